Source: an optimization exercise on an open RTL-to-GDS flow (aim: a short achievable clock period). Production flows keep margins and buffers that such runs may drop.
RTL that was checked went through simulation tests only; none was proved equivalent to the original.
Order is by start time. A run may have started before the one above it ended, and the first run may already hold edits.
Some runs may be left out. An edit can pass the tests and still lose a function that they never use.
No functional check of the RTL was part of runs 2 and 3.
In runs 5 to 11 the design's own scripts or RTL, not TritonCTS, make the clock network.
The flow treats the clock pin as an ideal source. Dropping or thinning the clock tree relies on that and would not hold on a real chip.

[run.sh]
#!/bin/bash
# synth_recipe.tcl (not shown) runs the flow's synth.tcl, then flattens the netlist and writes it again
# the make line also repeats each setting of config.mk as NAME=value (left out here)
make -C /OpenROAD-flow-scripts/flow DESIGN_CONFIG=/design/flow/config.mk WORK_HOME=/design/flow/orfs CLKGATE_MAP_FILE= SYNTH_SCRIPT=/design/flow/synth_recipe.tcl finish
[config.mk]
export PLATFORM = sky130hd
export DESIGN_NAME = Sine_wave
export DESIGN_NICKNAME = Sine_wave
export VERILOG_FILES = /design/flow/design.v
export SDC_FILE = /design/flow/constraint.sdc
export NUM_CORES = 4
export LEC_CHECK = 0
export CAP_MARGIN = 20
export CORE_MARGIN = 2
export CORE_UTILIZATION = 40
export SLEW_MARGIN = 20
[constraint.sdc]
create_clock -name core_clock -period 3.8 [get_ports {clk}]
set_input_delay 0.7600 -clock core_clock [delete_from_list [all_inputs] [get_ports {clk}]]
set_output_delay 0.7600 -clock core_clock [all_outputs]
set_load 0.01 [all_outputs]
[design.v]
`timescale 1ns / 1ps
module rotator
    #( 
    parameter DATA_WIDTH    = 12,
    parameter ANGLE_WIDTH   = 16,
    parameter ROTATOR_NUMBER = 1
    )(  
    input                                   clk,
    input                                   rst,
    input  wire signed [DATA_WIDTH:0]       x_i,
    input  wire signed [DATA_WIDTH:0]       y_i,
    input  wire signed [ANGLE_WIDTH:0]      z_i,
    input              [1:0]                quarter_in,
    input  wire        [ANGLE_WIDTH:0]      atan,
    output reg signed  [DATA_WIDTH:0]       x_o,
    output reg signed  [DATA_WIDTH:0]       y_o,
    output reg signed  [ANGLE_WIDTH:0]      z_o,
    output reg         [1:0]                quarter_out
);
wire signed [DATA_WIDTH:0] shifted_x;
wire signed [DATA_WIDTH:0] shifted_y;
assign shifted_x = x_i >>> ROTATOR_NUMBER;
assign shifted_y = y_i >>> ROTATOR_NUMBER;
always@(posedge clk)begin
    if (rst) begin
        x_o <= 0;
        y_o <= 0;
        z_o <= 0;
        quarter_out <=0;
    end else begin
        quarter_out <= quarter_in;
        if (z_i > 0) begin
            x_o <= x_i - shifted_y;
            y_o <= y_i + shifted_x;
            z_o <= z_i - atan;
        end else begin
            x_o <= x_i + shifted_y;
            y_o <= y_i - shifted_x;
            z_o <= z_i + atan;
        end
    end
end
endmodule
`timescale 1ns / 1ps
module cordic#(
    parameter DATA_WIDTH    = 12,
    parameter ANGLE_WIDTH   = 16
    )(
    input                           clk,
    input                           rst,
    input  signed [DATA_WIDTH:0]    x_i,
    input         [1:0]             quarter_in,
    input         [ANGLE_WIDTH-1:0]   theta_i,  
    output signed [DATA_WIDTH:0]    x_o,
    output signed [DATA_WIDTH:0]    y_o,
    output        [1:0]             quarter_out
    );
parameter ROTATORS_COUNT = 16;
genvar i;
wire signed   [DATA_WIDTH:0]  x_wire     [ROTATORS_COUNT:0]; 
wire signed   [DATA_WIDTH:0]  y_wire     [ROTATORS_COUNT:0]; 
wire signed   [ANGLE_WIDTH:0] z_wire     [ROTATORS_COUNT:0]; 
wire          [1:0]           quarter    [ROTATORS_COUNT:0]; 
assign x_wire[0][DATA_WIDTH:0] = x_i[DATA_WIDTH:0];
assign y_wire[0][DATA_WIDTH:0] = 0;
assign z_wire[0][ANGLE_WIDTH:0] = theta_i[ANGLE_WIDTH-1:0];
assign quarter[0][1:0] = quarter_in[1:0];
assign x_o[DATA_WIDTH:0] = x_wire[ROTATORS_COUNT][DATA_WIDTH:0];
assign y_o[DATA_WIDTH:0] = y_wire[ROTATORS_COUNT][DATA_WIDTH:0];
assign quarter_out[1:0] = quarter[ROTATORS_COUNT][1:0];
generate
    for(i=0; i < ROTATORS_COUNT; i = i + 1) begin
        rotator
        #( 
        .DATA_WIDTH    (DATA_WIDTH),
        .ANGLE_WIDTH   (ANGLE_WIDTH),
        .ROTATOR_NUMBER(i)
        ) rotator (  
        .clk        ( clk ),
        .rst        ( rst ),
        .x_i        ( x_wire[i][DATA_WIDTH:0]   ),
        .y_i        ( y_wire[i][DATA_WIDTH:0]   ),
        .z_i        ( z_wire[i][ANGLE_WIDTH:0]  ),
        .quarter_in (quarter[i]                 ),
        .atan       ( tanangle(i)               ),
        .x_o        ( x_wire[i+1][DATA_WIDTH:0] ),
        .y_o        ( y_wire[i+1][DATA_WIDTH:0] ),
        .z_o        ( z_wire[i+1][ANGLE_WIDTH:0]),
        .quarter_out( quarter[i+1]              )
        );
    end
endgenerate
function [ANGLE_WIDTH:0] tanangle;
    input [3:0] i;
begin
    case (i)
    4'b0000: tanangle = 25723;  
    4'b0001: tanangle = 15204;  
    4'b0010: tanangle = 8028;  
    4'b0011: tanangle = 4076;  
    4'b0100: tanangle = 2045;  
    4'b0101: tanangle = 1022;  
    4'b0110: tanangle = 511;  
    4'b0111: tanangle = 256;  
    4'b1000: tanangle = 128;  
    4'b1001: tanangle = 65;  
    4'b1010: tanangle = 32;  
    4'b1011: tanangle = 16;  
    4'b1100: tanangle = 8;  
    4'b1101: tanangle = 4;  
    4'b1110: tanangle = 2;  
    4'b1111: tanangle = 1;  
    endcase
    end
endfunction
endmodule
`timescale 1ns / 1ps
module Sine_wave
    #(
        parameter DATA_WIDTH    = 12,
        parameter ANGLE_WIDTH   = 16
    )(
    input                       clk,
    input                       reset,
    input                       ce,
    input  [DATA_WIDTH:0]       ampl,  
    input  [ANGLE_WIDTH-1:0]    step,  
    output [DATA_WIDTH:0]    sin_wave,
    output [DATA_WIDTH:0]    cos_wave   
);
localparam  MID_LVL = 2 << (DATA_WIDTH-1);
localparam angle_90 = 51315; 
wire signed [DATA_WIDTH:0] Xo_cordic, Yo_cordic;
reg [ANGLE_WIDTH-1:0] angle ;
wire [1:0] quarter;
localparam QUARTER_1 = 0;
localparam QUARTER_2 = 1;
localparam QUARTER_3 = 2;
localparam QUARTER_4 = 3;
reg [2:0] state;
cordic # (
    .DATA_WIDTH    (DATA_WIDTH),
    .ANGLE_WIDTH   (ANGLE_WIDTH)
    ) cordic ( 
    .clk        ( clk), 
    .rst        ( reset      ),
    .x_i        ( ampl       ), 
    .quarter_in ( state      ),
    .theta_i    ( angle      ),
    .x_o        ( Xo_cordic  ), 
    .y_o        ( Yo_cordic  ),
    .quarter_out( quarter    )
);
assign sin_wave = (quarter == QUARTER_1) | (quarter == QUARTER_2) ? MID_LVL + Yo_cordic : MID_LVL -Yo_cordic;
assign cos_wave = (quarter == QUARTER_1) | (quarter == QUARTER_4) ? MID_LVL + Xo_cordic : MID_LVL -Xo_cordic;
always@(posedge clk)begin
    if (!ce) begin
    end else if (reset) begin
        state <= QUARTER_1;
        angle <= 0;
    end else begin
        case (state)
            QUARTER_1: begin
                if (angle < angle_90 - step)
                    angle <= angle + step;
                else begin
                    state <= QUARTER_2;
                end
            end
            QUARTER_2: begin
                if (angle > step)
                    angle <= angle - step;
                else begin
                    state <= QUARTER_3;
                end
            end
            QUARTER_3: begin
                if (angle < angle_90 - step)
                    angle <= angle + step;
                else begin
                    state <= QUARTER_4;
                end
            end
            QUARTER_4: begin
                if (angle > step)
                    angle <= angle - step;
                else begin
                    state <= QUARTER_1;
                end
            end
        endcase
    end
end
endmodule
==> run summary, run 1 <==
CTS tree -> yes
Vias in the first global route -> 38200
Crit-path max FO -> 13
Cts bufs inserted -> 83
WL final -> 108000 um
Hold Path Class -> reg2reg
Setup Buffers After CTS -> 0
Chip Height -> 354 um
Gp weighted congestion -> 0.879
Initial antenna violation count -> 0
Worst-margin pin slew -> 869 ps
Fin cells -> 7615
Synth Flop Type -> dfxtp_1
Number of flops mapped to enable cells by yosys -> 18
First-pass GRT wire length -> 183000 um
Syn_area_per_cell -> 8.52 um^2
Gr usage total -> 0.171
Achievable frequency -> 279 MHz
Placed cells -> 7466
# hold bufs at CTS -> 0
Clock root buffer -> clkbuf_16
Initial core utilization -> 0.402
FF-to-FF path depth -> 15
Final Skew -> 41.4 ps
Detailed Route Iter0 Violations -> 2208
Critical Path Source -> cordic.genblk1[5].rotator.z_o[0]
Hold wc startpoint -> cordic.genblk1[7].rotator.quarter_out[1]
Worst reg2reg path startpoint -> cordic.genblk1[5].rotator.z_o[0]
HPWL after DPL -> 84200 um
Min Tclk post-route -> 3590 ps
Async SR Flop Fraction -> 0
Setup crit end kind -> flip-flop
Die X -> 354 um
Final setup vio count -> 0
Drt drc -> 0
Row count -> 128
IO Pins -> 58
H-tree level count -> 3
Largest net degree at the start of global routing -> 110
Fin nets -> 6639
CTS sink cnt -> 720
Detail Route Antenna Nets -> 0
Fin crit share -> 0.944
Synthesized cell area -> 48900 um^2
I/O Buffers -> 57
Relative slew slack -> 0.421
Unrepaired setup endpoints after global routing -> true
Die Area -> 125000 um^2
Pins Over Slew Limit -> 0
Clk pin slew, worst setup/hold paths -> 60 ps
Run status -> finished clean
DR vias/cell -> 5.18
Core area -> 122000 um^2
Global route total overflow -> 0
Filler cells -> 11800
Final Hold Viols -> 0
Crit start category -> flip-flop
# diodes -> 0
Largest cells by area after synthesis -> dfxtp_1, ha_1, xnor2_1
Top-area cell type share of the netlist area -> 0.287
Vias -> 39400
CP Data Required Time -> 4350 ps
Syn-to-layout area delta -> 13.8%
Max-cap violations -> 0
Pre-antenna DRT Iters -> 5
Clock Path Buffers -> 3
WL/cell -> 14.2 um
Critical Path AT -> 4140 ps
Number of synthesis warnings -> 19
Ratio of cells with drive above 1 in the final layout -> 0.0716
Commonest cells in the netlist -> nor2_1, dfxtp_1, ha_1, xnor2_1, a21oi_1
Post-synth top area cell -> dfxtp_1
Register area share after synthesis -> 0.298
Most frequent cell after synthesis -> nor2_1
Synth Register Bits -> 720
Post-synth cell types -> 87
Clock latency (worst-skew pair) -> 660 ps
Cells after Synth -> 5742
Hold Path Cell Cnt -> 1
WS Path Type -> reg2reg
==> sequential cells by signal, indices dropped and copies added (netlist names) <==
name                                flops
cordic.genblk1.rotator.x_o            208
state                                   2
angle                                  16
cordic.genblk1.rotator.z_o            255
cordic.genblk1.rotator.y_o            207
cordic.genblk1.rotator.quarter_out     32
==> per-layer routing <==
metal,vias up,wire [um],track usage
met3,141,3130,0.0221
met4,0,2530,0.0446
met2,475,49900,0.291
met1,18000,52900,0.226
met5,-,0,0
li1,20800,-,-
==> what timing repair did <==
| action | 4_1_cts | 5_1_grt |
|---|---|---|
| setup endpoints to repair | 1 | 22 |
| cloned | 0 | 0 |
| gates resized for setup | 1 | 21 |
| pin swaps | 0 | 1 |
==> per-stage QoR <==
step | setup slack [ps] | TNS [ps] | hold slack, ps | util | instance area [um^2]
final | 213 | 0 | 419 | 0.458 | 55700
after global routing | -24.9 | -24.9 | 426 | 0.458 | 55700
after CTS | 102 | 0 | 419 | 0.457 | 55600
after detailed placement | -391 | -6740 | 422 | 0.432 | 52500
after global placement | -389 | -6660 | 416 | 0.432 | 52500
after floorplan | 17.8 | 0 | 414 | - | 48900
==> critical path, stage by stage, from the launching register on <==
cell and delay (ps):
dfxtp_1 360, nor4_1 340, buf_4 180, a41oi_2 190, buf_4 260, nand2_1 70, o21ai_0 140, ha_1 310
a21oi_1 210, o21ai_0 150, a2111oi_0 560, buf_4 210, nor4_1 50, nor3_1 210, xor2_1 170, nor2_1 60
==> path summary, 6_finish.rpt <==
kind,end,slack [ps]
setup / recovery,cordic.genblk1[6].rotator.x_o[11],210
hold reg to reg,cordic.genblk1[8].rotator.quarter_out[1],420
hold / removal,cordic.genblk1[8].rotator.quarter_out[1],420
setup reg to reg,cordic.genblk1[6].rotator.x_o[11],210
==> layout by cell type, fill, tap and decap left out, drive strengths merged, types with 149 or more instances in the layout <==
cell type  count
a21o         189
nor2         846
buf          178
xnor2        379
nor2b        221
xor2         204
o21ai        254
ha           635
inv          271
nor3         149
nand2        252
dfxtp        702
a21oi        373
==> layout make-up <==
cell class	instances	area, um^2	area share
multi-input cells	4618	32900	0.591
flip-flops and latches	720	14600	0.262
clock buffers	111	2470	0.0444
repair buffers	234	2040	0.0367
well taps	1625	2030	0.0365
inverters	269	1020	0.0184
clock inverters	38	613	0.0110
==> kinds of logic (layout without fill, tap and decap cells) <==
group,Yosys count,after routing,synth area share
compound gates,1365,1365,0.182
xor+xnor,586,586,0.106
fa+ha+maj,681,681,0.181
buf+inv,404,652,0.0317
flops,720,720,0.298
mux,48,48,0.0111
simple gates,1938,1938,0.190
Power of run 1 is not shown: the default activity estimate is doubtful for this run.
==> run 2, diff against run 1 <==
==> design.v (replaced) <==
module rotator
    #(
    parameter DATA_WIDTH     = 12,
    parameter ZW             = 16,    
    parameter ZWO            = 16,    
    parameter ROTATOR_NUMBER = 2,
    parameter [16:0] ATAN    = 1
    )(
    input                                   clk,
    input  wire signed [DATA_WIDTH:0]       x_i,
    input  wire signed [DATA_WIDTH:0]       y_i,
    input  wire                             d_i,    
    input  wire signed [ZW-1:0]             z_i,
    input              [1:0]                quarter_in,
    input                                   kill_in,
    output reg signed  [DATA_WIDTH:0]       x_o,
    output reg signed  [DATA_WIDTH:0]       y_o,
    output reg                              d_o,    
    output reg signed  [ZWO-1:0]            z_o,
    output reg         [1:0]                quarter_out,
    output reg                              kill_out
);
wire signed [DATA_WIDTH:0] shifted_x = x_i >>> ROTATOR_NUMBER;
wire signed [DATA_WIDTH:0] shifted_y = y_i >>> ROTATOR_NUMBER;
wire signed [17:0] a   = $signed({1'b0, ATAN});
wire signed [17:0] z_e = z_i;
always @(posedge clk) begin
    quarter_out <= quarter_in;
    kill_out    <= kill_in;
    if (d_i) begin
        x_o <= x_i - shifted_y;
        y_o <= y_i + shifted_x;
        z_o <= z_e - a;
        d_o <= z_e > a;
    end else begin
        x_o <= x_i + shifted_y;
        y_o <= y_i - shifted_x;
        z_o <= z_e + a;
        d_o <= z_e > -a;
    end
end
endmodule
module cordic#(
    parameter DATA_WIDTH    = 12,
    parameter ANGLE_WIDTH   = 16
    )(
    input                           clk,
    input                           rst,       
    input  signed [DATA_WIDTH:0]    a_i,       
    input  signed [DATA_WIDTH:0]    na_i,      
    input                           kill_i,    
    input         [1:0]             quarter_in,
    input         [ANGLE_WIDTH-1:0] theta_i,   
    output reg    [DATA_WIDTH:0]    sin_o,
    output reg    [DATA_WIDTH:0]    cos_o
    );
localparam N = 16;
localparam W = DATA_WIDTH + 1;
function [16:0] tanangle;
    input integer i;
begin
    case (i)
    0: tanangle = 25723;
    1: tanangle = 15204;
    2: tanangle = 8028;
    3: tanangle = 4076;
    4: tanangle = 2045;
    5: tanangle = 1022;
    6: tanangle = 511;
    7: tanangle = 256;
    8: tanangle = 128;
    9: tanangle = 65;
    10: tanangle = 32;
    11: tanangle = 16;
    12: tanangle = 8;
    13: tanangle = 4;
    14: tanangle = 2;
    default: tanangle = 1;
    endcase
end
endfunction
function integer zwidth;
    input integer k;
begin
    if (k <= 1)      zwidth = 17;
    else if (k <= 3) zwidth = 16;
    else             zwidth = 15;
end
endfunction
wire [ANGLE_WIDTH-1:0] A = theta_i;
wire d0 = |A;
wire d1 = ~d0 | (A > 16'd25723);
wire signed [W-1:0] a  = a_i;
wire signed [W-1:0] na = na_i;
wire signed [W-1:0] P  = a  >>> 1;
wire signed [W-1:0] M  = na >>> 1;
wire signed [W-1:0] x2_11 = a - P;
wire signed [W-1:0] y2_11 = a + P;
wire signed [W-1:0] x2_10 = a + P;
wire signed [W-1:0] y2_10 = a - P;
wire signed [W-1:0] x2_01 = a - M;
wire signed [W-1:0] y2_01 = na + P;
wire signed [W-1:0] x2_00 = a + M;
wire signed [W-1:0] y2_00 = na - P;
wire signed [17:0] Ae = {2'b00, A};
wire signed [17:0] z2_11 = Ae - 18'sd40927;
wire signed [17:0] z2_10 = Ae - 18'sd10519;
wire signed [17:0] z2_0x = 18'sd10519;           
wire d2_11 = A > 16'd40927;
wire d2_10 = A > 16'd10519;
reg signed [W-1:0] x2, y2;
reg signed [15:0]  z2;
reg                d2;
reg        [1:0]   q2;
reg                k2;
always @(posedge clk) begin
    q2 <= quarter_in;
    k2 <= kill_i | rst;
    case ({d0, d1})
        2'b11: begin x2 <= x2_11; y2 <= y2_11; z2 <= z2_11; d2 <= d2_11; end
        2'b10: begin x2 <= x2_10; y2 <= y2_10; z2 <= z2_10; d2 <= d2_10; end
        2'b01: begin x2 <= x2_01; y2 <= y2_01; z2 <= z2_0x; d2 <= 1'b1;  end
        default: begin x2 <= x2_00; y2 <= y2_00; z2 <= z2_0x; d2 <= 1'b1;  end
    endcase
end
wire signed [W-1:0] xs [N:2];
wire signed [W-1:0] ys [N:2];
wire signed [17:0]  zs [N:2];
wire                ds [N:2];
wire        [1:0]   qs [N:2];
wire                ks [N:2];
assign xs[2] = x2;
assign ys[2] = y2;
assign zs[2] = z2;
assign ds[2] = d2;
assign qs[2] = q2;
assign ks[2] = k2;
genvar i;
generate
    for (i = 2; i < N-1; i = i + 1) begin : stage
        wire signed [zwidth(i+1)-1:0] z_o;
        rotator #(
            .DATA_WIDTH    (DATA_WIDTH),
            .ZW            (zwidth(i)),
            .ZWO           (zwidth(i+1)),
            .ROTATOR_NUMBER(i),
            .ATAN          (tanangle(i))
        ) rotator (
            .clk        (clk),
            .x_i        (xs[i]),
            .y_i        (ys[i]),
            .d_i        (ds[i]),
            .z_i        (zs[i][zwidth(i)-1:0]),
            .quarter_in (qs[i]),
            .kill_in    (ks[i] | rst),
            .x_o        (xs[i+1]),
            .y_o        (ys[i+1]),
            .d_o        (ds[i+1]),
            .z_o        (z_o),
            .quarter_out(qs[i+1]),
            .kill_out   (ks[i+1])
        );
        assign zs[i+1] = z_o;
    end
endgenerate
wire signed [W-1:0] x15 = xs[N-1];
wire signed [W-1:0] y15 = ys[N-1];
wire                d15 = ds[N-1];
wire        [1:0]   q15 = qs[N-1];
wire ux = y15[W-1];    
wire uy = x15[W-1];
wire signed [2:0] dx = ux ? (d15 ? 3'sd1 : -3'sd1) : 3'sd0;
wire signed [2:0] dy = uy ? (d15 ? -3'sd1 : 3'sd1) : 3'sd0;
wire neg_s = q15[1];
wire neg_c = q15[1] ^ q15[0];
wire signed [2:0] ey = neg_s ? 3'sd1 - dy : dy;
wire signed [2:0] ex = neg_c ? 3'sd1 - dx : dx;
wire [W-1:0] s_val = (y15 ^ {W{neg_s}}) + {{(W-3){ey[2]}}, ey};
wire [W-1:0] c_val = (x15 ^ {W{neg_c}}) + {{(W-3){ex[2]}}, ex};
always @(posedge clk) begin
    if (rst | ks[N-1]) begin
        sin_o <= 13'h1000;
        cos_o <= 13'h1000;
    end else begin
        sin_o <= s_val ^ 13'h1000;
        cos_o <= c_val ^ 13'h1000;
    end
end
endmodule
module Sine_wave
    #(
        parameter DATA_WIDTH    = 12,
        parameter ANGLE_WIDTH   = 16
    )(
    input                       clk,
    input                       reset,
    input                       ce,
    input  [DATA_WIDTH:0]       ampl,
    input  [ANGLE_WIDTH-1:0]    step,
    output [DATA_WIDTH:0]       sin_wave,
    output [DATA_WIDTH:0]       cos_wave
);
localparam angle_90 = 51315;
reg [ANGLE_WIDTH-1:0] step_r;
reg [ANGLE_WIDTH:0]   lim_r;      
reg                   ce_r, rst_r;
reg [DATA_WIDTH:0]    a_r, na_r;  
reg                   k0;         
always @(posedge clk) begin
    step_r <= step;
    lim_r  <= (step > angle_90) ? 17'h10000 : angle_90 - step;
    ce_r   <= ce;
    rst_r  <= reset;
    a_r    <= ampl;
    na_r   <= -ampl;
    k0     <= reset;
end
reg [ANGLE_WIDTH-1:0] angle;
reg [1:0]             state;
wire [ANGLE_WIDTH-1:0] a_sum  = angle + step_r;
wire [ANGLE_WIDTH-1:0] a_diff = angle - step_r;
wire go_up   = {1'b0, angle} < lim_r;
wire go_down = angle > step_r;
always @(posedge clk) begin
    if (ce_r) begin
        if (rst_r) begin
            state <= 2'd0;
            angle <= 0;
        end else if (!state[0]) begin
            if (go_up) angle <= a_sum;
            else       state <= state + 2'd1;
        end else begin
            if (go_down) angle <= a_diff;
            else         state <= state + 2'd1;
        end
    end
end
cordic #(
    .DATA_WIDTH    (DATA_WIDTH),
    .ANGLE_WIDTH   (ANGLE_WIDTH)
    ) cordic (
    .clk        (clk),
    .rst        (reset),
    .a_i        (a_r),
    .na_i       (na_r),
    .kill_i     (k0),
    .quarter_in (state),
    .theta_i    (angle),
    .sin_o      (sin_wave),
    .cos_o      (cos_wave)
);
endmodule
--- a/config.mk
+++ b/config.mk
@@ -6,6 +6,8 @@
 export NUM_CORES = 4
 export LEC_CHECK = 0
+export ABC_CLOCK_PERIOD_IN_PS = 1500
 export CAP_MARGIN = 20
 export CORE_MARGIN = 2
 export CORE_UTILIZATION = 40
+export SETUP_SLACK_MARGIN = 2.3
 export SLEW_MARGIN = 20
==> run 2 against run 1 <==
Against the previous run: wire length up 8.8%; area after synthesis down 11%; count of clock-buffer cells in the layout up 3; die area down 11%; sequential share of layout area down 2.6 points; final cell count down 7.7%.
==> run summary, run 2 <==
Final setup vio count -> 0
Post-synth cell types -> 87
Clock latency (worst-skew pair) -> 670 ps
Synth Register Bits -> 721
Register area share after synthesis -> 0.337
Core area -> 107000 um^2
Max reg flops -> 181
First-pass GRT wire length -> 182000 um
Worst-margin pin slew -> 817 ps
Simple-Gate Fraction of Synth Area -> 0.154
Top layer in use -> met4
Fin crit share -> 0.863
Gr usage total -> 0.195
Gp weighted congestion -> 0.884
Biggest regs -> cordic.stage.rotator.z_o: 181 flops, cordic.stage.rotator.x_o: 169 flops, cordic.stage.rotator.y_o: 169 flops
Cts bufs inserted -> 85
Worst reg2reg path startpoint -> angle[4]
Met3 wire length -> 4010 um
Synthesized cell area -> 43400 um^2
Syn-to-layout area delta -> 46.5%
Compound-cell area share of the yosys netlist -> 0.160
Syn_area_per_cell -> 9.03 um^2
Adder-cell area share of the yosys netlist -> 0.165
Most common cell after layout, fill and taps aside -> dfxtp_1
Hold wc startpoint -> step[2]
Drt drc -> 0
PnR worst setup slack -> 521 ps
Met1 wire length -> 51000 um
HPWL after DPL -> 74600 um
Largest cells by area after synthesis -> dfxtp_1, ha_1, xnor2_1
CP Data Required Time -> 4360 ps
FF-to-FF path depth -> 13
Max-cap violations -> 0
Vias -> 37400
Unrepaired setup endpoints after global routing -> true
Cells after Synth -> 4804
Most frequent cell after synthesis -> dfxtp_1
Min Tclk post-route -> 3280 ps
Synth Flop Type -> dfxtp_1
Fin nets -> 6136
Pre-antenna DRT Iters -> 5
Met2 WL -> 60200 um
Hold Path Cell Cnt -> 1
Fin cells -> 7025
Number of synthesis warnings -> 15
Top-area cell type share of the netlist area -> 0.324
Post-synth top area cell -> dfxtp_1
Hold endpoint -> step_r[2]
Run status -> finished clean
# diodes -> 0
Post-route setup TNS -> 0 ps
Chip Height -> 333 um
Setup crit end kind -> flip-flop
WL/cell -> 16.8 um
Initial core utilization -> 0.404
Relative slew slack -> 0.453
Global route total overflow -> 0
Place WS -> 426 ps
Number of flops mapped to enable cells by yosys -> 18
Commonest cells in the netlist -> dfxtp_1, ha_1, xnor2_1, nor2_1, a21oi_1
Reg2reg end -> cordic.y2[12]
Most frequent cells in the layout -> dfxtp_1, buf_4, xnor2_1
Detailed Route Iter0 Violations -> 1712
Clock Path Buffers -> 3
Clock root buffer -> clkbuf_16
Final Hold Viols -> 0
Placed cells -> 6188
Clk pin slew, worst setup/hold paths -> 70 ps
Largest family of logic cells by synthesized area -> adder cells
Async SR Flop Fraction -> 0
Largest net degree at the start of global routing -> 28
Die X -> 333 um
Crit-path max FO -> 5
DR vias/cell -> 5.33
Pins Over Slew Limit -> 0
Row count -> 120
H-tree level count -> 3
Achievable frequency -> 305 MHz
Crit start category -> flip-flop
Detail Route Antenna Nets -> 0
Final Skew -> 31.0 ps
I/O Buffers -> 57
WL final -> 118000 um
CTS tree -> yes
Ratio of cells with drive above 1 in the final layout -> 0.427
CTS sink cnt -> 721
Critical Path AT -> 3830 ps
Die Area -> 111000 um^2
XOR/XNOR share of the synthesized area -> 0.131
IO Pins -> 58
# hold bufs at CTS -> 0
Hold Path Class -> in2reg
Mux contribution to synthesized area -> 0.0162
WS Path Type -> reg2reg
Vias in the first global route -> 36400
Biggest register -> cordic.stage.rotator.z_o
Initial antenna violation count -> 0
R2R setup slack -> 520 ps
run 2: cell count changes in the layout (fill, tap and decap cells not counted), moves of 184 or more:
cell,previous run,this run
a21oi_1,369,139
a21oi_2,4,215
buf_4,166,485
ha_1,635,354
nor2_1,845,293
nor2b_1,221,37
o21ai_0,248,45
run 2: stage by stage:
| step | hold WS [ps] | util | area, um^2 |
|---|---|---|---|
| finish | 234 | 0.592 | 63600 |
| floorplan | 310 | - | 46300 |
| CTS | 193 | 0.543 | 58300 |
| detailed placement | 312 | 0.446 | 47900 |
| global route | 199 | 0.592 | 63600 |
| global placement | 310 | 0.446 | 47900 |
run 2: layer usage:
metal	vias up	global-route usage
met4	0	0.0574
met5	-	0
met3	199	0.0262
met2	599	0.347
li1	18500	-
met1	18100	0.245
run 2: cell type report:
type / count / area (um^2)
flip-flops and latches: 721 / 15000
clock buffers: 114 / 2420
repair buffers: 769 / 7250
multi-input cells: 3680 / 35400
well taps: 1403 / 1760
clock inverters: 43 / 490
repair inverters: 1 / 8.76
fillers: 8564 / 43800
inverters: 294 / 1210
run 2: logic make-up (layout without fill, tap and decap cells):
kind of cell,count (synthesis),after routing
mux,67,67
compound gates,1081,1082
simple gates,1327,1330
flops,721,721
buf+inv,407,1221
xor+xnor,649,649
fa+ha+maj,552,552
run 2: worst max-delay path by stage:
stage	startpoint	endpoint	slack, ps	cells after the start
global placement	angle[0]	cordic.x2[12]	450	16
finish	angle[4]	cordic.y2[12]	520	13
CTS	angle[0]	cordic.y2[12]	610	15
detailed placement	angle[0]	cordic.x2[12]	430	15
global route	a_r[2]	cordic.y2[12]	440	13
floorplan	angle[3]	cordic.x2[12]	650	14
run 2: repair_timing:
action / in CTS / in global routing
gates resized for setup: 1030 / 741
pin swaps: 558 / 585
setup endpoints to repair: 542 / 536
setup buffers: 436 / 228
gates cloned: 14 / 2
run 2: worst max-delay path, stage by stage (launching register included):
cell and delay (ps):
edfxtp_1 420, nor4_2 380, and4_4 340, buf_12 140, nor2_2 40, xnor2_1 120
ha_1 320, nor2b_4 130, o21a_1 200, o21ai_2 170, a21boi_2 110, a211o_1 310
xor2_1 150, a221o_1 330
Power of run 2 is left out: the tool's default activity adds up to more than one toggle a clock period on the data nets, which glitch-free logic cannot reach.
==> run 3, diff against run 2 <==
--- a/config.mk
+++ b/config.mk
@@ -9,5 +9,6 @@
 export CAP_MARGIN = 20
 export CORE_MARGIN = 2
-export CORE_UTILIZATION = 40
+export CORE_UTILIZATION = 60
+export PLACE_DENSITY = 0.7
 export SETUP_SLACK_MARGIN = 2.3
 export SLEW_MARGIN = 20
==> run 3 against run 2 <==
Against the previous run: still clean; highest routed layer is now met5; non-clock buffer count shrank 43; area after synthesis is the same; via count grew 4.5%; global-route usage grew 9.6 points; flip-flop and latch count is the same; wire length grew 11%; hold slack gained 13 ps; sequential share of layout area grew 0.72 points.
==> run summary, run 3 <==
Run status -> finished clean
Die X -> 273 um
Cts bufs inserted -> 79
Drt drc -> 0
Chip Height -> 273 um
Clock latency (worst-skew pair) -> 640 ps
Detailed Route Iter0 Violations -> 2802
H-tree level count -> 3
Crit start category -> flip-flop
DR vias/cell -> 6.00
Post-synth cell types -> 87
Crit-path max FO -> 11
Final Skew -> 32.3 ps
First-pass GRT wire length -> 181000 um
Critical path's slowest cell -> edfxtp_1
# diodes -> 0
Final Hold Viols -> 0
Pre-antenna DRT Iters -> 5
IO Pins -> 58
Syn-to-layout area delta -> 42.1%
Worst-path cell chain -> nor4_4, nand4_1, buf_12, nor2_4, a21oi_4, fa_2, a211oi_2, o21ai_1, a221o_1, a31oi_1, xnor2_1, o22ai_1, a21o_1
Post-route setup TNS -> 0 ps
Cell family with most CP delay -> compound AO/OA/AOI/OAI gates
Synthesized cell area -> 43400 um^2
WP buf/inv -> 1
WL final -> 132000 um
WS Path Type -> reg2reg
Hold Path Class -> in2reg
Top-area cell type share of the netlist area -> 0.324
Cells after Synth -> 4804
Achievable frequency -> 307 MHz
Gr usage total -> 0.291
Core area -> 71600 um^2
Filler cells -> 3591
Gp weighted congestion -> 0.888
Post-synth top area cell -> dfxtp_1
Critical Path AT -> 3780 ps
Register area share after synthesis -> 0.337
Max-cap violations -> 0
Max reg flops -> 181
Clock root buffer -> clkbuf_16
Most frequent cell after synthesis -> dfxtp_1
Async SR Flop Fraction -> 0
Final setup vio count -> 0
Relative slew slack -> 0.473
Pins Over Slew Limit -> 0
Synth Flop Type -> dfxtp_1
Fin crit share -> 0.856
Unrepaired setup endpoints after global routing -> true
Clk pin slew, worst setup/hold paths -> 60 ps
Setup crit end kind -> flip-flop
Number of synthesis warnings -> 15
CTS tree -> yes
CTS sink cnt -> 721
Vias -> 39100
Number of flops mapped to enable cells by yosys -> 18
Detail Route Antenna Nets -> 0
Row count -> 98
Worst path max stage delay -> 440 ps
Die Area -> 74500 um^2
Largest cells by area after synthesis -> dfxtp_1, ha_1, xnor2_1
Initial antenna violation count -> 1
Ratio of cells with drive above 1 in the final layout -> 0.414
WL/cell -> 20.2 um
I/O Buffers -> 57
Biggest regs -> cordic.stage.rotator.z_o: 181 flops, cordic.stage.rotator.x_o: 169 flops, cordic.stage.rotator.y_o: 169 flops
Largest net degree at the start of global routing -> 30
Fin nets -> 6086
Biggest register -> cordic.stage.rotator.z_o
Most common cell after layout, fill and taps aside -> dfxtp_1
Initial core utilization -> 0.606
Synth Register Bits -> 721
HPWL after DPL -> 71600 um
Syn_area_per_cell -> 9.03 um^2
Worst-margin pin slew -> 789 ps
Min Tclk post-route -> 3250 ps
Commonest cells in the netlist -> dfxtp_1, ha_1, xnor2_1, nor2_1, a21oi_1
Final Util -> 0.862
CP Data Required Time -> 4330 ps
Most frequent cells in the layout -> dfxtp_1, buf_4, xnor2_1
FF+latch area -> 15000 um^2
Vias in the first global route -> 36800
Global route total overflow -> 0
Clock Path Buffers -> 3
Area taken by multi-input logic gates -> 34900 um^2
-- run 3: worst paths after layout --
check	startpoint	endpoint	slack (ps)	cells after the start
worst max-delay path	angle[3]	cordic.x2[12]	550	13
worst min-delay path	step[2]	step_r[2]	250	1
worst max register to register	angle[3]	cordic.x2[12]	550	13
worst min register to register	cordic.stage[6].rotator.quarter_out[0]	cordic.stage[7].rotator.quarter_out[0]	310	0
-- run 3: cell families after synthesis --
group | after synthesis | share of synthesized area
multiplexers | 67 | 0.0162
AND/OR/NAND/NOR | 1327 | 0.154
adder cells (fa/ha/maj) | 552 | 0.165
XOR/XNOR | 649 | 0.131
flip-flops | 721 | 0.337
AO/OA/AOI/OAI | 1081 | 0.160
buffers and inverters | 407 | 0.0361
-- run 3: per-stage QoR --
step,setup slack (ps),cell area [um^2],hold WS [ps],instances
global route,407,61700,232,6516
floorplan,649,46300,310,4804
detailed placement,460,47300,312,5730
CTS,571,57000,224,6298
global placement,459,47300,311,5730
finish,548,61700,247,6516
-- run 3: layout make-up --
type                    instances  share of cell area
multi-input cells            3680               0.566
flip-flops and latches        721               0.244
repair buffers                726               0.107
clock buffers                 108              0.0364
inverters                     294              0.0196
well taps                     950              0.0193
clock inverters                37             0.00763
-- run 3: timing repair --
action / 4_1_cts / 5_1_grt
setup endpoints to repair: 546 / 527
pin swaps: 551 / 526
hold buffers: 0 / 0
cloned: 11 / 1
setup buffers: 412 / 217
gates resized for setup: 997 / 644
-- run 3: layer usage --
metal	wire length (um)	global-route usage
met4	5770	0.0850
met3	6240	0.0355
met5	13	0
met2	67200	0.524
met1	52300	0.363
Power of run 3 is left out for the same reason.
==> run 4, diff against run 3 <==
--- a/design.v
+++ b/design.v
@@ -21,24 +21,151 @@
     output reg                              kill_out
 );
-wire signed [DATA_WIDTH:0] shifted_x = x_i >>> ROTATOR_NUMBER;
-wire signed [DATA_WIDTH:0] shifted_y = y_i >>> ROTATOR_NUMBER;
-wire signed [17:0] a   = $signed({1'b0, ATAN});
-wire signed [17:0] z_e = z_i;
+localparam W = DATA_WIDTH + 1;
+wire signed [W-1:0] shifted_x = x_i >>> ROTATOR_NUMBER;
+wire signed [W-1:0] shifted_y = y_i >>> ROTATOR_NUMBER;
+wire [W-1:0] x_m, x_p, y_p, y_m;
+ks_add #(.W(W), .CIN(1)) u_xm (.a(x_i), .b(~shifted_y), .s(x_m));
+ks_add #(.W(W), .CIN(0)) u_xp (.a(x_i), .b( shifted_y), .s(x_p));
+ks_add #(.W(W), .CIN(0)) u_yp (.a(y_i), .b( shifted_x), .s(y_p));
+ks_add #(.W(W), .CIN(1)) u_ym (.a(y_i), .b(~shifted_x), .s(y_m));
+wire signed [ZW:0] z_e = z_i;
+wire signed [ZW:0] a_s = ATAN;
 always @(posedge clk) begin
     quarter_out <= quarter_in;
     kill_out    <= kill_in;
     if (d_i) begin
-        x_o <= x_i - shifted_y;
-        y_o <= y_i + shifted_x;
-        z_o <= z_e - a;
-        d_o <= z_e > a;
+        x_o <= x_m;
+        y_o <= y_p;
+        z_o <= z_e - a_s;
+        d_o <= z_e > a_s;
     end else begin
-        x_o <= x_i + shifted_y;
-        y_o <= y_i - shifted_x;
-        z_o <= z_e + a;
-        d_o <= z_e > -a;
+        x_o <= x_p;
+        y_o <= y_m;
+        z_o <= z_e + a_s;
+        d_o <= z_e > -a_s;
     end
 end
 endmodule
+module ks_add #(parameter W = 13, parameter CIN = 0) (
+    input  [W-1:0] a,
+    input  [W-1:0] b,
+    output [W-1:0] s
+);
+wire [W-2:0] c;      
+ks_prefix #(.W(W), .CIN(CIN), .MODE(0)) u_p (.a(a), .b(b), .c(c));
+assign s = a ^ b ^ {c, CIN[0]};
+endmodule
+module ks_cmp #(parameter W = 16, parameter CIN = 0) (
+    input  [W-1:0] a,
+    input  [W-1:0] b,
+    output         co
+);
+ks_prefix #(.W(W), .CIN(CIN), .MODE(2)) u_p (.a(a), .b(b), .c(co));
+endmodule
+module ks_prefix #(parameter W = 13, parameter CIN = 0, parameter MODE = 0) (
+    input  [W-1:0] a,
+    input  [W-1:0] b,
+    output [(MODE == 2 ? 1 : MODE == 1 ? W : W-1)-1:0] c
+);
+function integer nlev;
+    input integer w;
+    integer k;
+begin
+    nlev = 0;
+    for (k = 1; k < w; k = k * 2) nlev = nlev + 1;
+end
+endfunction
+localparam L = nlev(W);
+function [255:0] need;
+    input integer which;
+    reg [255:0] ng, nt;
+    integer l, i, k;
+begin
+    ng = 0;
+    nt = 0;
+    for (i = 0; i < W; i = i + 1)
+        ng[L*32+i] = (MODE == 0) ? (i <= W-2) : (MODE == 1) ? 1'b1 : (i == W-1);
+    for (l = L; l >= 1; l = l - 1) begin
+        k = 1 << (l-1);
+        for (i = 0; i < W; i = i + 1) begin
+            if (i >= k) begin
+                if (ng[l*32+i]) begin
+                    ng[(l-1)*32+i]   = 1'b1;
+                    nt[(l-1)*32+i]   = 1'b1;
+                    ng[(l-1)*32+i-k] = 1'b1;
+                end
+                if (nt[l*32+i]) begin
+                    nt[(l-1)*32+i]   = 1'b1;
+                    nt[(l-1)*32+i-k] = 1'b1;
+                end
+            end else if (ng[l*32+i]) begin
+                ng[(l-1)*32+i] = 1'b1;
+            end
+        end
+    end
+    need = which ? nt : ng;
+end
+endfunction
+localparam [255:0] NG = need(0);
+localparam [255:0] NT = need(1);
+wire [W-1:0] g [0:L];
+wire [W-1:0] t [0:L];
+genvar i, l;
+generate
+    for (i = 0; i < W; i = i + 1) begin : pg
+        if (i == 0) begin : b0
+            if (NG[i]) begin : g0
+                if (CIN) ks_nor2  u_g (.a(a[0]), .b(b[0]), .y(g[0][0]));
+                else     ks_nand2 u_g (.a(a[0]), .b(b[0]), .y(g[0][0]));
+            end
+        end else begin : bi
+            if (NG[i]) begin : gi
+                ks_nand2 u_g (.a(a[i]), .b(b[i]), .y(g[0][i]));
+            end
+            if (NT[i]) begin : ti
+                ks_nor2 u_t (.a(a[i]), .b(b[i]), .y(t[0][i]));
+            end
+        end
+    end
+    for (l = 1; l <= L; l = l + 1) begin : lev
+        for (i = 0; i < W; i = i + 1) begin : bt
+            if (i >= (1 << (l-1))) begin : comb
+                if (NG[l*32+i]) begin : gn
+                    if (l % 2) ks_oai21 u_g (.a1(t[l-1][i]), .a2(g[l-1][i-(1<<(l-1))]), .b1(g[l-1][i]), .y(g[l][i]));
+                    else       ks_aoi21 u_g (.a1(t[l-1][i]), .a2(g[l-1][i-(1<<(l-1))]), .b1(g[l-1][i]), .y(g[l][i]));
+                end
+                if (NT[l*32+i]) begin : tn
+                    if (l % 2) ks_nor2  u_t (.a(t[l-1][i]), .b(t[l-1][i-(1<<(l-1))]), .y(t[l][i]));
+                    else       ks_nand2 u_t (.a(t[l-1][i]), .b(t[l-1][i-(1<<(l-1))]), .y(t[l][i]));
+                end
+            end else if (NG[l*32+i]) begin : pass
+                ks_inv u_g (.a(g[l-1][i]), .y(g[l][i]));
+            end
+        end
+    end
+    if (MODE == 2) begin : o2
+        if (L % 2) assign c = g[L][W-1];
+        else       assign c = ~g[L][W-1];
+    end else begin : o01
+        if (L % 2) assign c = g[L][(MODE == 1 ? W : W-1)-1:0];
+        else       assign c = ~g[L][(MODE == 1 ? W : W-1)-1:0];
+    end
+endgenerate
+endmodule
+module ks_nand2 (input a, input b, output y);
+assign y = ~(a & b);
+endmodule
+module ks_nor2 (input a, input b, output y);
+assign y = ~(a | b);
+endmodule
+module ks_oai21 (input a1, input a2, input b1, output y);
+assign y = ~((a1 | a2) & b1);
+endmodule
+module ks_aoi21 (input a1, input a2, input b1, output y);
+assign y = ~((a1 & a2) | b1);
+endmodule
+module ks_inv (input a, output y);
+assign y = ~a;
+endmodule
 module cordic#(
     parameter DATA_WIDTH    = 12,
@@ -90,23 +217,28 @@
 wire [ANGLE_WIDTH-1:0] A = theta_i;
 wire d0 = |A;
-wire d1 = ~d0 | (A > 16'd25723);
+wire gt_a0, gt_a01, gt_a0m1;
+ks_cmp #(.W(16), .CIN(0)) u_c0 (.a(A), .b(~16'd25723), .co(gt_a0));
+ks_cmp #(.W(16), .CIN(0)) u_c1 (.a(A), .b(~16'd40927), .co(gt_a01));
+ks_cmp #(.W(16), .CIN(0)) u_c2 (.a(A), .b(~16'd10519), .co(gt_a0m1));
+wire d1 = ~d0 | gt_a0;
 wire signed [W-1:0] a  = a_i;
 wire signed [W-1:0] na = na_i;
 wire signed [W-1:0] P  = a  >>> 1;
 wire signed [W-1:0] M  = na >>> 1;
-wire signed [W-1:0] x2_11 = a - P;
-wire signed [W-1:0] y2_11 = a + P;
-wire signed [W-1:0] x2_10 = a + P;
-wire signed [W-1:0] y2_10 = a - P;
-wire signed [W-1:0] x2_01 = a - M;
-wire signed [W-1:0] y2_01 = na + P;
-wire signed [W-1:0] x2_00 = a + M;
-wire signed [W-1:0] y2_00 = na - P;
-wire signed [17:0] Ae = {2'b00, A};
-wire signed [17:0] z2_11 = Ae - 18'sd40927;
-wire signed [17:0] z2_10 = Ae - 18'sd10519;
-wire signed [17:0] z2_0x = 18'sd10519;           
-wire d2_11 = A > 16'd40927;
-wire d2_10 = A > 16'd10519;
+wire [W-1:0] x2_11, y2_11, x2_10, y2_10, x2_01, y2_01;
+ks_add #(.W(W), .CIN(1)) u_x11 (.a(a),  .b(~P), .s(x2_11));   
+ks_add #(.W(W), .CIN(0)) u_y11 (.a(a),  .b( P), .s(y2_11));   
+assign x2_10 = y2_11;                                              
+assign y2_10 = x2_11;                                              
+ks_add #(.W(W), .CIN(1)) u_x01 (.a(a),  .b(~M), .s(x2_01));   
+ks_add #(.W(W), .CIN(0)) u_y01 (.a(na), .b( P), .s(y2_01));   
+wire [16:0] Ae = {1'b0, A};
+wire [16:0] z2_11, z2_10;
+ks_add #(.W(17), .CIN(1)) u_z11 (.a(Ae), .b(~17'd40927), .s(z2_11));
+ks_add #(.W(17), .CIN(1)) u_z10 (.a(Ae), .b(~17'd10519), .s(z2_10));
+wire [16:0] z2_0x = 17'd10519;                     
+wire s11 = d0 & d1;
+wire s10 = d0 & ~d1;
+wire s0x = ~d0;
 reg signed [W-1:0] x2, y2;
 reg signed [15:0]  z2;
@@ -117,10 +249,8 @@
     q2 <= quarter_in;
     k2 <= kill_i | rst;
-    case ({d0, d1})
-        2'b11: begin x2 <= x2_11; y2 <= y2_11; z2 <= z2_11; d2 <= d2_11; end
-        2'b10: begin x2 <= x2_10; y2 <= y2_10; z2 <= z2_10; d2 <= d2_10; end
-        2'b01: begin x2 <= x2_01; y2 <= y2_01; z2 <= z2_0x; d2 <= 1'b1;  end
-        default: begin x2 <= x2_00; y2 <= y2_00; z2 <= z2_0x; d2 <= 1'b1;  end
-    endcase
+    x2 <= ({W{s11}} & x2_11) | ({W{s10}} & x2_10) | ({W{s0x}} & x2_01);
+    y2 <= ({W{s11}} & y2_11) | ({W{s10}} & y2_10) | ({W{s0x}} & y2_01);
+    z2 <= ({16{s11}} & z2_11[15:0]) | ({16{s10}} & z2_10[15:0]) | ({16{s0x}} & z2_0x[15:0]);
+    d2 <= (s11 & gt_a01) | (s10 & gt_a0m1) | s0x;
 end
 wire signed [W-1:0] xs [N:2];
@@ -176,6 +306,7 @@
 wire signed [2:0] ey = neg_s ? 3'sd1 - dy : dy;
 wire signed [2:0] ex = neg_c ? 3'sd1 - dx : dx;
-wire [W-1:0] s_val = (y15 ^ {W{neg_s}}) + {{(W-3){ey[2]}}, ey};
-wire [W-1:0] c_val = (x15 ^ {W{neg_c}}) + {{(W-3){ex[2]}}, ex};
+wire [W-1:0] s_val, c_val;
+ks_add #(.W(W), .CIN(0)) u_s (.a(y15 ^ {W{neg_s}}), .b({{(W-3){ey[2]}}, ey}), .s(s_val));
+ks_add #(.W(W), .CIN(0)) u_c (.a(x15 ^ {W{neg_c}}), .b({{(W-3){ex[2]}}, ex}), .s(c_val));
 always @(posedge clk) begin
     if (rst | ks[N-1]) begin
@@ -202,37 +333,40 @@
 );
 localparam angle_90 = 51315;
-reg [ANGLE_WIDTH-1:0] step_r;
-reg [ANGLE_WIDTH:0]   lim_r;      
-reg                   ce_r, rst_r;
+reg [ANGLE_WIDTH-1:0] step_r;     
+reg [ANGLE_WIDTH-1:0] nstep_r;    
+reg [ANGLE_WIDTH:0]   nlim_r;     
+reg                   go_r;       
+reg                   clr_r;      
 reg [DATA_WIDTH:0]    a_r, na_r;  
 reg                   k0;         
+wire [DATA_WIDTH:0] neg_ampl = -ampl;
 always @(posedge clk) begin
-    step_r <= step;
-    lim_r  <= (step > angle_90) ? 17'h10000 : angle_90 - step;
-    ce_r   <= ce;
-    rst_r  <= reset;
-    a_r    <= ampl;
-    na_r   <= -ampl;
-    k0     <= reset;
+    step_r  <= step;
+    nstep_r <= ~step;
+    nlim_r  <= (step > angle_90) ? ~17'h10000 : ~(angle_90 - step);
+    go_r    <= ce & ~reset;
+    clr_r   <= ce & reset;
+    a_r     <= ampl;
+    na_r    <= neg_ampl;
+    k0      <= reset;
 end
 reg [ANGLE_WIDTH-1:0] angle;
 reg [1:0]             state;
-wire [ANGLE_WIDTH-1:0] a_sum  = angle + step_r;
-wire [ANGLE_WIDTH-1:0] a_diff = angle - step_r;
-wire go_up   = {1'b0, angle} < lim_r;
-wire go_down = angle > step_r;
+wire [ANGLE_WIDTH-1:0] a_sum, a_diff;
+wire up_n, down;
+ks_add #(.W(ANGLE_WIDTH), .CIN(0)) u_sum  (.a(angle), .b(step_r),  .s(a_sum));
+ks_add #(.W(ANGLE_WIDTH), .CIN(1)) u_diff (.a(angle), .b(nstep_r), .s(a_diff));
+ks_cmp #(.W(ANGLE_WIDTH+1), .CIN(1)) u_up (.a({1'b0, angle}), .b(nlim_r), .co(up_n));
+ks_cmp #(.W(ANGLE_WIDTH),   .CIN(0)) u_dn (.a(angle), .b(nstep_r), .co(down));
+wire even     = ~state[0];
+wire sel_sum  = go_r &  even & ~up_n;
+wire sel_diff = go_r & ~even &  down;
+wire turn     = go_r & (even ? up_n : ~down);
+wire sel_hold = ~go_r & ~clr_r | turn;
 always @(posedge clk) begin
-    if (ce_r) begin
-        if (rst_r) begin
-            state <= 2'd0;
-            angle <= 0;
-        end else if (!state[0]) begin
-            if (go_up) angle <= a_sum;
-            else       state <= state + 2'd1;
-        end else begin
-            if (go_down) angle <= a_diff;
-            else         state <= state + 2'd1;
-        end
-    end
+    angle <= ({ANGLE_WIDTH{sel_sum}}  & a_sum)
+           | ({ANGLE_WIDTH{sel_diff}} & a_diff)
+           | ({ANGLE_WIDTH{sel_hold}} & angle);
+    state <= clr_r ? 2'd0 : state + {1'b0, turn};
 end
 cordic #(
--- a/config.mk
+++ b/config.mk
@@ -9,6 +9,7 @@
 export CAP_MARGIN = 20
 export CORE_MARGIN = 2
-export CORE_UTILIZATION = 60
-export PLACE_DENSITY = 0.7
+export CORE_UTILIZATION = 40
 export SETUP_SLACK_MARGIN = 2.3
 export SLEW_MARGIN = 20
+export SYNTH_HIERARCHICAL = 1
+export SYNTH_MINIMUM_KEEP_SIZE = 0
==> run 4 against run 3 <==
Against the previous run: utilization down 29 points; wire length up 87%; synthesized cell count increased by 110%; die area rose to 2.7 times the previous value; design area rose by 82%; register-to-register slack improved by 1100 ps.
==> run summary, run 4 <==
Drt drc -> 0
Ratio of cells with drive above 1 in the final layout -> 0.499
Cts bufs inserted -> 94
IO Pins -> 58
CTS tree -> yes
Pins Over Slew Limit -> 0
Detail Route Antenna Nets -> 0
Number of synthesis warnings -> 28
Syn-to-layout area delta -> 43.1%
Clock root buffer -> clkbuf_16
Final Hold Viols -> 0
WL/cell -> 17.3 um
Max reg flops -> 181
Final Skew -> 48.2 ps
Relative slew slack -> 0.586
Clock latency (worst-skew pair) -> 750 ps
H-tree level count -> 3
Vias -> 72400
Biggest regs -> cordic.stage.rotator.z_o: 181 flops, cordic.stage.rotator.x_o: 169 flops, cordic.stage.rotator.y_o: 169 flops
Initial core utilization -> 0.402
WS Path Type -> reg2reg
DR vias/cell -> 5.11
Clock Path Buffers -> 3
Area taken by multi-input logic gates -> 69400 um^2
CTS sink cnt -> 738
Achievable frequency -> 456 MHz
I/O Buffers -> 57
Max-cap violations -> 0
Cells after Synth -> 10200
Initial antenna violation count -> 1
Crit-path max FO -> 6
Core area -> 195000 um^2
Setup crit end kind -> flip-flop
Post-route setup TNS -> 0 ps
Unrepaired setup endpoints after global routing -> true
WL final -> 246000 um
Clk pin slew, worst setup/hold paths -> 60 ps
Die X -> 447 um
Chip Height -> 447 um
Fin nets -> 11600
Critical Path AT -> 2800 ps
Detailed Route Iter0 Violations -> 3820
CP Data Required Time -> 4410 ps
Biggest register -> cordic.stage.rotator.z_o
Most frequent cells in the layout -> inv_1, nand2_1, a21oi_2
Worst-margin pin slew -> 620 ps
Gr usage total -> 0.234
HPWL after DPL -> 157000 um
Row count -> 162
Synthesized cell area -> 78400 um^2
FF+latch area -> 15900 um^2
Filler cells -> 16700
Fin crit share -> 0.577
Most common cell after layout, fill and taps aside -> inv_1
Syn_area_per_cell -> 7.72 um^2
Run status -> finished clean
Largest net degree at the start of global routing -> 36
Final setup vio count -> 0
Crit start category -> flip-flop
Die Area -> 200000 um^2
First-pass GRT wire length -> 378000 um
Global route total overflow -> 0
Vias in the first global route -> 71700
Pre-antenna DRT Iters -> 7
# diodes -> 0
Hold Path Class -> in2reg
Min Tclk post-route -> 2190 ps
Gp weighted congestion -> 0.895
[run 4: final timing paths]
check / startpoint / end / slack (ps) / cells past startpoint
worst max-delay path: a_r[4] / cordic.y2[11] / 1610 / 10
worst min-delay path: step[2] / step_r[2] / 240 / 1
worst max register to register: a_r[4] / cordic.y2[11] / 1610 / 10
worst min register to register: cordic.stage[6].rotator.quarter_out[1] / cordic.stage[7].rotator.quarter_out[1] / 320 / 0
[run 4: area by class of cell]
type / count / area share
repair inverters: 25 / 0.00193
repair buffers: 1101 / 0.111
inverters: 1950 / 0.0691
clock buffers: 126 / 0.0245
multi-input cells: 7568 / 0.618
clock inverters: 51 / 0.00473
well taps: 2624 / 0.0292
flip-flops and latches: 738 / 0.142
[run 4: metal layers]
layer,up-vias,track usage,share of wire
li1,35700,-,-
met1,34600,0.288,0.42
met4,0,0.0889,0.040
met2,1609,0.420,0.50
met5,-,0,0
met3,540,0.0213,0.038
[run 4: worst max-delay path: stages (launching register included)]
cell,delay [ps]
dfxtp_4,390
buf_12,150
nor2_4,180
o21ai_4,90
a21oi_2,140
o21ai_1,90
a21oi_2,130
inv_1,60
xor3_2,270
mux2_4,290
mux2_4,250
[run 4: what timing repair did]
| item | CTS | global route |
|---|---|---|
| endpoints found under the setup margin | 554 | 531 |
| gates resized for setup | 2434 | 1237 |
| pin swaps | 635 | 515 |
| endpoints found under the hold margin | 0 | 0 |
| hold buffers | 0 | 0 |
| gates cloned | 81 | 5 |
| buffers inserted | 795 | 157 |
[run 4: metrics by stage]
step	utilization	cell area, um^2	worst slack, ps	instances	hold slack (ps)
global route	0.576	112000	1510	14200	214
floorplan	-	83700	1490	10300	310
CTS	0.546	107000	1610	14000	325
detailed placement	0.447	87200	998	13000	312
finish	0.576	112000	1610	14200	236
global placement	0.447	87200	1060	13000	312
Power of run 4 is left out for the same reason.
==> run 5, diff against run 4 <==
--- a/design.v
+++ b/design.v
@@ -5,5 +5,6 @@
     parameter ZWO            = 16,    
     parameter ROTATOR_NUMBER = 2,
-    parameter [16:0] ATAN    = 1
+    parameter [16:0] ATAN    = 1,
+    parameter        LAST    = 0      
     )(
     input                                   clk,
@@ -22,11 +23,8 @@
 );
 localparam W = DATA_WIDTH + 1;
-wire signed [W-1:0] shifted_x = x_i >>> ROTATOR_NUMBER;
-wire signed [W-1:0] shifted_y = y_i >>> ROTATOR_NUMBER;
-wire [W-1:0] x_m, x_p, y_p, y_m;
-ks_add #(.W(W), .CIN(1)) u_xm (.a(x_i), .b(~shifted_y), .s(x_m));
-ks_add #(.W(W), .CIN(0)) u_xp (.a(x_i), .b( shifted_y), .s(x_p));
-ks_add #(.W(W), .CIN(0)) u_yp (.a(y_i), .b( shifted_x), .s(y_p));
-ks_add #(.W(W), .CIN(1)) u_ym (.a(y_i), .b(~shifted_x), .s(y_m));
+localparam KE = ROTATOR_NUMBER < W - 1 ? ROTATOR_NUMBER : W - 1;
+wire [W-1:0] x_o_next, y_o_next;
+rot_half #(.W(W), .K(KE)) u_x (.a(x_i), .b(y_i), .sub(d_i),  .s(x_o_next));
+rot_half #(.W(W), .K(KE)) u_y (.a(y_i), .b(x_i), .sub(~d_i), .s(y_o_next));
 wire signed [ZW:0] z_e = z_i;
 wire signed [ZW:0] a_s = ATAN;
@@ -34,12 +32,10 @@
     quarter_out <= quarter_in;
     kill_out    <= kill_in;
+    x_o <= x_o_next ^ {W{LAST[0] & (quarter_in[1] ^ quarter_in[0])}};
+    y_o <= y_o_next ^ {W{LAST[0] & quarter_in[1]}};
     if (d_i) begin
-        x_o <= x_m;
-        y_o <= y_p;
         z_o <= z_e - a_s;
         d_o <= z_e > a_s;
     end else begin
-        x_o <= x_p;
-        y_o <= y_m;
         z_o <= z_e + a_s;
         d_o <= z_e > -a_s;
@@ -47,4 +43,115 @@
 end
 endmodule
+module rot_half #(parameter W = 13, parameter K = 2) (
+    input  [W-1:0] a,
+    input  [W-1:0] b,
+    input          sub,
+    output [W-1:0] s
+);
+localparam N = W - K;               
+wire         sgn = b[W-1];
+wire [N-1:0] a_lo = a[N-1:0];
+wire [N-1:0] b_lo = b[W-1:K] ^ {N{sub}};
+wire [K-1:0] a_hi = a[W-1:N];
+wire [N-1:0] lo;
+wire         c;
+ks_addv #(.W(N)) u_lo (.a(a_lo), .b(b_lo), .cin(sub), .s(lo), .co(c));
+wire [K-1:0] hi_p1, hi_m1;
+generate
+    if (K == 1) begin : k1
+        assign hi_p1 = ~a_hi;
+        assign hi_m1 = ~a_hi;
+    end else begin : kn
+        wire [K-2:0] all1, all0;
+        pf_and #(.W(K-1), .INV(0)) u_p1 (.a(a_hi[K-2:0]), .p(all1));
+        pf_and #(.W(K-1), .INV(1)) u_m1 (.a(a_hi[K-2:0]), .p(all0));
+        assign hi_p1 = a_hi ^ {all1, 1'b1};
+        assign hi_m1 = a_hi ^ {all0, 1'b1};
+    end
+endgenerate
+wire         e = ~(sub ^ sgn);
+wire [K-1:0] hi_c1 = e ? hi_p1 : a_hi;
+wire [K-1:0] hi_c0 = e ? a_hi  : hi_m1;
+wire [K-1:0] hi;
+genvar i;
+generate
+    for (i = 0; i < K; i = i + 1) begin : hm
+        cell_mux2 u_m (.s(c), .a1(hi_c1[i]), .a0(hi_c0[i]), .y(hi[i]));
+    end
+endgenerate
+assign s = {hi, lo};
+endmodule
+module cell_mux2 (input s, input a1, input a0, output y);
+assign y = s ? a1 : a0;
+endmodule
+module ks_addv #(parameter W = 11) (
+    input  [W-1:0] a,
+    input  [W-1:0] b,
+    input          cin,
+    output [W-1:0] s,
+    output         co
+);
+wire [W-1:0] c;      
+generate
+    if (W == 1) begin : w1
+        assign c = (a & b) | ((a | b) & cin);
+    end else begin : wn
+        ks_prefixv #(.W(W), .CIN(2), .MODE(1)) u_p (.a(a), .b(b), .cin(cin), .c(c));
+    end
+endgenerate
+assign s  = a ^ b ^ {c[W-2:0], cin};
+assign co = c[W-1];
+endmodule
+module pf_and #(parameter W = 4, parameter INV = 0) (
+    input  [W-1:0] a,
+    output [W-1:0] p
+);
+function integer nlev;
+    input integer w;
+    integer k;
+begin
+    nlev = 0;
+    for (k = 1; k < w; k = k * 2) nlev = nlev + 1;
+end
+endfunction
+localparam L = nlev(W);
+wire [W-1:0] v [0:L];
+assign v[0] = a;
+genvar i, l;
+generate
+    for (l = 1; l <= L; l = l + 1) begin : lev
+        for (i = 0; i < W; i = i + 1) begin : bt
+            if (i >= (1 << (l-1))) begin : comb
+                if ((INV + l) % 2) ks_nand2 u_c (.a(v[l-1][i]), .b(v[l-1][i-(1<<(l-1))]), .y(v[l][i]));
+                else               ks_nor2  u_c (.a(v[l-1][i]), .b(v[l-1][i-(1<<(l-1))]), .y(v[l][i]));
+            end else begin : pass
+                ks_inv u_c (.a(v[l-1][i]), .y(v[l][i]));
+            end
+        end
+    end
+    if ((INV + L) % 2) begin : o_inv
+        assign p = ~v[L];
+    end else begin : o_pos
+        assign p = v[L];
+    end
+endgenerate
+endmodule
+module ks_addc #(parameter W = 13, parameter CIN = 0) (
+    input  [W-1:0] a,
+    input  [W-1:0] b,
+    output [W-1:0] s,
+    output         co
+);
+wire [W-1:0] c;      
+generate
+    if (W == 1) begin : w1
+        assign c = CIN ? (a | b) : (a & b);
+    end else begin : wn
+        ks_prefix #(.W(W), .CIN(CIN), .MODE(1)) u_p (.a(a), .b(b), .c(c));
+    end
+endgenerate
+assign s  = a ^ b ^ {c[W-2:0], CIN[0]};
+assign co = c[W-1];
+endmodule
 module ks_add #(parameter W = 13, parameter CIN = 0) (
     input  [W-1:0] a,
@@ -116,6 +223,98 @@
         if (i == 0) begin : b0
             if (NG[i]) begin : g0
-                if (CIN) ks_nor2  u_g (.a(a[0]), .b(b[0]), .y(g[0][0]));
-                else     ks_nand2 u_g (.a(a[0]), .b(b[0]), .y(g[0][0]));
+                if (CIN == 1)      ks_nor2  u_g (.a(a[0]), .b(b[0]), .y(g[0][0]));
+                else               ks_nand2 u_g (.a(a[0]), .b(b[0]), .y(g[0][0]));
+            end
+        end else begin : bi
+            if (NG[i]) begin : gi
+                ks_nand2 u_g (.a(a[i]), .b(b[i]), .y(g[0][i]));
+            end
+            if (NT[i]) begin : ti
+                ks_nor2 u_t (.a(a[i]), .b(b[i]), .y(t[0][i]));
+            end
+        end
+    end
+    for (l = 1; l <= L; l = l + 1) begin : lev
+        for (i = 0; i < W; i = i + 1) begin : bt
+            if (i >= (1 << (l-1))) begin : comb
+                if (NG[l*32+i]) begin : gn
+                    if (l % 2) ks_oai21 u_g (.a1(t[l-1][i]), .a2(g[l-1][i-(1<<(l-1))]), .b1(g[l-1][i]), .y(g[l][i]));
+                    else       ks_aoi21 u_g (.a1(t[l-1][i]), .a2(g[l-1][i-(1<<(l-1))]), .b1(g[l-1][i]), .y(g[l][i]));
+                end
+                if (NT[l*32+i]) begin : tn
+                    if (l % 2) ks_nor2  u_t (.a(t[l-1][i]), .b(t[l-1][i-(1<<(l-1))]), .y(t[l][i]));
+                    else       ks_nand2 u_t (.a(t[l-1][i]), .b(t[l-1][i-(1<<(l-1))]), .y(t[l][i]));
+                end
+            end else if (NG[l*32+i]) begin : pass
+                ks_inv u_g (.a(g[l-1][i]), .y(g[l][i]));
+            end
+        end
+    end
+    if (MODE == 2) begin : o2
+        if (L % 2) assign c = g[L][W-1];
+        else       assign c = ~g[L][W-1];
+    end else begin : o01
+        if (L % 2) assign c = g[L][(MODE == 1 ? W : W-1)-1:0];
+        else       assign c = ~g[L][(MODE == 1 ? W : W-1)-1:0];
+    end
+endgenerate
+endmodule
+module ks_prefixv #(parameter W = 13, parameter CIN = 0, parameter MODE = 0) (
+    input  [W-1:0] a,
+    input  [W-1:0] b,
+    input          cin,      
+    output [(MODE == 2 ? 1 : MODE == 1 ? W : W-1)-1:0] c
+);
+function integer nlev;
+    input integer w;
+    integer k;
+begin
+    nlev = 0;
+    for (k = 1; k < w; k = k * 2) nlev = nlev + 1;
+end
+endfunction
+localparam L = nlev(W);
+function [255:0] need;
+    input integer which;
+    reg [255:0] ng, nt;
+    integer l, i, k;
+begin
+    ng = 0;
+    nt = 0;
+    for (i = 0; i < W; i = i + 1)
+        ng[L*32+i] = (MODE == 0) ? (i <= W-2) : (MODE == 1) ? 1'b1 : (i == W-1);
+    for (l = L; l >= 1; l = l - 1) begin
+        k = 1 << (l-1);
+        for (i = 0; i < W; i = i + 1) begin
+            if (i >= k) begin
+                if (ng[l*32+i]) begin
+                    ng[(l-1)*32+i]   = 1'b1;
+                    nt[(l-1)*32+i]   = 1'b1;
+                    ng[(l-1)*32+i-k] = 1'b1;
+                end
+                if (nt[l*32+i]) begin
+                    nt[(l-1)*32+i]   = 1'b1;
+                    nt[(l-1)*32+i-k] = 1'b1;
+                end
+            end else if (ng[l*32+i]) begin
+                ng[(l-1)*32+i] = 1'b1;
+            end
+        end
+    end
+    need = which ? nt : ng;
+end
+endfunction
+localparam [255:0] NG = need(0);
+localparam [255:0] NT = need(1);
+wire [W-1:0] g [0:L];
+wire [W-1:0] t [0:L];
+genvar i, l;
+generate
+    for (i = 0; i < W; i = i + 1) begin : pg
+        if (i == 0) begin : b0
+            if (NG[i]) begin : g0
+                if (CIN == 2)      ks_maj_n u_g (.a(a[0]), .b(b[0]), .c(cin), .y(g[0][0]));
+                else if (CIN == 1) ks_nor2  u_g (.a(a[0]), .b(b[0]), .y(g[0][0]));
+                else               ks_nand2 u_g (.a(a[0]), .b(b[0]), .y(g[0][0]));
             end
         end else begin : bi
@@ -165,4 +364,7 @@
 assign y = ~((a1 & a2) | b1);
 endmodule
+module ks_maj_n (input a, input b, input c, output y);
+assign y = ~((a & b) | ((a | b) & c));
+endmodule
 module ks_inv (input a, output y);
 assign y = ~a;
@@ -221,5 +423,4 @@
 ks_cmp #(.W(16), .CIN(0)) u_c1 (.a(A), .b(~16'd40927), .co(gt_a01));
 ks_cmp #(.W(16), .CIN(0)) u_c2 (.a(A), .b(~16'd10519), .co(gt_a0m1));
-wire d1 = ~d0 | gt_a0;
 wire signed [W-1:0] a  = a_i;
 wire signed [W-1:0] na = na_i;
@@ -238,7 +439,26 @@
 ks_add #(.W(17), .CIN(1)) u_z10 (.a(Ae), .b(~17'd10519), .s(z2_10));
 wire [16:0] z2_0x = 17'd10519;                     
-wire s11 = d0 & d1;
-wire s10 = d0 & ~d1;
-wire s0x = ~d0;
+wire [W-1:0] x2_g1 = d0 ? x2_11 : x2_01;
+wire [W-1:0] x2_g0 = d0 ? x2_10 : x2_01;
+wire [W-1:0] y2_g1 = d0 ? y2_11 : y2_01;
+wire [W-1:0] y2_g0 = d0 ? y2_10 : y2_01;
+wire [15:0]  z2_g1 = d0 ? z2_11[15:0] : z2_0x[15:0];
+wire [15:0]  z2_g0 = d0 ? z2_10[15:0] : z2_0x[15:0];
+wire         d2_g1 = ~d0 | gt_a01;
+wire         d2_g0 = ~d0 | gt_a0m1;
+wire [W-1:0] x2_n, y2_n;
+wire [15:0]  z2_n;
+wire         d2_n;
+genvar j;
+generate
+    for (j = 0; j < W; j = j + 1) begin : m1
+        cell_mux2 u_x (.s(gt_a0), .a1(x2_g1[j]), .a0(x2_g0[j]), .y(x2_n[j]));
+        cell_mux2 u_y (.s(gt_a0), .a1(y2_g1[j]), .a0(y2_g0[j]), .y(y2_n[j]));
+    end
+    for (j = 0; j < 16; j = j + 1) begin : m2
+        cell_mux2 u_z (.s(gt_a0), .a1(z2_g1[j]), .a0(z2_g0[j]), .y(z2_n[j]));
+    end
+endgenerate
+cell_mux2 u_d (.s(gt_a0), .a1(d2_g1), .a0(d2_g0), .y(d2_n));
 reg signed [W-1:0] x2, y2;
 reg signed [15:0]  z2;
@@ -249,8 +469,8 @@
     q2 <= quarter_in;
     k2 <= kill_i | rst;
-    x2 <= ({W{s11}} & x2_11) | ({W{s10}} & x2_10) | ({W{s0x}} & x2_01);
-    y2 <= ({W{s11}} & y2_11) | ({W{s10}} & y2_10) | ({W{s0x}} & y2_01);
-    z2 <= ({16{s11}} & z2_11[15:0]) | ({16{s10}} & z2_10[15:0]) | ({16{s0x}} & z2_0x[15:0]);
-    d2 <= (s11 & gt_a01) | (s10 & gt_a0m1) | s0x;
+    x2 <= x2_n;
+    y2 <= y2_n;
+    z2 <= z2_n;
+    d2 <= d2_n;
 end
 wire signed [W-1:0] xs [N:2];
@@ -275,5 +495,6 @@
             .ZWO           (zwidth(i+1)),
             .ROTATOR_NUMBER(i),
-            .ATAN          (tanangle(i))
+            .ATAN          (tanangle(i)),
+            .LAST          (i == N-2)
         ) rotator (
             .clk        (clk),
@@ -294,19 +515,19 @@
     end
 endgenerate
-wire signed [W-1:0] x15 = xs[N-1];
-wire signed [W-1:0] y15 = ys[N-1];
-wire                d15 = ds[N-1];
 wire        [1:0]   q15 = qs[N-1];
-wire ux = y15[W-1];    
-wire uy = x15[W-1];
-wire signed [2:0] dx = ux ? (d15 ? 3'sd1 : -3'sd1) : 3'sd0;
-wire signed [2:0] dy = uy ? (d15 ? -3'sd1 : 3'sd1) : 3'sd0;
 wire neg_s = q15[1];
 wire neg_c = q15[1] ^ q15[0];
+wire [W-1:0] x15c = xs[N-1];
+wire [W-1:0] y15c = ys[N-1];
+wire                d15 = ds[N-1];
+wire ux = y15c[W-1] ^ neg_s;    
+wire uy = x15c[W-1] ^ neg_c;    
+wire signed [2:0] dx = ux ? (d15 ? 3'sd1 : -3'sd1) : 3'sd0;
+wire signed [2:0] dy = uy ? (d15 ? -3'sd1 : 3'sd1) : 3'sd0;
 wire signed [2:0] ey = neg_s ? 3'sd1 - dy : dy;
 wire signed [2:0] ex = neg_c ? 3'sd1 - dx : dx;
 wire [W-1:0] s_val, c_val;
-ks_add #(.W(W), .CIN(0)) u_s (.a(y15 ^ {W{neg_s}}), .b({{(W-3){ey[2]}}, ey}), .s(s_val));
-ks_add #(.W(W), .CIN(0)) u_c (.a(x15 ^ {W{neg_c}}), .b({{(W-3){ex[2]}}, ex}), .s(c_val));
+ks_add #(.W(W), .CIN(0)) u_s (.a(y15c), .b({{(W-3){ey[2]}}, ey}), .s(s_val));
+ks_add #(.W(W), .CIN(0)) u_c (.a(x15c), .b({{(W-3){ex[2]}}, ex}), .s(c_val));
 always @(posedge clk) begin
     if (rst | ks[N-1]) begin
@@ -354,18 +575,28 @@
 reg [1:0]             state;
 wire [ANGLE_WIDTH-1:0] a_sum, a_diff;
-wire up_n, down;
 ks_add #(.W(ANGLE_WIDTH), .CIN(0)) u_sum  (.a(angle), .b(step_r),  .s(a_sum));
 ks_add #(.W(ANGLE_WIDTH), .CIN(1)) u_diff (.a(angle), .b(nstep_r), .s(a_diff));
-ks_cmp #(.W(ANGLE_WIDTH+1), .CIN(1)) u_up (.a({1'b0, angle}), .b(nlim_r), .co(up_n));
-ks_cmp #(.W(ANGLE_WIDTH),   .CIN(0)) u_dn (.a(angle), .b(nstep_r), .co(down));
-wire even     = ~state[0];
-wire sel_sum  = go_r &  even & ~up_n;
-wire sel_diff = go_r & ~even &  down;
-wire turn     = go_r & (even ? up_n : ~down);
-wire sel_hold = ~go_r & ~clr_r | turn;
+wire [1:0] up_n, down;
+genvar h, i;
+generate
+    for (h = 0; h < 2; h = h + 1) begin : cp
+        ks_cmp #(.W(ANGLE_WIDTH+1), .CIN(1)) u_up (.a({1'b0, angle}), .b(nlim_r), .co(up_n[h]));
+        ks_cmp #(.W(ANGLE_WIDTH),   .CIN(0)) u_dn (.a(angle), .b(nstep_r), .co(down[h]));
+    end
+endgenerate
+wire       even = ~state[0];
+wire [1:0] move = {go_r & (even ? ~up_n[1] : down[1]),
+                   go_r & (even ? ~up_n[0] : down[0])};
+wire       turn = go_r & (even ? up_n[0] : ~down[0]);
+wire [ANGLE_WIDTH-1:0] moved = even ? a_sum : a_diff;
+wire [ANGLE_WIDTH-1:0] held  = clr_r ? {ANGLE_WIDTH{1'b0}} : angle;
+wire [ANGLE_WIDTH-1:0] angle_next;
+generate
+    for (i = 0; i < ANGLE_WIDTH; i = i + 1) begin : nx
+        cell_mux2 u_m (.s(move[i / (ANGLE_WIDTH / 2)]), .a1(moved[i]), .a0(held[i]), .y(angle_next[i]));
+    end
+endgenerate
 always @(posedge clk) begin
-    angle <= ({ANGLE_WIDTH{sel_sum}}  & a_sum)
-           | ({ANGLE_WIDTH{sel_diff}} & a_diff)
-           | ({ANGLE_WIDTH{sel_hold}} & angle);
+    angle <= angle_next;
     state <= clr_r ? 2'd0 : state + {1'b0, turn};
 end
==> flow/run.sh (new file) <==
#!/bin/bash
# Layout flow: the standard ORFS flow, except that the clock tree is
# built by flow/cts_custom.tcl (two buffer levels: the clock port drives
# four root buffers, each root drives a column of leaf buffers, each leaf
# drives a balanced cluster of flip-flops).  Each tool's output goes to a
# log file of its own in this folder.
set -euo pipefail
export TREE_COLS=4
export TREE_ROWS=10

# synthesis, floorplan and placement: standard
bash standard.sh place > 1_standard_to_place.log 2>&1

# clock tree: the make command of standard.sh, running our script
MAKECMD=$(grep '^make ' standard.sh | sed 's/"\${@:-finish}"//')
eval "$MAKECMD run RUN_SCRIPT=$PWD/flow/cts_custom.tcl RUN_LOG_NAME_STEM=4_1_cts" > 2_custom_cts.log 2>&1

# routing and finishing: standard (CTS results are up to date)
bash standard.sh finish > 3_standard_finish.log 2>&1
==> flow/cts_custom.tcl (new file) <==
# Clock tree built by hand: the clock port drives a few root buffers, each
# root drives a column of leaf buffers, each leaf drives one balanced
# cluster of flip-flops.  Then the usual post-CTS steps of ORFS's cts.tcl.
utl::set_metrics_stage "cts__{}"
source $::env(SCRIPTS_DIR)/load.tcl
erase_non_stage_variables cts
load_design 3_place.odb 3_place.sdc
set_dont_use $::env(DONT_USE_CELLS)

set NCOL   [expr {[info exists ::env(TREE_COLS)] ? $::env(TREE_COLS) : 4}]
set NROW   [expr {[info exists ::env(TREE_ROWS)] ? $::env(TREE_ROWS) : 5}]
set LEAF   [expr {[info exists ::env(TREE_LEAF)] ? $::env(TREE_LEAF) : "sky130_fd_sc_hd__clkbuf_16"}]
set ROOT   [expr {[info exists ::env(TREE_ROOT)] ? $::env(TREE_ROOT) : "sky130_fd_sc_hd__clkbuf_16"}]

set db    [ord::get_db]
set block [ord::get_db_block]
set clk   [$block findNet clk]
set leafm [$db findMaster $LEAF]
set rootm [$db findMaster $ROOT]

# sinks: every instance pin on the clock net
set sinks {}
foreach it [$clk getITerms] {
  set inst [$it getInst]
  set b [$inst getBBox]
  lappend sinks [list $it [expr {([$b xMin] + [$b xMax]) / 2}] [expr {([$b yMin] + [$b yMax]) / 2}]]
}
set n [llength $sinks]
puts "tree: $n sinks, $NCOL columns x $NROW rows"

# balanced grid: columns by x, then rows by y inside each column
set byx [lsort -integer -index 1 $sinks]
set cols {}
for {set c 0} {$c < $NCOL} {incr c} {
  set lo [expr {$c * $n / $NCOL}]
  set hi [expr {($c + 1) * $n / $NCOL - 1}]
  lappend cols [lrange $byx $lo $hi]
}

proc centroid {pts} {
  set sx 0; set sy 0
  foreach p $pts { set sx [expr {$sx + [lindex $p 1]}]; set sy [expr {$sy + [lindex $p 2]}] }
  set k [llength $pts]
  return [list [expr {$sx / $k}] [expr {$sy / $k}]]
}

set c 0
foreach col $cols {
  set m [llength $col]
  set byy [lsort -integer -index 2 $col]
  # root of this column
  set rnet [odb::dbNet_create $block "clknet_root_$c"]
  $rnet setSigType CLOCK
  set rinst [odb::dbInst_create $block $rootm "clkbuf_root_$c"]
  set leafpos {}
  for {set r 0} {$r < $NROW} {incr r} {
    set lo [expr {$r * $m / $NROW}]
    set hi [expr {($r + 1) * $m / $NROW - 1}]
    set grp [lrange $byy $lo $hi]
    lassign [centroid $grp] lx ly
    lappend leafpos [list x $lx $ly]
    set lnet [odb::dbNet_create $block "clknet_leaf_${c}_$r"]
    $lnet setSigType CLOCK
    set linst [odb::dbInst_create $block $leafm "clkbuf_leaf_${c}_$r"]
    $linst setLocation [expr {$lx - [$leafm getWidth] / 2}] $ly
    $linst setPlacementStatus PLACED
    [$linst findITerm A] connect $rnet
    [$linst findITerm X] connect $lnet
    foreach p $grp {
      set it [lindex $p 0]
      $it disconnect
      $it connect $lnet
    }
  }
  lassign [centroid $leafpos] rx ry
  $rinst setLocation [expr {$rx - [$rootm getWidth] / 2}] $ry
  $rinst setPlacementStatus PLACED
  [$rinst findITerm A] connect $clk
  [$rinst findITerm X] connect $rnet
  incr c
}

set_propagated_clock [all_clocks]
estimate_parasitics -placement
report_clock_latency

set_placement_padding -global \
  -left $::env(CELL_PAD_IN_SITES_DETAIL_PLACEMENT) \
  -right $::env(CELL_PAD_IN_SITES_DETAIL_PLACEMENT)
detailed_placement
estimate_parasitics -placement
report_clock_latency

if { !$::env(SKIP_CTS_REPAIR_TIMING) } {
  repair_timing_helper
  detailed_placement
  check_placement -verbose
}

report_clock_latency
report_metrics 4 "cts final"
orfs_write_db $::env(RESULTS_DIR)/4_1_cts.odb
orfs_write_sdc $::env(RESULTS_DIR)/4_cts.sdc
==> standard.sh (new file) <==
#!/bin/bash
# synth_recipe.tcl (not shown) runs the flow's synth.tcl, then flattens the netlist and writes it again
# the make line also repeats each setting of config.mk as NAME=value (left out here)
make -C /OpenROAD-flow-scripts/flow DESIGN_CONFIG=/design/flow/config.mk WORK_HOME=/design/flow/orfs CLKGATE_MAP_FILE= SYNTH_SCRIPT=/design/flow/synth_recipe.tcl "${@:-finish}"
removed: run.sh
==> run 5 against run 4 <==
Against the previous run: largest cell class unchanged; maximum frequency up 0.39%; die area is 26% lower; wire length shrank 37%.
==> run summary, run 5 <==
Setup crit end kind -> flip-flop
Most common cell after layout, fill and taps aside -> nand2_1
Synthesized cell area -> 58000 um^2
Fin nets -> 8242
CP Data Required Time -> 4110 ps
Syn-to-layout area delta -> 33.4%
Initial antenna violation count -> 0
Ratio of cells with drive above 1 in the final layout -> 0.386
Worst-margin pin slew -> 897 ps
Max-cap violations -> 0
Number of synthesis warnings -> 61
Clk pin slew, worst setup/hold paths -> 80 ps
Unrepaired setup endpoints after global routing -> true
Final Skew -> 30.5 ps
Vias -> 48100
Relative slew slack -> 0.401
HPWL after DPL -> 103000 um
Die X -> 385 um
Pins Over Slew Limit -> 0
Biggest regs -> cordic.stage.rotator.z_o: 181 flops, cordic.stage.rotator.x_o: 169 flops, cordic.stage.rotator.y_o: 169 flops
Achievable frequency -> 458 MHz
Crit-path max FO -> 8
Drt drc -> 0
Chip Height -> 385 um
Row count -> 139
Largest net degree at the start of global routing -> 87
Biggest register -> cordic.stage.rotator.z_o
IO Pins -> 58
Vias in the first global route -> 46400
WS Path Type -> reg2reg
Cells after Synth -> 7319
WL/cell -> 15.3 um
Core area -> 144000 um^2
Clock latency (worst-skew pair) -> 420 ps
Gr usage total -> 0.196
Crit start category -> flip-flop
Most frequent cells in the layout -> nand2_1, inv_1, nor2_1
# diodes -> 0
First-pass GRT wire length -> 239000 um
Final setup vio count -> 0
Final Hold Viols -> 0
Gp weighted congestion -> 0.870
Syn_area_per_cell -> 7.92 um^2
Die Area -> 148000 um^2
Detailed Route Iter0 Violations -> 2230
Detail Route Antenna Nets -> 0
WL final -> 154000 um
Post-route setup TNS -> 0 ps
DR vias/cell -> 4.78
Fin crit share -> 0.574
Global route total overflow -> 0
Hold Path Class -> reg2reg
Initial core utilization -> 0.403
Run status -> finished clean
Pre-antenna DRT Iters -> 16
Critical Path AT -> 2490 ps
I/O Buffers -> 57
WHS -> 320 ps
Min Tclk post-route -> 2180 ps
Max reg flops -> 181
## run 5: critical path, cell delays in order (launching register included)
cell and delay [ps]:
dfxtp_4 380, buf_12 130, buf_16 140, nand2_8 60, o21ai_2 70, a21oi_2 190
o21ai_2 120, a21oi_2 170, inv_1 60, xor3_1 220, mux2_4 270, mux2_4 250
## run 5: final timing paths
check,depth (start not counted),startpoint,slack (ps),end
hold / removal,0,cordic.stage[6].rotator.quarter_out[1],320,cordic.stage[7].rotator.quarter_out[1]
setup reg to reg,11,angle[3],1620,angle[14]
hold reg to reg,0,cordic.stage[6].rotator.quarter_out[1],320,cordic.stage[7].rotator.quarter_out[1]
setup / recovery,11,angle[3],1620,angle[14]
## run 5: layout make-up
| class | count | area (um^2) |
|---|---|---|
| timing repair buffer | 694 | 7520 |
| sequential | 738 | 15200 |
| multi-input combinational | 5363 | 45700 |
| tap | 1903 | 2380 |
| timing repair inverter | 9 | 131 |
| inverter | 1304 | 5290 |
| fill | 12800 | 66400 |
| buffer | 44 | 1100 |
## run 5: what timing repair did
action                                  in CTS  in global routing
endpoints found under the setup margin     548                550
pin swaps                                  293                297
buffers inserted                           460                144
cloned                                      23                  8
hold buffers                                 0                  0
gates resized for setup                   1018                685
## run 5: per-layer routing
metal,global-route usage,wire length [um],share of wire
met3,0.00703,4030,0.026
met1,0.240,64800,0.42
met4,0.0475,4740,0.031
met5,0,0,0
met2,0.376,80100,0.52
## run 5: stage by stage
step	area (um^2)	utilization	instances	setup slack (ps)
detailed placement	64300	0.447	9376	1060
floorplan	62200	-	7503	1270
global route	77300	0.538	10100	1520
global placement	64300	0.447	9376	1090
finish	77300	0.538	10100	1620
Power of run 5 is not shown: the default activity estimate is doubtful for this run.
==> run 6, diff against run 5 <==
--- a/design.v
+++ b/design.v
@@ -12,4 +12,7 @@
     input  wire signed [DATA_WIDTH:0]       y_i,
     input  wire                             d_i,    
+    input  wire                             dn_i,   
+    input  wire                             d2_i,   
+    input  wire                             dn2_i,  
     input  wire signed [ZW-1:0]             z_i,
     input              [1:0]                quarter_in,
@@ -18,4 +21,7 @@
     output reg signed  [DATA_WIDTH:0]       y_o,
     output reg                              d_o,    
+    output reg                              dn_o,   
+    output wire                             d2_o,   
+    output wire                             dn2_o,  
     output reg signed  [ZWO-1:0]            z_o,
     output reg         [1:0]                quarter_out,
@@ -25,6 +31,9 @@
 localparam KE = ROTATOR_NUMBER < W - 1 ? ROTATOR_NUMBER : W - 1;
 wire [W-1:0] x_o_next, y_o_next;
-rot_half #(.W(W), .K(KE)) u_x (.a(x_i), .b(y_i), .sub(d_i),  .s(x_o_next));
-rot_half #(.W(W), .K(KE)) u_y (.a(y_i), .b(x_i), .sub(~d_i), .s(y_o_next));
+rot_half #(.W(W), .K(KE)) u_x (.a(x_i), .b(y_i), .sub(d_i),  .sub2(d2_i),  .s(x_o_next));
+rot_half #(.W(W), .K(KE)) u_y (.a(y_i), .b(x_i), .sub(dn_i), .sub2(dn2_i), .s(y_o_next));
+wire d_next = d_i ? (z_e > a_s) : (z_e > -a_s);
+dreg u_d2  (.clk(clk), .d( d_next), .q(d2_o));
+dreg u_dn2 (.clk(clk), .d(~d_next), .q(dn2_o));
 wire signed [ZW:0] z_e = z_i;
 wire signed [ZW:0] a_s = ATAN;
@@ -37,7 +46,9 @@
         z_o <= z_e - a_s;
         d_o <= z_e > a_s;
+        dn_o <= ~(z_e > a_s);
     end else begin
         z_o <= z_e + a_s;
         d_o <= z_e > -a_s;
+        dn_o <= ~(z_e > -a_s);
     end
 end
@@ -47,4 +58,5 @@
     input  [W-1:0] b,
     input          sub,
+    input          sub2,    
     output [W-1:0] s
 );
@@ -52,9 +64,10 @@
 wire         sgn = b[W-1];
 wire [N-1:0] a_lo = a[N-1:0];
-wire [N-1:0] b_lo = b[W-1:K] ^ {N{sub}};
+localparam NH = N / 2;
+wire [N-1:0] b_lo = b[W-1:K] ^ {{(N-NH){sub2}}, {NH{sub}}};
 wire [K-1:0] a_hi = a[W-1:N];
 wire [N-1:0] lo;
 wire         c;
-ks_addv #(.W(N)) u_lo (.a(a_lo), .b(b_lo), .cin(sub), .s(lo), .co(c));
+ks_addv #(.W(N)) u_lo (.a(a_lo), .b(b_lo), .cin(sub2), .s(lo), .co(c));
 wire [K-1:0] hi_p1, hi_m1;
 generate
@@ -70,5 +83,5 @@
     end
 endgenerate
-wire         e = ~(sub ^ sgn);
+wire         e = ~(sub2 ^ sgn);
 wire [K-1:0] hi_c1 = e ? hi_p1 : a_hi;
 wire [K-1:0] hi_c0 = e ? a_hi  : hi_m1;
@@ -82,4 +95,41 @@
 assign s = {hi, lo};
 endmodule
+module add_small #(parameter W = 13) (
+    input  [W-1:0] a,
+    input  [2:0]   e,
+    input          kill,
+    output [W-1:0] s
+);
+localparam K = W - 2;
+wire [K-1:0] a_hi = a[W-1:2];
+wire [1:0]   lo = a[1:0] + e[1:0];
+wire         gn0, gn1, tn1;
+wire [1:0]   c;
+ks_nand2 u_g0 (.a(a[0]), .b(e[0]), .y(gn0));
+ks_nand2 u_g1 (.a(a[1]), .b(e[1]), .y(gn1));
+ks_nor2  u_t1 (.a(a[1]), .b(e[1]), .y(tn1));
+ks_oai21 u_c0 (.a1(tn1), .a2(gn0), .b1(gn1), .y(c[0]));
+ks_oai21 u_c1 (.a1(tn1), .a2(gn0), .b1(gn1), .y(c[1]));
+wire [K-2:0] all1, all0;
+pf_and #(.W(K-1), .INV(0)) u_p1 (.a(a_hi[K-2:0]), .p(all1));
+pf_and #(.W(K-1), .INV(1)) u_m1 (.a(a_hi[K-2:0]), .p(all0));
+wire [K-1:0] hi_p1 = a_hi ^ {all1, 1'b1};
+wire [K-1:0] hi_m1 = a_hi ^ {all0, 1'b1};
+wire [K-1:0] mid   = {1'b1, {(K-1){1'b0}}};
+wire [K-1:0] flip  = {1'b1, {(K-1){1'b0}}};
+wire [K-1:0] hi_c1 = kill ? mid : (e[2] ? a_hi  : hi_p1) ^ flip;
+wire [K-1:0] hi_c0 = kill ? mid : (e[2] ? hi_m1 : a_hi) ^ flip;
+wire [K-1:0] hi;
+genvar i;
+generate
+    for (i = 0; i < K; i = i + 1) begin : hm
+        cell_mux2 u_m (.s(c[i * 2 / K]), .a1(hi_c1[i]), .a0(hi_c0[i]), .y(hi[i]));
+    end
+endgenerate
+assign s = {hi, kill ? 2'b00 : lo};
+endmodule
+module dreg (input clk, input d, output reg q);
+always @(posedge clk) q <= d;
+endmodule
 module cell_mux2 (input s, input a1, input a0, output y);
 assign y = s ? a1 : a0;
@@ -100,7 +150,21 @@
     end
 endgenerate
-assign s  = a ^ b ^ {c[W-2:0], cin};
+generate
+    if (W == 1) begin : s1
+        assign s = a ^ b ^ cin;
+    end else begin : sn
+        ks_sumv #(.W(W)) u_s (.a(a), .b(b), .c(c[W-2:0]), .cin(cin), .s(s));
+    end
+endgenerate
 assign co = c[W-1];
 endmodule
+module ks_cmpv #(parameter W = 16) (
+    input  [W-1:0] a,
+    input  [W-1:0] b,
+    input          cin,
+    output         co
+);
+ks_prefixv #(.W(W), .CIN(2), .MODE(2)) u_p (.a(a), .b(b), .cin(cin), .c(co));
+endmodule
 module pf_and #(parameter W = 4, parameter INV = 0) (
     input  [W-1:0] a,
@@ -151,5 +215,5 @@
     end
 endgenerate
-assign s  = a ^ b ^ {c[W-2:0], CIN[0]};
+ks_sum #(.W(W), .CIN(CIN)) u_s (.a(a), .b(b), .c(c[W-2:0]), .s(s));
 assign co = c[W-1];
 endmodule
@@ -161,5 +225,5 @@
 wire [W-2:0] c;      
 ks_prefix #(.W(W), .CIN(CIN), .MODE(0)) u_p (.a(a), .b(b), .c(c));
-assign s = a ^ b ^ {c, CIN[0]};
+ks_sum #(.W(W), .CIN(CIN)) u_s (.a(a), .b(b), .c(c), .s(s));
 endmodule
 module ks_cmp #(parameter W = 16, parameter CIN = 0) (
@@ -352,4 +416,44 @@
 endgenerate
 endmodule
+module ks_sum #(parameter W = 13, parameter CIN = 0) (
+    input  [W-1:0] a,
+    input  [W-1:0] b,
+    input  [W-2:0] c,       
+    output [W-1:0] s
+);
+wire [W-1:0] p;
+genvar i;
+generate
+    for (i = 0; i < W; i = i + 1) begin : bt
+        ks_xor2 u_p (.a(a[i]), .b(b[i]), .y(p[i]));
+        if (i > 0) begin : hi
+            ks_xor2 u_s (.a(p[i]), .b(c[i-1]), .y(s[i]));
+        end
+    end
+endgenerate
+assign s[0] = CIN ? ~p[0] : p[0];
+endmodule
+module ks_sumv #(parameter W = 13) (
+    input  [W-1:0] a,
+    input  [W-1:0] b,
+    input  [W-2:0] c,       
+    input          cin,
+    output [W-1:0] s
+);
+wire [W-1:0] p;
+genvar i;
+generate
+    for (i = 0; i < W; i = i + 1) begin : bt
+        ks_xor2 u_p (.a(a[i]), .b(b[i]), .y(p[i]));
+        if (i > 0) begin : hi
+            ks_xor2 u_s (.a(p[i]), .b(c[i-1]), .y(s[i]));
+        end
+    end
+endgenerate
+assign s[0] = p[0] ^ cin;
+endmodule
+module ks_xor2 (input a, input b, output y);
+assign y = a ^ b;
+endmodule
 module ks_nand2 (input a, input b, output y);
 assign y = ~(a & b);
@@ -376,9 +480,11 @@
     input                           clk,
     input                           rst,       
-    input  signed [DATA_WIDTH:0]    a_i,       
-    input  signed [DATA_WIDTH:0]    na_i,      
+    input         [DATA_WIDTH:0]    am_i,      
+    input         [DATA_WIDTH:0]    ap_i,      
+    input         [DATA_WIDTH:0]    x01_i,     
+    input         [DATA_WIDTH:0]    y01_i,     
     input                           kill_i,    
     input         [1:0]             quarter_in,
-    input         [ANGLE_WIDTH-1:0] theta_i,   
+    input         [ANGLE_WIDTH-1:0] theta_next,  
     output reg    [DATA_WIDTH:0]    sin_o,
     output reg    [DATA_WIDTH:0]    cos_o
@@ -417,21 +523,20 @@
 end
 endfunction
-wire [ANGLE_WIDTH-1:0] A = theta_i;
+reg [ANGLE_WIDTH-1:0] A;
+always @(posedge clk) A <= theta_next;
 wire d0 = |A;
-wire gt_a0, gt_a01, gt_a0m1;
-ks_cmp #(.W(16), .CIN(0)) u_c0 (.a(A), .b(~16'd25723), .co(gt_a0));
+wire [2:0] gt_a0;
+wire gt_a01, gt_a0m1;
+genvar j;
+generate
+    for (j = 0; j < 3; j = j + 1) begin : c0
+        ks_cmp #(.W(16), .CIN(0)) u_c0 (.a(A), .b(~16'd25723), .co(gt_a0[j]));
+    end
+endgenerate
 ks_cmp #(.W(16), .CIN(0)) u_c1 (.a(A), .b(~16'd40927), .co(gt_a01));
 ks_cmp #(.W(16), .CIN(0)) u_c2 (.a(A), .b(~16'd10519), .co(gt_a0m1));
-wire signed [W-1:0] a  = a_i;
-wire signed [W-1:0] na = na_i;
-wire signed [W-1:0] P  = a  >>> 1;
-wire signed [W-1:0] M  = na >>> 1;
-wire [W-1:0] x2_11, y2_11, x2_10, y2_10, x2_01, y2_01;
-ks_add #(.W(W), .CIN(1)) u_x11 (.a(a),  .b(~P), .s(x2_11));   
-ks_add #(.W(W), .CIN(0)) u_y11 (.a(a),  .b( P), .s(y2_11));   
-assign x2_10 = y2_11;                                              
-assign y2_10 = x2_11;                                              
-ks_add #(.W(W), .CIN(1)) u_x01 (.a(a),  .b(~M), .s(x2_01));   
-ks_add #(.W(W), .CIN(0)) u_y01 (.a(na), .b( P), .s(y2_01));   
+wire [W-1:0] x2_11 = am_i,  y2_11 = ap_i;
+wire [W-1:0] x2_10 = ap_i,  y2_10 = am_i;
+wire [W-1:0] x2_01 = x01_i, y2_01 = y01_i;
 wire [16:0] Ae = {1'b0, A};
 wire [16:0] z2_11, z2_10;
@@ -450,18 +555,17 @@
 wire [15:0]  z2_n;
 wire         d2_n;
-genvar j;
 generate
     for (j = 0; j < W; j = j + 1) begin : m1
-        cell_mux2 u_x (.s(gt_a0), .a1(x2_g1[j]), .a0(x2_g0[j]), .y(x2_n[j]));
-        cell_mux2 u_y (.s(gt_a0), .a1(y2_g1[j]), .a0(y2_g0[j]), .y(y2_n[j]));
+        cell_mux2 u_x (.s(gt_a0[0]), .a1(x2_g1[j]), .a0(x2_g0[j]), .y(x2_n[j]));
+        cell_mux2 u_y (.s(gt_a0[1]), .a1(y2_g1[j]), .a0(y2_g0[j]), .y(y2_n[j]));
     end
     for (j = 0; j < 16; j = j + 1) begin : m2
-        cell_mux2 u_z (.s(gt_a0), .a1(z2_g1[j]), .a0(z2_g0[j]), .y(z2_n[j]));
+        cell_mux2 u_z (.s(gt_a0[2]), .a1(z2_g1[j]), .a0(z2_g0[j]), .y(z2_n[j]));
     end
 endgenerate
-cell_mux2 u_d (.s(gt_a0), .a1(d2_g1), .a0(d2_g0), .y(d2_n));
+cell_mux2 u_d (.s(gt_a0[2]), .a1(d2_g1), .a0(d2_g0), .y(d2_n));
 reg signed [W-1:0] x2, y2;
 reg signed [15:0]  z2;
-reg                d2;
+reg                d2, d2n;
 reg        [1:0]   q2;
 reg                k2;
@@ -473,9 +577,16 @@
     z2 <= z2_n;
     d2 <= d2_n;
+    d2n <= ~d2_n;
 end
+wire d2b, d2nb;
+dreg u_d2b  (.clk(clk), .d( d2_n), .q(d2b));
+dreg u_d2nb (.clk(clk), .d(~d2_n), .q(d2nb));
 wire signed [W-1:0] xs [N:2];
 wire signed [W-1:0] ys [N:2];
 wire signed [17:0]  zs [N:2];
 wire                ds [N:2];
+wire                dns[N:2];
+wire                d2s[N:2];
+wire                dn2s[N:2];
 wire        [1:0]   qs [N:2];
 wire                ks [N:2];
@@ -484,4 +595,7 @@
 assign zs[2] = z2;
 assign ds[2] = d2;
+assign dns[2] = d2n;
+assign d2s[2] = d2b;
+assign dn2s[2] = d2nb;
 assign qs[2] = q2;
 assign ks[2] = k2;
@@ -502,4 +616,7 @@
             .y_i        (ys[i]),
             .d_i        (ds[i]),
+            .dn_i       (dns[i]),
+            .d2_i       (d2s[i]),
+            .dn2_i      (dn2s[i]),
             .z_i        (zs[i][zwidth(i)-1:0]),
             .quarter_in (qs[i]),
@@ -508,4 +625,7 @@
             .y_o        (ys[i+1]),
             .d_o        (ds[i+1]),
+            .dn_o       (dns[i+1]),
+            .d2_o       (d2s[i+1]),
+            .dn2_o      (dn2s[i+1]),
             .z_o        (z_o),
             .quarter_out(qs[i+1]),
@@ -527,15 +647,11 @@
 wire signed [2:0] ey = neg_s ? 3'sd1 - dy : dy;
 wire signed [2:0] ex = neg_c ? 3'sd1 - dx : dx;
+wire kill = rst | ks[N-1];
 wire [W-1:0] s_val, c_val;
-ks_add #(.W(W), .CIN(0)) u_s (.a(y15c), .b({{(W-3){ey[2]}}, ey}), .s(s_val));
-ks_add #(.W(W), .CIN(0)) u_c (.a(x15c), .b({{(W-3){ex[2]}}, ex}), .s(c_val));
+add_small #(.W(W)) u_s (.a(y15c), .e(ey), .kill(kill), .s(s_val));
+add_small #(.W(W)) u_c (.a(x15c), .e(ex), .kill(kill), .s(c_val));
 always @(posedge clk) begin
-    if (rst | ks[N-1]) begin
-        sin_o <= 13'h1000;
-        cos_o <= 13'h1000;
-    end else begin
-        sin_o <= s_val ^ 13'h1000;
-        cos_o <= c_val ^ 13'h1000;
-    end
+    sin_o <= s_val;
+    cos_o <= c_val;
 end
 endmodule
@@ -557,17 +673,39 @@
 reg [ANGLE_WIDTH-1:0] nstep_r;    
 reg [ANGLE_WIDTH:0]   nlim_r;     
-reg                   go_r;       
+reg                   fdn_r;      
 reg                   clr_r;      
-reg [DATA_WIDTH:0]    a_r, na_r;  
+reg [DATA_WIDTH:0]    am_r, ap_r, x01_r, y01_r;
 reg                   k0;         
-wire [DATA_WIDTH:0] neg_ampl = -ampl;
+localparam W = DATA_WIDTH + 1;
+wire [W-1:0] P = {ampl[W-1], ampl[W-1:1]};
+wire [W-1:0] am, ap, apo, pma;
+ks_add  #(.W(W), .CIN(1)) u_am  (.a(ampl), .b(~P),   .s(am));           
+ks_add  #(.W(W), .CIN(0)) u_ap  (.a(ampl), .b(P),    .s(ap));           
+ks_addv #(.W(W))          u_apo (.a(ampl), .b(P), .cin(ampl[0]), .s(apo), .co());  
+ks_add  #(.W(W), .CIN(1)) u_pma (.a(P),    .b(~ampl), .s(pma));         
+wire [W-1:0] x01 = (ampl == {1'b1, {(W-1){1'b0}}}) ? {2'b11, {(W-2){1'b0}}} : apo;
+wire [ANGLE_WIDTH:0] nlim = (step > angle_90) ? ~17'h10000 : ~(angle_90 - step);
 always @(posedge clk) begin
-    step_r  <= step;
-    nstep_r <= ~step;
-    nlim_r  <= (step > angle_90) ? ~17'h10000 : ~(angle_90 - step);
-    go_r    <= ce & ~reset;
+    if (!ce) begin
+        step_r  <= {ANGLE_WIDTH{1'b0}};
+        nstep_r <= {ANGLE_WIDTH{1'b1}};
+        nlim_r  <= ~17'h10000;
+        fdn_r   <= 1'b1;
+    end else if (reset) begin
+        step_r  <= {ANGLE_WIDTH{1'b0}};
+        nstep_r <= {ANGLE_WIDTH{1'b0}};
+        nlim_r  <= 17'h1ffff;
+        fdn_r   <= 1'b0;
+    end else begin
+        step_r  <= step;
+        nstep_r <= ~step;
+        nlim_r  <= nlim;
+        fdn_r   <= 1'b0;
+    end
     clr_r   <= ce & reset;
-    a_r     <= ampl;
-    na_r    <= neg_ampl;
+    am_r    <= am;
+    ap_r    <= ap;
+    x01_r   <= x01;
+    y01_r   <= pma;
     k0      <= reset;
 end
@@ -577,16 +715,14 @@
 ks_add #(.W(ANGLE_WIDTH), .CIN(0)) u_sum  (.a(angle), .b(step_r),  .s(a_sum));
 ks_add #(.W(ANGLE_WIDTH), .CIN(1)) u_diff (.a(angle), .b(nstep_r), .s(a_diff));
-wire [1:0] up_n, down;
+wire [3:0] up_n, down;
 genvar h, i;
 generate
-    for (h = 0; h < 2; h = h + 1) begin : cp
-        ks_cmp #(.W(ANGLE_WIDTH+1), .CIN(1)) u_up (.a({1'b0, angle}), .b(nlim_r), .co(up_n[h]));
-        ks_cmp #(.W(ANGLE_WIDTH),   .CIN(0)) u_dn (.a(angle), .b(nstep_r), .co(down[h]));
+    for (h = 0; h < 4; h = h + 1) begin : cp
+        ks_cmp  #(.W(ANGLE_WIDTH+1), .CIN(1)) u_up (.a({1'b0, angle}), .b(nlim_r), .co(up_n[h]));
+        ks_cmpv #(.W(ANGLE_WIDTH))            u_dn (.a(angle), .b(nstep_r), .cin(fdn_r), .co(down[h]));
     end
 endgenerate
 wire       even = ~state[0];
-wire [1:0] move = {go_r & (even ? ~up_n[1] : down[1]),
-                   go_r & (even ? ~up_n[0] : down[0])};
-wire       turn = go_r & (even ? up_n[0] : ~down[0]);
+wire [3:0] move = even ? ~up_n : down;
 wire [ANGLE_WIDTH-1:0] moved = even ? a_sum : a_diff;
 wire [ANGLE_WIDTH-1:0] held  = clr_r ? {ANGLE_WIDTH{1'b0}} : angle;
@@ -594,10 +730,10 @@
 generate
     for (i = 0; i < ANGLE_WIDTH; i = i + 1) begin : nx
-        cell_mux2 u_m (.s(move[i / (ANGLE_WIDTH / 2)]), .a1(moved[i]), .a0(held[i]), .y(angle_next[i]));
+        cell_mux2 u_m (.s(move[i / (ANGLE_WIDTH / 4)]), .a1(moved[i]), .a0(held[i]), .y(angle_next[i]));
     end
 endgenerate
 always @(posedge clk) begin
     angle <= angle_next;
-    state <= clr_r ? 2'd0 : state + {1'b0, turn};
+    state <= clr_r ? 2'd0 : state + {1'b0, ~move[0]};
 end
 cordic #(
@@ -607,9 +743,11 @@
     .clk        (clk),
     .rst        (reset),
-    .a_i        (a_r),
-    .na_i       (na_r),
+    .am_i       (am_r),
+    .ap_i       (ap_r),
+    .x01_i      (x01_r),
+    .y01_i      (y01_r),
     .kill_i     (k0),
     .quarter_in (state),
-    .theta_i    (angle),
+    .theta_next (angle_next),
     .sin_o      (sin_wave),
     .cos_o      (cos_wave)
==> run 6 against run 5 <==
Against the previous run: utilization down 0.45 points; wire length up 2.6%; critical path depth down 3; clock skew down 11 ps; global-route usage down 0.46 points; synthesized cell count up 11%; register-to-register slack better by 90 ps; still clean on timing, DRC and antenna; flip-flop and latch count up 79; via count up 7.6%; maximum frequency up 4.2%; highest routed layer unchanged; worst setup slack better by 87 ps.
==> run summary, run 6 <==
WL final -> 158000 um
Setup crit end kind -> flip-flop
Core area -> 149000 um^2
I/O Buffers -> 57
IO Pins -> 58
Chip Height -> 391 um
CP Data Required Time -> 4100 ps
Post-route setup TNS -> 0 ps
Initial antenna violation count -> 2
First-pass GRT wire length -> 246000 um
Min Tclk post-route -> 2100 ps
Final Hold Viols -> 0
Gr usage total -> 0.192
Clock latency (worst-skew pair) -> 420 ps
Initial core utilization -> 0.401
Number of synthesis warnings -> 63
Drt drc -> 0
Hold Path Class -> reg2reg
Crit start category -> flip-flop
Fin crit share -> 0.552
Crit-path max FO -> 8
Global route total overflow -> 0
# diodes -> 0
HPWL after DPL -> 108000 um
Fin nets -> 9147
Biggest regs -> cordic.stage.rotator.z_o: 181 flops, cordic.stage.rotator.x_o: 169 flops, cordic.stage.rotator.y_o: 169 flops
Pre-antenna DRT Iters -> 8
WL/cell -> 14.2 um
Worst path max stage delay -> 420 ps
Synthesized cell area -> 60000 um^2
Run status -> finished clean
Detail Route Antenna Nets -> 0
Row count -> 142
Unrepaired setup endpoints after global routing -> true
Pins Over Slew Limit -> 0
Vias -> 51800
Die X -> 391 um
DR vias/cell -> 4.67
Die Area -> 153000 um^2
Relative slew slack -> 0.448
Most common cell after layout, fill and taps aside -> nand2_1
Critical path's slowest cell -> dfxtp_1
Max reg flops -> 181
Critical Path AT -> 2400 ps
Largest net degree at the start of global routing -> 49
Vias in the first global route -> 48900
Achievable frequency -> 477 MHz
Gp weighted congestion -> 0.871
Syn_area_per_cell -> 7.37 um^2
WS Path Type -> reg2reg
Final Skew -> 19.2 ps
Worst-path cell chain -> nor2_1, o21ai_1, a21oi_2, o21ai_2, a21oi_2, o21ai_4, o21ai_4, mux2_4
Detailed Route Iter0 Violations -> 2518
Clk pin slew, worst setup/hold paths -> 90 ps
Fin cells -> 11100
# hold bufs at CTS -> 0
Final setup vio count -> 0
Max-cap violations -> 0
Placed cells -> 10400
Most frequent cells in the layout -> nand2_1, inv_1, nor2_1
Syn-to-layout area delta -> 32.9%
Worst-margin pin slew -> 827 ps
Ratio of cells with drive above 1 in the final layout -> 0.352
Biggest register -> cordic.stage.rotator.z_o
Cells after Synth -> 8139
run 6: path summary, 6_finish.rpt:
path | startpoint | to | slack (ps) | depth (start not counted)
setup / recovery | nlim_r[2] | angle[0] | 1700 | 8
hold / removal | cordic.stage[12].rotator.quarter_out[1] | cordic.stage[13].rotator.quarter_out[1] | 330 | 0
setup reg to reg | nlim_r[2] | angle[0] | 1700 | 8
hold reg to reg | cordic.stage[12].rotator.quarter_out[1] | cordic.stage[13].rotator.quarter_out[1] | 330 | 0
run 6: stage by stage:
stage | utilization | instance area [um^2] | hold slack, ps | setup slack [ps]
2_1_floorplan | - | 64100 | 310 | 1820
3_3_place_gp | 0.444 | 66400 | 311 | 721
3_5_place_dp | 0.444 | 66400 | 312 | 678
5_1_grt | 0.534 | 79700 | 336 | 1640
6_report | 0.534 | 79700 | 328 | 1700
run 6: layer usage:
layer / share of wire / routed length [um] / GRT usage
met1: 0.45 / 70300 / 0.248
met2: 0.50 / 79000 / 0.350
met3: 0.025 / 4020 / 0.00690
met4: 0.027 / 4310 / 0.0465
met5: 0 / 0 / 0
run 6: repair_timing:
item,CTS,global route
endpoints found under the setup margin,647,609
cloned,22,4
pin swaps,364,338
setup buffers,455,173
resized for setup,1210,712
run 6: final cells by class:
cell class | count | area [um^2]
inverters | 1320 | 5140
well taps | 2016 | 2520
repair inverters | 2 | 15.0
repair buffers | 736 | 7660
multi-input cells | 6138 | 46100
plain buffers | 44 | 1100
flip-flops and latches | 817 | 17200
fillers | 13500 | 69700
run 6: critical path, delay by kind of cell (launching register included):
kind,cells,cell delay (ps)
flip-flops,1,420
AO/OA/AOI/OAI,6,1000
AND/OR/NAND/NOR,1,200
multiplexers,1,350
Power of run 6 is not shown: the default activity estimate is doubtful for this run.
==> run 7, diff against run 6 <==
--- a/design.v
+++ b/design.v
@@ -129,4 +129,10 @@
 assign s = {hi, kill ? 2'b00 : lo};
 endmodule
+module vreg #(parameter W = 16) (input clk, input [W-1:0] d, output reg [W-1:0] q);
+always @(posedge clk) q <= d;
+endmodule
+module or_reduce #(parameter W = 16) (input [W-1:0] a, output y);
+assign y = |a;
+endmodule
 module dreg (input clk, input d, output reg q);
 always @(posedge clk) q <= d;
@@ -525,5 +531,8 @@
 reg [ANGLE_WIDTH-1:0] A;
 always @(posedge clk) A <= theta_next;
-wire d0 = |A;
+wire [2:0] d0v;
+or_reduce #(.W(ANGLE_WIDTH)) u_or0 (.a(A), .y(d0v[0]));
+or_reduce #(.W(ANGLE_WIDTH)) u_or1 (.a(A), .y(d0v[1]));
+or_reduce #(.W(ANGLE_WIDTH)) u_or2 (.a(A), .y(d0v[2]));
 wire [2:0] gt_a0;
 wire gt_a01, gt_a0m1;
@@ -544,12 +553,12 @@
 ks_add #(.W(17), .CIN(1)) u_z10 (.a(Ae), .b(~17'd10519), .s(z2_10));
 wire [16:0] z2_0x = 17'd10519;                     
-wire [W-1:0] x2_g1 = d0 ? x2_11 : x2_01;
-wire [W-1:0] x2_g0 = d0 ? x2_10 : x2_01;
-wire [W-1:0] y2_g1 = d0 ? y2_11 : y2_01;
-wire [W-1:0] y2_g0 = d0 ? y2_10 : y2_01;
-wire [15:0]  z2_g1 = d0 ? z2_11[15:0] : z2_0x[15:0];
-wire [15:0]  z2_g0 = d0 ? z2_10[15:0] : z2_0x[15:0];
-wire         d2_g1 = ~d0 | gt_a01;
-wire         d2_g0 = ~d0 | gt_a0m1;
+wire [W-1:0] x2_g1 = d0v[0] ? x2_11 : x2_01;
+wire [W-1:0] x2_g0 = d0v[0] ? x2_10 : x2_01;
+wire [W-1:0] y2_g1 = d0v[1] ? y2_11 : y2_01;
+wire [W-1:0] y2_g0 = d0v[1] ? y2_10 : y2_01;
+wire [15:0]  z2_g1 = d0v[2] ? z2_11[15:0] : z2_0x[15:0];
+wire [15:0]  z2_g0 = d0v[2] ? z2_10[15:0] : z2_0x[15:0];
+wire         d2_g1 = ~d0v[2] | gt_a01;
+wire         d2_g0 = ~d0v[2] | gt_a0m1;
 wire [W-1:0] x2_n, y2_n;
 wire [15:0]  z2_n;
@@ -715,10 +724,11 @@
 ks_add #(.W(ANGLE_WIDTH), .CIN(0)) u_sum  (.a(angle), .b(step_r),  .s(a_sum));
 ks_add #(.W(ANGLE_WIDTH), .CIN(1)) u_diff (.a(angle), .b(nstep_r), .s(a_diff));
+wire [ANGLE_WIDTH-1:0] angle_c;
 wire [3:0] up_n, down;
 genvar h, i;
 generate
     for (h = 0; h < 4; h = h + 1) begin : cp
-        ks_cmp  #(.W(ANGLE_WIDTH+1), .CIN(1)) u_up (.a({1'b0, angle}), .b(nlim_r), .co(up_n[h]));
-        ks_cmpv #(.W(ANGLE_WIDTH))            u_dn (.a(angle), .b(nstep_r), .cin(fdn_r), .co(down[h]));
+        ks_cmp  #(.W(ANGLE_WIDTH+1), .CIN(1)) u_up (.a({1'b0, angle_c}), .b(nlim_r), .co(up_n[h]));
+        ks_cmpv #(.W(ANGLE_WIDTH))            u_dn (.a(angle_c), .b(nstep_r), .cin(fdn_r), .co(down[h]));
     end
 endgenerate
@@ -733,4 +743,5 @@
     end
 endgenerate
+vreg #(.W(ANGLE_WIDTH)) u_angle_c (.clk(clk), .d(angle_next), .q(angle_c));
 always @(posedge clk) begin
     angle <= angle_next;
==> run 7 against run 6 <==
Against the previous run: still clean; global-route usage shrank 0.065 points; die area grew 0.60%; worst setup slack gained 92 ps; via count grew 1.4%; sequential share of layout area grew 0.52 points; clock skew grew 1.8 ps; first-iteration DRC count grew 12%; utilization grew 0.080 points; hold slack gained 3.1 ps; synthesized cell count grew 1.3%.
==> run summary, run 7 <==
Final Skew -> 21.1 ps
Initial core utilization -> 0.403
Gr usage total -> 0.191
Relative slew slack -> 0.341
First-pass GRT wire length -> 247000 um
DR vias/cell -> 4.70
Largest net degree at the start of global routing -> 40
Ratio of cells with drive above 1 in the final layout -> 0.355
Fin crit share -> 0.527
Synthesized cell area -> 60300 um^2
Crit start category -> flip-flop
Gp weighted congestion -> 0.877
Chip Height -> 392 um
Biggest register -> cordic.stage.rotator.z_o
Pins Over Slew Limit -> 0
Worst-path cell chain -> nor2_4, o21ai_4, a21oi_2, o21ai_1, a21oi_2, inv_2, xor2_2, mux2_4, mux2_4
Pre-antenna DRT Iters -> 5
Critical Path AT -> 2310 ps
Row count -> 142
Global route total overflow -> 0
Clock latency (worst-skew pair) -> 420 ps
Most frequent cells in the layout -> nand2_1, inv_1, nor2_1
Syn-to-layout area delta -> 32.7%
Syn_area_per_cell -> 7.32 um^2
Vias -> 52500
Most common cell after layout, fill and taps aside -> nand2_1
HPWL after DPL -> 111000 um
Critical path's slowest cell -> dfxtp_4
Initial antenna violation count -> 0
Number of synthesis warnings -> 64
Worst path max stage delay -> 380 ps
Fin cells -> 11200
Detailed Route Iter0 Violations -> 2832
Hold Path Class -> reg2reg
Min Tclk post-route -> 2000 ps
Final setup vio count -> 0
Achievable frequency -> 499 MHz
Cell family with most CP delay -> compound AO/OA/AOI/OAI gates
WL/cell -> 14.3 um
Hold Path Cell Cnt -> 0
Final Hold Viols -> 0
Biggest regs -> cordic.stage.rotator.z_o: 181 flops, cordic.stage.rotator.x_o: 169 flops, cordic.stage.rotator.y_o: 169 flops
Vias in the first global route -> 49400
I/O Buffers -> 57
Crit-path max FO -> 3
Fin nets -> 9254
Setup crit end kind -> flip-flop
# diodes -> 0
Cells after Synth -> 8247
Drt drc -> 0
WP buf/inv -> 1
Place WS -> 468 ps
Final Util -> 0.534
IO Pins -> 58
Unrepaired setup endpoints after global routing -> true
Max-cap violations -> 0
Die X -> 392 um
Detail Route Antenna Nets -> 0
Die Area -> 154000 um^2
Max reg flops -> 181
PnR worst setup slack -> 1800 ps
Stages on worst setup path -> 9
WS Path Type -> reg2reg
Run status -> finished clean
Placed cells -> 10500
Clk pin slew, worst setup/hold paths -> 90 ps
Filler cells -> 13700
Worst-margin pin slew -> 987 ps
WL final -> 159000 um
Post-route setup TNS -> 0 ps
CP Data Required Time -> 4110 ps
FF-to-FF path depth -> 9
Core area -> 150000 um^2
[run 7: final timing paths]
path                                                              start                                       to  slack (ps)
worst max-delay path                                          step_r[6]                           u_angle_c.q[9]        1800
worst min-delay path            cordic.stage[12].rotator.quarter_out[1]  cordic.stage[13].rotator.quarter_out[1]         330
worst max register to register                                step_r[6]                           u_angle_c.q[9]        1800
worst min register to register  cordic.stage[12].rotator.quarter_out[1]  cordic.stage[13].rotator.quarter_out[1]         330
[run 7: through the flow]
step / hold WS (ps) / cell area, um^2
2_1_floorplan: 310 / 64400
3_3_place_gp: 311 / 66800
3_5_place_dp: 312 / 66800
5_1_grt: 340 / 80000
6_report: 331 / 80000
[run 7: routing by layer]
metal  track usage  part of all wire  vias to the layer above
met1         0.246              0.44                    24500
met2         0.354              0.51                      761
met4        0.0410             0.027                        0
li1              -                 -                    27000
met5             0                 0                        -
met3       0.00459             0.022                      230
[run 7: final cells by class]
type	count	area, um^2	area share
buffer	44	1100	0.0138
inverter	1320	5130	0.0641
timing repair buffer	735	7210	0.0901
sequential	833	17700	0.221
multi-input combinational	6230	46400	0.580
timing repair inverter	2	13.8	0.000172
tap	2016	2520	0.0315
[run 7: timing repair]
item / 4_1_cts / 5_1_grt
cloned: 9 / 7
buffers inserted: 438 / 200
hold buffers: 0 / 0
setup endpoints to repair: 647 / 612
pin swaps: 389 / 383
gates resized for setup: 1222 / 823
Power of run 7 is not shown: the default activity estimate is doubtful for this run.
==> run 8, diff against run 7 <==
--- a/design.v
+++ b/design.v
@@ -33,5 +33,12 @@
 rot_half #(.W(W), .K(KE)) u_x (.a(x_i), .b(y_i), .sub(d_i),  .sub2(d2_i),  .s(x_o_next));
 rot_half #(.W(W), .K(KE)) u_y (.a(y_i), .b(x_i), .sub(dn_i), .sub2(dn2_i), .s(y_o_next));
-wire d_next = d_i ? (z_e > a_s) : (z_e > -a_s);
+wire [ZW-1:0] z_u = {~z_i[ZW-1], z_i[ZW-2:0]};
+wire gt_p, gt_m;
+kcmp #(.W(ZW), .C((1 << (ZW-1)) + ATAN)) u_gp (.a(z_u), .y(gt_p));
+kcmp #(.W(ZW), .C((1 << (ZW-1)) - ATAN)) u_gm (.a(z_u), .y(gt_m));
+wire d_next = d_i ? gt_p : gt_m;
+wire [ZWO-1:0] z_sub, z_add;
+zadd #(.W(ZWO), .C(-ATAN)) u_zs (.a(z_e[ZWO-1:0]), .s(z_sub));
+zadd #(.W(ZWO), .C( ATAN)) u_za (.a(z_e[ZWO-1:0]), .s(z_add));
 dreg u_d2  (.clk(clk), .d( d_next), .q(d2_o));
 dreg u_dn2 (.clk(clk), .d(~d_next), .q(dn2_o));
@@ -41,15 +48,9 @@
     quarter_out <= quarter_in;
     kill_out    <= kill_in;
+    d_o  <= d_next;
+    dn_o <= ~d_next;
     x_o <= x_o_next ^ {W{LAST[0] & (quarter_in[1] ^ quarter_in[0])}};
     y_o <= y_o_next ^ {W{LAST[0] & quarter_in[1]}};
-    if (d_i) begin
-        z_o <= z_e - a_s;
-        d_o <= z_e > a_s;
-        dn_o <= ~(z_e > a_s);
-    end else begin
-        z_o <= z_e + a_s;
-        d_o <= z_e > -a_s;
-        dn_o <= ~(z_e > -a_s);
-    end
+    z_o <= d_i ? z_sub : z_add;
 end
 endmodule
@@ -129,4 +130,121 @@
 assign s = {hi, kill ? 2'b00 : lo};
 endmodule
+module kcmp #(parameter W = 15, parameter [31:0] C = 0) (
+    input  [W-1:0] a,
+    output         y
+);
+function integer nlev;
+    input integer w;
+    integer k;
+begin
+    nlev = 0;
+    for (k = 1; k < w; k = k * 2) nlev = nlev + 1;
+end
+endfunction
+localparam L = nlev(W);
+localparam [31:0] K = ~C;
+function [1023:0] kinds;
+    input integer which;
+    reg [1023:0] kg, kt;
+    integer l, i, k, gh, th, gl, tl, g, t;
+begin
+    kg = 0;
+    kt = 0;
+    for (i = 0; i < W; i = i + 1) begin
+        kg[i*2 +: 2] = K[i] ? 2 : 0;
+        kt[i*2 +: 2] = K[i] ? 1 : 2;
+    end
+    for (l = 1; l <= L; l = l + 1) begin
+        k = 1 << (l-1);
+        for (i = 0; i < W; i = i + 1) begin
+            gh = kg[((l-1)*32+i)*2 +: 2];
+            th = kt[((l-1)*32+i)*2 +: 2];
+            if (i >= k) begin
+                gl = kg[((l-1)*32+i-k)*2 +: 2];
+                tl = kt[((l-1)*32+i-k)*2 +: 2];
+                if (gh == 1)                 g = 1;
+                else if (th == 0 || gl == 0) g = gh;
+                else if (th == 1 && gl == 1) g = 1;
+                else                         g = 2;
+                if (th == 0 || tl == 0)      t = 0;
+                else if (th == 1)            t = tl;
+                else if (tl == 1)            t = th;
+                else                         t = 2;
+            end else begin
+                g = gh;
+                t = th;
+            end
+            kg[(l*32+i)*2 +: 2] = g;
+            kt[(l*32+i)*2 +: 2] = t;
+        end
+    end
+    kinds = which ? kt : kg;
+end
+endfunction
+localparam [1023:0] KG = kinds(0);
+localparam [1023:0] KT = kinds(1);
+wire [W-1:0] g [0:L];
+wire [W-1:0] t [0:L];
+genvar i, l;
+generate
+    for (i = 0; i < W; i = i + 1) begin : lv0
+        if (K[i]) begin : one
+            assign g[0][i] = a[i];
+            assign t[0][i] = 1'b1;
+        end else begin : zero
+            assign g[0][i] = 1'b0;
+            assign t[0][i] = a[i];
+        end
+    end
+    for (l = 1; l <= L; l = l + 1) begin : lev
+        for (i = 0; i < W; i = i + 1) begin : bt
+            localparam integer GH = KG[((l-1)*32+i)*2 +: 2];
+            localparam integer TH = KT[((l-1)*32+i)*2 +: 2];
+            localparam integer GO = KG[(l*32+i)*2 +: 2];
+            localparam integer TO = KT[(l*32+i)*2 +: 2];
+            if (i >= (1 << (l-1))) begin : comb
+                localparam integer GL = KG[((l-1)*32+i-(1<<(l-1)))*2 +: 2];
+                localparam integer TL = KT[((l-1)*32+i-(1<<(l-1)))*2 +: 2];
+                if (GO == 0)      begin : g0 assign g[l][i] = 1'b0; end
+                else if (GO == 1) begin : g1 assign g[l][i] = 1'b1; end
+                else if (TH == 0 || GL == 0) begin : gw assign g[l][i] = g[l-1][i]; end
+                else if (TH == 1) begin : gt1
+                    if (GH == 0) begin : w assign g[l][i] = g[l-1][i-(1<<(l-1))]; end
+                    else begin : o kc_or2 u_g (.a(g[l-1][i]), .b(g[l-1][i-(1<<(l-1))]), .y(g[l][i])); end
+                end else if (GL == 1) begin : gl1
+                    if (GH == 0) begin : w assign g[l][i] = t[l-1][i]; end
+                    else begin : o kc_or2 u_g (.a(g[l-1][i]), .b(t[l-1][i]), .y(g[l][i])); end
+                end else if (GH == 0) begin : ga
+                    kc_and2 u_g (.a(t[l-1][i]), .b(g[l-1][i-(1<<(l-1))]), .y(g[l][i]));
+                end else begin : gao
+                    kc_ao21 u_g (.a1(t[l-1][i]), .a2(g[l-1][i-(1<<(l-1))]), .b1(g[l-1][i]), .y(g[l][i]));
+                end
+                if (TO == 0)      begin : t0 assign t[l][i] = 1'b0; end
+                else if (TO == 1) begin : t1 assign t[l][i] = 1'b1; end
+                else if (TH == 1) begin : tl assign t[l][i] = t[l-1][i-(1<<(l-1))]; end
+                else if (TL == 1) begin : tw assign t[l][i] = t[l-1][i]; end
+                else if (i >= (1 << l)) begin : ta
+                    kc_and2 u_t (.a(t[l-1][i]), .b(t[l-1][i-(1<<(l-1))]), .y(t[l][i]));
+                end else begin : tu
+                    assign t[l][i] = 1'b0;     
+                end
+            end else begin : pass
+                assign g[l][i] = g[l-1][i];
+                assign t[l][i] = t[l-1][i];
+            end
+        end
+    end
+endgenerate
+assign y = g[L][W-1];
+endmodule
+module kc_and2 (input a, input b, output y);
+assign y = a & b;
+endmodule
+module kc_or2 (input a, input b, output y);
+assign y = a | b;
+endmodule
+module kc_ao21 (input a1, input a2, input b1, output y);
+assign y = (a1 & a2) | b1;
+endmodule
 module vreg #(parameter W = 16) (input clk, input [W-1:0] d, output reg [W-1:0] q);
 always @(posedge clk) q <= d;
@@ -480,4 +598,10 @@
 assign y = ~a;
 endmodule
+module zadd #(parameter W = 16, parameter integer C = 0) (
+    input  [W-1:0] a,
+    output [W-1:0] s
+);
+assign s = a + C;
+endmodule
 module cordic#(
     parameter DATA_WIDTH    = 12,
@@ -540,16 +664,16 @@
 generate
     for (j = 0; j < 3; j = j + 1) begin : c0
-        ks_cmp #(.W(16), .CIN(0)) u_c0 (.a(A), .b(~16'd25723), .co(gt_a0[j]));
+        kcmp #(.W(16), .C(25723)) u_c0 (.a(A), .y(gt_a0[j]));
     end
 endgenerate
-ks_cmp #(.W(16), .CIN(0)) u_c1 (.a(A), .b(~16'd40927), .co(gt_a01));
-ks_cmp #(.W(16), .CIN(0)) u_c2 (.a(A), .b(~16'd10519), .co(gt_a0m1));
+kcmp #(.W(16), .C(40927)) u_c1 (.a(A), .y(gt_a01));
+kcmp #(.W(16), .C(10519)) u_c2 (.a(A), .y(gt_a0m1));
 wire [W-1:0] x2_11 = am_i,  y2_11 = ap_i;
 wire [W-1:0] x2_10 = ap_i,  y2_10 = am_i;
 wire [W-1:0] x2_01 = x01_i, y2_01 = y01_i;
 wire [16:0] Ae = {1'b0, A};
-wire [16:0] z2_11, z2_10;
-ks_add #(.W(17), .CIN(1)) u_z11 (.a(Ae), .b(~17'd40927), .s(z2_11));
-ks_add #(.W(17), .CIN(1)) u_z10 (.a(Ae), .b(~17'd10519), .s(z2_10));
+wire [15:0] z2_11, z2_10;          
+zadd #(.W(16), .C(-40927)) u_z11 (.a(A), .s(z2_11));
+zadd #(.W(16), .C(-10519)) u_z10 (.a(A), .s(z2_10));
 wire [16:0] z2_0x = 17'd10519;                     
 wire [W-1:0] x2_g1 = d0v[0] ? x2_11 : x2_01;
@@ -557,6 +681,6 @@
 wire [W-1:0] y2_g1 = d0v[1] ? y2_11 : y2_01;
 wire [W-1:0] y2_g0 = d0v[1] ? y2_10 : y2_01;
-wire [15:0]  z2_g1 = d0v[2] ? z2_11[15:0] : z2_0x[15:0];
-wire [15:0]  z2_g0 = d0v[2] ? z2_10[15:0] : z2_0x[15:0];
+wire [15:0]  z2_g1 = d0v[2] ? z2_11 : z2_0x[15:0];
+wire [15:0]  z2_g0 = d0v[2] ? z2_10 : z2_0x[15:0];
 wire         d2_g1 = ~d0v[2] | gt_a01;
 wire         d2_g0 = ~d0v[2] | gt_a0m1;
==> run 8 against run 7 <==
Against the previous run: register-to-register slack worse by 40 ps; via count hardly changed; first-iteration DRC count shrank 3.7%; utilization fell by 1.6 points.
==> run summary, run 8 <==
R2R setup slack -> 1750 ps
Cells after Synth -> 8297
Synthesized cell area -> 63600 um^2
Met1 wire length -> 67800 um
Unrepaired setup endpoints after global routing -> true
IO Pins -> 58
Placed cells -> 10300
Worst-margin pin slew -> 776 ps
Detailed Route Iter0 Violations -> 2726
Setup crit end kind -> flip-flop
Final Skew -> 23.3 ps
Gp weighted congestion -> 0.846
HPWL after DPL -> 109000 um
Crit start category -> flip-flop
Met3 wire length -> 3220 um
Pre-antenna DRT Iters -> 6
Biggest regs -> cordic.stage.rotator.z_o: 181 flops, cordic.stage.rotator.x_o: 169 flops, cordic.stage.rotator.y_o: 169 flops
Achievable frequency -> 489 MHz
Clock latency (worst-skew pair) -> 420 ps
Hold Path Cell Cnt -> 0
Core area -> 158000 um^2
WL/cell -> 14.5 um
Vias -> 52500
Biggest register -> cordic.stage.rotator.z_o
Run status -> finished clean
Pins Over Slew Limit -> 0
DR vias/cell -> 4.77
Placed cell areas -> 68300 um^2
WL final -> 160000 um
# hold bufs at CTS -> 0
WHS -> 331 ps
Critical Path AT -> 2330 ps
Initial core utilization -> 0.402
Reg2reg end -> cordic.A[10]
Largest net degree at the start of global routing -> 40
Final Hold Viols -> 0
Hold Path Class -> reg2reg
Row count -> 146
I/O Buffers -> 57
Met2 WL -> 84200 um
Final instance area -> 82100 um^2
Chip Height -> 403 um
First-pass GRT wire length -> 250000 um
Global route total overflow -> 0
Fin crit share -> 0.538
Max reg flops -> 181
Crit-path max FO -> 8
Fin cells -> 11000
Most common cell after layout, fill and taps aside -> nand2_1
Ratio of cells with drive above 1 in the final layout -> 0.382
Relative slew slack -> 0.482
CP Data Required Time -> 4090 ps
Number of synthesis warnings -> 91
Syn-to-layout area delta -> 28.9%
WS Path Type -> reg2reg
Worst reg2reg path startpoint -> nstep_r[7]
FF-to-FF path depth -> 9
Max-cap violations -> 0
Clk pin slew, worst setup/hold paths -> 80 ps
Die Area -> 162000 um^2
Drt drc -> 0
Fin nets -> 9012
Post-route setup TNS -> 0 ps
Initial antenna violation count -> 1
Hold endpoint -> cordic.stage[3].rotator.quarter_out[1]
Most frequent cells in the layout -> nand2_1, inv_1, nor2_1
Vias in the first global route -> 50300
Final setup vio count -> 0
Syn_area_per_cell -> 7.67 um^2
Detail Route Antenna Nets -> 0
Top layer in use -> met4
Gr usage total -> 0.182
Die X -> 403 um
Hold wc startpoint -> cordic.stage[2].rotator.quarter_out[1]
Min Tclk post-route -> 2050 ps
run 8: critical path: stages, from the launching register on:
cell,delay [ps]
dfxtp_4,400
nor2_4,210
o21ai_4,90
a21oi_4,200
o21ai_1,100
a21oi_2,120
inv_1,70
xor2_1,170
mux2_4,260
mux2_4,290
run 8: repair_timing:
| item | CTS | global route |
|---|---|---|
| pin swaps | 382 | 323 |
| buffers inserted | 491 | 170 |
| endpoints found under the hold margin | 0 | 0 |
| gates cloned | 19 | 9 |
| endpoints found under the setup margin | 696 | 647 |
| gates resized for setup | 1323 | 762 |
run 8: metal layers:
metal  up-vias  track usage
met5         -            0
met4         0       0.0428
met3       249      0.00539
met2       775        0.351
met1     24600        0.220
li1      26800            -
run 8: cell type report:
cell class / count / area [um^2]
Inverter: 1271 / 4930
Tap cell: 2072 / 2590
Fill cell: 14200 / 76100
Timing Repair inverter: 2 / 15.0
Multi-Input combinational cell: 6028 / 48100
Buffer: 44 / 1100
Antenna cell: 2 / 5.00
Timing Repair Buffer: 765 / 7520
Sequential cell: 833 / 17800
run 8: worst max-delay path by stage:
stage / start / to / slack (ps) / cells after the start
floorplan: ampl[4] / x01_r[10] / 1820 / 5
global placement: ampl[4] / x01_r[10] / 510 / 5
detailed placement: ampl[4] / x01_r[5] / 480 / 5
CTS: angle[7] / cordic.A[10] / 1810 / 9
global route: nstep_r[7] / u_angle_c.q[14] / 1720 / 9
finish: nstep_r[7] / cordic.A[10] / 1750 / 9
run 8: per-stage QoR:
step	worst slack, ps	utilization
floorplan	1820	-
global placement	513	0.432
detailed placement	481	0.432
global route	1720	0.519
finish	1750	0.519
Power of run 8 is not shown: the default activity estimate is doubtful for this run.
==> run 9, diff against run 8 <==
--- a/design.v
+++ b/design.v
@@ -63,12 +63,13 @@
 );
 localparam N = W - K;               
+localparam NH = N / 2;
 wire         sgn = b[W-1];
 wire [N-1:0] a_lo = a[N-1:0];
-localparam NH = N / 2;
-wire [N-1:0] b_lo = b[W-1:K] ^ {{(N-NH){sub2}}, {NH{sub}}};
+wire [N-1:0] b_lo = b[W-1:K];
 wire [K-1:0] a_hi = a[W-1:N];
-wire [N-1:0] lo;
-wire         c;
-ks_addv #(.W(N)) u_lo (.a(a_lo), .b(b_lo), .cin(sub2), .s(lo), .co(c));
+wire [N-1:0] lo_pn, lo_mn;         
+wire         c_p, c_m;
+ks_addc #(.W(N), .CIN(0), .NS(1)) u_lp (.a(a_lo), .b( b_lo), .s(lo_pn), .co(c_p));
+ks_addc #(.W(N), .CIN(1), .NS(1)) u_lm (.a(a_lo), .b(~b_lo), .s(lo_mn), .co(c_m));
 wire [K-1:0] hi_p1, hi_m1;
 generate
@@ -84,12 +85,23 @@
     end
 endgenerate
-wire         e = ~(sub2 ^ sgn);
-wire [K-1:0] hi_c1 = e ? hi_p1 : a_hi;
-wire [K-1:0] hi_c0 = e ? a_hi  : hi_m1;
-wire [K-1:0] hi;
+wire [K-1:0] hp1 = sgn ? a_hi  : hi_p1;
+wire [K-1:0] hp0 = sgn ? hi_m1 : a_hi;
+wire [K-1:0] hm1 = sgn ? hi_p1 : a_hi;
+wire [K-1:0] hm0 = sgn ? a_hi  : hi_m1;
+wire [K-1:0] hi_pn, hi_mn, hi;
+wire [N-1:0] lo;
 genvar i;
 generate
     for (i = 0; i < K; i = i + 1) begin : hm
-        cell_mux2 u_m (.s(c), .a1(hi_c1[i]), .a0(hi_c0[i]), .y(hi[i]));
+        cell_mux2i u_p (.s(c_p), .a1(hp1[i]), .a0(hp0[i]), .y(hi_pn[i]));
+        cell_mux2i u_m (.s(c_m), .a1(hm1[i]), .a0(hm0[i]), .y(hi_mn[i]));
+        cell_mux2i u_s (.s(sub2), .a1(hi_mn[i]), .a0(hi_pn[i]), .y(hi[i]));
+    end
+    for (i = 0; i < N; i = i + 1) begin : lm
+        if (i < NH) begin : l0
+            cell_mux2i u_s (.s(sub), .a1(lo_mn[i]), .a0(lo_pn[i]), .y(lo[i]));
+        end else begin : l1
+            cell_mux2i u_s (.s(sub2), .a1(lo_mn[i]), .a0(lo_pn[i]), .y(lo[i]));
+        end
     end
 endgenerate
@@ -125,5 +137,5 @@
 generate
     for (i = 0; i < K; i = i + 1) begin : hm
-        cell_mux2 u_m (.s(c[i * 2 / K]), .a1(hi_c1[i]), .a0(hi_c0[i]), .y(hi[i]));
+        cell_mux2i u_m (.s(c[i * 2 / K]), .a1(~hi_c1[i]), .a0(~hi_c0[i]), .y(hi[i]));
     end
 endgenerate
@@ -256,4 +268,7 @@
 always @(posedge clk) q <= d;
 endmodule
+module cell_mux2i (input s, input a1, input a0, output y);
+assign y = ~(s ? a1 : a0);
+endmodule
 module cell_mux2 (input s, input a1, input a0, output y);
 assign y = s ? a1 : a0;
@@ -325,5 +340,5 @@
 endgenerate
 endmodule
-module ks_addc #(parameter W = 13, parameter CIN = 0) (
+module ks_addc #(parameter W = 13, parameter CIN = 0, parameter NS = 0) (
     input  [W-1:0] a,
     input  [W-1:0] b,
@@ -335,9 +350,10 @@
     if (W == 1) begin : w1
         assign c = CIN ? (a | b) : (a & b);
+        assign s = (CIN ^ NS) ? ~(a ^ b) : (a ^ b);
     end else begin : wn
         ks_prefix #(.W(W), .CIN(CIN), .MODE(1)) u_p (.a(a), .b(b), .c(c));
+        ks_sum #(.W(W), .CIN(CIN), .NS(NS)) u_s (.a(a), .b(b), .c(c[W-2:0]), .s(s));
     end
 endgenerate
-ks_sum #(.W(W), .CIN(CIN)) u_s (.a(a), .b(b), .c(c[W-2:0]), .s(s));
 assign co = c[W-1];
 endmodule
@@ -540,5 +556,5 @@
 endgenerate
 endmodule
-module ks_sum #(parameter W = 13, parameter CIN = 0) (
+module ks_sum #(parameter W = 13, parameter CIN = 0, parameter NS = 0) (
     input  [W-1:0] a,
     input  [W-1:0] b,
@@ -552,9 +568,10 @@
         ks_xor2 u_p (.a(a[i]), .b(b[i]), .y(p[i]));
         if (i > 0) begin : hi
-            ks_xor2 u_s (.a(p[i]), .b(c[i-1]), .y(s[i]));
+            if (NS) begin : n ks_xnor2 u_s (.a(p[i]), .b(c[i-1]), .y(s[i])); end
+            else    begin : q ks_xor2  u_s (.a(p[i]), .b(c[i-1]), .y(s[i])); end
         end
     end
 endgenerate
-assign s[0] = CIN ? ~p[0] : p[0];
+assign s[0] = (CIN ^ NS) ? ~p[0] : p[0];
 endmodule
 module ks_sumv #(parameter W = 13) (
@@ -577,4 +594,7 @@
 assign s[0] = p[0] ^ cin;
 endmodule
+module ks_xnor2 (input a, input b, output y);
+assign y = ~(a ^ b);
+endmodule
 module ks_xor2 (input a, input b, output y);
 assign y = a ^ b;
@@ -690,9 +710,9 @@
 generate
     for (j = 0; j < W; j = j + 1) begin : m1
-        cell_mux2 u_x (.s(gt_a0[0]), .a1(x2_g1[j]), .a0(x2_g0[j]), .y(x2_n[j]));
-        cell_mux2 u_y (.s(gt_a0[1]), .a1(y2_g1[j]), .a0(y2_g0[j]), .y(y2_n[j]));
+        cell_mux2i u_x (.s(gt_a0[0]), .a1(~x2_g1[j]), .a0(~x2_g0[j]), .y(x2_n[j]));
+        cell_mux2i u_y (.s(gt_a0[1]), .a1(~y2_g1[j]), .a0(~y2_g0[j]), .y(y2_n[j]));
     end
     for (j = 0; j < 16; j = j + 1) begin : m2
-        cell_mux2 u_z (.s(gt_a0[2]), .a1(z2_g1[j]), .a0(z2_g0[j]), .y(z2_n[j]));
+        cell_mux2i u_z (.s(gt_a0[2]), .a1(~z2_g1[j]), .a0(~z2_g0[j]), .y(z2_n[j]));
     end
 endgenerate
@@ -859,10 +879,11 @@
 wire       even = ~state[0];
 wire [3:0] move = even ? ~up_n : down;
-wire [ANGLE_WIDTH-1:0] moved = even ? a_sum : a_diff;
-wire [ANGLE_WIDTH-1:0] held  = clr_r ? {ANGLE_WIDTH{1'b0}} : angle;
+wire [ANGLE_WIDTH-1:0] moved_n;
+wire [ANGLE_WIDTH-1:0] held_n = ~(clr_r ? {ANGLE_WIDTH{1'b0}} : angle);
 wire [ANGLE_WIDTH-1:0] angle_next;
 generate
     for (i = 0; i < ANGLE_WIDTH; i = i + 1) begin : nx
-        cell_mux2 u_m (.s(move[i / (ANGLE_WIDTH / 4)]), .a1(moved[i]), .a0(held[i]), .y(angle_next[i]));
+        cell_mux2i u_e (.s(even), .a1(a_sum[i]), .a0(a_diff[i]), .y(moved_n[i]));
+        cell_mux2i u_m (.s(move[i / (ANGLE_WIDTH / 4)]), .a1(moved_n[i]), .a0(held_n[i]), .y(angle_next[i]));
     end
 endgenerate
==> run 9 against run 8 <==
Against the previous run: critical path depth down 2; register-to-register slack improved by 70 ps; highest routed layer unchanged; final cell count is 29% higher; utilization is 0.43 points higher; wire length is 36% higher; hold slack better by 1.7 ps; critical endpoint is now cordic.z2[2]; die area rose by 25%; area after synthesis is 25% higher; largest cell class unchanged.
==> run summary, run 9 <==
Run status -> finished clean
Placed cell areas -> 82500 um^2
Final setup vio count -> 0
Cells after Synth -> 10900
Crit start category -> flip-flop
Cell family with most CP delay -> simple AND/OR/NAND/NOR gates
First-pass GRT wire length -> 340000 um
HPWL after DPL -> 141000 um
WL final -> 218000 um
Syn_area_per_cell -> 7.34 um^2
Fin cells -> 14200
Chip Height -> 450 um
Setup crit end kind -> flip-flop
WP buf/inv -> 3
Critical Path AT -> 2320 ps
# hold bufs at CTS -> 0
Detail Route Antenna Nets -> 0
Most frequent cells in the layout -> nand2_1, inv_1, xnor2_1
Max-cap violations -> 0
R2R setup slack -> 1830 ps
Crit path to -> cordic.z2[2]
Detailed Route Iter0 Violations -> 3381
Fin crit share -> 0.520
Worst-margin pin slew -> 928 ps
Max reg flops -> 181
WS Path Type -> reg2reg
Crit-path max FO -> 8
Placed cells -> 13200
Gp weighted congestion -> 0.880
Core area -> 198000 um^2
Largest net degree at the start of global routing -> 50
Hold Path Class -> reg2reg
DR vias/cell -> 4.92
Reg2reg end -> cordic.z2[2]
Worst path max stage delay -> 390 ps
WL/cell -> 15.4 um
Synthesized cell area -> 79700 um^2
Drt drc -> 0
CP dominant cell by count -> buf_4
Unrepaired setup endpoints after global routing -> true
Initial antenna violation count -> 1
Syn-to-layout area delta -> 29.6%
Critical path's slowest cell -> dfxtp_4
Biggest regs -> cordic.stage.rotator.z_o: 181 flops, cordic.stage.rotator.x_o: 169 flops, cordic.stage.rotator.y_o: 169 flops
Vias in the first global route -> 68000
Global route total overflow -> 0
Min Tclk post-route -> 1970 ps
Vias -> 70000
FF-to-FF path depth -> 7
Biggest register -> cordic.stage.rotator.z_o
Pre-antenna DRT Iters -> 6
Final Hold Viols -> 0
Pins Over Slew Limit -> 0
Initial core utilization -> 0.403
Achievable frequency -> 506 MHz
Worst-path cell chain -> buf_4, nor4_4, nand4_1, buf_4, clkbuf_16, nor2b_1, mux2i_1
Number of synthesis warnings -> 101
Relative slew slack -> 0.381
Final instance area -> 103000 um^2
Gr usage total -> 0.197
Fin nets -> 11600
CP Data Required Time -> 4150 ps
WHS -> 332 ps
Die Area -> 203000 um^2
I/O Buffers -> 57
Most common cell after layout, fill and taps aside -> nand2_1
Die X -> 450 um
Ratio of cells with drive above 1 in the final layout -> 0.386
IO Pins -> 58
Clock latency (worst-skew pair) -> 430 ps
Filler cells -> 17700
Clk pin slew, worst setup/hold paths -> 90 ps
Worst reg2reg path startpoint -> cordic.A[11]
Final Skew -> 27.4 ps
Post-route setup TNS -> 0 ps
Stages on worst setup path -> 7
Critical Path Source -> cordic.A[11]
Row count -> 163
run 9: per-layer routing:
metal	GRT usage	up-vias	part of all wire
li1	-	35100	-
met1	0.238	33300	0.42
met2	0.374	1238	0.52
met3	0.00832	394	0.027
met4	0.0547	0	0.033
met5	0	-	0
run 9: worst min-delay path by stage:
| stage | startpoint | endpoint | slack, ps | depth (start not counted) |
|---|---|---|---|---|
| after floorplan | cordic.stage[9].rotator.quarter_out[0] | cordic.stage[10].rotator.quarter_out[0] | 310 | 0 |
| after global placement | cordic.stage[11].rotator.quarter_out[1] | cordic.stage[12].rotator.quarter_out[1] | 320 | 0 |
| after detailed placement | cordic.stage[4].rotator.quarter_out[0] | cordic.stage[5].rotator.quarter_out[0] | 310 | 0 |
| after CTS | cordic.stage[4].rotator.quarter_out[0] | cordic.stage[5].rotator.quarter_out[0] | 340 | 0 |
| after global routing | cordic.q2[1] | cordic.stage[2].rotator.quarter_out[1] | 340 | 0 |
| final | cordic.stage[4].rotator.quarter_out[0] | cordic.stage[5].rotator.quarter_out[0] | 330 | 0 |
run 9: area by class of cell:
| type | count | area, um^2 | area share |
|---|---|---|---|
| multi-input cells | 7956 | 63100 | 0.611 |
| flip-flops and latches | 833 | 18400 | 0.178 |
| repair buffers | 1075 | 10900 | 0.105 |
| inverters | 1660 | 6520 | 0.0631 |
| well taps | 2640 | 3300 | 0.0320 |
| plain buffers | 44 | 1100 | 0.0107 |
| repair inverters | 4 | 31.3 | 0.000303 |
| diodes | 3 | 7.51 | 0.0000726 |
run 9: worst reg2reg max path, stage by stage (launching register included):
cell       delay, ps
dfxtp_4          390
buf_4            170
nor4_4           290
nand4_1          320
buf_4            270
clkbuf_16        150
nor2b_1          140
mux2i_1          160
run 9: metrics by stage:
stage / setup WS [ps] / utilization
2_1_floorplan: 1820 / -
3_3_place_gp: 708 / 0.417
3_5_place_dp: 695 / 0.418
5_1_grt: 1800 / 0.523
6_report: 1830 / 0.523
run 9: what timing repair did:
item | CTS | global route
setup buffers | 689 | 255
setup endpoints to repair | 716 | 622
gates cloned | 29 | 11
pin swaps | 489 | 661
resized for setup | 2303 | 1456
Power of run 9 is not shown: the default activity estimate is doubtful for this run.
==> run 10, diff against run 9 <==
--- a/design.v
+++ b/design.v
@@ -697,11 +697,11 @@
 zadd #(.W(16), .C(-10519)) u_z10 (.a(A), .s(z2_10));
 wire [16:0] z2_0x = 17'd10519;                     
-wire [W-1:0] x2_g1 = d0v[0] ? x2_11 : x2_01;
+wire [W-1:0] x2_g1 = x2_11;
 wire [W-1:0] x2_g0 = d0v[0] ? x2_10 : x2_01;
-wire [W-1:0] y2_g1 = d0v[1] ? y2_11 : y2_01;
+wire [W-1:0] y2_g1 = y2_11;
 wire [W-1:0] y2_g0 = d0v[1] ? y2_10 : y2_01;
-wire [15:0]  z2_g1 = d0v[2] ? z2_11 : z2_0x[15:0];
+wire [15:0]  z2_g1 = z2_11;
 wire [15:0]  z2_g0 = d0v[2] ? z2_10 : z2_0x[15:0];
-wire         d2_g1 = ~d0v[2] | gt_a01;
+wire         d2_g1 = gt_a01;
 wire         d2_g0 = ~d0v[2] | gt_a0m1;
 wire [W-1:0] x2_n, y2_n;
==> run 10 against run 9 <==
Against the previous run: final cell count about the same; register-to-register slack gained 40 ps; wire length rose by 0.20%; first-iteration DRC count rose by 7.6%; maximum frequency grew 2.0%; global-route usage decreased by 0.11 points; flip-flop and latch count stayed put; critical path type unchanged.
==> run summary, run 10 <==
WS Path Type -> reg2reg
Critical Path AT -> 2250 ps
Largest net degree at the start of global routing -> 50
Fin crit share -> 0.509
Worst-margin pin slew -> 915 ps
WL final -> 219000 um
Fin cells -> 14200
Vias -> 69800
Unrepaired setup endpoints after global routing -> true
Die Area -> 203000 um^2
Crit-path max FO -> 6
Final instance area -> 103000 um^2
Global route total overflow -> 0
Critical path's slowest cell -> dfxtp_4
Detailed Route Iter0 Violations -> 3639
CP Data Required Time -> 4110 ps
Hold Path Class -> reg2reg
Worst-path cell chain -> a21o_1, o21ai_2, o21ai_2, a21oi_2, o21ai_2, a21oi_2, inv_2, nand2_2, o21ai_4, buf_12, mux2i_4
Gr usage total -> 0.196
Relative slew slack -> 0.389
Cells after Synth -> 10800
CP dominant cell by count -> o21ai_2
I/O Buffers -> 57
Clk pin slew, worst setup/hold paths -> 90 ps
Crit start category -> flip-flop
Pre-antenna DRT Iters -> 6
PnR worst setup slack -> 1860 ps
Most frequent cells in the layout -> inv_1, nand2_1, xnor2_1
Gp weighted congestion -> 0.877
Syn_area_per_cell -> 7.36 um^2
Row count -> 163
Fin nets -> 11700
Vias in the first global route -> 66900
HPWL after DPL -> 141000 um
Most common cell after layout, fill and taps aside -> inv_1
Number of synthesis warnings -> 101
Detail Route Antenna Nets -> 0
Synthesized cell area -> 79600 um^2
Drt drc -> 0
Setup crit end kind -> flip-flop
Min Tclk post-route -> 1940 ps
Biggest register -> cordic.stage.rotator.z_o
Run status -> finished clean
Cell family with most CP delay -> compound AO/OA/AOI/OAI gates
Max-cap violations -> 0
DR vias/cell -> 4.90
Final setup vio count -> 0
Pins Over Slew Limit -> 0
Filler cells -> 17800
Ratio of cells with drive above 1 in the final layout -> 0.383
Placed cells -> 13200
Core area -> 198000 um^2
Final Hold Viols -> 0
# hold bufs at CTS -> 0
Achievable frequency -> 517 MHz
Place WS -> 589 ps
Max reg flops -> 181
IO Pins -> 58
WP buf/inv -> 2
Clock latency (worst-skew pair) -> 430 ps
Chip Height -> 450 um
Initial antenna violation count -> 4
Syn-to-layout area delta -> 29.7%
Initial core utilization -> 0.403
Biggest regs -> cordic.stage.rotator.z_o: 181 flops, cordic.stage.rotator.x_o: 169 flops, cordic.stage.rotator.y_o: 169 flops
Post-route setup TNS -> 0 ps
Placed cell areas -> 82400 um^2
Die X -> 450 um
Final Skew -> 25.0 ps
First-pass GRT wire length -> 336000 um
WL/cell -> 15.4 um
Worst path max stage delay -> 370 ps
-- run 10: layout make-up --
class / count / area [um^2] / area share
antenna: 2 / 5.00 / 0.0000485
buffer: 44 / 1100 / 0.0107
inverter: 1702 / 6680 / 0.0647
multi-input combinational: 7890 / 62600 / 0.606
sequential: 833 / 18400 / 0.178
tap: 2640 / 3300 / 0.0320
timing repair buffer: 1115 / 11200 / 0.108
timing repair inverter: 3 / 21.3 / 0.000206
-- run 10: worst paths after layout --
path	cells past startpoint	start	endpoint	slack [ps]
max reg2reg	11	u_angle_c.q[0]	u_angle_c.q[1]	1860
max	11	u_angle_c.q[0]	u_angle_c.q[1]	1860
min	0	cordic.stage[12].rotator.quarter_out[1]	cordic.stage[13].rotator.quarter_out[1]	330
min reg2reg	0	cordic.stage[12].rotator.quarter_out[1]	cordic.stage[13].rotator.quarter_out[1]	330
-- run 10: per-layer routing --
metal | part of all wire | wire [um] | GRT usage | vias up
li1 | - | - | - | 35100
met5 | 0.00021 | 45 | 0 | -
met4 | 0.027 | 5940 | 0.0406 | 6
met1 | 0.42 | 92300 | 0.239 | 33200
met2 | 0.52 | 114000 | 0.375 | 1169
met3 | 0.028 | 6210 | 0.00791 | 340
-- run 10: repair_timing --
item / CTS / global route
pin swaps: 474 / 642
cloned: 34 / 12
endpoints found under the setup margin: 711 / 636
endpoints found under the hold margin: 0 / 0
buffers inserted: 683 / 298
resized for setup: 2196 / 1481
-- run 10: metrics by stage --
step	hold WS, ps	util
6_report	331	0.522
5_1_grt	341	0.522
3_5_place_dp	318	0.417
3_3_place_gp	317	0.417
2_1_floorplan	310	-
Power of run 10 is not shown: the default activity estimate is doubtful for this run.
==> run 11, diff against run 10 <==
--- a/design.v
+++ b/design.v
@@ -873,5 +873,7 @@
 generate
     for (h = 0; h < 4; h = h + 1) begin : cp
-        ks_cmp  #(.W(ANGLE_WIDTH+1), .CIN(1)) u_up (.a({1'b0, angle_c}), .b(nlim_r), .co(up_n[h]));
+        wire c16;
+        ks_cmp  #(.W(ANGLE_WIDTH), .CIN(1)) u_up (.a(angle_c), .b(nlim_r[ANGLE_WIDTH-1:0]), .co(c16));
+        assign up_n[h] = nlim_r[ANGLE_WIDTH] & c16;
         ks_cmpv #(.W(ANGLE_WIDTH))            u_dn (.a(angle_c), .b(nstep_r), .cin(fdn_r), .co(down[h]));
     end
==> run 11 against run 10 <==
Against the previous run: sequential share of layout area about the same; first-iteration DRC count down 3.8%; synthesized cell count down 0.42%; maximum frequency down 0.84%; utilization about the same; clock skew up 14 ps; hold slack better by 6.2 ps; final cell count down 0.36%; via count down 0.22%; critical endpoint is now u_angle_c.q[15].
==> run summary, run 11 <==
Max-cap violations -> 0
Fin cells -> 14200
Die Area -> 202000 um^2
Most common cell after layout, fill and taps aside -> inv_1
Initial core utilization -> 0.402
Final setup vio count -> 0
Detailed Route Iter0 Violations -> 3499
Fin crit share -> 0.514
Critical Path AT -> 2290 ps
I/O Buffers -> 57
Biggest register -> cordic.stage.rotator.z_o
Cells after Synth -> 10800
Max reg flops -> 181
Vias in the first global route -> 67800
Clk pin slew, worst setup/hold paths -> 90 ps
Row count -> 163
Run status -> finished clean
Drt drc -> 0
Pre-antenna DRT Iters -> 6
Clock latency (worst-skew pair) -> 440 ps
Filler cells -> 17800
Most frequent cells in the layout -> inv_1, nand2_1, xnor2_1
Ratio of cells with drive above 1 in the final layout -> 0.385
Core area -> 197000 um^2
Placed cells -> 13100
Detail Route Antenna Nets -> 0
DR vias/cell -> 4.91
Syn-to-layout area delta -> 29.9%
Die X -> 450 um
Top layer in use -> met4
Worst-margin pin slew -> 907 ps
Relative slew slack -> 0.394
Final Skew -> 39.1 ps
Min Tclk post-route -> 1950 ps
Chip Height -> 450 um
Met1 wire length -> 91400 um
Post-route setup TNS -> 0 ps
WS Path Type -> reg2reg
IO Pins -> 58
First-pass GRT wire length -> 338000 um
Crit start category -> flip-flop
HPWL after DPL -> 140000 um
Met3 wire length -> 6100 um
Unrepaired setup endpoints after global routing -> true
Hold Path Class -> reg2reg
Gr usage total -> 0.197
Vias -> 69600
Pins Over Slew Limit -> 0
Setup crit end kind -> flip-flop
CP Data Required Time -> 4140 ps
WL final -> 218000 um
Number of synthesis warnings -> 101
Achievable frequency -> 512 MHz
WL/cell -> 15.4 um
Biggest regs -> cordic.stage.rotator.z_o: 181 flops, cordic.stage.rotator.x_o: 169 flops, cordic.stage.rotator.y_o: 169 flops
Synthesized cell area -> 79400 um^2
Crit-path max FO -> 7
Fin nets -> 11600
Initial antenna violation count -> 4
Global route total overflow -> 0
Gp weighted congestion -> 0.882
Final Hold Viols -> 0
Syn_area_per_cell -> 7.37 um^2
# hold bufs at CTS -> 0
Largest net degree at the start of global routing -> 50
Met2 WL -> 114000 um
## run 11: worst max-delay path, stage by stage, from the launching register on
cell and delay (ps):
dfxtp_4 370, buf_6 140, nor2_1 130, o21ai_2 80
a21oi_2 160, o21ai_2 100, a21oi_2 240, inv_2 70
a2bb2oi_4 140, buf_12 150, mux2i_4 280
## run 11: cell type report
class | instances | area (um^2) | share of cell area
multi-input cells | 7851 | 62700 | 0.607
flip-flops and latches | 833 | 18400 | 0.178
repair buffers | 1114 | 11000 | 0.107
inverters | 1690 | 6660 | 0.0646
well taps | 2640 | 3300 | 0.0320
plain buffers | 44 | 1100 | 0.0107
repair inverters | 5 | 36.3 | 0.000352
diodes | 1 | 2.50 | 0.0000242
## run 11: per-layer routing
metal	GRT usage	vias up
met2	0.374	1227
met3	0.00776	368
li1	-	34900
met1	0.236	33100
met4	0.0600	0
met5	0	-
## run 11: path summary, 6_finish.rpt
kind | start | cells past startpoint | end | slack, ps
worst max-delay path | u_angle_c.q[0] | 10 | u_angle_c.q[15] | 1850
worst min-delay path | cordic.stage[7].rotator.quarter_out[1] | 0 | cordic.stage[8].rotator.quarter_out[1] | 340
worst max register to register | u_angle_c.q[0] | 10 | u_angle_c.q[15] | 1850
worst min register to register | cordic.stage[7].rotator.quarter_out[1] | 0 | cordic.stage[8].rotator.quarter_out[1] | 340
## run 11: timing repair
item                        CTS  global route
setup endpoints to repair   744           623
buffers inserted            697           277
cloned                       41             9
pin swaps                   511           616
gates resized for setup    2262          1422
## run 11: stage by stage
stage | utilization | hold WS [ps] | instance area (um^2) | setup WS (ps)
after global routing | 0.523 | 346 | 103000 | 1790
after detailed placement | 0.417 | 319 | 82300 | 592
after global placement | 0.417 | 318 | 82300 | 621
final | 0.523 | 338 | 103000 | 1850
after floorplan | - | 310 | 80900 | 1820
Power of run 11 is not shown: the default activity estimate is doubtful for this run.

[afterwards: timing with drivers on the ports]
In the flow no input, the clock included, has a driving cell. The finished layouts below were timed again as built, in two steps. Step 1 assumes that a clkbuf_16 drives the clock port and a buf_2 every other input. Step 2 also shifts input and output timing later by t, the mid clock arrival at the registers, as if the neighbouring blocks saw the same clock. a / b / c = ideal ports / drivers / drivers and shift; a / b = the first two.
run	t (ns)	slack for setup (ns)	latest minus earliest clock arrival (ns)	worst slew at a driven data input, ns	cell pins on the clock port's net
run 1	0.710	0.213 / 0.213 / -0.394	0.042 / 0.042	0.06	1
run 2	0.726	0.521 / 0.521 / 0.521	0.034 / 0.034	0.07	1
run 3	0.699	0.548 / 0.548 / 0.548	0.034 / 0.034	0.07	1
run 4	0.820	1.609 / 1.609 / 1.585	0.051 / 0.051	0.06	1
run 5	0.530	1.617 / 1.617 / 1.617	0.035 / 0.035	0.06	4
run 6	0.534	1.704 / 1.704 / 1.538	0.023 / 0.023	0.07	4
run 7	0.544	1.796 / 1.796 / 1.567	0.045 / 0.045	0.15	4
run 8	0.538	1.755 / 1.755 / 1.522	0.026 / 0.027	0.07	4
run 9	0.568	1.825 / 1.825 / 1.511	0.034 / 0.034	0.08	4
run 10	0.567	1.864 / 1.864 / 1.516	0.033 / 0.034	0.08	4
run 11	0.568	1.848 / 1.848 / 1.409	0.045 / 0.045	0.06	4
With both steps, setup timing fails in run 1, where it was met with ideal ports. The setup slack of run 1, which loses most, moves by 0.000 ns with the drivers and by -0.607 ns with both steps.
